This design comes from an exercise in tuning for small area, a short achievable clock period and few clock cycles on the open sky130 flow, not from production work. The RTL was checked by simulation tests, not by an equivalence proof against the original design. The runs stand in the order in which they began. Some may have run side by side, so a run need not build on the results above it, and the first need not be the original design. Some runs may be left out. An edit can pass the tests and still lose a function that they never use. No activity file was given, so power comes from the tool's default toggle rates.

### design/flow/design.v
module uriscv_alu (
    input       [3:0]   op_i,
    input       [31:0]  a_i,
    input       [31:0]  b_i,
    output      [31:0]  p_o
);
logic   [31:0]      result_r;
logic   [31:16]     shift_right_fill_r;
logic   [31:0]      shift_right_1_r;
logic   [31:0]      shift_right_2_r;
logic   [31:0]      shift_right_4_r;
logic   [31:0]      shift_right_8_r;
logic   [31:0]      shift_left_1_r;
logic   [31:0]      shift_left_2_r;
logic   [31:0]      shift_left_4_r;
logic   [31:0]      shift_left_8_r;
logic   [31:0]      sub_res_w;
assign sub_res_w = a_i - b_i;
always_comb
begin
    shift_right_fill_r = 'h0;
    shift_right_1_r    = 'h0;
    shift_right_2_r    = 'h0;
    shift_right_4_r    = 'h0;
    shift_right_8_r    = 'h0;
    shift_left_1_r     = 'h0;
    shift_left_2_r     = 'h0;
    shift_left_4_r     = 'h0;
    shift_left_8_r     = 'h0;
    case (op_i)
        4'b0001 :
        begin
             if (b_i[0] == 1'b1)
                 shift_left_1_r = {a_i[30:0],1'b0};
             else
                 shift_left_1_r = a_i;
             if (b_i[1] == 1'b1)
                 shift_left_2_r = {shift_left_1_r[29:0],2'b00};
             else
                 shift_left_2_r = shift_left_1_r;
             if (b_i[2] == 1'b1)
                 shift_left_4_r = {shift_left_2_r[27:0],4'b0000};
             else
                 shift_left_4_r = shift_left_2_r;
             if (b_i[3] == 1'b1)
                 shift_left_8_r = {shift_left_4_r[23:0],8'b00000000};
             else
                 shift_left_8_r = shift_left_4_r;
             if (b_i[4] == 1'b1)
                 result_r = {shift_left_8_r[15:0],16'b0000000000000000};
             else
                 result_r = shift_left_8_r;
        end
        4'b0010, 4'b0011:
        begin
             if (a_i[31] == 1'b1 && op_i == 4'b0011)
                 shift_right_fill_r = 16'b1111111111111111;
             else
                 shift_right_fill_r = 16'b0000000000000000;
             if (b_i[0] == 1'b1)
                 shift_right_1_r = {shift_right_fill_r[31], a_i[31:1]};
             else
                 shift_right_1_r = a_i;
             if (b_i[1] == 1'b1)
                 shift_right_2_r = {shift_right_fill_r[31:30], shift_right_1_r[31:2]};
             else
                 shift_right_2_r = shift_right_1_r;
             if (b_i[2] == 1'b1)
                 shift_right_4_r = {shift_right_fill_r[31:28], shift_right_2_r[31:4]};
             else
                 shift_right_4_r = shift_right_2_r;
             if (b_i[3] == 1'b1)
                 shift_right_8_r = {shift_right_fill_r[31:24], shift_right_4_r[31:8]};
             else
                 shift_right_8_r = shift_right_4_r;
             if (b_i[4] == 1'b1)
                 result_r = {shift_right_fill_r[31:16], shift_right_8_r[31:16]};
             else
                 result_r = shift_right_8_r;
        end
        4'b0100 :
        begin
             result_r      = (a_i + b_i);
        end
        4'b0110 :
        begin
             result_r      = sub_res_w;
        end
        4'b0111 :
        begin
             result_r      = (a_i & b_i);
        end
        4'b1000  :
        begin
             result_r      = (a_i | b_i);
        end
        4'b1001 :
        begin
             result_r      = (a_i ^ b_i);
        end
        4'b1010 :
        begin
             result_r      = (a_i < b_i) ? 32'h1 : 32'h0;
        end
        4'b1011 :
        begin
             if (a_i[31] != b_i[31])
                 result_r  = a_i[31] ? 32'h1 : 32'h0;
             else
                 result_r  = sub_res_w[31] ? 32'h1 : 32'h0;
        end
        default :
        begin
             result_r      = a_i;
        end
    endcase
end
assign p_o = result_r;
endmodule
module uriscv_branch (
    input   [31:0]      pc_i,
    input   [31:0]      opcode_i,
    input   [31:0]      rs1_val_i,
    input   [31:0]      rs2_val_i,
    output              branch_o,
    output  [31:0]      branch_target_o
);
function [0:0] less_than_signed;
    input  [31:0] x;
    input  [31:0] y;
    reg [31:0] v;
begin
    v = (x - y);
    if (x[31] != y[31])
        less_than_signed = x[31];
    else
        less_than_signed = v[31];
end
endfunction
function [0:0] greater_than_signed;
    input  [31:0] x;
    input  [31:0] y;
    reg [31:0] v;
begin
    v = (y - x);
    if (x[31] != y[31])
        greater_than_signed = y[31];
    else
        greater_than_signed = v[31];
end
endfunction
wire            type_branch_w  = (opcode_i[6:2] == 5'b11000);
wire            type_jalr_w    = (opcode_i[6:2] == 5'b11001);
wire            type_jal_w     = (opcode_i[6:2] == 5'b11011);
wire    [2:0]   func3_w        = opcode_i[14:12];  
wire            branch_beq_w   = (func3_w == 3'b000);
wire            branch_bne_w   = (func3_w == 3'b001);
wire            branch_blt_w   = (func3_w == 3'b100);
wire            branch_bge_w   = (func3_w == 3'b101);
wire            branch_bltu_w  = (func3_w == 3'b110);
wire            branch_bgeu_w  = (func3_w == 3'b111);
logic           branch_r;
logic   [31:0]  branch_target_r;
logic   [31:0]  imm12_r;
logic   [31:0]  bimm_r;
logic   [31:0]  jimm20_r;
always_comb
begin
    branch_r        = 1'b0;
    branch_target_r = 32'b0;
    imm12_r         = {{20{opcode_i[31]}}, opcode_i[31:20]};
    bimm_r          = {{19{opcode_i[31]}}, opcode_i[31],    opcode_i[7],  opcode_i[30:25], opcode_i[11:8],  1'b0};
    jimm20_r        = {{12{opcode_i[31]}}, opcode_i[19:12], opcode_i[20], opcode_i[30:25], opcode_i[24:21], 1'b0};
    branch_target_r = (pc_i + bimm_r);
    if (type_jal_w)
    begin
        branch_r        = 1'b1;
        branch_target_r = pc_i + jimm20_r;
    end
    else if (type_jalr_w)
    begin
        branch_r            = 1'b1;
        branch_target_r     = rs1_val_i + imm12_r;
        branch_target_r[0]  = 1'b0;
    end
    else if (type_branch_w)
    begin
        case (1'b1)
            branch_beq_w:  
                branch_r      = (rs1_val_i == rs2_val_i);
            branch_bne_w:  
                branch_r      = (rs1_val_i != rs2_val_i);
            branch_blt_w:  
                branch_r      = less_than_signed(rs1_val_i, rs2_val_i);
            branch_bge_w:  
                branch_r      = greater_than_signed(rs1_val_i, rs2_val_i) | (rs1_val_i == rs2_val_i);
            branch_bltu_w:  
                branch_r      = (rs1_val_i < rs2_val_i);
            branch_bgeu_w:  
                branch_r      = (rs1_val_i >= rs2_val_i);
            default : ;
        endcase
    end
end
assign branch_o        = branch_r;
assign branch_target_o = branch_target_r;
endmodule
module uriscv_lsu (
    input   [31:0]  opcode_i,
    input   [31:0]  rs1_val_i,
    input   [31:0]  rs2_val_i,
    output          mem_rd_o,
    output  [3:0]   mem_wr_o,
    output  [31:0]  mem_addr_o,
    output  [31:0]  mem_data_o,
    output          mem_misaligned_o
);
wire    [2:0]   func3_w      = opcode_i[14:12];  
wire            type_load_w  = (opcode_i[6:2] == 5'b00000);
wire            type_store_w = (opcode_i[6:2] == 5'b01000);
wire            inst_lh_w    = type_load_w  & (func3_w == 3'b001);
wire            inst_lw_w    = type_load_w  & (func3_w == 3'b010);
wire            inst_lhu_w   = type_load_w  & (func3_w == 3'b101);
wire            inst_sb_w    = type_store_w & (func3_w == 3'b000);
wire            inst_sh_w    = type_store_w & (func3_w == 3'b001);
wire            inst_sw_w    = type_store_w & (func3_w == 3'b010);
logic   [31:0]  imm12_r;
logic   [31:0]  storeimm_r;
logic   [31:0]  mem_addr_r;
logic   [31:0]  mem_data_r;
logic   [3:0]   mem_wr_r;
logic           mem_rd_r;
logic           mem_misaligned_r;
always_comb
begin
    imm12_r     = {{20{opcode_i[31]}}, opcode_i[31:20]};
    storeimm_r  = {{20{opcode_i[31]}}, opcode_i[31:25], opcode_i[11:7]};
    mem_addr_r  = rs1_val_i + (type_store_w ? storeimm_r : imm12_r);
    mem_misaligned_r = (inst_lh_w | inst_lhu_w | inst_sh_w) ? mem_addr_r[0]:
                       (inst_lw_w | inst_sw_w)              ? (|mem_addr_r[1:0]):
                       1'b0;
    mem_data_r = 32'h00000000;
    mem_wr_r   = 4'b0000;
    mem_rd_r   = 1'b0;
    case (1'b1)
        type_load_w:
            mem_rd_r   = 1'b1;
        inst_sb_w:
        begin
            case (mem_addr_r[1:0])
            2'h3 :
            begin
                mem_data_r      = {rs2_val_i[7:0], 24'h000000};
                mem_wr_r        = 4'b1000;
                mem_rd_r        = 1'b0;
            end
            2'h2 :
            begin
                mem_data_r      = {8'h00,rs2_val_i[7:0],16'h0000};
                mem_wr_r        = 4'b0100;
                mem_rd_r        = 1'b0;
            end
            2'h1 :
            begin
                mem_data_r      = {16'h0000,rs2_val_i[7:0],8'h00};
                mem_wr_r        = 4'b0010;
                mem_rd_r        = 1'b0;
            end
            2'h0 :
            begin
                mem_data_r      = {24'h000000,rs2_val_i[7:0]};
                mem_wr_r        = 4'b0001;
                mem_rd_r        = 1'b0;
            end
            default : ;
            endcase
        end
        inst_sh_w:
        begin
            case (mem_addr_r[1:0])
            2'h2 :
            begin
                mem_data_r      = {rs2_val_i[15:0],16'h0000};
                mem_wr_r        = 4'b1100;
                mem_rd_r        = 1'b0;
            end
            default :
            begin
                mem_data_r      = {16'h0000,rs2_val_i[15:0]};
                mem_wr_r        = 4'b0011;
                mem_rd_r        = 1'b0;
            end
            endcase
        end
        inst_sw_w:
        begin
            mem_data_r          = rs2_val_i;
            mem_wr_r            = 4'b1111;
            mem_rd_r            = 1'b0;
        end
        default : ;
    endcase
end
assign mem_rd_o         = mem_rd_r;
assign mem_wr_o         = mem_wr_r;
assign mem_addr_o       = mem_addr_r;
assign mem_data_o       = mem_data_r;
assign mem_misaligned_o = mem_misaligned_r;
endmodule
module uriscv_csr (
    input               clk,
    input               rst_n,
    input               intr_i,
    input   [31:0]      cpu_id_i,
    input               valid_i,
    input   [31:0]      pc_i,
    input   [31:0]      opcode_i,
    input   [31:0]      rs1_val_i,
    input   [31:0]      rs2_val_i,
    output  [31:0]      csr_rdata_o,
    input               excpn_invalid_inst_i,
    input               excpn_lsu_align_i,
    input   [31:0]      mem_addr_i,
    output  [31:0]      csr_mepc_o,
    output              exception_o,
    output  [5:0]       exception_type_o,
    output  [31:0]      exception_pc_o
);
logic   take_interrupt_w;
logic   exception_w;
wire [2:0] func3_w     = opcode_i[14:12];  
wire [4:0] rs1_w       = opcode_i[19:15];
wire type_system_w     = (opcode_i[6:2] == 5'b11100);
wire type_store_w      = (opcode_i[6:2] == 5'b01000);
wire inst_csr_w        = type_system_w && (func3_w != 3'b000 && func3_w != 3'b100);
wire inst_csrrw_w      = inst_csr_w  && (func3_w == 3'b001);
wire inst_csrrs_w      = inst_csr_w  && (func3_w == 3'b010);
wire inst_csrrc_w      = inst_csr_w  && (func3_w == 3'b011);
wire inst_csrrwi_w     = inst_csr_w  && (func3_w == 3'b101);
wire inst_csrrsi_w     = inst_csr_w  && (func3_w == 3'b110);
wire inst_csrrci_w     = inst_csr_w  && (func3_w == 3'b111);
wire inst_ecall_w      = type_system_w && (opcode_i[31:7] == 25'h000000);
wire inst_ebreak_w     = type_system_w && (opcode_i[31:7] == 25'h002000);
wire inst_mret_w       = type_system_w && (opcode_i[31:7] == 25'h604000);
wire [11:0] csr_addr_w = valid_i ? opcode_i[31:20] : 12'b0;
wire [31:0] csr_data_w = (inst_csrrwi_w || inst_csrrsi_w || inst_csrrci_w) ? {27'b0, rs1_w} : rs1_val_i;
wire        csr_set_w  = (valid_i && !exception_w) ? (inst_csrrw_w || inst_csrrs_w || inst_csrrwi_w || inst_csrrsi_w): 1'b0;
wire        csr_clr_w  = (valid_i && !exception_w) ? (inst_csrrw_w || inst_csrrc_w || inst_csrrwi_w || inst_csrrci_w): 1'b0;
reg [31:0] csr_mepc_q;
reg [31:0] csr_mepc_r;
reg [31:0] csr_mcause_q;
reg [31:0] csr_mcause_r;
reg [31:0] csr_sr_q;
reg [31:0] csr_sr_r;
reg [31:0] csr_mscratch_q;
reg [31:0] csr_mscratch_r;
reg [31:0] csr_mip_q;
reg [31:0] csr_mip_r;
reg [31:0] csr_mie_q;
reg [31:0] csr_mie_r;
reg [31:0] csr_mtvec_q;
reg [31:0] csr_mtvec_r;
reg [31:0] csr_mtval_q;
reg [31:0] csr_mtval_r;
always_comb
begin
    csr_mepc_r      = csr_mepc_q;
    csr_mcause_r    = csr_mcause_q;
    csr_sr_r        = csr_sr_q;
    csr_mscratch_r  = csr_mscratch_q;
    csr_mip_r       = csr_mip_q;
    csr_mie_r       = csr_mie_q;
    csr_mtvec_r     = csr_mtvec_q;
    csr_mtval_r     = csr_mtval_q;
    if (intr_i)
        csr_mip_r[11] = 1'b1;
    if (valid_i)
    begin
        if (exception_w || inst_ebreak_w || inst_ecall_w)
        begin
            csr_sr_r[7] = csr_sr_q[3];
            csr_sr_r[12:11]  = 3;
            csr_sr_r[3]  = 1'b0;
            csr_mepc_r           = pc_i;
            csr_mtval_r          = 32'b0;
            if (excpn_invalid_inst_i)
            begin
                csr_mcause_r   = ((0 << 31) | 2);
                csr_mtval_r    = opcode_i;
            end
            else if (inst_ebreak_w)
                csr_mcause_r   = ((0 << 31) | 3);
            else if (inst_ecall_w)
                csr_mcause_r   = ((0 << 31) | 11);
            else if (excpn_lsu_align_i)
            begin
                csr_mcause_r   = type_store_w ? ((0 << 31) | 6) : ((0 << 31) | 4);
                csr_mtval_r    = mem_addr_i;
            end
            else if (take_interrupt_w)
                csr_mcause_r   = (1'b1 << 31);
        end
        else if (inst_mret_w)
        begin
            csr_sr_r[3]  = csr_sr_r[7];
            csr_sr_r[7] = 1'b1;
            csr_sr_r[12:11] = 3;
        end
        else
        begin
            case (csr_addr_w)
                12'h341:
                begin
                    if (csr_set_w && csr_clr_w)
                        csr_mepc_r = csr_data_w;
                    else if (csr_set_w)
                        csr_mepc_r = csr_mepc_r | csr_data_w;
                    else if (csr_clr_w)
                        csr_mepc_r = csr_mepc_r & ~csr_data_w;
                end
                12'h342:
                begin
                    if (csr_set_w && csr_clr_w)
                        csr_mcause_r = csr_data_w;
                    else if (csr_set_w)
                        csr_mcause_r = csr_mcause_r | csr_data_w;
                    else if (csr_clr_w)
                        csr_mcause_r = csr_mcause_r & ~csr_data_w;
                end
                12'h300:
                begin
                    if (csr_set_w && csr_clr_w)
                        csr_sr_r = csr_data_w;
                    else if (csr_set_w)
                        csr_sr_r = csr_sr_r | csr_data_w;
                    else if (csr_clr_w)
                        csr_sr_r = csr_sr_r & ~csr_data_w;
                end
                12'h340:
                begin
                    if (csr_set_w && csr_clr_w)
                        csr_mscratch_r = csr_data_w;
                    else if (csr_set_w)
                        csr_mscratch_r = csr_mscratch_r | csr_data_w;
                    else if (csr_clr_w)
                        csr_mscratch_r = csr_mscratch_r & ~csr_data_w;
                end
                12'h344:
                begin
                    if (csr_set_w && csr_clr_w)
                        csr_mip_r = csr_data_w;
                    else if (csr_set_w)
                        csr_mip_r = csr_mip_r | csr_data_w;
                    else if (csr_clr_w)
                        csr_mip_r = csr_mip_r & ~csr_data_w;
                end
                12'h304:
                begin
                    if (csr_set_w && csr_clr_w)
                        csr_mie_r = csr_data_w;
                    else if (csr_set_w)
                        csr_mie_r = csr_mie_r | csr_data_w;
                    else if (csr_clr_w)
                        csr_mie_r = csr_mie_r & ~csr_data_w;
                end
                12'h305:
                begin
                    if (csr_set_w && csr_clr_w)
                        csr_mtvec_r = csr_data_w;
                    else if (csr_set_w)
                        csr_mtvec_r = csr_mtvec_r | csr_data_w;
                    else if (csr_clr_w)
                        csr_mtvec_r = csr_mtvec_r & ~csr_data_w;
                end
                12'h343:
                begin
                    if (csr_set_w && csr_clr_w)
                        csr_mtval_r = csr_data_w;
                    else if (csr_set_w)
                        csr_mtval_r = csr_mtval_r | csr_data_w;
                    else if (csr_clr_w)
                        csr_mtval_r = csr_mtval_r & ~csr_data_w;
                end
                default : ;
            endcase
        end
    end
end
always_ff @(posedge clk, negedge rst_n)
begin
    if (~rst_n)
    begin
        csr_mepc_q       <= 32'b0;
        csr_mcause_q     <= 32'b0;
        csr_sr_q         <= 32'b0;
        csr_mscratch_q   <= 32'b0;
        csr_mie_q        <= 32'b0;
        csr_mip_q        <= 32'b0;
        csr_mtvec_q      <= 32'b0;
        csr_mtval_q      <= 32'b0;
    end
    else
    begin
        csr_mepc_q       <= csr_mepc_r;
        csr_mcause_q     <= csr_mcause_r;
        csr_sr_q         <= csr_sr_r;
        csr_mscratch_q   <= csr_mscratch_r;
        csr_mie_q        <= csr_mie_r;
        csr_mip_q        <= csr_mip_r;
        csr_mtvec_q      <= csr_mtvec_r;
        csr_mtval_q      <= csr_mtval_r;
    end
end
reg [31:0] csr_data_r;
always_comb
begin
    csr_data_r = 32'b0;
    case (csr_addr_w)
        12'h341:      csr_data_r = csr_mepc_q & 32'hFFFFFFFF;
        12'h342:    csr_data_r = csr_mcause_q & 32'h8000000F;
        12'h300:   csr_data_r = csr_sr_q & 32'hFFFFFFFF;
        12'h305:     csr_data_r = csr_mtvec_q & 32'hFFFFFFFF;
        12'h343:     csr_data_r = csr_mtval_q & 32'hFFFFFFFF;
        12'h340:  csr_data_r = csr_mscratch_q & 32'hFFFFFFFF;
        12'h344:       csr_data_r = csr_mip_q & ((1 << 11)   |                       (1 << 7) |                       (1 << 3));
        12'h304:       csr_data_r = csr_mie_q & ((1 << 11)   |                       (1 << 7) |                       (1 << 3));
        12'h301:      csr_data_r = 32'h00001000 | 32'h40000000 | 32'h00000100;
        12'hF14:   csr_data_r = cpu_id_i;
        default:        csr_data_r = 32'b0;
    endcase
end
assign csr_rdata_o       = csr_data_r;
assign take_interrupt_w  = (|(csr_mip_q & csr_mie_q)) & csr_sr_q[3];
assign exception_w       = valid_i && (take_interrupt_w || excpn_invalid_inst_i || excpn_lsu_align_i);
assign exception_o       = exception_w;
assign exception_pc_o    = csr_mtvec_q;
assign csr_mepc_o        = csr_mepc_q;
reg [5:0] v_etype_r;
always_comb
begin
    v_etype_r = 6'b0;
    if (csr_mcause_r[31])
        v_etype_r = 6'h20;
    else
        case (csr_mcause_r)
            ((0 << 31) | 0)   : v_etype_r = 6'h10;
            ((0 << 31) | 1)        : v_etype_r = 6'h11;
            ((0 << 31) | 2): v_etype_r = 6'h12;
            ((0 << 31) | 3)         : v_etype_r = 6'h13;
            ((0 << 31) | 4)    : v_etype_r = 6'h14;
            ((0 << 31) | 5)         : v_etype_r = 6'h15;
            ((0 << 31) | 6)   : v_etype_r = 6'h16;
            ((0 << 31) | 7)        : v_etype_r = 6'h17;
            ((0 << 31) | 8)            : v_etype_r = 6'h18;
            ((0 << 31) | 9)            : v_etype_r = 6'h19;
            ((0 << 31) | 10)            : v_etype_r = 6'h1a;
            ((0 << 31) | 11)            : v_etype_r = 6'h1b;
            ((0 << 31) | 12)    : v_etype_r = 6'h1c;
            ((0 << 31) | 13)    : v_etype_r = 6'h1d;
            ((0 << 31) | 15)   : v_etype_r = 6'h1f;
            default                    : v_etype_r = 6'b0;
        endcase
end
assign exception_type_o = v_etype_r;
endmodule
module uriscv_muldiv (
    input           clk,
    input           rst_n,
    input           valid_i,
    input           inst_mul_i,
    input           inst_mulh_i,
    input           inst_mulhsu_i,
    input           inst_mulhu_i,
    input           inst_div_i,
    input           inst_divu_i,
    input           inst_rem_i,
    input           inst_remu_i,
    input   [31:0]  operand_ra_i,
    input   [31:0]  operand_rb_i,
    output          ready_o,
    output  [31:0]  result_o
);
logic   [32:0]      mul_operand_a_q;
logic   [32:0]      mul_operand_b_q;
logic               mulhi_sel_q;
logic   [64:0]      mult_result_w;
logic   [32:0]      operand_b_r;
logic   [32:0]      operand_a_r;
logic   [31:0]      mul_result_r;
logic               mul_busy_q;
logic   [31:0]      dividend_q;
logic   [62:0]      divisor_q;
logic   [31:0]      quotient_q;
logic   [31:0]      q_mask_q;
logic               div_inst_q;
logic               div_busy_q;
logic               invert_res_q;
logic   [31:0]      div_result_r;
logic   [31:0]      result_q;
logic               ready_q;
logic               stall_w;
wire mult_inst_w    = inst_mul_i     |
                      inst_mulh_i    |
                      inst_mulhsu_i  |
                      inst_mulhu_i;
always_comb
begin
    if (inst_mulhsu_i)
        operand_a_r = {operand_ra_i[31], operand_ra_i[31:0]};
    else if (inst_mulh_i)
        operand_a_r = {operand_ra_i[31], operand_ra_i[31:0]};
    else  
        operand_a_r = {1'b0, operand_ra_i[31:0]};
end
always_comb
begin
    if (inst_mulhsu_i)
        operand_b_r = {1'b0, operand_rb_i[31:0]};
    else if (inst_mulh_i)
        operand_b_r = {operand_rb_i[31], operand_rb_i[31:0]};
    else  
        operand_b_r = {1'b0, operand_rb_i[31:0]};
end
always_ff @(posedge clk, negedge rst_n)
begin
    if (~rst_n)
    begin
        mul_operand_a_q <= 33'b0;
        mul_operand_b_q <= 33'b0;
        mulhi_sel_q     <= 1'b0;
    end
    else if (valid_i && mult_inst_w)
    begin
        mul_operand_a_q <= operand_a_r;
        mul_operand_b_q <= operand_b_r;
        mulhi_sel_q     <= ~inst_mul_i;
    end
    else
    begin
        mul_operand_a_q <= 33'b0;
        mul_operand_b_q <= 33'b0;
        mulhi_sel_q     <= 1'b0;
    end
end
assign mult_result_w = {{ 32 {mul_operand_a_q[32]}}, mul_operand_a_q}*{{ 32 {mul_operand_b_q[32]}}, mul_operand_b_q};
always_comb
begin
    mul_result_r = mulhi_sel_q ? mult_result_w[63:32] : mult_result_w[31:0];
end
always_ff @(posedge clk, negedge rst_n)
begin
    if (~rst_n)
        mul_busy_q <= 1'b0;
    else
        mul_busy_q <= valid_i & mult_inst_w;
end
wire div_rem_inst_w     = inst_div_i  |
                          inst_divu_i |
                          inst_rem_i  |
                          inst_remu_i;
wire signed_operation_w = inst_div_i | inst_rem_i;
wire div_operation_w    = inst_div_i | inst_divu_i;
wire div_start_w    = valid_i & div_rem_inst_w & !stall_w;
wire div_complete_w = !(|q_mask_q) & div_busy_q;
always_ff @(posedge clk, negedge rst_n)
begin
    if (~rst_n)
    begin
        div_busy_q     <= 1'b0;
        dividend_q     <= 32'b0;
        divisor_q      <= 63'b0;
        invert_res_q   <= 1'b0;
        quotient_q     <= 32'b0;
        q_mask_q       <= 32'b0;
        div_inst_q     <= 1'b0;
    end
    else if (div_start_w)
    begin
        div_busy_q     <= 1'b1;
        div_inst_q     <= div_operation_w;
        if (signed_operation_w && operand_ra_i[31])
            dividend_q <= -operand_ra_i;
        else
            dividend_q <= operand_ra_i;
        if (signed_operation_w && operand_rb_i[31])
            divisor_q <= {-operand_rb_i, 31'b0};
        else
            divisor_q <= {operand_rb_i, 31'b0};
        invert_res_q  <= (inst_div_i && (operand_ra_i[31] != operand_rb_i[31]) && |operand_rb_i) ||
                         (inst_rem_i && operand_ra_i[31]);
        quotient_q     <= 32'b0;
        q_mask_q       <= 32'h80000000;
    end
    else if (div_complete_w)
    begin
        div_busy_q <= 1'b0;
    end
    else if (div_busy_q)
    begin
        if (divisor_q <= {31'b0, dividend_q})
        begin
            dividend_q <= dividend_q - divisor_q[31:0];
            quotient_q <= quotient_q | q_mask_q;
        end
        divisor_q <= {1'b0, divisor_q[62:1]};
        q_mask_q  <= {1'b0, q_mask_q[31:1]};
    end
end
always_comb
begin
    div_result_r = 32'b0;
    if (div_inst_q)
        div_result_r = invert_res_q ? -quotient_q : quotient_q;
    else
        div_result_r = invert_res_q ? -dividend_q : dividend_q;
end
assign stall_w = (div_busy_q & (mult_inst_w | div_rem_inst_w)) |
                 (mul_busy_q & div_rem_inst_w);
always_ff @(posedge clk, negedge rst_n)
begin
    if (~rst_n)
        ready_q <= 1'b0;
    else if (mul_busy_q)
        ready_q <= 1'b1;
    else if (div_complete_w)
        ready_q <= 1'b1;
    else
        ready_q <= 1'b0;
end
always_ff @(posedge clk, negedge rst_n)
begin
    if (~rst_n)
        result_q <= 32'b0;
    else if (div_complete_w)
        result_q <= div_result_r;
    else if (mul_busy_q)
        result_q <= mul_result_r;
end
assign result_o  = result_q;
assign ready_o   = ready_q;
endmodule
module uriscv_core #(
    parameter   SUPPORT_BRAM_REGFILE = 1,
    parameter   RST_VECTOR           = 32'h00000000
) (
    input           clk,
    input           rst_n,
    input           intr_i,
    output          mem_i_rd_o,
    output  [31:0]  mem_i_pc_o,
    input   [31:0]  mem_i_inst_i,
    input           mem_i_accept_i,
    input           mem_i_valid_i,
    output          mem_d_rd_o,
    output  [3:0]   mem_d_wr_o,
    output  [31:0]  mem_d_addr_o,
    input   [31:0]  mem_d_data_rd_i,
    output  [31:0]  mem_d_data_wr_o,
    input           mem_d_accept_i,
    input           mem_d_ack_i
);
localparam  STATE_RESET    = 3'h0;
localparam  STATE_FETCH_WB = 3'h1;
localparam  STATE_EXEC     = 3'h2;
localparam  STATE_MEM      = 3'h3;
localparam  STATE_DECODE   = 3'h4;  
logic   [2:0]   state_q;
logic   [31:0]  pc_q;
logic   [4:0]   rd_q;
logic           rd_wr_en_q;
logic   [31:0]  alu_a_q;
logic   [31:0]  alu_b_q;
logic   [3:0]   alu_func_q;
logic   [31:0]  csr_data_w;
logic           invalid_inst_r;
logic   [4:0]   rd_w;
logic   [31:0]  rs1_val_w;
logic   [31:0]  rs2_val_w;
logic   [31:0]  opcode_w;
logic           opcode_valid_w;
logic           opcode_fetch_w;
logic           exception_w;
logic   [5:0]   exception_type_w;
logic   [31:0]  exception_target_w;
logic   [31:0]  csr_mepc_w;
logic   [31:0]  load_result_r;
logic           rd_writeen_w;
logic   [31:0]  rd_val_w;
logic           mem_misaligned_w;
logic   [31:0]  mem_addr_q;
logic   [31:0]  mem_data_q;
logic   [3:0]   mem_wr_q;
logic           mem_rd_q;
logic   [1:0]   load_offset_q;
logic           load_signed_q;
logic           load_byte_q;
logic           load_half_q;
logic   [31:0]  muldiv_result_w;
logic           muldiv_ready_w;
logic           muldiv_inst_w;
uriscv_alu u_alu (
    .op_i   (alu_func_q ),
    .a_i    (alu_a_q    ),
    .b_i    (alu_b_q    ),
    .p_o    (rd_val_w   )
);
logic   [31:0]  reg_file[0:31];
logic   [31:0]  rs1_val_gpr_w;
logic   [31:0]  rs2_val_gpr_w;
logic   [31:0]  rs1_val_gpr_q;
logic   [31:0]  rs2_val_gpr_q;
always_ff @(posedge clk)
begin
    reg_file[rd_q] <= rd_writeen_w ? rd_val_w : reg_file[rd_q];
end
assign rs1_val_gpr_w = reg_file[mem_i_inst_i[19:15]];
assign rs2_val_gpr_w = reg_file[mem_i_inst_i[24:20]];
always_ff @(posedge clk)
begin
    rs1_val_gpr_q <= rs1_val_gpr_w;
    rs2_val_gpr_q <= rs2_val_gpr_w;
end
assign rs1_val_w = SUPPORT_BRAM_REGFILE ? rs1_val_gpr_q : rs1_val_gpr_w;
assign rs2_val_w = SUPPORT_BRAM_REGFILE ? rs2_val_gpr_q : rs2_val_gpr_w;
assign rd_writeen_w  = rd_wr_en_q & (state_q == STATE_FETCH_WB);
wire [31:0] x0_zero_w = reg_file[0];
wire [31:0] x1_ra_w   = reg_file[1];
wire [31:0] x2_sp_w   = reg_file[2];
wire [31:0] x3_gp_w   = reg_file[3];
wire [31:0] x4_tp_w   = reg_file[4];
wire [31:0] x5_t0_w   = reg_file[5];
wire [31:0] x6_t1_w   = reg_file[6];
wire [31:0] x7_t2_w   = reg_file[7];
wire [31:0] x8_s0_w   = reg_file[8];
wire [31:0] x9_s1_w   = reg_file[9];
wire [31:0] x10_a0_w  = reg_file[10];
wire [31:0] x11_a1_w  = reg_file[11];
wire [31:0] x12_a2_w  = reg_file[12];
wire [31:0] x13_a3_w  = reg_file[13];
wire [31:0] x14_a4_w  = reg_file[14];
wire [31:0] x15_a5_w  = reg_file[15];
wire [31:0] x16_a6_w  = reg_file[16];
wire [31:0] x17_a7_w  = reg_file[17];
wire [31:0] x18_s2_w  = reg_file[18];
wire [31:0] x19_s3_w  = reg_file[19];
wire [31:0] x20_s4_w  = reg_file[20];
wire [31:0] x21_s5_w  = reg_file[21];
wire [31:0] x22_s6_w  = reg_file[22];
wire [31:0] x23_s7_w  = reg_file[23];
wire [31:0] x24_s8_w  = reg_file[24];
wire [31:0] x25_s9_w  = reg_file[25];
wire [31:0] x26_s10_w = reg_file[26];
wire [31:0] x27_s11_w = reg_file[27];
wire [31:0] x28_t3_w  = reg_file[28];
wire [31:0] x29_t4_w  = reg_file[29];
wire [31:0] x30_t5_w  = reg_file[30];
wire [31:0] x31_t6_w  = reg_file[31];
wire type_rvc_w     = (opcode_w[1:0] != 2'b11);
wire type_load_w    = (opcode_w[6:2] == 5'b00000);
wire type_opimm_w   = (opcode_w[6:2] == 5'b00100);
wire type_auipc_w   = (opcode_w[6:2] == 5'b00101);
wire type_store_w   = (opcode_w[6:2] == 5'b01000);
wire type_op_w      = (opcode_w[6:2] == 5'b01100);
wire type_lui_w     = (opcode_w[6:2] == 5'b01101);
wire type_branch_w  = (opcode_w[6:2] == 5'b11000);
wire type_jalr_w    = (opcode_w[6:2] == 5'b11001);
wire type_jal_w     = (opcode_w[6:2] == 5'b11011);
wire type_system_w  = (opcode_w[6:2] == 5'b11100);
wire type_miscm_w   = (opcode_w[6:2] == 5'b00011);
wire [2:0] func3_w  = opcode_w[14:12];  
wire [6:0] func7_w  = opcode_w[31:25];  
wire type_alu_op_w  = (type_op_w && (func7_w == 7'b0000000)) ||
                      (type_op_w && (func7_w == 7'b0100000));
wire inst_lb_w       = (func3_w == 3'b000);
wire inst_lh_w       = (func3_w == 3'b001);
wire inst_lbu_w      = (func3_w == 3'b100);
wire inst_lhu_w      = (func3_w == 3'b101);
wire inst_ecall_w    = type_system_w && (opcode_w[31:7] == 25'h000000);
wire inst_ebreak_w   = type_system_w && (opcode_w[31:7] == 25'h002000);
wire inst_mret_w     = type_system_w && (opcode_w[31:7] == 25'h604000);
wire inst_csr_w      = type_system_w && (func3_w != 3'b000 && func3_w != 3'b100);
wire mul_inst_w      = type_op_w && (func7_w == 7'b0000001) && ~func3_w[2];
wire div_inst_w      = type_op_w && (func7_w == 7'b0000001) &&  func3_w[2];
wire inst_mul_w      = mul_inst_w && (func3_w == 3'b000);
wire inst_mulh_w     = mul_inst_w && (func3_w == 3'b001);
wire inst_mulhsu_w   = mul_inst_w && (func3_w == 3'b010);
wire inst_mulhu_w    = mul_inst_w && (func3_w == 3'b011);
wire inst_div_w      = div_inst_w && (func3_w == 3'b100);
wire inst_divu_w     = div_inst_w && (func3_w == 3'b101);
wire inst_rem_w      = div_inst_w && (func3_w == 3'b110);
wire inst_remu_w     = div_inst_w && (func3_w == 3'b111);
wire inst_nop_w      = (type_miscm_w && (func3_w == 3'b000)) |  
                       (type_miscm_w && (func3_w == 3'b001));   
logic   [2:0]   next_state_r;
always_comb
begin
    next_state_r = state_q;
    case (state_q)
        STATE_RESET:
        begin
            next_state_r = STATE_FETCH_WB;
        end
        STATE_FETCH_WB :
        begin
            if (opcode_fetch_w)
                next_state_r    = SUPPORT_BRAM_REGFILE ? STATE_DECODE : STATE_EXEC;
        end
        STATE_DECODE:
        begin
            if (mem_i_valid_i)
                next_state_r = STATE_EXEC;
        end
        STATE_EXEC :
        begin
            if (opcode_valid_w)
            begin
                if (exception_w)
                    next_state_r    = STATE_FETCH_WB;
                else if (type_load_w || type_store_w)
                    next_state_r    = STATE_MEM;
                else if (muldiv_inst_w)
                    ;
                else
                    next_state_r    = STATE_FETCH_WB;
            end
            else if (muldiv_ready_w)
                next_state_r    = STATE_FETCH_WB;
        end
        STATE_MEM :
        begin
            if (mem_d_ack_i)
                next_state_r = STATE_FETCH_WB;
        end
        default : ;
    endcase
end
always_ff @(posedge clk, negedge rst_n)
begin
    if (~rst_n)
        state_q   <= STATE_RESET;
    else
        state_q   <= next_state_r;
end
logic   [31:0]  opcode_q;
logic           opcode_valid_q;
always_ff @(posedge clk, negedge rst_n)
begin
    if (~rst_n)
        opcode_q <= 32'h0;
    else if (state_q == STATE_DECODE)
        opcode_q <= mem_i_inst_i;
end
always_ff @(posedge clk, negedge rst_n)
begin
    if (~rst_n)
        opcode_valid_q <= 1'b0;
    else if (state_q == STATE_DECODE)
        opcode_valid_q <= mem_i_valid_i;
    else
        opcode_valid_q <= 1'b0;
end
assign opcode_fetch_w = mem_i_rd_o & mem_i_accept_i;
assign opcode_w       = SUPPORT_BRAM_REGFILE ? opcode_q : mem_i_inst_i;
assign opcode_valid_w = SUPPORT_BRAM_REGFILE ? opcode_valid_q : mem_i_valid_i;
assign rd_w  = opcode_w[11:7];
assign muldiv_inst_w = mul_inst_w | div_inst_w;
logic   [31:0]      imm20_r;
logic   [31:0]      imm12_r;
always_comb
begin
    imm20_r = {opcode_w[31:12], 12'b0};
    imm12_r = {{20{opcode_w[31]}}, opcode_w[31:20]};
end
logic   [3:0]   alu_func_r;
logic   [31:0]  alu_input_a_r;
logic   [31:0]  alu_input_b_r;
logic           write_rd_r;
always_comb
begin
    alu_func_r     = 4'b0000;
    alu_input_a_r  = rs1_val_w;
    alu_input_b_r  = rs2_val_w;
    write_rd_r     = 1'b0;
    case (1'b1)
        type_alu_op_w:
        begin
            alu_input_a_r  = rs1_val_w;
            alu_input_b_r  = rs2_val_w;
        end
        type_opimm_w:
        begin
            alu_input_a_r  = rs1_val_w;
            alu_input_b_r  = imm12_r;
        end
        type_lui_w:
        begin
            alu_input_a_r  = 32'b0;
            alu_input_b_r  = imm20_r;
        end
        type_auipc_w:
        begin
            alu_input_a_r  = pc_q;
            alu_input_b_r  = imm20_r;
        end
        type_jal_w,
        type_jalr_w:
        begin
            alu_input_a_r  = pc_q;
            alu_input_b_r  = 32'd4;
        end
        default : ;
    endcase
    if (muldiv_inst_w)
        write_rd_r     = 1'b1;
    else if (type_opimm_w || type_alu_op_w)
    begin
        case (func3_w)
            3'b000:  alu_func_r =  (type_op_w & opcode_w[30]) ?
                                  4'b0110:               
                                  4'b0100;               
            3'b001:  alu_func_r = 4'b0001;            
            3'b010:  alu_func_r = 4'b1011;  
            3'b011:  alu_func_r = 4'b1010;         
            3'b100:  alu_func_r = 4'b1001;               
            3'b101:  alu_func_r = opcode_w[30] ?
                                  4'b0011:      
                                  4'b0010;            
            3'b110:  alu_func_r = 4'b1000;                
            3'b111:  alu_func_r = 4'b0111;               
        endcase
        write_rd_r = 1'b1;
    end
    else if (inst_csr_w)
    begin
        alu_func_r     = 4'b0100;
        alu_input_a_r  = 32'b0;
        alu_input_b_r  = csr_data_w;
        write_rd_r     = 1'b1;
    end
    else if (type_auipc_w || type_lui_w || type_jalr_w || type_jal_w)
    begin
        write_rd_r     = 1'b1;
        alu_func_r     = 4'b0100;
    end
    else if (type_load_w)
        write_rd_r     = 1'b1;
end
always_comb
begin
    load_result_r = 32'b0;
    if (load_byte_q)
    begin
        case (load_offset_q[1:0])
            2'h3:
                load_result_r = {24'b0, mem_d_data_rd_i[31:24]};
            2'h2:
                load_result_r = {24'b0, mem_d_data_rd_i[23:16]};
            2'h1:
                load_result_r = {24'b0, mem_d_data_rd_i[15:8]};
            2'h0:
                load_result_r = {24'b0, mem_d_data_rd_i[7:0]};
        endcase
        if (load_signed_q && load_result_r[7])
            load_result_r = {24'hFFFFFF, load_result_r[7:0]};
    end
    else if (load_half_q)
    begin
        if (load_offset_q[1])
            load_result_r = {16'b0, mem_d_data_rd_i[31:16]};
        else
            load_result_r = {16'b0, mem_d_data_rd_i[15:0]};
        if (load_signed_q && load_result_r[15])
            load_result_r = {16'hFFFF, load_result_r[15:0]};
    end
    else
        load_result_r = mem_d_data_rd_i;
end
logic           branch_w;
logic   [31:0]  branch_target_w;
uriscv_branch u_branch (
    .pc_i               (pc_q               ),
    .opcode_i           (opcode_w           ),
    .rs1_val_i          (rs1_val_w          ),
    .rs2_val_i          (rs2_val_w          ),
    .branch_o           (branch_w           ),
    .branch_target_o    (branch_target_w    )
);
always_comb
begin
    invalid_inst_r = 1'b1;
    if (   type_load_w
         | type_opimm_w
         | type_auipc_w
         | type_store_w
         | type_alu_op_w
         | type_lui_w
         | type_branch_w
         | type_jalr_w
         | type_jal_w
         | inst_ecall_w
         | inst_ebreak_w
         | inst_mret_w
         | inst_csr_w
         | inst_nop_w
         | muldiv_inst_w)
        invalid_inst_r = type_rvc_w;
end
always_ff @(posedge clk, negedge rst_n)
begin
    if (~rst_n)
    begin
        alu_func_q   <= 4'b0000;
        alu_a_q      <= 32'h00000000;
        alu_b_q      <= 32'h00000000;
        rd_q         <= 5'b00000;
        rd_wr_en_q   <= 1'b1;
    end
    else if ((state_q == STATE_MEM) && mem_d_ack_i)
    begin
        alu_func_q   <= 4'b0000;
        alu_a_q      <= load_result_r;
        alu_b_q      <= 32'b0;
    end
    else if (muldiv_ready_w)
    begin
        alu_func_q   <= 4'b0000;
        alu_a_q      <= muldiv_result_w;
        alu_b_q      <= 32'b0;
    end
    else if (opcode_valid_w)
    begin
        alu_func_q   <= alu_func_r;
        alu_a_q      <= alu_input_a_r;
        alu_b_q      <= alu_input_b_r;
        if (exception_w)
        begin
            rd_q         <= 5'b0;
            rd_wr_en_q   <= 1'b0;
        end
        else
        begin
            rd_q         <= rd_w;
            rd_wr_en_q   <= write_rd_r & (rd_w != 5'b0);
        end
    end
    else if (state_q == STATE_FETCH_WB)
       rd_wr_en_q   <= 1'b0;
end
always_ff @(posedge clk, negedge rst_n)
begin
    if (~rst_n)
        pc_q <= RST_VECTOR;
    else if (state_q == STATE_RESET)
        pc_q <= RST_VECTOR;
    else if (opcode_valid_w)
    begin
        if (exception_w || inst_ebreak_w || inst_ecall_w)
            pc_q <= exception_target_w;
        else if (inst_mret_w)
            pc_q <= csr_mepc_w;
        else if (branch_w)
            pc_q <= branch_target_w;
        else
            pc_q <= pc_q + 32'h4;
    end
end
assign mem_i_rd_o = (state_q == STATE_FETCH_WB);
assign mem_i_pc_o = pc_q;
logic           mem_rd_w;
logic   [3:0]   mem_wr_w;
logic   [31:0]  mem_addr_w;
logic   [31:0]  mem_data_w;
uriscv_lsu u_lsu (
    .opcode_i           (opcode_w           ),
    .rs1_val_i          (rs1_val_w          ),
    .rs2_val_i          (rs2_val_w          ),
    .mem_rd_o           (mem_rd_w           ),
    .mem_wr_o           (mem_wr_w           ),
    .mem_addr_o         (mem_addr_w         ),
    .mem_data_o         (mem_data_w         ),
    .mem_misaligned_o   (mem_misaligned_w   )
);
always_ff @(posedge clk, negedge rst_n)
begin
    if (~rst_n)
    begin
        mem_addr_q <= 32'h00000000;
        mem_data_q <= 32'h00000000;
        mem_wr_q   <= 4'b0000;
        mem_rd_q   <= 1'b0;
    end
    else if (opcode_valid_w && !exception_w)
    begin
        mem_addr_q <= {mem_addr_w[31:2], 2'b0};
        mem_data_q <= mem_data_w;
        mem_wr_q   <= mem_wr_w;
        mem_rd_q   <= mem_rd_w;
    end
    else if (mem_d_accept_i)
    begin
        mem_wr_q   <= 4'b0000;
        mem_rd_q   <= 1'b0;
    end
end
always_ff @(posedge clk, negedge rst_n)
begin
    if (~rst_n)
    begin
        load_signed_q  <= 1'b0;
        load_byte_q    <= 1'b0;
        load_half_q    <= 1'b0;
        load_offset_q  <= 2'b0;
    end
    else if (opcode_valid_w)
    begin
        load_signed_q  <= inst_lh_w | inst_lb_w;
        load_byte_q    <= inst_lb_w | inst_lbu_w;
        load_half_q    <= inst_lh_w | inst_lhu_w;
        load_offset_q  <= mem_addr_w[1:0];
    end
end
assign mem_d_addr_o    = mem_addr_q;
assign mem_d_data_wr_o = mem_data_q;
assign mem_d_wr_o      = mem_wr_q;
assign mem_d_rd_o      = mem_rd_q;
uriscv_csr u_csr (
    .clk                    (clk                    ),
    .rst_n                  (rst_n                  ),
    .cpu_id_i               (32'h0                  ),
    .intr_i                 (intr_i                 ),
    .valid_i                (opcode_valid_w         ),
    .opcode_i               (opcode_w               ),
    .pc_i                   (pc_q                   ),
    .rs1_val_i              (rs1_val_w              ),
    .rs2_val_i              (rs2_val_w              ),
    .csr_rdata_o            (csr_data_w             ),
    .excpn_invalid_inst_i   (invalid_inst_r         ),
    .excpn_lsu_align_i      (mem_misaligned_w       ),
    .mem_addr_i             (mem_addr_w             ),
    .csr_mepc_o             (csr_mepc_w             ),
    .exception_o            (exception_w            ),
    .exception_type_o       (exception_type_w       ),
    .exception_pc_o         (exception_target_w     )
);
uriscv_muldiv u_muldiv (
    .clk                    (clk                            ),
    .rst_n                  (rst_n                          ),
    .valid_i                (opcode_valid_w & ~exception_w  ),
    .inst_mul_i             (inst_mul_w                     ),
    .inst_mulh_i            (inst_mulh_w                    ),
    .inst_mulhsu_i          (inst_mulhsu_w                  ),
    .inst_mulhu_i           (inst_mulhu_w                   ),
    .inst_div_i             (inst_div_w                     ),
    .inst_divu_i            (inst_divu_w                    ),
    .inst_rem_i             (inst_rem_w                     ),
    .inst_remu_i            (inst_remu_w                    ),
    .operand_ra_i           (rs1_val_w                      ),
    .operand_rb_i           (rs2_val_w                      ),
    .ready_o                (muldiv_ready_w                 ),
    .result_o               (muldiv_result_w                )
);
endmodule
### design/flow/run.sh
#!/bin/bash
# synth_recipe.tcl (not shown) runs the flow's synth.tcl, then flattens the netlist and writes it again
# the make line also repeats each setting of config.mk as NAME=value (left out here)
make -C /OpenROAD-flow-scripts/flow DESIGN_CONFIG=/design/flow/config.mk WORK_HOME=/design/flow/orfs CLKGATE_MAP_FILE= SYNTH_SCRIPT=/design/flow/synth_recipe.tcl finish
### design/flow/config.mk
export PLATFORM = sky130hd
export DESIGN_NAME = uriscv_core
export DESIGN_NICKNAME = uriscv_core
export VERILOG_FILES = /design/flow/design.v
export SDC_FILE = /design/flow/constraint.sdc
export NUM_CORES = 4
export LEC_CHECK = 0
export CAP_MARGIN = 20
export CORE_MARGIN = 2
export CORE_UTILIZATION = 35
export SLEW_MARGIN = 20
### design/flow/constraint.sdc
create_clock -name core_clock -period 10.0 [get_ports {clk}]
set_input_delay 2.0000 -clock core_clock [delete_from_list [all_inputs] [get_ports {clk}]]
set_output_delay 2.0000 -clock core_clock [all_outputs]
set_load 0.01 [all_outputs]
==> results of run 1 <==
==> worst paths after layout <==
| path | slack (ps) | from | end | cells past startpoint |
|---|---|---|---|---|
| worst min-delay path | 470 | mem_data_q[31] | mem_data_q[31] | 2 |
| worst max register to register | 940 | u_muldiv.mul_operand_b_q[9] | u_muldiv.result_q[31] | 28 |
| worst max-delay path | 940 | u_muldiv.mul_operand_b_q[9] | u_muldiv.result_q[31] | 28 |
| min in group asynchronous | 1100 | rst_n | opcode_q[31] | 1 |
| worst min register to register | 470 | mem_data_q[31] | mem_data_q[31] | 2 |
| max in group asynchronous | 7280 | rst_n | alu_b_q[21] | 2 |
==> cell families after synthesis <==
| logic type | Yosys count |
|---|---|
| adder cells (fa/ha/maj) | 1653 |
| AND/OR/NAND/NOR | 3423 |
| buffers and inverters | 2273 |
| flip-flops | 1794 |
| XOR/XNOR | 360 |
| AO/OA/AOI/OAI | 2776 |
| other | 1 |
| multiplexers | 909 |
==> power breakdown <==
group	internal (mW)	total, mW	switching (mW)
registers	9.77	10.7	0.949
logic	4.08	14.1	10.0
clock network	4.63	8.06	3.42
==> cells in the final DEF, fill, tap and decap left out, types with 274 or more instances in the layout <==
cell type  Yosys  routed
buf_4          2     382
a21oi_1      792     775
fa_1        1135    1135
dfrtp_1      705     693
ha_1         518     518
xnor2_1      276     274
and2_1       557     556
mux4_2       669     669
nor2_1       596     558
edfxtp_1    1024    1024
o21ai_0      902     875
nand2_1     1478    1472
inv_1       1369    1369
==> metal layers <==
layer	up-vias	global-route usage [%]
met4	40	17.3
met2	6137	40.1
met1	56500	35.6
li1	46100	-
met5	-	0
met3	1347	7.16
==> cell type report <==
type | instances | area share, %
diodes | 24 | 0.0382
clock buffers | 269 | 3.60
clock inverters | 115 | 0.913
inverters | 1377 | 3.29
multi-input cells | 9123 | 53.2
flip-flops and latches | 1794 | 31.7
well taps | 5287 | 4.21
repair buffers | 565 | 3.08
==> worst reg2reg max path, delay by kind of cell (launching register included) <==
| kind | cells | cell delay, ps |
|---|---|---|
| AOI/OAI and AO/OA | 8 | 1420 |
| adders and majority gates | 9 | 5100 |
| buffers and inverters | 8 | 1200 |
| DFF | 1 | 650 |
| muxes | 1 | 140 |
| and+or+nand+nor | 2 | 430 |
==> per-stage QoR <==
stage | util [%] | total power, mW | instance area [sq um] | setup WS [ps]
floorplan | - | 17.8 | 141000 | 2100
global placement | 37.2 | 24.4 | 150000 | 1120
detailed placement | 37.3 | 24.4 | 150000 | 1030
CTS | 39.0 | 32.4 | 157000 | 985
global route | 39.1 | 33.8 | 157000 | 497
finish | 39.1 | 32.9 | 157000 | 937
==> impl_metrics.tcl, run 1 <==
set metrics [dict create \
    outcome "timing/DRC/antenna clean" \
    grt_start_max_net_pins 167 \
    synth_compound_gate_area_share_pct 12.0 \
    finish.net_count 14800 \
    synth_flop_cell "edfxtp_1" \
    finish.cell_count_without_fillers 18600 \
    drc_errors 0 \
    synth_adder_area_share_pct 20.7 \
    multiplexer_area_fraction_after_synthesis_pct 12.5 \
    final_period_minus_worst_setup_slack_ps 9060 \
    grt-ovfl-total 0 \
    synthesis.instances 13200 \
    grt_antenna_before_repair 42 \
    ys_warn_count 6 \
    maxSlewHeadroom_pct 14.8 \
    fraction_of_synthesized_cell_area_taken_by_the_top_area_cell_type_pct 21.8 \
    die_area_sq_mm 0.408 \
    worst_hold_path_type "reg -> reg" \
    worst-path-max-fanout 19 \
    synthArstFlopShare_pct 39.4 \
    cts-htree-levels 4 \
    crit_type "reg -> reg" \
    place.port_buffers 170 \
    dr_wl_met2_um 242000 \
    final.period_utilization_pct 90.6 \
    synth_common_cells "nand2_1 (1478), inv_1 (1369), fa_1 (1135), edfxtp_1 (1024), o21ai_0 (902)" \
    synth.avg_cell_area_sq_um 10.7 \
    post_synthesis_to_final_layout_area_growth_pct 11.3 \
    rsz0062_at_grt "no" \
    vias 110000 \
    yosys.area_share.simple_pct 11.3 \
    path_common_cell "fa_1" \
    synth_most_common_cell "nand2_1" \
    seq_area_sq_mm 0.0497 \
    detailed_router_s_first_iteration_violation_count 13900 \
    pwr_density_cell_mw_per_mm2 209 \
    final_hold_viol_count 0 \
    cp_data_required_time_ps 10800 \
    routed_met3_length_um 61600 \
    max_cap_viol_count 0 \
    antenna_violating_nets_post_route 0 \
    power_leakage_nw 64.5 \
    cp_num_buf_inv 8 \
    synth_enable_flop_cells 1024 \
    post_route_cells_drive_above_1_share_pct 12.7 \
    multi_input_area_sq_mm 0.0835 \
    cp_startpoint_kind "flop" \
    worst_path_largest_cell_delay_ps 830 \
    number_of_buffers_inserted_by_post_cts_setup_repair 0 \
    vdd.ir_drop.worst_mv 0.191 \
    grt_pass1_wl_um 806000 \
    clock_latency_ps 980 \
    syn-cell-area_sq_mm 0.141 \
    track_usage_pct 27.2 \
    share_of_synthesized_area_occupied_by_flip_flops_and_latches_pct 35.2 \
    clock-skew-final_ps 130 \
    final-setup-viol-count 0 \
    synth_seq_cells 1794 \
    cts_tree "built" \
    element_type_at_the_critical_path_end "flop" \
    top_family_by_delay_on_critical_path "adder cells" \
    cts_root_buf "clkbuf_16" \
    gp_congestion 1.02 \
    number_of_instances_resized_during_post_cts_repair 0 \
    final_max_slew_viol_count 0 \
    maxClockFrequency_mhz 110 \
    fin_hold_ws_ps 472 \
    routedLengthMet1_um 217000 \
    crit_arrival_ps 9860 \
    drt-vias-per-instance 5.93 \
    numPlacedInstances 18100 \
    wire_per_inst_um 30.3 \
    setup_total_negative_slack_ps 0 \
    firstDrtPassIters 7 \
    hpwlAfterDp_um 409000 \
    synth-xor-area-share_pct 2.23 \
    cts_made_buffers 207 \
    cts_hold_buffers 0 \
    initial_core_util_pct 35.1 \
    synth_top_cells_by_area "edfxtp_1 (22%), fa_1 (16%), dfrtp_1 (12%), mux4_2 (11%), ha_1 (4.6%)" \
    grt_pass1_vias 108000 \
    timing.critical_path.slowest_stage_cell "fa_1" \
    synth_top_area_cell "edfxtp_1" \
    clk_pin_slew_ps 60 \
    die_x_um 639 \
    final_routed_wirelength_across_all_metal_layers_um 563000 \
    main_combinational_cell_family_by_area_after_synthesis "adder cells" \
    placementRows 233 \
    clock_tree.buffer_depth 4 \
    core_sq_mm 0.402 \
    topRoutingLayerUsed "met5" \
    num_io_pins 173 \
    n_fill_cell 38900 \
    die_y_extent_um 639 \
    yosysUniqueCellTypes 97 \
    clock_sinks 1794 \
    tightest_slew_ps 1280 \
]
Testbench counts, summed over its fixed seeds: cycles 259,986.
==> run 2: changes to the inputs <==
==> design/flow/design.v (replaced) <==
module uriscv_muldiv (
    input           clk,
    input           rst_n,
    input           start_i,
    input   [2:0]   func3_i,
    input   [31:0]  operand_ra_i,
    input   [31:0]  operand_rb_i,
    output          done_o,
    output  [31:0]  result_o
);
localparam  S_IDLE = 3'd0;
localparam  S_MUL  = 3'd1;
localparam  S_NORM = 3'd2;
localparam  S_ITER = 3'd3;
localparam  S_FIN  = 3'd4;
logic   [2:0]   state_q;
logic   [4:0]   cnt_q;
logic   [33:0]  r_q;         
logic   [31:0]  d_q;         
logic   [31:0]  q_q;         
logic           neg_q;
wire        is_div   = func3_i[2];
wire        div_sgn  = ~func3_i[0];            
wire        div_quot = ~func3_i[1];            
wire        a_sgn    = (func3_i[1:0] == 2'b01) | (func3_i[1:0] == 2'b10);
wire        b_sgn    = (func3_i[1:0] == 2'b01);
wire [31:0] a = operand_ra_i;
wire [31:0] b = operand_rb_i;
logic   [8:0]   chunk_r;
always_comb
begin
    case (cnt_q[1:0])
    2'd0:    chunk_r = {1'b0, b[7:0]};
    2'd1:    chunk_r = {1'b0, b[15:8]};
    2'd2:    chunk_r = {1'b0, b[23:16]};
    default: chunk_r = {b_sgn & b[31], b[31:24]};
    endcase
end
wire signed [32:0]  mul_a_w   = {a_sgn & a[31], a};
wire signed [8:0]   mul_c_w   = chunk_r;
wire signed [41:0]  mul_pp_w  = mul_a_w * mul_c_w;
wire signed [41:0]  mul_acc_w = (state_q == S_MUL) ? {{8{r_q[33]}}, r_q} : 42'd0;
wire        [41:0]  mul_sum_w = mul_acc_w + mul_pp_w;
wire        b_zero_w = (b == 32'b0);
wire [31:0] a_abs_w  = (div_sgn & a[31]) ? -a : a;
wire [31:0] b_abs_w  = (div_sgn & b[31]) ? -b : b;
function automatic [5:0] clz32(input [31:0] x);
    integer i;
    begin
        clz32 = 6'd32;
        for (i = 0; i < 32; i = i + 1)
            if (x[i])
                clz32 = 6'd31 - i[5:0];
    end
endfunction
wire [5:0]  clz_r_w  = clz32(r_q[31:0]);
wire [5:0]  clz_d_w  = clz32(d_q);
wire [5:0]  norm_w   = clz_d_w - clz_r_w;
wire        quick_w  = (clz_d_w < clz_r_w);
wire [32:0] diff_w   = {1'b0, r_q[31:0]} - {1'b0, d_q};
wire        ge_w     = ~diff_w[32];
always_ff @(posedge clk, negedge rst_n)
begin
    if (~rst_n)
    begin
        state_q <= S_IDLE;
        cnt_q   <= 5'd0;
    end
    else
    begin
        case (state_q)
        S_IDLE:
            if (start_i)
            begin
                if (!is_div)
                begin
                    cnt_q   <= 5'd1;
                    state_q <= S_MUL;
                end
                else if (!b_zero_w)
                    state_q <= S_NORM;
            end
        S_MUL:
        begin
            cnt_q <= cnt_q + 5'd1;
            if (cnt_q[1:0] == 2'd3)
                state_q <= S_FIN;
        end
        S_NORM:
        begin
            cnt_q <= quick_w ? 5'd0 : norm_w[4:0];
            state_q <= quick_w ? S_IDLE : S_ITER;
        end
        S_ITER:
        begin
            cnt_q <= cnt_q - 5'd1;
            if (cnt_q == 5'd0)
                state_q <= S_FIN;
        end
        default:
        begin
            cnt_q   <= 5'd0;
            state_q <= S_IDLE;
        end
        endcase
    end
end
always_ff @(posedge clk)
begin
    case (state_q)
    S_IDLE:
    begin
        if (!is_div)
        begin
            r_q   <= mul_sum_w[41:8];
            q_q   <= {mul_sum_w[7:0], 24'b0};
            neg_q <= 1'b0;
        end
        else
        begin
            r_q   <= {2'b0, a_abs_w};
            d_q   <= b_abs_w;
            q_q   <= 32'b0;
            neg_q <= div_quot ? (div_sgn & (a[31] ^ b[31])) : (div_sgn & a[31]);
        end
    end
    S_MUL:
    begin
        r_q   <= mul_sum_w[41:8];
        q_q   <= {mul_sum_w[7:0], q_q[31:8]};
    end
    S_NORM:
        d_q   <= d_q << norm_w[4:0];
    S_ITER:
    begin
        if (ge_w)
            r_q[31:0] <= diff_w[31:0];
        q_q   <= {q_q[30:0], ge_w};
        d_q   <= {1'b0, d_q[31:1]};
    end
    default: ;
    endcase
end
wire        sel_q_w  = is_div ? div_quot : (func3_i[1:0] == 2'b00);
wire [31:0] res_w    = sel_q_w ? q_q : r_q[31:0];
wire [31:0] fin_w    = neg_q ? -res_w : res_w;
wire        dz_done_w = (state_q == S_IDLE) & start_i & is_div & b_zero_w;
assign done_o   = (state_q == S_FIN) | ((state_q == S_NORM) & quick_w) | dz_done_w;
assign result_o = dz_done_w ? (div_quot ? 32'hFFFFFFFF : a) : fin_w;
endmodule
module uriscv_core #(
    parameter   SUPPORT_BRAM_REGFILE = 1,
    parameter   RST_VECTOR           = 32'h00000000
) (
    input           clk,
    input           rst_n,
    input           intr_i,
    output          mem_i_rd_o,
    output  [31:0]  mem_i_pc_o,
    input   [31:0]  mem_i_inst_i,
    input           mem_i_accept_i,
    input           mem_i_valid_i,
    output          mem_d_rd_o,
    output  [3:0]   mem_d_wr_o,
    output  [31:0]  mem_d_addr_o,
    input   [31:0]  mem_d_data_rd_i,
    output  [31:0]  mem_d_data_wr_o,
    input           mem_d_accept_i,
    input           mem_d_ack_i
);
logic   [31:0]  nfa_q;           
logic           nfa_inc_q;       
logic   [1:0]   live_q;          
logic   [1:0]   disc_q;          
logic   [1:0]   sk_cnt_q;
logic   [31:0]  sk0_q;
logic   [31:0]  sk1_q;
logic           e_valid_q;
logic           e_first_q;
logic   [31:0]  pc_q;
logic   [31:0]  ir_q;
logic   [31:0]  rs1_q;
logic   [31:0]  rs2_q;
logic   [31:0]  imm_q;
logic           c_alu_q;         
logic           c_bimm_q;        
logic           c_lui_q;
logic           c_auipc_q;
logic           c_jal_q;
logic           c_jalr_q;
logic           c_branch_q;
logic           c_load_q;
logic           c_store_q;
logic           c_csr_q;
logic           c_ecall_q;
logic           c_ebreak_q;
logic           c_mret_q;
logic           c_md_q;
logic           c_illegal_q;
logic           c_wr_q;          
logic   [3:0]   c_aluop_q;
logic           ld_wait_q;
logic   [5:0]   dq_q;            
logic           e_done_w;
logic           redirect_w;
logic   [31:0]  target_w;
logic           wb_en_w;
logic   [31:0]  wb_val_w;
wire    [4:0]   e_rd_w = ir_q[11:7];
wire        sk_has_w  = (sk_cnt_q != 2'd0);
wire        arr_w     = mem_i_valid_i;
wire        arr_live_w= arr_w & (disc_q == 2'd0);
wire        arr_disc_w= arr_w & (disc_q != 2'd0);
wire [31:0] d_inst_w  = sk_has_w ? sk0_q : mem_i_inst_i;
wire        d_avail_w = sk_has_w | arr_live_w;
wire        e_free_w  = ~e_valid_q | e_done_w;
wire        e_load_w  = e_free_w & d_avail_w & ~redirect_w;
wire [4:0]  d_opc     = d_inst_w[6:2];
wire [2:0]  d_f3      = d_inst_w[14:12];
wire [6:0]  d_f7      = d_inst_w[31:25];
wire [4:0]  d_rd      = d_inst_w[11:7];
wire [4:0]  d_rs1     = d_inst_w[19:15];
wire [4:0]  d_rs2     = d_inst_w[24:20];
wire d_rvc     = (d_inst_w[1:0] != 2'b11);
wire d_load    = (d_opc == 5'b00000);
wire d_opimm   = (d_opc == 5'b00100);
wire d_auipc   = (d_opc == 5'b00101);
wire d_store   = (d_opc == 5'b01000);
wire d_op      = (d_opc == 5'b01100);
wire d_lui     = (d_opc == 5'b01101);
wire d_branch  = (d_opc == 5'b11000);
wire d_jalr    = (d_opc == 5'b11001);
wire d_jal     = (d_opc == 5'b11011);
wire d_system  = (d_opc == 5'b11100);
wire d_miscm   = (d_opc == 5'b00011);
wire d_alu_op  = d_op & ((d_f7 == 7'b0000000) | (d_f7 == 7'b0100000));
wire d_md      = d_op & (d_f7 == 7'b0000001);
wire d_ecall   = d_system & (d_inst_w[31:7] == 25'h000000);
wire d_ebreak  = d_system & (d_inst_w[31:7] == 25'h002000);
wire d_mret    = d_system & (d_inst_w[31:7] == 25'h604000);
wire d_csr     = d_system & (d_f3 != 3'b000) & (d_f3 != 3'b100);
wire d_nop     = d_miscm & (d_f3[2:1] == 2'b00);
wire d_known   = d_load | d_opimm | d_auipc | d_store | d_alu_op | d_lui |
                 d_branch | d_jalr | d_jal | d_ecall | d_ebreak | d_mret |
                 d_csr | d_nop | d_md;
wire d_illegal = ~d_known | d_rvc;
wire d_wr      = (d_md | d_opimm | d_alu_op | d_csr | d_auipc | d_lui |
                  d_jalr | d_jal | d_load) & (d_rd != 5'b0);
logic [3:0] d_aluop;
always_comb
begin
    case (d_f3)
    3'b000:  d_aluop = (d_op & d_inst_w[30]) ? 4'b0110 : 4'b0100;
    3'b001:  d_aluop = 4'b0001;
    3'b010:  d_aluop = 4'b1011;
    3'b011:  d_aluop = 4'b1010;
    3'b100:  d_aluop = 4'b1001;
    3'b101:  d_aluop = d_inst_w[30] ? 4'b0011 : 4'b0010;
    3'b110:  d_aluop = 4'b1000;
    default: d_aluop = 4'b0111;
    endcase
end
logic [31:0] d_imm;
always_comb
begin
    if (d_store)
        d_imm = {{20{d_inst_w[31]}}, d_inst_w[31:25], d_inst_w[11:7]};
    else if (d_lui | d_auipc)
        d_imm = {d_inst_w[31:12], 12'b0};
    else if (d_branch)
        d_imm = {{19{d_inst_w[31]}}, d_inst_w[31], d_inst_w[7], d_inst_w[30:25], d_inst_w[11:8], 1'b0};
    else if (d_jal)
        d_imm = {{11{d_inst_w[31]}}, d_inst_w[31], d_inst_w[19:12], d_inst_w[20], d_inst_w[30:21], 1'b0};
    else
        d_imm = {{20{d_inst_w[31]}}, d_inst_w[31:20]};
end
logic   [31:0]  rf_q [1:31];
always_ff @(posedge clk)
begin
    if (wb_en_w)
        rf_q[e_rd_w] <= wb_val_w;
end
wire [31:0] rf_rs1_w = (d_rs1 == 5'd0) ? 32'b0 : rf_q[d_rs1];
wire [31:0] rf_rs2_w = (d_rs2 == 5'd0) ? 32'b0 : rf_q[d_rs2];
wire [31:0] d_rs1_val = (wb_en_w && (e_rd_w == d_rs1)) ? wb_val_w : rf_rs1_w;
wire [31:0] d_rs2_val = (wb_en_w && (e_rd_w == d_rs2)) ? wb_val_w : rf_rs2_w;
wire [31:0] seq_fa_w = nfa_inc_q ? (nfa_q + 32'd4) : nfa_q;
assign mem_i_pc_o = redirect_w ? target_w : seq_fa_w;
logic run_q;
always_ff @(posedge clk, negedge rst_n)
    if (~rst_n)
        run_q <= 1'b0;
    else
        run_q <= 1'b1;
wire [2:0] f_occ_w = {1'b0, live_q} + {1'b0, sk_cnt_q};
assign mem_i_rd_o = redirect_w | (run_q & (f_occ_w <= 3'd1));
wire        f_acc_w = mem_i_rd_o & mem_i_accept_i;
always_ff @(posedge clk, negedge rst_n)
begin
    if (~rst_n)
    begin
        nfa_q     <= RST_VECTOR;
        nfa_inc_q <= 1'b0;
        live_q    <= 2'd0;
        disc_q    <= 2'd0;
    end
    else
    begin
        if (f_acc_w)
        begin
            nfa_q     <= mem_i_pc_o;
            nfa_inc_q <= 1'b1;
        end
        else if (redirect_w)
        begin
            nfa_q     <= target_w;
            nfa_inc_q <= 1'b0;
        end
        if (redirect_w)
        begin
            disc_q <= disc_q - {1'b0, arr_disc_w} + live_q - {1'b0, arr_live_w};
            live_q <= {1'b0, f_acc_w};
        end
        else
        begin
            disc_q <= disc_q - {1'b0, arr_disc_w};
            live_q <= live_q - {1'b0, arr_live_w} + {1'b0, f_acc_w};
        end
    end
end
wire sk_pop_w  = e_load_w & sk_has_w;
wire sk_push_w = arr_live_w & ~redirect_w & ~(e_load_w & ~sk_has_w);
always_ff @(posedge clk, negedge rst_n)
begin
    if (~rst_n)
        sk_cnt_q <= 2'd0;
    else if (redirect_w)
        sk_cnt_q <= 2'd0;
    else
        sk_cnt_q <= sk_cnt_q - {1'b0, sk_pop_w} + {1'b0, sk_push_w};
end
always_ff @(posedge clk)
begin
    if (sk_pop_w)
    begin
        sk0_q <= (sk_cnt_q == 2'd2) ? sk1_q : mem_i_inst_i;
        sk1_q <= mem_i_inst_i;
    end
    else if (sk_push_w)
    begin
        if (sk_cnt_q == 2'd0)
            sk0_q <= mem_i_inst_i;
        else
            sk1_q <= mem_i_inst_i;
    end
end
always_ff @(posedge clk, negedge rst_n)
begin
    if (~rst_n)
    begin
        e_valid_q <= 1'b0;
        e_first_q <= 1'b0;
    end
    else
    begin
        if (e_load_w)
            e_valid_q <= 1'b1;
        else if (e_done_w)
            e_valid_q <= 1'b0;
        e_first_q <= e_load_w;
    end
end
always_ff @(posedge clk)
begin
    if (e_free_w)
    begin
        ir_q        <= d_inst_w;
        rs1_q       <= d_rs1_val;
        rs2_q       <= d_rs2_val;
        imm_q       <= d_imm;
        c_alu_q     <= d_opimm | d_alu_op;
        c_bimm_q    <= ~d_op & ~d_branch;
        c_lui_q     <= d_lui;
        c_auipc_q   <= d_auipc;
        c_jal_q     <= d_jal;
        c_jalr_q    <= d_jalr;
        c_branch_q  <= d_branch;
        c_load_q    <= d_load;
        c_store_q   <= d_store;
        c_csr_q     <= d_csr;
        c_ecall_q   <= d_ecall;
        c_ebreak_q  <= d_ebreak;
        c_mret_q    <= d_mret;
        c_md_q      <= d_md;
        c_illegal_q <= d_illegal;
        c_wr_q      <= d_wr;
        c_aluop_q   <= (d_opimm | d_alu_op) ? d_aluop : 4'b0100;
    end
end
wire [2:0]  e_f3      = ir_q[14:12];
wire [31:0] alu_b_w   = c_bimm_q ? imm_q : rs2_q;
wire        alu_sub_w = c_branch_q | (c_aluop_q == 4'b0110) |
                        (c_aluop_q == 4'b1010) | (c_aluop_q == 4'b1011);
wire [32:0] alu_sum_w = {1'b0, rs1_q} + {1'b0, alu_sub_w ? ~alu_b_w : alu_b_w} + {32'b0, alu_sub_w};
wire        ltu_w     = ~alu_sum_w[32];
wire        lts_w     = (rs1_q[31] ^ alu_b_w[31]) ? rs1_q[31] : alu_sum_w[31];
wire        eq_w      = (rs1_q == rs2_q);
wire        shl_w     = (c_aluop_q == 4'b0001);
wire [31:0] sh_in_w;
wire [31:0] sh_out_w;
genvar gi;
generate
for (gi = 0; gi < 32; gi = gi + 1)
begin : g_rev
    assign sh_in_w[gi] = shl_w ? rs1_q[31-gi] : rs1_q[gi];
end
endgenerate
wire        sh_fill_w = (c_aluop_q == 4'b0011) & rs1_q[31];
wire [63:0] sh_ext_w  = {{32{sh_fill_w}}, sh_in_w} >> alu_b_w[4:0];
wire [31:0] shr_w     = sh_ext_w[31:0];
generate
for (gi = 0; gi < 32; gi = gi + 1)
begin : g_rev2
    assign sh_out_w[gi] = shl_w ? shr_w[31-gi] : shr_w[gi];
end
endgenerate
logic [31:0] alu_res_r;
always_comb
begin
    case (c_aluop_q)
    4'b0001,
    4'b0010,
    4'b0011:       alu_res_r = sh_out_w;
    4'b1010:          alu_res_r = {31'b0, ltu_w};
    4'b1011:   alu_res_r = {31'b0, lts_w};
    4'b1001:                alu_res_r = rs1_q ^ alu_b_w;
    4'b1000:                 alu_res_r = rs1_q | alu_b_w;
    4'b0111:                alu_res_r = rs1_q & alu_b_w;
    default:                    alu_res_r = alu_sum_w[31:0];
    endcase
end
wire [31:0] pc_imm_w  = pc_q + imm_q;
wire [31:0] pc4_w     = pc_q + 32'd4;
logic br_take_r;
always_comb
begin
    case (e_f3)
    3'b000:  br_take_r = eq_w;
    3'b001:  br_take_r = ~eq_w;
    3'b100:  br_take_r = lts_w;
    3'b101:  br_take_r = ~lts_w;
    3'b110:  br_take_r = ltu_w;
    3'b111:  br_take_r = ~ltu_w;
    default: br_take_r = 1'b0;
    endcase
end
wire [31:0] addr_w    = alu_sum_w[31:0];
wire        ls_half_w = (e_f3 == 3'b001) | (c_load_q & (e_f3 == 3'b101));
wire        ls_word_w = (e_f3 == 3'b010);
wire        misalign_w= (c_load_q | c_store_q) &
                        ((ls_half_w & addr_w[0]) | (ls_word_w & (addr_w[1:0] != 2'b00)));
logic   [31:0]  csr_mepc_q;
logic   [4:0]   csr_mcause_q;    
logic   [31:0]  csr_sr_q;
logic   [31:0]  csr_mscratch_q;
logic   [31:0]  csr_mip_q;
logic   [31:0]  csr_mie_q;
logic   [31:0]  csr_mtvec_q;
logic   [31:0]  csr_mtval_q;
wire [11:0] csr_addr_w = ir_q[31:20];
wire        take_int_w = (|(csr_mip_q & csr_mie_q)) & csr_sr_q[3];
wire        exc_w      = e_valid_q & e_first_q & (take_int_w | c_illegal_q | misalign_w);
wire        trap_w     = exc_w | (e_valid_q & (c_ecall_q | c_ebreak_q));
logic [31:0] csr_rdata_r;
always_comb
begin
    case (csr_addr_w)
    12'h341:      csr_rdata_r = csr_mepc_q;
    12'h342:    csr_rdata_r = {csr_mcause_q[4], 27'b0, csr_mcause_q[3:0]};
    12'h300:   csr_rdata_r = csr_sr_q;
    12'h305:     csr_rdata_r = csr_mtvec_q;
    12'h343:     csr_rdata_r = csr_mtval_q;
    12'h340:  csr_rdata_r = csr_mscratch_q;
    12'h344:       csr_rdata_r = csr_mip_q & ((1 << 11)   |                       (1 << 7) |                       (1 << 3));
    12'h304:       csr_rdata_r = csr_mie_q & ((1 << 11)   |                       (1 << 7) |                       (1 << 3));
    12'h301:      csr_rdata_r = 32'h00001000 | 32'h40000000 | 32'h00000100;
    default:        csr_rdata_r = 32'b0;
    endcase
end
wire [31:0] csr_data_w = e_f3[2] ? {27'b0, ir_q[19:15]} : rs1_q;
wire        csr_set_w  = (e_f3[1:0] == 2'b01) | (e_f3[1:0] == 2'b10);
wire        csr_clr_w  = (e_f3[1:0] == 2'b01) | (e_f3[1:0] == 2'b11);
wire        csr_we_w   = e_valid_q & c_csr_q & ~trap_w;
function automatic [31:0] csr_upd(input [31:0] old, input [31:0] data, input set, input clr);
    begin
        if (set && clr)
            csr_upd = data;
        else if (set)
            csr_upd = old | data;
        else if (clr)
            csr_upd = old & ~data;
        else
            csr_upd = old;
    end
endfunction
wire [31:0] mip_in_w = intr_i ? (csr_mip_q | (32'b1 << 11)) : csr_mip_q;
always_ff @(posedge clk, negedge rst_n)
begin
    if (~rst_n)
    begin
        csr_mepc_q     <= 32'b0;
        csr_mcause_q   <= 5'b0;
        csr_sr_q       <= 32'b0;
        csr_mscratch_q <= 32'b0;
        csr_mip_q      <= 32'b0;
        csr_mie_q      <= 32'b0;
        csr_mtvec_q    <= 32'b0;
        csr_mtval_q    <= 32'b0;
    end
    else
    begin
        csr_mip_q <= mip_in_w;
        if (trap_w)
        begin
            csr_sr_q[7] <= csr_sr_q[3];
            csr_sr_q[12:11]  <= 3;
            csr_sr_q[3]  <= 1'b0;
            csr_mepc_q           <= pc_q;
            if (c_illegal_q)
            begin
                csr_mcause_q <= 5'd2;
                csr_mtval_q  <= ir_q;
            end
            else if (c_ebreak_q)
            begin
                csr_mcause_q <= 5'd3;
                csr_mtval_q  <= 32'b0;
            end
            else if (c_ecall_q)
            begin
                csr_mcause_q <= 5'd11;
                csr_mtval_q  <= 32'b0;
            end
            else if (misalign_w)
            begin
                csr_mcause_q <= c_store_q ? 5'd6 : 5'd4;
                csr_mtval_q  <= addr_w;
            end
            else
            begin
                csr_mcause_q <= 5'b10000;
                csr_mtval_q  <= 32'b0;
            end
        end
        else if (e_valid_q & c_mret_q)
        begin
            csr_sr_q[3]  <= csr_sr_q[7];
            csr_sr_q[7] <= 1'b1;
            csr_sr_q[12:11]  <= 3;
        end
        else if (csr_we_w)
        begin
            case (csr_addr_w)
            12'h341:     csr_mepc_q     <= csr_upd(csr_mepc_q, csr_data_w, csr_set_w, csr_clr_w);
            12'h342:
            begin
                csr_mcause_q[4]   <= csr_upd({31'b0, csr_mcause_q[4]}, {31'b0, csr_data_w[31]}, csr_set_w, csr_clr_w);
                csr_mcause_q[3:0] <= csr_upd({28'b0, csr_mcause_q[3:0]}, {28'b0, csr_data_w[3:0]}, csr_set_w, csr_clr_w);
            end
            12'h300:  csr_sr_q       <= csr_upd(csr_sr_q, csr_data_w, csr_set_w, csr_clr_w);
            12'h340: csr_mscratch_q <= csr_upd(csr_mscratch_q, csr_data_w, csr_set_w, csr_clr_w);
            12'h344:      csr_mip_q      <= csr_upd(mip_in_w, csr_data_w, csr_set_w, csr_clr_w);
            12'h304:      csr_mie_q      <= csr_upd(csr_mie_q, csr_data_w, csr_set_w, csr_clr_w);
            12'h305:    csr_mtvec_q    <= csr_upd(csr_mtvec_q, csr_data_w, csr_set_w, csr_clr_w);
            12'h343:    csr_mtval_q    <= csr_upd(csr_mtval_q, csr_data_w, csr_set_w, csr_clr_w);
            default: ;
            endcase
        end
    end
end
wire        md_start_w = e_valid_q & e_first_q & c_md_q & ~trap_w;
wire        md_done_w;
wire [31:0] md_res_w;
uriscv_muldiv u_muldiv (
    .clk            (clk        ),
    .rst_n          (rst_n      ),
    .start_i        (md_start_w ),
    .func3_i        (e_f3       ),
    .operand_ra_i   (rs1_q      ),
    .operand_rb_i   (rs2_q      ),
    .done_o         (md_done_w  ),
    .result_o       (md_res_w   )
);
wire        dq_ok_w   = (dq_q != 6'd63);
wire        ls_go_w   = e_valid_q & ~trap_w & dq_ok_w;
wire        d_rd_w    = ls_go_w & c_load_q & ~ld_wait_q;
wire        d_st_w    = ls_go_w & c_store_q;
logic [3:0] st_strb_r;
always_comb
begin
    case (e_f3[1:0])
    2'b00:   st_strb_r = 4'b0001 << addr_w[1:0];
    2'b01:   st_strb_r = addr_w[1] ? 4'b1100 : 4'b0011;
    2'b10:   st_strb_r = 4'b1111;
    default: st_strb_r = 4'b0000;
    endcase
end
assign mem_d_rd_o      = d_rd_w;
assign mem_d_wr_o      = d_st_w ? st_strb_r : 4'b0000;
assign mem_d_addr_o    = {addr_w[31:2], 2'b00};
assign mem_d_data_wr_o = (e_f3[1:0] == 2'b00) ? {4{rs2_q[7:0]}} :
                         (e_f3[1:0] == 2'b01) ? {2{rs2_q[15:0]}} : rs2_q;
wire        d_req_acc_w = (mem_d_rd_o | (mem_d_wr_o != 4'b0)) & mem_d_accept_i;
wire        ld_done_w   = ld_wait_q & mem_d_ack_i & (dq_q == 6'd1);
logic [1:0] ld_off_q;
always_ff @(posedge clk, negedge rst_n)
begin
    if (~rst_n)
    begin
        ld_wait_q <= 1'b0;
        dq_q      <= 6'd0;
    end
    else
    begin
        dq_q <= dq_q + {5'b0, d_req_acc_w} - {5'b0, mem_d_ack_i};
        if (d_rd_w & mem_d_accept_i)
            ld_wait_q <= 1'b1;
        else if (ld_done_w)
            ld_wait_q <= 1'b0;
    end
end
always_ff @(posedge clk)
    if (d_rd_w)
        ld_off_q <= addr_w[1:0];
logic [31:0] ld_res_r;
logic [7:0]  lb;
logic [15:0] lh;
always_comb
begin
    case (ld_off_q)
    2'd0:    lb = mem_d_data_rd_i[7:0];
    2'd1:    lb = mem_d_data_rd_i[15:8];
    2'd2:    lb = mem_d_data_rd_i[23:16];
    default: lb = mem_d_data_rd_i[31:24];
    endcase
    lh = ld_off_q[1] ? mem_d_data_rd_i[31:16] : mem_d_data_rd_i[15:0];
    if (e_f3[1:0] == 2'b00)
        ld_res_r = {{24{lb[7] & ~e_f3[2]}}, lb};
    else if (e_f3[1:0] == 2'b01)
        ld_res_r = {{16{lh[15] & ~e_f3[2]}}, lh};
    else
        ld_res_r = mem_d_data_rd_i;
end
always_comb
begin
    if (~e_valid_q)
        e_done_w = 1'b0;
    else if (trap_w)
        e_done_w = 1'b1;
    else if (c_load_q)
        e_done_w = ld_done_w;
    else if (c_store_q)
        e_done_w = mem_d_accept_i & dq_ok_w;
    else if (c_md_q)
        e_done_w = md_done_w;
    else
        e_done_w = 1'b1;
end
assign redirect_w = e_valid_q & (trap_w | c_mret_q | c_jal_q | c_jalr_q | (c_branch_q & br_take_r));
always_comb
begin
    if (trap_w)
        target_w = csr_mtvec_q;
    else if (c_mret_q)
        target_w = csr_mepc_q;
    else if (c_jalr_q)
        target_w = {addr_w[31:1], 1'b0};
    else
        target_w = pc_imm_w;
end
assign wb_en_w = e_done_w & c_wr_q & ~trap_w;
always_comb
begin
    if (c_load_q)
        wb_val_w = ld_res_r;
    else if (c_md_q)
        wb_val_w = md_res_w;
    else if (c_csr_q)
        wb_val_w = csr_rdata_r;
    else if (c_jal_q | c_jalr_q)
        wb_val_w = pc4_w;
    else if (c_auipc_q)
        wb_val_w = pc_imm_w;
    else if (c_lui_q)
        wb_val_w = imm_q;
    else
        wb_val_w = alu_res_r;
end
always_ff @(posedge clk, negedge rst_n)
begin
    if (~rst_n)
        pc_q <= RST_VECTOR;
    else if (e_done_w)
        pc_q <= redirect_w ? target_w : pc4_w;
end
endmodule
--- a/design/flow/config.mk
+++ b/design/flow/config.mk
@@ -8,4 +8,5 @@
 export CAP_MARGIN = 20
 export CORE_MARGIN = 2
 export CORE_UTILIZATION = 35
+export SETUP_SLACK_MARGIN = 3
 export SLEW_MARGIN = 20
==> run 2 against run 1 <==
Compared with the run above: hold slack got worse by 2.0 ps; clock skew decreased by 20 ps; maximum frequency increased by 18%; final cell count decreased by 12%; clock-buffer cell count decreased by 35; die area decreased by 22%; critical path depth decreased by 6; global-route usage increased by 4.4 points; core utilization increased by 1.5 points; largest cell class unchanged.
==> impl_metrics.tcl, run 2 <==
set metrics [dict create \
    cts_root_buf "clkbuf_16" \
    placementRows 205 \
    clk_pin_slew_ps 60 \
    synth.avg_cell_area_sq_um 9.15 \
    initial_core_util_pct 35.2 \
    track_usage_pct 31.6 \
    clock-skew-final_ps 110 \
    final_period_minus_worst_setup_slack_ps 7670 \
    grt_pass1_wl_um 725000 \
    multi_input_area_sq_mm 0.0593 \
    yosys.area_share.simple_pct 18.6 \
    synth_top_cells_by_area "edfxtp_1 (36%), nand2_1 (8.4%), dfrtp_1 (7.2%), fa_1 (5.1%), nand3_1 (3.6%)" \
    place.port_buffers 170 \
    synth_most_common_cell "nand2_1" \
    final_max_slew_viol_count 0 \
    synth-xor-area-share_pct 3.07 \
    yosysUniqueCellTypes 108 \
    top_family_by_delay_on_critical_path "compound AO/OA/AOI/OAI gates" \
    synth_flop_cell "edfxtp_1" \
    syn-cell-area_sq_mm 0.110 \
    grt_antenna_before_repair 50 \
    synthesis.instances 12000 \
    timing.critical_path.slowest_stage_cell "or4_4" \
    seq_area_sq_mm 0.0471 \
    hpwlAfterDp_um 347000 \
    synth_compound_gate_area_share_pct 17.3 \
    mostFrequentLayoutCells "nand2_1 (2433), edfxtp_1 (1303), nand3_1 (783)" \
    worst_path_largest_cell_delay_ps 530 \
    synth_common_cells "nand2_1 (2447), edfxtp_1 (1303), nand3_1 (789), a21oi_1 (724), clkbuf_1 (707)" \
    firstDrtPassIters 10 \
    cts-htree-levels 4 \
    grt_start_max_net_pins 160 \
    maxSlewHeadroom_pct 4.08 \
    synth_top_area_cell "edfxtp_1" \
    synthArstFlopShare_pct 19.6 \
    cts_made_buffers 189 \
    rsz0062_at_grt "yes" \
    final_hold_viol_count 0 \
    fraction_of_synthesized_cell_area_taken_by_the_top_area_cell_type_pct 35.6 \
    n_fill_cell 30500 \
    post_synthesis_to_final_layout_area_growth_pct 15.2 \
    wire_per_inst_um 31.9 \
    crit_path_cell_trace "nor2b_1 -> buf_4 -> a211oi_4 -> buf_6 -> buf_12 -> xnor2_4 -> ha_4 -> or4_4 -> o21ai_2 -> a2111o_1 -> o211ai_4 -> a2111o_1 -> a21bo_2 -> a41oi_4 -> a31oi_4 -> a21oi_4 -> buf_12 -> buf_8 -> buf_6 -> nand2_1 -> a21boi_2 -> buf_2" \
    synth_seq_cells 1621 \
    clock_sinks 1621 \
    drt-vias-per-instance 6.27 \
    worst-path-max-fanout 7 \
    core_sq_mm 0.312 \
    grt_pass1_vias 94500 \
    detailed_router_s_first_iteration_violation_count 16400 \
    cts_tree "built" \
    die_x_um 564 \
    final.period_utilization_pct 76.7 \
    main_combinational_cell_family_by_area_after_synthesis "simple AND/OR/NAND/NOR gates" \
    setup_total_negative_slack_ps 0 \
    antenna_violating_nets_post_route 0 \
    crit_arrival_ps 5670 \
    die_y_extent_um 564 \
    cp_startpoint_kind "flop" \
    final-setup-viol-count 0 \
    grt-ovfl-total 0 \
    synth_adder_area_share_pct 8.43 \
    vias 102000 \
    element_type_at_the_critical_path_end "output port" \
    worst_hold_path_type "reg -> reg" \
    maxClockFrequency_mhz 130 \
    synth_enable_flop_cells 1303 \
    die_area_sq_mm 0.319 \
    final_routed_wirelength_across_all_metal_layers_um 521000 \
    multiplexer_area_fraction_after_synthesis_pct 4.43 \
    layout_commonest_cell "nand2_1" \
    tightest_slew_ps 1420 \
    clock_latency_ps 920 \
    finish.net_count 12700 \
    cp_num_buf_inv 7 \
    gp_congestion 1.07 \
    post_route_cells_drive_above_1_share_pct 11.7 \
    ys_warn_count 2 \
    crit_type "reg -> out" \
    share_of_synthesized_area_occupied_by_flip_flops_and_latches_pct 42.8 \
    num_io_pins 173 \
    drc_errors 0 \
    max_cap_viol_count 0 \
    outcome "timing/DRC/antenna clean" \
    clock_tree.buffer_depth 4 \
    cp_data_required_time_ps 8000 \
    reg2reg_setup_slack_ps 2890 \
]
[run 2: changes by cell type after synthesis, moves of 279 or more]
cell      previous run  this run
and2_1             557       140
a311oi_1             7       338
dfrtp_1            705       318
nand3_1            143       789
edfxtp_1          1024      1303
nand2_1           1478      2447
fa_1              1135       282
mux4_2             669        44
inv_1             1369       547
[run 2: through the flow]
stage | setup slack [ps] | util, % | area [sq um] | instances | hold slack (ps)
after CTS | 2370 | 40.2 | 126000 | 16300 | 474
after detailed placement | 1480 | 37.3 | 117000 | 15700 | 459
after global routing | 2210 | 40.5 | 127000 | 16300 | 511
after global placement | 1490 | 37.3 | 117000 | 15700 | 471
final | 2330 | 40.6 | 127000 | 16300 | 470
after floorplan | 3010 | - | 110000 | 12000 | 439
[run 2: worst paths after layout]
path	from	to	cells after the start
max	c_aluop_q[3]	mem_i_pc_o[11]	22
min	nfa_q[1]	nfa_q[1]	2
max reg2reg	rs2_q[3]	u_muldiv.r_q[25]	27
min reg2reg	nfa_q[1]	nfa_q[1]	2
max in group asynchronous	rst_n	e_first_q	2
min in group asynchronous	rst_n	async pin	1
[run 2: logic make-up (layout without fill, tap and decap cells)]
kind of cell    after synthesis  in the layout
simple gates               4631           4632
fa+ha+maj                   571            571
mux                         418            422
compound gates             2893           2896
buf+inv                    1495           1643
xor+xnor                    385            385
other cells                   2             24
flops                      1621           1621
[run 2: worst register-to-register path, cell delays in order, from the launching register on]
cell and delay, ps:
edfxtp_1 420, buf_4 160, buf_6 110, buf_12 120, mux4_2 490, buf_12 180, and2_4 160, fa_1 530
inv_1 50, fa_1 460, fa_1 520, fa_1 500, inv_1 50, fa_1 510, ha_4 320, and3_4 190
o211ai_1 100, o21ai_2 220, buf_4 170, a31oi_4 80, buf_6 140, buf_4 130, o21a_4 230, o211ai_1 220
a31oi_2 160, buf_4 160, xnor2_1 120, a221o_1 290
[run 2: cell type report]
class                   count  share of cell area [%]
inverters                 562                    1.71
clock inverters            98                   0.788
clock buffers             234                    3.96
multi-input cells        8909                    46.9
well taps                4140                    4.09
repair inverters            1                 0.00395
flip-flops and latches   1621                    37.2
diodes                     21                  0.0415
repair buffers            748                    5.36
[run 2: layer usage]
metal / global-route usage [%] / share of wire, % / vias to the layer above
li1: - / - / 43400
met1: 41.1 / 38 / 50100
met2: 46.3 / 42 / 7278
met3: 9.00 / 13 / 1598
met4: 19.8 / 7.4 / 24
met5: 0 / 0.044 / -
[run 2: repair_timing]
item	CTS	global route
hold buffers	0	0
setup buffers	201	45
endpoints found under the setup margin	903	1346
gates cloned	14	2
resized for setup	456	152
pin swaps	102	81
Testbench counts for the RTL of run 2, summed over its fixed seeds: cycles 84,660.
Power of run 2 is left out: the tool's default activity adds up to more than one toggle a clock period on the data nets, which glitch-free logic cannot reach.
==> run 3: changes to the inputs <==
--- a/design/flow/design.v
+++ b/design/flow/design.v
@@ -168,8 +168,6 @@
     input           mem_d_accept_i,
     input           mem_d_ack_i
 );
-logic   [31:0]  nfa_q;           
-logic           nfa_inc_q;       
 logic   [1:0]   live_q;          
 logic   [1:0]   disc_q;          
 logic   [1:0]   sk_cnt_q;
@@ -284,48 +282,46 @@
 wire [31:0] rf_rs2_w = (d_rs2 == 5'd0) ? 32'b0 : rf_q[d_rs2];
 wire [31:0] d_rs1_val = (wb_en_w && (e_rd_w == d_rs1)) ? wb_val_w : rf_rs1_w;
 wire [31:0] d_rs2_val = (wb_en_w && (e_rd_w == d_rs2)) ? wb_val_w : rf_rs2_w;
-wire [31:0] seq_fa_w = nfa_inc_q ? (nfa_q + 32'd4) : nfa_q;
-assign mem_i_pc_o = redirect_w ? target_w : seq_fa_w;
-logic run_q;
-always_ff @(posedge clk, negedge rst_n)
-    if (~rst_n)
-        run_q <= 1'b0;
+logic           f_rd_q;
+logic   [31:0]  f_pc_q;
+logic   [1:0]   live_n;
+logic   [1:0]   disc_n;
+logic   [1:0]   sk_cnt_n;
+assign mem_i_rd_o = f_rd_q;
+assign mem_i_pc_o = f_pc_q;
+wire        f_acc_w = f_rd_q & mem_i_accept_i;
+always_comb
+begin
+    if (redirect_w)
+    begin
+        disc_n = disc_q - {1'b0, arr_disc_w} + live_q - {1'b0, arr_live_w} + {1'b0, f_acc_w};
+        live_n = 2'd0;
+    end
     else
-        run_q <= 1'b1;
-wire [2:0] f_occ_w = {1'b0, live_q} + {1'b0, sk_cnt_q};
-assign mem_i_rd_o = redirect_w | (run_q & (f_occ_w <= 3'd1));
-wire        f_acc_w = mem_i_rd_o & mem_i_accept_i;
+    begin
+        disc_n = disc_q - {1'b0, arr_disc_w};
+        live_n = live_q - {1'b0, arr_live_w} + {1'b0, f_acc_w};
+    end
+end
+wire [2:0] f_occ_n = {1'b0, live_n} + {1'b0, sk_cnt_n};
 always_ff @(posedge clk, negedge rst_n)
 begin
     if (~rst_n)
     begin
-        nfa_q     <= RST_VECTOR;
-        nfa_inc_q <= 1'b0;
-        live_q    <= 2'd0;
-        disc_q    <= 2'd0;
+        f_rd_q  <= 1'b0;
+        f_pc_q  <= RST_VECTOR;
+        live_q  <= 2'd0;
+        disc_q  <= 2'd0;
     end
     else
     begin
-        if (f_acc_w)
-        begin
-            nfa_q     <= mem_i_pc_o;
-            nfa_inc_q <= 1'b1;
-        end
-        else if (redirect_w)
-        begin
-            nfa_q     <= target_w;
-            nfa_inc_q <= 1'b0;
-        end
+        f_rd_q <= redirect_w | (f_occ_n <= 3'd1);
         if (redirect_w)
-        begin
-            disc_q <= disc_q - {1'b0, arr_disc_w} + live_q - {1'b0, arr_live_w};
-            live_q <= {1'b0, f_acc_w};
-        end
-        else
-        begin
-            disc_q <= disc_q - {1'b0, arr_disc_w};
-            live_q <= live_q - {1'b0, arr_live_w} + {1'b0, f_acc_w};
-        end
+            f_pc_q <= target_w;
+        else if (f_acc_w)
+            f_pc_q <= f_pc_q + 32'd4;
+        live_q <= live_n;
+        disc_q <= disc_n;
     end
 end
 wire sk_pop_w  = e_load_w & sk_has_w;
@@ -334,11 +330,10 @@
 begin
     if (~rst_n)
         sk_cnt_q <= 2'd0;
-    else if (redirect_w)
-        sk_cnt_q <= 2'd0;
     else
-        sk_cnt_q <= sk_cnt_q - {1'b0, sk_pop_w} + {1'b0, sk_push_w};
+        sk_cnt_q <= sk_cnt_n;
 end
+assign sk_cnt_n = redirect_w ? 2'd0 : (sk_cnt_q - {1'b0, sk_pop_w} + {1'b0, sk_push_w});
 always_ff @(posedge clk)
 begin
     if (sk_pop_w)
@@ -591,10 +586,16 @@
     .done_o         (md_done_w  ),
     .result_o       (md_res_w   )
 );
-wire        dq_ok_w   = (dq_q != 6'd63);
-wire        ls_go_w   = e_valid_q & ~trap_w & dq_ok_w;
-wire        d_rd_w    = ls_go_w & c_load_q & ~ld_wait_q;
-wire        d_st_w    = ls_go_w & c_store_q;
+logic           m_rd_q;
+logic   [3:0]   m_wr_q;
+logic   [31:0]  m_addr_q;
+logic   [31:0]  m_data_q;
+wire        m_act_w   = m_rd_q | (m_wr_q != 4'b0);
+wire        m_free_w  = ~m_act_w | mem_d_accept_i;
+wire        dq_ok_w   = (dq_q[5:1] != 5'b11111);
+wire        ls_go_w   = e_valid_q & ~trap_w & dq_ok_w & m_free_w;
+wire        ld_iss_w  = ls_go_w & c_load_q & ~ld_wait_q;
+wire        st_iss_w  = ls_go_w & c_store_q;
 logic [3:0] st_strb_r;
 always_comb
 begin
@@ -605,13 +606,39 @@
     default: st_strb_r = 4'b0000;
     endcase
 end
-assign mem_d_rd_o      = d_rd_w;
-assign mem_d_wr_o      = d_st_w ? st_strb_r : 4'b0000;
-assign mem_d_addr_o    = {addr_w[31:2], 2'b00};
-assign mem_d_data_wr_o = (e_f3[1:0] == 2'b00) ? {4{rs2_q[7:0]}} :
-                         (e_f3[1:0] == 2'b01) ? {2{rs2_q[15:0]}} : rs2_q;
-wire        d_req_acc_w = (mem_d_rd_o | (mem_d_wr_o != 4'b0)) & mem_d_accept_i;
-wire        ld_done_w   = ld_wait_q & mem_d_ack_i & (dq_q == 6'd1);
+always_ff @(posedge clk, negedge rst_n)
+begin
+    if (~rst_n)
+    begin
+        m_rd_q <= 1'b0;
+        m_wr_q <= 4'b0;
+    end
+    else if (ld_iss_w | st_iss_w)
+    begin
+        m_rd_q <= ld_iss_w;
+        m_wr_q <= st_iss_w ? st_strb_r : 4'b0000;
+    end
+    else if (mem_d_accept_i)
+    begin
+        m_rd_q <= 1'b0;
+        m_wr_q <= 4'b0;
+    end
+end
+always_ff @(posedge clk)
+begin
+    if (ld_iss_w | st_iss_w)
+    begin
+        m_addr_q <= {addr_w[31:2], 2'b00};
+        m_data_q <= (e_f3[1:0] == 2'b00) ? {4{rs2_q[7:0]}} :
+                    (e_f3[1:0] == 2'b01) ? {2{rs2_q[15:0]}} : rs2_q;
+    end
+end
+assign mem_d_rd_o      = m_rd_q;
+assign mem_d_wr_o      = m_wr_q;
+assign mem_d_addr_o    = m_addr_q;
+assign mem_d_data_wr_o = m_data_q;
+wire        d_req_acc_w = m_act_w & mem_d_accept_i;
+wire        ld_done_w   = ld_wait_q & ~m_act_w & mem_d_ack_i & (dq_q == 6'd1);
 logic [1:0] ld_off_q;
 always_ff @(posedge clk, negedge rst_n)
 begin
@@ -623,14 +650,14 @@
     else
     begin
         dq_q <= dq_q + {5'b0, d_req_acc_w} - {5'b0, mem_d_ack_i};
-        if (d_rd_w & mem_d_accept_i)
+        if (ld_iss_w)
             ld_wait_q <= 1'b1;
         else if (ld_done_w)
             ld_wait_q <= 1'b0;
     end
 end
 always_ff @(posedge clk)
-    if (d_rd_w)
+    if (ld_iss_w)
         ld_off_q <= addr_w[1:0];
 logic [31:0] ld_res_r;
 logic [7:0]  lb;
@@ -660,7 +687,7 @@
     else if (c_load_q)
         e_done_w = ld_done_w;
     else if (c_store_q)
-        e_done_w = mem_d_accept_i & dq_ok_w;
+        e_done_w = m_free_w & dq_ok_w;
     else if (c_md_q)
         e_done_w = md_done_w;
     else
==> design/flow/config.mk (replaced) <==
export PLATFORM = sky130hd
export DESIGN_NAME = uriscv_core
export DESIGN_NICKNAME = uriscv_core
export VERILOG_FILES = /design/flow/design.v
export SDC_FILE = /design/flow/constraint.sdc
export NUM_CORES = 4
export LEC_CHECK = 0
export CAP_MARGIN = 40
export CORE_MARGIN = 2
export CORE_UTILIZATION = 30
export SETUP_SLACK_MARGIN = 4
export SLEW_MARGIN = 20
==> run 3 against run 2 <==
Compared with the run above: still clean; critical path depth unchanged; clock skew fell by 6.2 ps; synthesized cell count up 2.0%; critical path type is now reg -> reg.
==> impl_metrics.tcl, run 3 <==
set metrics [dict create \
    outcome "timing/DRC/antenna clean" \
    max_cap_viol_count 0 \
    finish.net_count 13000 \
    timing.rr.start "u_muldiv.cnt_q[0]" \
    synth_seq_cells 1687 \
    n_fill_cell 37600 \
    layout_commonest_cell "nand2_1" \
    synthesis.instances 12300 \
    reg2reg_setup_slack_ps 3090 \
    fraction_of_synthesized_cell_area_taken_by_the_top_area_cell_type_pct 36.6 \
    drc_errors 0 \
    worst-path-max-fanout 7 \
    num_io_pins 173 \
    cts_made_buffers 191 \
    clock_tree.buffer_depth 4 \
    tightest_slew_ps 1030 \
    topRoutingLayerUsed "met5" \
    finish.cell_count_without_fillers 17500 \
    antenna_violating_nets_post_route 0 \
    placementRows 224 \
    hpwlAfterDp_um 367000 \
    synth_top_area_cell "edfxtp_1" \
    synth_top_cells_by_area "edfxtp_1 (37%), nand2_1 (8.3%), dfrtp_1 (7.2%), fa_1 (5.1%), nand3_1 (4.5%)" \
    grt_pass1_vias 96700 \
    grt_start_max_net_pins 151 \
    wire_per_inst_um 30.6 \
    vias 106000 \
    final.period_utilization_pct 69.1 \
    synth_enable_flop_cells 1365 \
    element_type_at_the_critical_path_end "flop" \
    holdCritStartpoint "f_pc_q[1]" \
    die_x_um 615 \
    die_y_extent_um 615 \
    clock-skew-final_ps 103 \
    share_of_synthesized_area_occupied_by_flip_flops_and_latches_pct 43.8 \
    crit_arrival_ps 7510 \
    setup_total_negative_slack_ps 0 \
    final-setup-viol-count 0 \
    cts_tree "built" \
    cts_hold_buffers 0 \
    clock_sinks 1687 \
    synthArstFlopShare_pct 19.1 \
    cp_data_required_time_ps 10600 \
    post_synthesis_to_final_layout_area_growth_pct 16.8 \
    worst_hold_path_type "reg -> reg" \
    timing.rr.end "u_muldiv.r_q[30]" \
    synth_common_cells "nand2_1 (2470), edfxtp_1 (1365), nand3_1 (996), o21ai_0 (742), clkbuf_1 (718)" \
    final_period_minus_worst_setup_slack_ps 6910 \
    track_usage_pct 27.0 \
    maxSlewHeadroom_pct 31.1 \
    crit_type "reg -> reg" \
    clock_latency_ps 970 \
    core_sq_mm 0.372 \
    seq_area_sq_mm 0.0491 \
    gp_congestion 1.10 \
    post_route_cells_drive_above_1_share_pct 11.3 \
    place.port_buffers 170 \
    synth_flop_cell "edfxtp_1" \
    dr_wl_met2_um 224000 \
    clk_pin_slew_ps 60 \
    drt-vias-per-instance 6.05 \
    maxClockFrequency_mhz 145 \
    initial_core_util_pct 30.1 \
    firstDrtPassIters 8 \
    grt-ovfl-total 0 \
    cts_root_buf "clkbuf_16" \
    cp_startpoint_kind "flop" \
    final_max_slew_viol_count 0 \
    final_hold_viol_count 0 \
    whs_path_depth 2 \
    yosysUniqueCellTypes 104 \
    min_delay_worst_endpoint "f_pc_q[1]" \
    routed_met3_length_um 72100 \
    synth.avg_cell_area_sq_um 9.14 \
    synth_most_common_cell "nand2_1" \
    grt_pass1_wl_um 745000 \
    final_routed_wirelength_across_all_metal_layers_um 535000 \
    multi_input_area_sq_mm 0.0595 \
    ys_warn_count 2 \
    syn-cell-area_sq_mm 0.112 \
    detailed_router_s_first_iteration_violation_count 16800 \
    die_area_sq_mm 0.378 \
    cts-htree-levels 4 \
    worst-r2r-cell-count 22 \
    numPlacedInstances 16900 \
    mostFrequentLayoutCells "nand2_1 (2458), edfxtp_1 (1365), nand3_1 (990)" \
    rsz0062_at_grt "yes" \
    routedLengthMet1_um 201000 \
    grt_antenna_before_repair 49 \
]
-- run 3: cells by family after synthesis --
group,Yosys count,share of synthesized area (%)
compound gates,2861,16.5
xor+xnor,340,2.66
fa+ha+maj,571,8.28
buf+inv,1429,4.92
flops,1687,43.8
mux,373,4.12
other cells,1,0.00335
simple gates,4989,19.7
-- run 3: through the flow --
stage / util (%) / hold slack (ps) / setup WS, ps / area [sq um]
floorplan: - / 421 / 2870 / 112000
global placement: 32.3 / 466 / 2430 / 120000
detailed placement: 32.6 / 485 / 2410 / 121000
CTS: 34.8 / 499 / 3220 / 129000
global route: 35.2 / 513 / 2950 / 131000
finish: 35.2 / 492 / 3090 / 131000
-- run 3: cell type report --
class	count	share of cell area [%]
clock inverter	109	0.840
timing repair buffer	813	5.99
multi-input combinational	9142	45.5
sequential	1687	37.5
antenna	24	0.0459
tap	4972	4.76
inverter	499	1.48
clock buffer	235	3.88
-- run 3: timing repair --
action,CTS,global route
gates resized for setup,155,118
setup endpoints to repair,2178,715
pin swaps,64,75
gates cloned,7,5
buffers inserted,143,61
-- run 3: layer usage --
layer  GRT usage, %  up-vias
met5          0.227        -
met1           35.2    51600
li1               -    44600
met4           15.9       36
met3           8.49     1623
met2           39.2     7914
-- run 3: worst max path at each step --
stage | slack (ps) | end | from | depth (start not counted)
final | 3090 | u_muldiv.r_q[30] | u_muldiv.cnt_q[0] | 22
after global routing | 2950 | u_muldiv.r_q[30] | u_muldiv.cnt_q[0] | 22
after CTS | 3220 | u_muldiv.r_q[30] | u_muldiv.cnt_q[0] | 23
after detailed placement | 2410 | u_muldiv.r_q[26] | u_muldiv.cnt_q[0] | 20
after global placement | 2430 | u_muldiv.r_q[32] | u_muldiv.cnt_q[0] | 20
after floorplan | 2870 | f_rd_q | u_muldiv.d_q[2] | 26
-- run 3: worst max-delay path: stages, from the launching register on --
cell	delay (ps)
dfrtp_4	500
buf_12	160
mux4_2	620
buf_6	200
and2_1	160
fa_2	520
inv_1	50
fa_2	540
fa_2	460
fa_1	490
inv_1	60
fa_2	530
ha_2	300
and3_1	220
nand2_1	70
a21boi_0	70
a311o_1	410
a211o_4	410
a31oi_4	240
a21oi_4	100
a31oi_1	180
xor2_1	190
o211ai_1	100
Testbench counts for the RTL of run 3, summed over its fixed seeds: cycles 97,181.
Power of run 3 is left out for the same reason.
==> run 4: changes to the inputs <==
--- a/design/flow/design.v
+++ b/design/flow/design.v
@@ -5,6 +5,7 @@
     input   [2:0]   func3_i,
     input   [31:0]  operand_ra_i,
     input   [31:0]  operand_rb_i,
+    input   [31:0]  operand_ra_raw_i,
     output          done_o,
     output  [31:0]  result_o
 );
@@ -19,6 +20,7 @@
 logic   [31:0]  d_q;         
 logic   [31:0]  q_q;         
 logic           neg_q;
+logic   [9:0]   pph_q;       
 wire        is_div   = func3_i[2];
 wire        div_sgn  = ~func3_i[0];            
 wire        div_quot = ~func3_i[1];            
@@ -26,21 +28,12 @@
 wire        b_sgn    = (func3_i[1:0] == 2'b01);
 wire [31:0] a = operand_ra_i;
 wire [31:0] b = operand_rb_i;
-logic   [8:0]   chunk_r;
-always_comb
-begin
-    case (cnt_q[1:0])
-    2'd0:    chunk_r = {1'b0, b[7:0]};
-    2'd1:    chunk_r = {1'b0, b[15:8]};
-    2'd2:    chunk_r = {1'b0, b[23:16]};
-    default: chunk_r = {b_sgn & b[31], b[31:24]};
-    endcase
-end
-wire signed [32:0]  mul_a_w   = {a_sgn & a[31], a};
-wire signed [8:0]   mul_c_w   = chunk_r;
+wire [31:0] ar = operand_ra_raw_i;
+wire                mul_top_w = (cnt_q[2:0] == 3'd4);
+wire signed [32:0]  mul_a_w   = {a_sgn & ar[31], ar};
+wire signed [8:0]   mul_c_w   = {mul_top_w & b_sgn & q_q[7], q_q[7:0]};
 wire signed [41:0]  mul_pp_w  = mul_a_w * mul_c_w;
-wire signed [41:0]  mul_acc_w = (state_q == S_MUL) ? {{8{r_q[33]}}, r_q} : 42'd0;
-wire        [41:0]  mul_sum_w = mul_acc_w + mul_pp_w;
+wire        [41:0]  mul_sum_w = {{8{r_q[33]}}, r_q} + {pph_q, d_q};
 wire        b_zero_w = (b == 32'b0);
 wire [31:0] a_abs_w  = (div_sgn & a[31]) ? -a : a;
 wire [31:0] b_abs_w  = (div_sgn & b[31]) ? -b : b;
@@ -83,13 +76,16 @@
         S_MUL:
         begin
             cnt_q <= cnt_q + 5'd1;
-            if (cnt_q[1:0] == 2'd3)
-                state_q <= S_FIN;
+            if (cnt_q[2:0] == 3'd5)
+            begin
+                cnt_q   <= 5'd0;
+                state_q <= S_IDLE;
+            end
         end
         S_NORM:
         begin
-            cnt_q <= quick_w ? 5'd0 : norm_w[4:0];
-            state_q <= quick_w ? S_IDLE : S_ITER;
+            cnt_q   <= quick_w ? 5'd0 : norm_w[4:0];
+            state_q <= quick_w ? S_FIN : S_ITER;
         end
         S_ITER:
         begin
@@ -112,9 +108,10 @@
     begin
         if (!is_div)
         begin
-            r_q   <= mul_sum_w[41:8];
-            q_q   <= {mul_sum_w[7:0], 24'b0};
-            neg_q <= 1'b0;
+            r_q          <= 34'b0;
+            {pph_q, d_q} <= 42'b0;
+            q_q          <= b;
+            neg_q        <= 1'b0;
         end
         else
         begin
@@ -126,8 +123,9 @@
     end
     S_MUL:
     begin
-        r_q   <= mul_sum_w[41:8];
-        q_q   <= {mul_sum_w[7:0], q_q[31:8]};
+        r_q          <= mul_sum_w[41:8];
+        q_q          <= {mul_sum_w[7:0], q_q[31:8]};
+        {pph_q, d_q} <= mul_pp_w;
     end
     S_NORM:
         d_q   <= d_q << norm_w[4:0];
@@ -144,9 +142,12 @@
 wire        sel_q_w  = is_div ? div_quot : (func3_i[1:0] == 2'b00);
 wire [31:0] res_w    = sel_q_w ? q_q : r_q[31:0];
 wire [31:0] fin_w    = neg_q ? -res_w : res_w;
-wire        dz_done_w = (state_q == S_IDLE) & start_i & is_div & b_zero_w;
-assign done_o   = (state_q == S_FIN) | ((state_q == S_NORM) & quick_w) | dz_done_w;
-assign result_o = dz_done_w ? (div_quot ? 32'hFFFFFFFF : a) : fin_w;
+wire        dz_done_w  = (state_q == S_IDLE) & start_i & is_div & b_zero_w;
+wire        mul_last_w = (state_q == S_MUL) & (cnt_q[2:0] == 3'd5);
+wire [31:0] mul_res_w  = (func3_i[1:0] == 2'b00) ? {mul_sum_w[7:0], q_q[31:8]} : mul_sum_w[39:8];
+assign done_o   = (state_q == S_FIN) | dz_done_w | mul_last_w;
+assign result_o = mul_last_w ? mul_res_w :
+                  dz_done_w  ? (div_quot ? 32'hFFFFFFFF : a) : fin_w;
 endmodule
 module uriscv_core #(
     parameter   SUPPORT_BRAM_REGFILE = 1,
@@ -178,13 +179,16 @@
 logic   [31:0]  pc_q;
 logic   [31:0]  ir_q;
 logic   [31:0]  rs1_q;
-logic   [31:0]  rs2_q;
-logic   [31:0]  imm_q;
+logic   [31:0]  opb_q;           
+logic   [31:0]  tgt_q;           
+logic           fwd1_q;          
+logic           fwd2_q;          
+logic           fwdb_q;          
 logic           c_alu_q;         
-logic           c_bimm_q;        
 logic           c_lui_q;
 logic           c_auipc_q;
 logic           c_jal_q;
+logic           c_pred_q;        
 logic           c_jalr_q;
 logic           c_branch_q;
 logic           c_load_q;
@@ -197,7 +201,14 @@
 logic           c_illegal_q;
 logic           c_wr_q;          
 logic   [3:0]   c_aluop_q;
-logic           ld_wait_q;
+logic           ld_wait_q;       
+logic   [4:0]   lp_rd_q;
+logic           lp_wr_q;
+logic   [2:0]   lp_f3_q;
+logic           ld_done_w;
+logic           ld_iss_w;
+logic           lw_en_w;
+logic   [31:0]  ld_res_r;
 logic   [5:0]   dq_q;            
 logic           e_done_w;
 logic           redirect_w;
@@ -205,6 +216,7 @@
 logic           wb_en_w;
 logic   [31:0]  wb_val_w;
 wire    [4:0]   e_rd_w = ir_q[11:7];
+wire    [31:0]  pc4_w  = pc_q + 32'd4;
 wire        sk_has_w  = (sk_cnt_q != 2'd0);
 wire        arr_w     = mem_i_valid_i;
 wire        arr_live_w= arr_w & (disc_q == 2'd0);
@@ -212,7 +224,8 @@
 wire [31:0] d_inst_w  = sk_has_w ? sk0_q : mem_i_inst_i;
 wire        d_avail_w = sk_has_w | arr_live_w;
 wire        e_free_w  = ~e_valid_q | e_done_w;
-wire        e_load_w  = e_free_w & d_avail_w & ~redirect_w;
+logic       d_blk_w;
+wire        e_load_w  = e_free_w & d_avail_w & ~redirect_w & ~d_blk_w;
 wire [4:0]  d_opc     = d_inst_w[6:2];
 wire [2:0]  d_f3      = d_inst_w[14:12];
 wire [6:0]  d_f7      = d_inst_w[31:25];
@@ -273,15 +286,44 @@
         d_imm = {{20{d_inst_w[31]}}, d_inst_w[31:20]};
 end
 logic   [31:0]  rf_q [1:31];
+logic           w_en_q;
+logic   [4:0]   w_rd_q;
+logic   [31:0]  w_val_q;
+always_ff @(posedge clk, negedge rst_n)
+    if (~rst_n)
+        w_en_q <= 1'b0;
+    else
+        w_en_q <= wb_en_w | lw_en_w;
+always_ff @(posedge clk)
+    if (lw_en_w)
+    begin
+        w_rd_q  <= lp_rd_q;
+        w_val_q <= ld_res_r;
+    end
+    else if (wb_en_w)
+    begin
+        w_rd_q  <= e_rd_w;
+        w_val_q <= wb_val_w;
+    end
 always_ff @(posedge clk)
 begin
-    if (wb_en_w)
-        rf_q[e_rd_w] <= wb_val_w;
+    if (w_en_q)
+        rf_q[w_rd_q] <= w_val_q;
 end
 wire [31:0] rf_rs1_w = (d_rs1 == 5'd0) ? 32'b0 : rf_q[d_rs1];
 wire [31:0] rf_rs2_w = (d_rs2 == 5'd0) ? 32'b0 : rf_q[d_rs2];
-wire [31:0] d_rs1_val = (wb_en_w && (e_rd_w == d_rs1)) ? wb_val_w : rf_rs1_w;
-wire [31:0] d_rs2_val = (wb_en_w && (e_rd_w == d_rs2)) ? wb_val_w : rf_rs2_w;
+wire [31:0] d_rs1_val = (w_en_q && (w_rd_q == d_rs1)) ? w_val_q : rf_rs1_w;
+wire [31:0] d_rs2_val = (w_en_q && (w_rd_q == d_rs2)) ? w_val_q : rf_rs2_w;
+wire        src_en_w  = wb_en_w | lw_en_w;
+wire [4:0]  src_rd_w  = lw_en_w ? lp_rd_q : e_rd_w;
+wire        d_fwd1    = src_en_w && (src_rd_w == d_rs1);
+wire        d_fwd2    = src_en_w && (src_rd_w == d_rs2);
+wire        d_lsmd_w = d_load | d_store | d_md;
+assign d_blk_w = (ld_wait_q & ~ld_done_w &
+                  (d_lsmd_w | (lp_wr_q & ((lp_rd_q == d_rs1) | (lp_rd_q == d_rs2) | (lp_rd_q == d_rd))))) |
+                 (ld_iss_w &
+                  (d_lsmd_w | (c_wr_q & ((e_rd_w == d_rs1) | (e_rd_w == d_rs2) | (e_rd_w == d_rd)))));
+wire        d_bimm    = ~d_op & ~d_branch;
 logic           f_rd_q;
 logic   [31:0]  f_pc_q;
 logic   [1:0]   live_n;
@@ -290,9 +332,15 @@
 assign mem_i_rd_o = f_rd_q;
 assign mem_i_pc_o = f_pc_q;
 wire        f_acc_w = f_rd_q & mem_i_accept_i;
+wire        d_pred_w   = d_jal | (d_branch & d_inst_w[31]);
+wire        d_redir_w  = e_load_w & d_pred_w;
+wire [31:0] d_pc_w     = e_valid_q ? (c_pred_q ? tgt_q : pc4_w) : pc_q;
+wire [31:0] d_tgt_w    = d_pc_w + d_imm;
+wire        f_redir_w  = redirect_w | d_redir_w;
+wire [31:0] f_target_w = redirect_w ? target_w : d_tgt_w;
 always_comb
 begin
-    if (redirect_w)
+    if (f_redir_w)
     begin
         disc_n = disc_q - {1'b0, arr_disc_w} + live_q - {1'b0, arr_live_w} + {1'b0, f_acc_w};
         live_n = 2'd0;
@@ -315,9 +363,9 @@
     end
     else
     begin
-        f_rd_q <= redirect_w | (f_occ_n <= 3'd1);
-        if (redirect_w)
-            f_pc_q <= target_w;
+        f_rd_q <= f_redir_w | (f_occ_n <= 3'd1);
+        if (f_redir_w)
+            f_pc_q <= f_target_w;
         else if (f_acc_w)
             f_pc_q <= f_pc_q + 32'd4;
         live_q <= live_n;
@@ -325,7 +373,7 @@
     end
 end
 wire sk_pop_w  = e_load_w & sk_has_w;
-wire sk_push_w = arr_live_w & ~redirect_w & ~(e_load_w & ~sk_has_w);
+wire sk_push_w = arr_live_w & ~f_redir_w & ~(e_load_w & ~sk_has_w);
 always_ff @(posedge clk, negedge rst_n)
 begin
     if (~rst_n)
@@ -333,7 +381,7 @@
     else
         sk_cnt_q <= sk_cnt_n;
 end
-assign sk_cnt_n = redirect_w ? 2'd0 : (sk_cnt_q - {1'b0, sk_pop_w} + {1'b0, sk_push_w});
+assign sk_cnt_n = f_redir_w ? 2'd0 : (sk_cnt_q - {1'b0, sk_pop_w} + {1'b0, sk_push_w});
 always_ff @(posedge clk)
 begin
     if (sk_pop_w)
@@ -370,11 +418,8 @@
     if (e_free_w)
     begin
         ir_q        <= d_inst_w;
-        rs1_q       <= d_rs1_val;
-        rs2_q       <= d_rs2_val;
-        imm_q       <= d_imm;
+        c_pred_q    <= d_pred_w;
         c_alu_q     <= d_opimm | d_alu_op;
-        c_bimm_q    <= ~d_op & ~d_branch;
         c_lui_q     <= d_lui;
         c_auipc_q   <= d_auipc;
         c_jal_q     <= d_jal;
@@ -392,14 +437,42 @@
         c_aluop_q   <= (d_opimm | d_alu_op) ? d_aluop : 4'b0100;
     end
 end
+wire unfwd_w = ~e_free_w;
+always_ff @(posedge clk)
+begin
+    if (e_free_w)
+    begin
+        rs1_q  <= d_rs1_val;
+        fwd1_q <= d_fwd1;
+        opb_q  <= d_bimm ? d_imm : d_rs2_val;
+        fwdb_q <= d_fwd2 & ~d_bimm;
+        tgt_q  <= d_store ? d_rs2_val : d_tgt_w;
+        fwd2_q <= d_fwd2;
+    end
+    else if (unfwd_w)
+    begin
+        if (fwd1_q)
+            rs1_q <= w_val_q;
+        if (fwdb_q)
+            opb_q <= w_val_q;
+        if (fwd2_q & c_store_q)
+            tgt_q <= w_val_q;
+        fwd1_q <= 1'b0;
+        fwdb_q <= 1'b0;
+        fwd2_q <= 1'b0;
+    end
+end
 wire [2:0]  e_f3      = ir_q[14:12];
-wire [31:0] alu_b_w   = c_bimm_q ? imm_q : rs2_q;
+wire [31:0] op1_w     = fwd1_q ? w_val_q : rs1_q;
+wire [31:0] alu_b_w   = fwdb_q ? w_val_q : opb_q;
+wire [31:0] op2_w     = alu_b_w;                         
+wire [31:0] st_data_w = fwd2_q ? w_val_q : tgt_q;        
 wire        alu_sub_w = c_branch_q | (c_aluop_q == 4'b0110) |
                         (c_aluop_q == 4'b1010) | (c_aluop_q == 4'b1011);
-wire [32:0] alu_sum_w = {1'b0, rs1_q} + {1'b0, alu_sub_w ? ~alu_b_w : alu_b_w} + {32'b0, alu_sub_w};
+wire [32:0] alu_sum_w = {1'b0, op1_w} + {1'b0, alu_sub_w ? ~alu_b_w : alu_b_w} + {32'b0, alu_sub_w};
 wire        ltu_w     = ~alu_sum_w[32];
-wire        lts_w     = (rs1_q[31] ^ alu_b_w[31]) ? rs1_q[31] : alu_sum_w[31];
-wire        eq_w      = (rs1_q == rs2_q);
+wire        lts_w     = (op1_w[31] ^ alu_b_w[31]) ? op1_w[31] : alu_sum_w[31];
+wire        eq_w      = (op1_w == op2_w);
 wire        shl_w     = (c_aluop_q == 4'b0001);
 wire [31:0] sh_in_w;
 wire [31:0] sh_out_w;
@@ -407,10 +480,10 @@
 generate
 for (gi = 0; gi < 32; gi = gi + 1)
 begin : g_rev
-    assign sh_in_w[gi] = shl_w ? rs1_q[31-gi] : rs1_q[gi];
+    assign sh_in_w[gi] = shl_w ? op1_w[31-gi] : op1_w[gi];
 end
 endgenerate
-wire        sh_fill_w = (c_aluop_q == 4'b0011) & rs1_q[31];
+wire        sh_fill_w = (c_aluop_q == 4'b0011) & op1_w[31];
 wire [63:0] sh_ext_w  = {{32{sh_fill_w}}, sh_in_w} >> alu_b_w[4:0];
 wire [31:0] shr_w     = sh_ext_w[31:0];
 generate
@@ -428,14 +501,13 @@
     4'b0011:       alu_res_r = sh_out_w;
     4'b1010:          alu_res_r = {31'b0, ltu_w};
     4'b1011:   alu_res_r = {31'b0, lts_w};
-    4'b1001:                alu_res_r = rs1_q ^ alu_b_w;
-    4'b1000:                 alu_res_r = rs1_q | alu_b_w;
-    4'b0111:                alu_res_r = rs1_q & alu_b_w;
+    4'b1001:                alu_res_r = op1_w ^ alu_b_w;
+    4'b1000:                 alu_res_r = op1_w | alu_b_w;
+    4'b0111:                alu_res_r = op1_w & alu_b_w;
     default:                    alu_res_r = alu_sum_w[31:0];
     endcase
 end
-wire [31:0] pc_imm_w  = pc_q + imm_q;
-wire [31:0] pc4_w     = pc_q + 32'd4;
+wire [31:0] pc_imm_w  = tgt_q;
 logic br_take_r;
 always_comb
 begin
@@ -482,10 +554,10 @@
     default:        csr_rdata_r = 32'b0;
     endcase
 end
-wire [31:0] csr_data_w = e_f3[2] ? {27'b0, ir_q[19:15]} : rs1_q;
+wire [31:0] csr_data_w = e_f3[2] ? {27'b0, ir_q[19:15]} : op1_w;
 wire        csr_set_w  = (e_f3[1:0] == 2'b01) | (e_f3[1:0] == 2'b10);
 wire        csr_clr_w  = (e_f3[1:0] == 2'b01) | (e_f3[1:0] == 2'b11);
-wire        csr_we_w   = e_valid_q & c_csr_q & ~trap_w;
+wire        csr_we_w   = e_done_w & c_csr_q & ~trap_w;
 function automatic [31:0] csr_upd(input [31:0] old, input [31:0] data, input set, input clr);
     begin
         if (set && clr)
@@ -547,7 +619,7 @@
                 csr_mtval_q  <= 32'b0;
             end
         end
-        else if (e_valid_q & c_mret_q)
+        else if (e_done_w & c_mret_q)
         begin
             csr_sr_q[3]  <= csr_sr_q[7];
             csr_sr_q[7] <= 1'b1;
@@ -581,8 +653,9 @@
     .rst_n          (rst_n      ),
     .start_i        (md_start_w ),
     .func3_i        (e_f3       ),
-    .operand_ra_i   (rs1_q      ),
-    .operand_rb_i   (rs2_q      ),
+    .operand_ra_i   (op1_w      ),
+    .operand_rb_i   (op2_w      ),
+    .operand_ra_raw_i (rs1_q    ),
     .done_o         (md_done_w  ),
     .result_o       (md_res_w   )
 );
@@ -594,7 +667,7 @@
 wire        m_free_w  = ~m_act_w | mem_d_accept_i;
 wire        dq_ok_w   = (dq_q[5:1] != 5'b11111);
 wire        ls_go_w   = e_valid_q & ~trap_w & dq_ok_w & m_free_w;
-wire        ld_iss_w  = ls_go_w & c_load_q & ~ld_wait_q;
+assign      ld_iss_w  = ls_go_w & c_load_q & ~ld_wait_q;
 wire        st_iss_w  = ls_go_w & c_store_q;
 logic [3:0] st_strb_r;
 always_comb
@@ -629,8 +702,8 @@
     if (ld_iss_w | st_iss_w)
     begin
         m_addr_q <= {addr_w[31:2], 2'b00};
-        m_data_q <= (e_f3[1:0] == 2'b00) ? {4{rs2_q[7:0]}} :
-                    (e_f3[1:0] == 2'b01) ? {2{rs2_q[15:0]}} : rs2_q;
+        m_data_q <= (e_f3[1:0] == 2'b00) ? {4{st_data_w[7:0]}} :
+                    (e_f3[1:0] == 2'b01) ? {2{st_data_w[15:0]}} : st_data_w;
     end
 end
 assign mem_d_rd_o      = m_rd_q;
@@ -638,7 +711,8 @@
 assign mem_d_addr_o    = m_addr_q;
 assign mem_d_data_wr_o = m_data_q;
 wire        d_req_acc_w = m_act_w & mem_d_accept_i;
-wire        ld_done_w   = ld_wait_q & ~m_act_w & mem_d_ack_i & (dq_q == 6'd1);
+assign      ld_done_w   = ld_wait_q & ~m_act_w & mem_d_ack_i & (dq_q == 6'd1);
+assign      lw_en_w     = ld_done_w & lp_wr_q;
 logic [1:0] ld_off_q;
 always_ff @(posedge clk, negedge rst_n)
 begin
@@ -658,8 +732,12 @@
 end
 always_ff @(posedge clk)
     if (ld_iss_w)
+    begin
         ld_off_q <= addr_w[1:0];
-logic [31:0] ld_res_r;
+        lp_rd_q  <= e_rd_w;
+        lp_wr_q  <= c_wr_q;
+        lp_f3_q  <= e_f3;
+    end
 logic [7:0]  lb;
 logic [15:0] lh;
 always_comb
@@ -671,10 +749,10 @@
     default: lb = mem_d_data_rd_i[31:24];
     endcase
     lh = ld_off_q[1] ? mem_d_data_rd_i[31:16] : mem_d_data_rd_i[15:0];
-    if (e_f3[1:0] == 2'b00)
-        ld_res_r = {{24{lb[7] & ~e_f3[2]}}, lb};
-    else if (e_f3[1:0] == 2'b01)
-        ld_res_r = {{16{lh[15] & ~e_f3[2]}}, lh};
+    if (lp_f3_q[1:0] == 2'b00)
+        ld_res_r = {{24{lb[7] & ~lp_f3_q[2]}}, lb};
+    else if (lp_f3_q[1:0] == 2'b01)
+        ld_res_r = {{16{lh[15] & ~lp_f3_q[2]}}, lh};
     else
         ld_res_r = mem_d_data_rd_i;
 end
@@ -685,15 +763,16 @@
     else if (trap_w)
         e_done_w = 1'b1;
     else if (c_load_q)
-        e_done_w = ld_done_w;
+        e_done_w = ld_iss_w;
     else if (c_store_q)
         e_done_w = m_free_w & dq_ok_w;
     else if (c_md_q)
         e_done_w = md_done_w;
     else
-        e_done_w = 1'b1;
+        e_done_w = ~(c_wr_q & ld_done_w);   
 end
-assign redirect_w = e_valid_q & (trap_w | c_mret_q | c_jal_q | c_jalr_q | (c_branch_q & br_take_r));
+wire   br_miss_w  = c_branch_q & (br_take_r ^ c_pred_q);
+assign redirect_w = e_done_w & (trap_w | c_mret_q | c_jalr_q | br_miss_w);
 always_comb
 begin
     if (trap_w)
@@ -702,15 +781,15 @@
         target_w = csr_mepc_q;
     else if (c_jalr_q)
         target_w = {addr_w[31:1], 1'b0};
+    else if (c_pred_q)
+        target_w = pc4_w;            
     else
         target_w = pc_imm_w;
 end
-assign wb_en_w = e_done_w & c_wr_q & ~trap_w;
+assign wb_en_w = e_done_w & c_wr_q & ~trap_w & ~c_load_q;
 always_comb
 begin
-    if (c_load_q)
-        wb_val_w = ld_res_r;
-    else if (c_md_q)
+    if (c_md_q)
         wb_val_w = md_res_w;
     else if (c_csr_q)
         wb_val_w = csr_rdata_r;
@@ -719,7 +798,7 @@
     else if (c_auipc_q)
         wb_val_w = pc_imm_w;
     else if (c_lui_q)
-        wb_val_w = imm_q;
+        wb_val_w = opb_q;
     else
         wb_val_w = alu_res_r;
 end
@@ -728,6 +807,6 @@
     if (~rst_n)
         pc_q <= RST_VECTOR;
     else if (e_done_w)
-        pc_q <= redirect_w ? target_w : pc4_w;
+        pc_q <= redirect_w ? target_w : (c_pred_q ? tgt_q : pc4_w);
 end
 endmodule
==> run 4 against run 3 <==
Compared with the run above: clock-buffer cell count up 9; critical path depth down 1; global-route usage increased by 1.0 points; first-iteration DRC count up 5.4%; area after synthesis rose by 4.0%; worst setup slack better by 370 ps; via count is 2.5% higher; final cell count rose by 0.38%; die area increased by 4.0%; still clean.
==> impl_metrics.tcl, run 4 <==
set metrics [dict create \
    grt_pass1_wl_um 788000 \
    die_y_extent_um 627 \
    final-setup-viol-count 0 \
    finish.net_count 12800 \
    initial_core_util_pct 30.2 \
    drc_errors 0 \
    max_cap_viol_count 0 \
    clock_sinks 1748 \
    yosysUniqueCellTypes 101 \
    die_x_um 627 \
    synthesis.instances 12200 \
    post_route_cells_drive_above_1_share_pct 12.6 \
    cts-htree-levels 4 \
    cp_data_required_time_ps 10800 \
    setup_total_negative_slack_ps 0 \
    use_met1_pct 36.9 \
    grt-ovfl-total 0 \
    clock_latency_ps 940 \
    worst_hold_path_type "reg -> reg" \
    final_period_minus_worst_setup_slack_ps 6540 \
    maxSlewHeadroom_pct 29.5 \
    drt-vias-per-instance 6.18 \
    synth_common_cells "nand2_1 (2155), edfxtp_1 (1358), o21ai_0 (814), clkbuf_1 (750), nor2_1 (732)" \
    clk_pin_slew_ps 80 \
    final_hold_viol_count 0 \
    cp_startpoint_kind "flop" \
    synth_seq_cells 1748 \
    hpwlAfterDp_um 399000 \
    critical_path.startpoint "w_val_q[26]" \
    synth.avg_cell_area_sq_um 9.58 \
    cts_tree "built" \
    global_route.usage.met2_pct 39.4 \
    post_synthesis_to_final_layout_area_growth_pct 15.6 \
    synth_top_area_cell "edfxtp_1" \
    element_type_at_the_critical_path_end "flop" \
    place.port_buffers 170 \
    die_area_sq_mm 0.393 \
    synth_flop_cell "edfxtp_1" \
    ys_warn_count 2 \
    clock_tree.buffer_depth 4 \
    grt_pass1_vias 98900 \
    timing.rr.start "w_val_q[26]" \
    crit_arrival_ps 7340 \
    synth_top_cells_by_area "edfxtp_1 (35%), nand2_1 (6.9%), dfrtp_1 (6.9%), fa_1 (4.2%), mux4_2 (3.8%)" \
    layout_commonest_cell "nand2_1" \
    fraction_of_synthesized_cell_area_taken_by_the_top_area_cell_type_pct 35.0 \
    syn-cell-area_sq_mm 0.116 \
    final_routed_wirelength_across_all_metal_layers_um 572000 \
    maxClockFrequency_mhz 153 \
    cts_root_buf "clkbuf_16" \
    placementRows 228 \
    core_sq_mm 0.386 \
    use_met3_pct 9.22 \
    outcome "timing/DRC/antenna clean" \
    clock-skew-final_ps 114 \
    synthArstFlopShare_pct 18.5 \
    synth_enable_flop_cells 1358 \
    mostFrequentLayoutCells "nand2_1 (2147), edfxtp_1 (1358), o21ai_0 (799)" \
    wire_per_inst_um 32.6 \
    firstDrtPassIters 7 \
    grt_start_max_net_pins 159 \
    top_usage_layer "met2" \
    final_max_slew_viol_count 0 \
    synth_most_common_cell "nand2_1" \
    detailed_router_s_first_iteration_violation_count 17700 \
    share_of_synthesized_area_occupied_by_flip_flops_and_latches_pct 43.1 \
    cts_made_buffers 199 \
    worst-path-max-fanout 36 \
    gp_congestion 1.15 \
    rsz0062_at_grt "yes" \
    vias 108000 \
    cts_hold_buffers 0 \
    grt_antenna_before_repair 63 \
    track_usage_pct 28.1 \
    num_io_pins 173 \
    tightest_slew_ps 1050 \
    final.period_utilization_pct 65.4 \
    crit_type "reg -> reg" \
    antenna_violating_nets_post_route 0 \
]
## run 4: changes by cell type after synthesis, sizes merged, moves of 82 or more
cell / change
o21ai: +91
and3: +82
nand3: -542
nand2: -315
mux4: +139
a21oi: -85
## run 4: stage by stage
stage          setup slack, ps  util [%]  cells  hold slack [ps]  instance area, sq um
2_1_floorplan             3470         -  12200              424                117000
3_3_place_gp              2110      32.4  17000              472                125000
3_5_place_dp              2330      32.6  17000              477                126000
4_1_cts                   3540      34.6  17400              491                133000
5_1_grt                   3420      34.9  17500              504                135000
6_report                  3460      34.9  17500              489                135000
## run 4: repair_timing
| action | CTS | global route |
|---|---|---|
| setup buffers | 52 | 33 |
| setup endpoints to repair | 570 | 292 |
| endpoints found under the hold margin | 0 | 0 |
| cloned | 4 | 1 |
| gates resized for setup | 121 | 92 |
| pin swaps | 44 | 36 |
## run 4: worst paths after layout
path                                     end  slack (ps)  cells past startpoint
max                                   f_rd_q        3460                     21
min                                     flop         490                      1
max reg2reg                           f_rd_q        3460                     21
min reg2reg                             flop         490                      1
max in group asynchronous  u_muldiv.cnt_q[0]        7410                      2
min in group asynchronous          async pin        1210                      1
## run 4: metal layers
metal  share of wire, %  wire length (um)
met1                 38            219000
met5              0.051               290
met3                 14             77300
met2                 41            232000
met4                7.6             43400
## run 4: final cells by class
cell class | instances | area (sq um)
multi-input combinational | 9005 | 62700
tap | 5175 | 6470
inverter | 489 | 1900
clock buffer | 244 | 5260
fill | 38800 | 251000
clock inverter | 108 | 1190
timing repair buffer | 741 | 6820
sequential | 1748 | 50200
antenna | 37 | 92.6
## run 4: critical path: stages, from the launching register on
cell and delay (ps):
edfxtp_1 510, buf_4 330, mux2i_1 260, buf_4 360
inv_1 300, ha_2 500, nand2_1 120, or4_1 540
or4_1 470, a211o_4 400, or4_4 470, a31oi_4 200
buf_12 170, nand2b_4 180, a211o_1 150, ha_1 240
inv_1 60, ha_1 220, and3_1 160, ha_1 190
fa_1 490, o21bai_1 70
## run 4: kinds of logic (layout without fill, tap and decap cells)
family          after synthesis  after routing  synth area share, %
simple gates               4396           4397                 16.9
compound gates             3053           3053                 17.3
flops                      1748           1748                 43.1
buf+inv                    1408           1582                 4.62
mux                         597            598                 7.44
fa+ha+maj                   568            568                 7.69
xor+xnor                    387            387                 2.91
other cells                   1             39              0.00322
Testbench counts for the RTL of run 4, summed over its fixed seeds: cycles 92,488.
Power of run 4 is left out for the same reason.
==> run 5: changes to the inputs <==
--- a/design/flow/design.v
+++ b/design/flow/design.v
@@ -200,6 +200,7 @@
 logic           c_md_q;
 logic           c_illegal_q;
 logic           c_wr_q;          
+logic           c_alusel_q;      
 logic   [3:0]   c_aluop_q;
 logic           ld_wait_q;       
 logic   [4:0]   lp_rd_q;
@@ -225,7 +226,8 @@
 wire        d_avail_w = sk_has_w | arr_live_w;
 wire        e_free_w  = ~e_valid_q | e_done_w;
 logic       d_blk_w;
-wire        e_load_w  = e_free_w & d_avail_w & ~redirect_w & ~d_blk_w;
+wire        e_take_w  = e_free_w & d_avail_w & ~d_blk_w;      
+wire        e_load_w  = e_take_w & ~redirect_w;
 wire [4:0]  d_opc     = d_inst_w[6:2];
 wire [2:0]  d_f3      = d_inst_w[14:12];
 wire [6:0]  d_f7      = d_inst_w[31:25];
@@ -351,7 +353,12 @@
         live_n = live_q - {1'b0, arr_live_w} + {1'b0, f_acc_w};
     end
 end
-wire [2:0] f_occ_n = {1'b0, live_n} + {1'b0, sk_cnt_n};
+wire [2:0] f_base_w = {1'b0, live_q} + {1'b0, sk_cnt_q};
+wire       f_le0_w  = (f_base_w == 3'd0);
+wire       f_le1_w  = (f_base_w <= 3'd1);
+wire       f_le2_w  = (f_base_w <= 3'd2);
+wire       f_room_w = e_load_w ? (f_acc_w ? f_le1_w : f_le2_w)
+                               : (f_acc_w ? f_le0_w : f_le1_w);
 always_ff @(posedge clk, negedge rst_n)
 begin
     if (~rst_n)
@@ -363,7 +370,7 @@
     end
     else
     begin
-        f_rd_q <= f_redir_w | (f_occ_n <= 3'd1);
+        f_rd_q <= f_redir_w | f_room_w;
         if (f_redir_w)
             f_pc_q <= f_target_w;
         else if (f_acc_w)
@@ -382,14 +389,16 @@
         sk_cnt_q <= sk_cnt_n;
 end
 assign sk_cnt_n = f_redir_w ? 2'd0 : (sk_cnt_q - {1'b0, sk_pop_w} + {1'b0, sk_push_w});
+wire sk_popd_w  = e_take_w & sk_has_w;
+wire sk_pushd_w = arr_live_w & ~(e_take_w & ~sk_has_w);
 always_ff @(posedge clk)
 begin
-    if (sk_pop_w)
+    if (sk_popd_w)
     begin
         sk0_q <= (sk_cnt_q == 2'd2) ? sk1_q : mem_i_inst_i;
         sk1_q <= mem_i_inst_i;
     end
-    else if (sk_push_w)
+    else if (sk_pushd_w)
     begin
         if (sk_cnt_q == 2'd0)
             sk0_q <= mem_i_inst_i;
@@ -419,6 +428,7 @@
     begin
         ir_q        <= d_inst_w;
         c_pred_q    <= d_pred_w;
+        c_alusel_q  <= ~(d_md | d_csr | d_jal | d_jalr | d_auipc | d_lui);
         c_alu_q     <= d_opimm | d_alu_op;
         c_lui_q     <= d_lui;
         c_auipc_q   <= d_auipc;
@@ -787,21 +797,12 @@
         target_w = pc_imm_w;
 end
 assign wb_en_w = e_done_w & c_wr_q & ~trap_w & ~c_load_q;
-always_comb
-begin
-    if (c_md_q)
-        wb_val_w = md_res_w;
-    else if (c_csr_q)
-        wb_val_w = csr_rdata_r;
-    else if (c_jal_q | c_jalr_q)
-        wb_val_w = pc4_w;
-    else if (c_auipc_q)
-        wb_val_w = pc_imm_w;
-    else if (c_lui_q)
-        wb_val_w = opb_q;
-    else
-        wb_val_w = alu_res_r;
-end
+assign wb_val_w = ({32{c_md_q}}              & md_res_w)    |
+                  ({32{c_csr_q}}             & csr_rdata_r) |
+                  ({32{c_jal_q | c_jalr_q}}  & pc4_w)       |
+                  ({32{c_auipc_q}}           & pc_imm_w)    |
+                  ({32{c_lui_q}}             & opb_q)       |
+                  ({32{c_alusel_q}}          & alu_res_r);
 always_ff @(posedge clk, negedge rst_n)
 begin
     if (~rst_n)
==> run 5 against run 4 <==
Compared with the run above: still clean on timing, DRC and antenna; register-to-register slack better by 160 ps; sequential share of layout area grew 0.45 points; routed wire length is 5.1% lower; synthesized cell count down 8.4%; core utilization about the same; critical path depth up 2; clock-buffer cell count decreased by 17; final cell count is 6.0% lower; first-iteration DRC count down 6.5%; clock skew rose by 22 ps; largest cell class unchanged; highest routed layer unchanged.
==> impl_metrics.tcl, run 5 <==
set metrics [dict create \
    preCtsSetupSlack_ps 2110 \
    clock_sinks 1749 \
    drt-vias-per-instance 6.11 \
    final_hold_viol_count 0 \
    synth_most_common_cell "nand2_1" \
    hpwlAfterDp_um 385000 \
    worst-path-max-fanout 17 \
    cts-htree-levels 4 \
    element_type_at_the_critical_path_end "flop" \
    grt_pass1_wl_um 741000 \
    max_cap_viol_count 0 \
    grt_antenna_before_repair 40 \
    final.period_utilization_pct 63.8 \
    maxSlewHeadroom_pct 28.2 \
    post_route_cells_drive_above_1_share_pct 15.6 \
    core_sq_mm 0.381 \
    rsz0062_at_grt "yes" \
    synth.avg_cell_area_sq_um 10.3 \
    crit_type "reg -> reg" \
    die_y_extent_um 622 \
    fin_hold_ws_ps 510 \
    num_io_pins 173 \
    drc_errors 0 \
    clk_pin_slew_ps 70 \
    synth_top_area_cell "edfxtp_1" \
    post_synthesis_to_final_layout_area_growth_pct 16.1 \
    grt_start_max_net_pins 179 \
    crit_arrival_ps 6930 \
    yosysUniqueCellTypes 103 \
    synthArstFlopShare_pct 18.5 \
    synth_top_cells_by_area "edfxtp_1 (36%), dfrtp_1 (7.0%), mux4_2 (6.6%), nand2_1 (4.9%), fa_1 (4.3%)" \
    antenna_violating_nets_post_route 0 \
    clock-skew-final_ps 137 \
    n_fill_cell 38000 \
    synth_common_cells "nand2_1 (1501), edfxtp_1 (1359), o21ai_0 (772), nor2_1 (716), a21oi_1 (684)" \
    tightest_slew_ps 1070 \
    share_of_synthesized_area_occupied_by_flip_flops_and_latches_pct 43.8 \
    crit_path_setup_slack_layout_ps 3620 \
    mostFrequentLayoutCells "nand2_1 (1494), edfxtp_1 (1359), o21ai_0 (748)" \
    finalInstanceArea_sq_mm 0.133 \
    maxClockFrequency_mhz 157 \
    ys_warn_count 2 \
    cts_root_buf "clkbuf_16" \
    die_area_sq_mm 0.387 \
    track_usage_pct 26.8 \
    initial_core_util_pct 30.1 \
    dpl_cell_area_sq_mm 0.124 \
    final_routed_wirelength_across_all_metal_layers_um 543000 \
    wire_per_inst_um 32.9 \
    cp_data_required_time_ps 10550 \
    syn-cell-area_sq_mm 0.115 \
    outcome "timing/DRC/antenna clean" \
    final_max_slew_viol_count 0 \
    synth_enable_flop_cells 1359 \
    grt_pass1_vias 92400 \
    cts_tree "built" \
    cts_made_buffers 194 \
    cts_hold_buffers 0 \
    firstDrtPassIters 10 \
    layout_commonest_cell "nand2_1" \
    cp_startpoint_kind "flop" \
    die_x_um 622 \
    setup_total_negative_slack_ps 0 \
    grt-ovfl-total 0 \
    fraction_of_synthesized_cell_area_taken_by_the_top_area_cell_type_pct 35.6 \
    final-setup-viol-count 0 \
    synth_flop_cell "edfxtp_1" \
    final_period_minus_worst_setup_slack_ps 6380 \
    clock_latency_ps 960 \
    place.port_buffers 170 \
    placementRows 227 \
    clock_tree.buffer_depth 4 \
    vias 101000 \
    synth_seq_cells 1749 \
    synthesis.instances 11100 \
    gp_congestion 1.07 \
    detailed_router_s_first_iteration_violation_count 16600 \
    worst_hold_path_type "reg -> reg" \
    finish.net_count 11900 \
]
==> run 5: cell types whose count changed after synthesis, sizes merged, moves of 103 or more <==
| cell | previous run | this run |
|---|---|---|
| mux4 | 199 | 336 |
| nand2 | 2155 | 1501 |
| mux2i | 267 | 426 |
| a311oi | 242 | 139 |
| and3 | 217 | 73 |
| clkbuf | 751 | 645 |
==> run 5: logic make-up (layout without fill, tap and decap cells) <==
logic type,count (synthesis),after routing,share of synthesized area [%]
flops,1749,1749,43.8
other cells,1,40,0.00327
mux,932,932,12.0
buf+inv,1357,1643,4.52
compound gates,2826,2826,16.0
xor+xnor,373,373,2.85
fa+ha+maj,567,567,7.80
simple gates,3332,3333,12.9
==> run 5: final timing paths <==
check	from	to	slack (ps)	cells after the start
worst max-delay path	ir_q[13]	u_muldiv.d_q[31]	3620	23
min in group asynchronous	rst_n	async pin	1160	1
max in group asynchronous	rst_n	pc_q[6]	7090	5
worst max register to register	ir_q[13]	u_muldiv.d_q[31]	3620	23
worst min register to register	flop	flop	510	1
worst min-delay path	flop	flop	510	1
==> run 5: repair_timing <==
| action | in CTS | in global routing |
|---|---|---|
| cloned | 1 | 6 |
| pin swaps | 45 | 49 |
| setup buffers | 39 | 43 |
| endpoints found under the setup margin | 684 | 207 |
| gates resized for setup | 142 | 105 |
==> run 5: final cells by class <==
| class | instances | area, sq um | area share, % |
|---|---|---|---|
| multi-input combinational | 8033 | 61300 | 46.1 |
| clock buffer | 227 | 5030 | 3.78 |
| tap | 5038 | 6300 | 4.74 |
| sequential | 1749 | 50200 | 37.7 |
| clock inverter | 116 | 1330 | 1.00 |
| inverter | 550 | 2140 | 1.61 |
| antenna | 38 | 95.1 | 0.0714 |
| timing repair buffer | 750 | 6640 | 4.98 |
==> run 5: layer usage <==
metal / vias up / track usage [%] / wire length, um
met5: - / 0 / 130
met4: 18 / 16.0 / 40300
met3: 1433 / 8.13 / 71700
met2: 7216 / 38.7 / 225000
met1: 50500 / 35.3 / 206000
li1: 41800 / - / -
==> run 5: worst max-delay path, stage by stage (launching register included) <==
cell and delay [ps]:
edfxtp_1 510, inv_4 110, ha_4 240, nand4_1 200, buf_4 210, bufbuf_16 290
or2_2 290, fa_1 460, fa_1 400, fa_1 510, inv_1 50, fa_1 440
ha_1 290, ha_2 460, o21ai_2 110, a31oi_4 230, o211ai_1 140, buf_4 180
a31oi_4 210, a31oi_4 110, o21bai_1 140, a21oi_1 90, xor2_1 260, o21ai_1 90
==> run 5: metrics by stage <==
step	utilization, %	cells
after global placement	32.4	15900
after detailed placement	32.6	16000
after CTS	34.6	16400
after floorplan	-	11100
after global routing	34.9	16500
final	34.9	16500
Testbench counts for the RTL of run 5, summed over its fixed seeds: cycles 92,488.
Power of run 5 is left out for the same reason.
==> run 6: changes to the inputs <==
--- a/design/flow/design.v
+++ b/design/flow/design.v
@@ -21,6 +21,8 @@
 logic   [31:0]  q_q;         
 logic           neg_q;
 logic   [9:0]   pph_q;       
+logic           sa_q;        
+logic           sb_q;        
 wire        is_div   = func3_i[2];
 wire        div_sgn  = ~func3_i[0];            
 wire        div_quot = ~func3_i[1];            
@@ -30,20 +32,30 @@
 wire [31:0] b = operand_rb_i;
 wire [31:0] ar = operand_ra_raw_i;
 wire                mul_top_w = (cnt_q[2:0] == 3'd4);
-wire signed [32:0]  mul_a_w   = {a_sgn & ar[31], ar};
-wire signed [8:0]   mul_c_w   = {mul_top_w & b_sgn & q_q[7], q_q[7:0]};
+wire signed [32:0]  mul_a_w   = {sa_q, ar};
+wire signed [8:0]   mul_c_w   = {mul_top_w & sb_q, q_q[7:0]};
 wire signed [41:0]  mul_pp_w  = mul_a_w * mul_c_w;
 wire        [41:0]  mul_sum_w = {{8{r_q[33]}}, r_q} + {pph_q, d_q};
 wire        b_zero_w = (b == 32'b0);
 wire [31:0] a_abs_w  = (div_sgn & a[31]) ? -a : a;
 wire [31:0] b_abs_w  = (div_sgn & b[31]) ? -b : b;
 function automatic [5:0] clz32(input [31:0] x);
-    integer i;
-    begin
-        clz32 = 6'd32;
-        for (i = 0; i < 32; i = i + 1)
-            if (x[i])
-                clz32 = 6'd31 - i[5:0];
+    reg        z16, z8, z4, z2, z1;
+    reg [15:0] y16;
+    reg [7:0]  y8;
+    reg [3:0]  y4;
+    reg [1:0]  y2;
+    begin
+        z16 = ~|x[31:16];
+        y16 = z16 ? x[15:0] : x[31:16];
+        z8  = ~|y16[15:8];
+        y8  = z8 ? y16[7:0] : y16[15:8];
+        z4  = ~|y8[7:4];
+        y4  = z4 ? y8[3:0] : y8[7:4];
+        z2  = ~|y4[3:2];
+        y2  = z2 ? y4[1:0] : y4[3:2];
+        z1  = ~y2[1];
+        clz32 = (x == 32'b0) ? 6'd32 : {1'b0, z16, z8, z4, z2, z1};
     end
 endfunction
 wire [5:0]  clz_r_w  = clz32(r_q[31:0]);
@@ -112,6 +124,8 @@
             {pph_q, d_q} <= 42'b0;
             q_q          <= b;
             neg_q        <= 1'b0;
+            sa_q         <= a_sgn & a[31];
+            sb_q         <= b_sgn & b[31];
         end
         else
         begin
@@ -201,6 +215,8 @@
 logic           c_illegal_q;
 logic           c_wr_q;          
 logic           c_alusel_q;      
+logic           c_mhalf_q;       
+logic           c_mword_q;       
 logic   [3:0]   c_aluop_q;
 logic           ld_wait_q;       
 logic   [4:0]   lp_rd_q;
@@ -320,7 +336,7 @@
 wire [4:0]  src_rd_w  = lw_en_w ? lp_rd_q : e_rd_w;
 wire        d_fwd1    = src_en_w && (src_rd_w == d_rs1);
 wire        d_fwd2    = src_en_w && (src_rd_w == d_rs2);
-wire        d_lsmd_w = d_load | d_store | d_md;
+wire        d_lsmd_w = d_load | d_md;            
 assign d_blk_w = (ld_wait_q & ~ld_done_w &
                   (d_lsmd_w | (lp_wr_q & ((lp_rd_q == d_rs1) | (lp_rd_q == d_rs2) | (lp_rd_q == d_rd))))) |
                  (ld_iss_w &
@@ -429,6 +445,8 @@
         ir_q        <= d_inst_w;
         c_pred_q    <= d_pred_w;
         c_alusel_q  <= ~(d_md | d_csr | d_jal | d_jalr | d_auipc | d_lui);
+        c_mhalf_q   <= (d_load | d_store) & ((d_f3 == 3'b001) | (d_load & (d_f3 == 3'b101)));
+        c_mword_q   <= (d_load | d_store) & (d_f3 == 3'b010);
         c_alu_q     <= d_opimm | d_alu_op;
         c_lui_q     <= d_lui;
         c_auipc_q   <= d_auipc;
@@ -532,10 +550,8 @@
     endcase
 end
 wire [31:0] addr_w    = alu_sum_w[31:0];
-wire        ls_half_w = (e_f3 == 3'b001) | (c_load_q & (e_f3 == 3'b101));
-wire        ls_word_w = (e_f3 == 3'b010);
-wire        misalign_w= (c_load_q | c_store_q) &
-                        ((ls_half_w & addr_w[0]) | (ls_word_w & (addr_w[1:0] != 2'b00)));
+wire [1:0]  ls_lo_w   = op1_w[1:0] + alu_b_w[1:0];
+wire        misalign_w= (c_mhalf_q & ls_lo_w[0]) | (c_mword_q & (ls_lo_w != 2'b00));
 logic   [31:0]  csr_mepc_q;
 logic   [4:0]   csr_mcause_q;    
 logic   [31:0]  csr_sr_q;
@@ -721,7 +737,13 @@
 assign mem_d_addr_o    = m_addr_q;
 assign mem_d_data_wr_o = m_data_q;
 wire        d_req_acc_w = m_act_w & mem_d_accept_i;
-assign      ld_done_w   = ld_wait_q & ~m_act_w & mem_d_ack_i & (dq_q == 6'd1);
+logic [5:0] ld_pos_q;
+assign      ld_done_w   = ld_wait_q & ~m_rd_q & mem_d_ack_i & (ld_pos_q == 6'd0);
+always_ff @(posedge clk)
+    if (ld_iss_w)
+        ld_pos_q <= dq_q + {5'b0, m_act_w & mem_d_accept_i} - {5'b0, mem_d_ack_i};
+    else if (mem_d_ack_i && (ld_pos_q != 6'd0))
+        ld_pos_q <= ld_pos_q - 6'd1;
 assign      lw_en_w     = ld_done_w & lp_wr_q;
 logic [1:0] ld_off_q;
 always_ff @(posedge clk, negedge rst_n)
--- a/design/flow/config.mk
+++ b/design/flow/config.mk
@@ -8,5 +8,5 @@
 export CAP_MARGIN = 40
 export CORE_MARGIN = 2
 export CORE_UTILIZATION = 30
-export SETUP_SLACK_MARGIN = 4
+export SETUP_SLACK_MARGIN = 4.5
 export SLEW_MARGIN = 20
==> run 6 against run 5 <==
Compared with the run above: critical path type unchanged; via count grew 3.0%; non-clock buffer count grew 111; clock skew shrank 34 ps; sequential share of layout area shrank 0.36 points; core utilization grew 0.51 points; routed wire length grew 0.37%; still clean on timing, DRC and antenna; cell area grew 1.6%; largest cell class unchanged; clock-buffer cell count grew 26; critical endpoint is now u_muldiv.pph_q[5]; hold slack lost 25 ps.
==> impl_metrics.tcl, run 6 <==
set metrics [dict create \
    timing.rr.end "u_muldiv.pph_q[5]" \
    top_family_by_delay_on_critical_path "adder cells" \
    timing.rr.start "u_muldiv.cnt_q[0]" \
    final_routed_wirelength_across_all_metal_layers_um 545000 \
    wire_per_inst_um 31.7 \
    seq_area_sq_mm 0.0506 \
    whs_path_depth 2 \
    vias 104000 \
    critical_path.startpoint "u_muldiv.cnt_q[0]" \
    multi_input_area_sq_mm 0.0619 \
    placementRows 227 \
    cts-htree-levels 4 \
    final.period_utilization_pct 62.4 \
    initial_core_util_pct 30.1 \
    n_fill_cell 38000 \
    worst_hold_path_type "reg -> reg" \
    outcome "timing/DRC/antenna clean" \
    post_route_cells_drive_above_1_share_pct 15.6 \
    clock_sinks 1759 \
    element_type_at_the_critical_path_end "flop" \
    final-setup-viol-count 0 \
    tightest_slew_ps 1300 \
    synth_top_cells_by_area "edfxtp_1 (36%), dfrtp_1 (7.0%), nand2_1 (6.4%), mux4_2 (5.0%), fa_1 (4.3%)" \
    cts_made_buffers 199 \
    fraction_of_synthesized_cell_area_taken_by_the_top_area_cell_type_pct 35.7 \
    layout_commonest_cell "nand2_1" \
    timing.critical_path.slowest_stage_cell "fa_2" \
    track_usage_pct 26.8 \
    core_sq_mm 0.382 \
    clock_latency_ps 940 \
    gp_congestion 1.09 \
    clk_pin_slew_ps 60 \
    num_io_pins 173 \
    clock_tree.buffer_depth 4 \
    crit_arrival_ps 6830 \
    cp_data_required_time_ps 10600 \
    global_route.usage.met2_pct 38.9 \
    grt_antenna_before_repair 50 \
    path_common_cell "fa_2" \
    synthesis.instances 11700 \
    place.port_buffers 170 \
    synth_common_cells "nand2_1 (1967), edfxtp_1 (1369), o21ai_0 (877), a21oi_1 (770), nor2_1 (720)" \
    reg2reg_setup_slack_ps 3760 \
    cts_root_buf "clkbuf_16" \
    detailed_router_s_first_iteration_violation_count 17500 \
    grt-ovfl-total 0 \
    die_y_extent_um 623 \
    drt-vias-per-instance 6.05 \
    final_max_slew_viol_count 0 \
    cp_num_buf_inv 5 \
    top_usage_layer "met2" \
    worst-r2r-cell-count 26 \
    die_area_sq_mm 0.388 \
    die_x_um 623 \
    firstDrtPassIters 8 \
    synth_enable_flop_cells 1369 \
    final_hold_viol_count 0 \
    maxSlewHeadroom_pct 13.1 \
    antenna_violating_nets_post_route 0 \
    worst-path-max-fanout 7 \
    synth_most_common_cell "nand2_1" \
    maxClockFrequency_mhz 160 \
    clock-skew-final_ps 102 \
    synth.avg_cell_area_sq_um 9.80 \
    synth_top_area_cell "edfxtp_1" \
    cp_startpoint_kind "flop" \
    yosysUniqueCellTypes 101 \
    synth_seq_cells 1759 \
    grt_pass1_vias 96300 \
    mostFrequentLayoutCells "nand2_1 (1953), edfxtp_1 (1369), o21ai_0 (832)" \
    crit_type "reg -> reg" \
    cts_tree "built" \
    worst_path_largest_cell_delay_ps 540 \
    share_of_synthesized_area_occupied_by_flip_flops_and_latches_pct 43.9 \
    drc_errors 0 \
    synthArstFlopShare_pct 18.4 \
    use_met1_pct 34.1 \
    use_met3_pct 9.02 \
    ys_warn_count 2 \
    synth_flop_cell "edfxtp_1" \
    final_period_minus_worst_setup_slack_ps 6240 \
    rsz0062_at_grt "yes" \
    grt_pass1_wl_um 751000 \
    syn-cell-area_sq_mm 0.115 \
    post_synthesis_to_final_layout_area_growth_pct 17.6 \
    setup_total_negative_slack_ps 0 \
    grt_start_max_net_pins 169 \
    max_cap_viol_count 0 \
    finish.net_count 12600 \
    hpwlAfterDp_um 375000 \
]
## run 6: cell types whose count changed after synthesis, moves of 58 or more
cell | before | now
a21oi_1 | 684 | 770
a311oi_1 | 139 | 65
a32o_1 | 1 | 62
a32oi_1 | 98 | 34
mux2i_1 | 420 | 362
mux4_2 | 336 | 255
nand2_1 | 1501 | 1967
nand3_1 | 425 | 646
o21ai_0 | 772 | 877
## run 6: cells by family after synthesis
group           after synthesis  synth area share (%)
fa+ha+maj                   566                  7.76
simple gates               3997                  15.2
flops                      1759                  43.9
mux                         766                  9.62
other cells                   1               0.00326
buf+inv                    1357                  4.55
compound gates             2899                  16.0
xor+xnor                    394                  3.00
## run 6: cell type report
type                    count  area share, %
multi-input cells        8634           45.8
diodes                     17         0.0315
inverters                 502           1.46
flip-flops and latches   1759           37.4
clock buffers             253           3.94
well taps                5038           4.66
repair buffers            861           5.80
clock inverters           114          0.928
## run 6: metrics by stage
stage          area (sq um)  instances  util (%)  setup slack (ps)  hold slack, ps
2_1_floorplan        116000      11700         -              4010             424
3_3_place_gp         124000      16400      32.4              2630             462
3_5_place_dp         125000      16500      32.6              2900             470
4_1_cts              133000      17000      34.8              3740             483
5_1_grt              135000      17200      35.4              3600             506
6_report             135000      17200      35.4              3760             485
## run 6: worst max-delay path by stage
stage | depth (start not counted) | slack (ps) | to
finish | 26 | 3760 | u_muldiv.pph_q[5]
global route | 25 | 3600 | u_muldiv.pph_q[5]
CTS | 25 | 3740 | u_muldiv.pph_q[9]
detailed placement | 17 | 2900 | f_pc_q[4]
global placement | 13 | 2630 | w_val_q[18]
floorplan | 25 | 4010 | u_muldiv.pph_q[9]
## run 6: what timing repair did
action / 4_1_cts / 5_1_grt
endpoints found under the setup margin: 631 / 398
hold buffers: 0 / 0
setup buffers: 93 / 121
gates resized for setup: 186 / 237
gates cloned: 7 / 12
pin swaps: 89 / 133
## run 6: per-layer routing
layer	vias up	wire, um
met5	-	141
met4	22	44200
met3	1686	73900
met2	7625	226000
met1	51100	201000
li1	43400	-
## run 6: worst min-delay path, delay by kind of cell (launching register included)
kind / cells / cell delay [ps]
and+or+nand+nor: 1 / 40
DFF: 1 / 350
AOI/OAI and AO/OA: 1 / 60
Testbench counts for the RTL of run 6, summed over its fixed seeds: cycles 91,527.
Power of run 6 is left out for the same reason.
==> run 7: changes to the inputs <==
--- a/design/flow/design.v
+++ b/design/flow/design.v
@@ -6,6 +6,8 @@
     input   [31:0]  operand_ra_i,
     input   [31:0]  operand_rb_i,
     input   [31:0]  operand_ra_raw_i,
+    input   [7:0]   operand_rb_raw_i,    
+    input           raw_ok_i,            
     output          done_o,
     output  [31:0]  result_o
 );
@@ -20,7 +22,8 @@
 logic   [31:0]  d_q;         
 logic   [31:0]  q_q;         
 logic           neg_q;
-logic   [9:0]   pph_q;       
+logic   [5:0]   pph_q;       
+logic   [37:0]  pphi_q;      
 logic           sa_q;        
 logic           sb_q;        
 wire        is_div   = func3_i[2];
@@ -32,10 +35,16 @@
 wire [31:0] b = operand_rb_i;
 wire [31:0] ar = operand_ra_raw_i;
 wire                mul_top_w = (cnt_q[2:0] == 3'd4);
-wire signed [32:0]  mul_a_w   = {sa_q, ar};
-wire signed [8:0]   mul_c_w   = {mul_top_w & sb_q, q_q[7:0]};
-wire signed [41:0]  mul_pp_w  = mul_a_w * mul_c_w;
-wire        [41:0]  mul_sum_w = {{8{r_q[33]}}, r_q} + {pph_q, d_q};
+wire                mul_idle_w = (state_q == S_IDLE);
+wire signed [32:0]  mul_a_w   = {mul_idle_w ? (a_sgn & ar[31]) : sa_q, ar};
+wire        [7:0]   mul_cb_w  = mul_idle_w ? operand_rb_raw_i : q_q[7:0];
+wire signed [8:0]   mul_c_w   = {mul_top_w & sb_q, mul_cb_w};
+wire signed [4:0]   mul_cl_w  = {1'b0, mul_c_w[3:0]};
+wire signed [4:0]   mul_ch_w  = mul_c_w[8:4];
+wire signed [37:0]  mul_pl_w  = mul_a_w * mul_cl_w;
+wire signed [37:0]  mul_ph_w  = mul_a_w * mul_ch_w;
+wire        [41:0]  mul_sum_w = {{8{r_q[33]}}, r_q} + {{4{pph_q[5]}}, pph_q, d_q} +
+                                {pphi_q, 4'b0};
 wire        b_zero_w = (b == 32'b0);
 wire [31:0] a_abs_w  = (div_sgn & a[31]) ? -a : a;
 wire [31:0] b_abs_w  = (div_sgn & b[31]) ? -b : b;
@@ -79,7 +88,7 @@
             begin
                 if (!is_div)
                 begin
-                    cnt_q   <= 5'd1;
+                    cnt_q   <= raw_ok_i ? 5'd2 : 5'd1;
                     state_q <= S_MUL;
                 end
                 else if (!b_zero_w)
@@ -121,8 +130,18 @@
         if (!is_div)
         begin
             r_q          <= 34'b0;
-            {pph_q, d_q} <= 42'b0;
-            q_q          <= b;
+            if (raw_ok_i)
+            begin
+                {pph_q, d_q} <= mul_pl_w;
+                pphi_q       <= mul_ph_w;
+                q_q          <= {8'b0, b[31:8]};
+            end
+            else
+            begin
+                {pph_q, d_q} <= 38'b0;
+                pphi_q       <= 38'b0;
+                q_q          <= b;
+            end
             neg_q        <= 1'b0;
             sa_q         <= a_sgn & a[31];
             sb_q         <= b_sgn & b[31];
@@ -139,7 +158,8 @@
     begin
         r_q          <= mul_sum_w[41:8];
         q_q          <= {mul_sum_w[7:0], q_q[31:8]};
-        {pph_q, d_q} <= mul_pp_w;
+        {pph_q, d_q} <= mul_pl_w;
+        pphi_q       <= mul_ph_w;
     end
     S_NORM:
         d_q   <= d_q << norm_w[4:0];
@@ -217,7 +237,10 @@
 logic           c_alusel_q;      
 logic           c_mhalf_q;       
 logic           c_mword_q;       
-logic   [3:0]   c_aluop_q;
+logic           c_sub_q;         
+logic           c_shl_q;         
+logic           c_sra_q;         
+logic           r_add_q, r_sh_q, r_slt_q, r_sltu_q, r_xor_q, r_or_q, r_and_q;
 logic           ld_wait_q;       
 logic   [4:0]   lp_rd_q;
 logic           lp_wr_q;
@@ -462,7 +485,19 @@
         c_md_q      <= d_md;
         c_illegal_q <= d_illegal;
         c_wr_q      <= d_wr;
-        c_aluop_q   <= (d_opimm | d_alu_op) ? d_aluop : 4'b0100;
+        c_sub_q     <= d_branch | ((d_opimm | d_alu_op) &
+                       ((d_aluop == 4'b0110) | (d_aluop == 4'b1010) |
+                        (d_aluop == 4'b1011)));
+        c_shl_q     <= (d_opimm | d_alu_op) & (d_aluop == 4'b0001);
+        c_sra_q     <= (d_opimm | d_alu_op) & (d_aluop == 4'b0011);
+        r_add_q     <= ~(d_opimm | d_alu_op) | (d_aluop == 4'b0100) | (d_aluop == 4'b0110);
+        r_sh_q      <= (d_opimm | d_alu_op) & ((d_aluop == 4'b0001) | (d_aluop == 4'b0010) |
+                                              (d_aluop == 4'b0011));
+        r_slt_q     <= (d_opimm | d_alu_op) & (d_aluop == 4'b1011);
+        r_sltu_q    <= (d_opimm | d_alu_op) & (d_aluop == 4'b1010);
+        r_xor_q     <= (d_opimm | d_alu_op) & (d_aluop == 4'b1001);
+        r_or_q      <= (d_opimm | d_alu_op) & (d_aluop == 4'b1000);
+        r_and_q     <= (d_opimm | d_alu_op) & (d_aluop == 4'b0111);
     end
 end
 wire unfwd_w = ~e_free_w;
@@ -495,13 +530,12 @@
 wire [31:0] alu_b_w   = fwdb_q ? w_val_q : opb_q;
 wire [31:0] op2_w     = alu_b_w;                         
 wire [31:0] st_data_w = fwd2_q ? w_val_q : tgt_q;        
-wire        alu_sub_w = c_branch_q | (c_aluop_q == 4'b0110) |
-                        (c_aluop_q == 4'b1010) | (c_aluop_q == 4'b1011);
+wire        alu_sub_w = c_sub_q;
 wire [32:0] alu_sum_w = {1'b0, op1_w} + {1'b0, alu_sub_w ? ~alu_b_w : alu_b_w} + {32'b0, alu_sub_w};
 wire        ltu_w     = ~alu_sum_w[32];
 wire        lts_w     = (op1_w[31] ^ alu_b_w[31]) ? op1_w[31] : alu_sum_w[31];
 wire        eq_w      = (op1_w == op2_w);
-wire        shl_w     = (c_aluop_q == 4'b0001);
+wire        shl_w     = c_shl_q;
 wire [31:0] sh_in_w;
 wire [31:0] sh_out_w;
 genvar gi;
@@ -511,7 +545,7 @@
     assign sh_in_w[gi] = shl_w ? op1_w[31-gi] : op1_w[gi];
 end
 endgenerate
-wire        sh_fill_w = (c_aluop_q == 4'b0011) & op1_w[31];
+wire        sh_fill_w = c_sra_q & op1_w[31];
 wire [63:0] sh_ext_w  = {{32{sh_fill_w}}, sh_in_w} >> alu_b_w[4:0];
 wire [31:0] shr_w     = sh_ext_w[31:0];
 generate
@@ -520,21 +554,13 @@
     assign sh_out_w[gi] = shl_w ? shr_w[31-gi] : shr_w[gi];
 end
 endgenerate
-logic [31:0] alu_res_r;
-always_comb
-begin
-    case (c_aluop_q)
-    4'b0001,
-    4'b0010,
-    4'b0011:       alu_res_r = sh_out_w;
-    4'b1010:          alu_res_r = {31'b0, ltu_w};
-    4'b1011:   alu_res_r = {31'b0, lts_w};
-    4'b1001:                alu_res_r = op1_w ^ alu_b_w;
-    4'b1000:                 alu_res_r = op1_w | alu_b_w;
-    4'b0111:                alu_res_r = op1_w & alu_b_w;
-    default:                    alu_res_r = alu_sum_w[31:0];
-    endcase
-end
+wire [31:0] alu_res_r = ({32{r_add_q}}  & alu_sum_w[31:0])  |
+                       ({32{r_sh_q}}   & sh_out_w)          |
+                       ({32{r_sltu_q}} & {31'b0, ltu_w})    |
+                       ({32{r_slt_q}}  & {31'b0, lts_w})    |
+                       ({32{r_xor_q}}  & (op1_w ^ alu_b_w)) |
+                       ({32{r_or_q}}   & (op1_w | alu_b_w)) |
+                       ({32{r_and_q}}  & (op1_w & alu_b_w));
 wire [31:0] pc_imm_w  = tgt_q;
 logic br_take_r;
 always_comb
@@ -682,6 +708,8 @@
     .operand_ra_i   (op1_w      ),
     .operand_rb_i   (op2_w      ),
     .operand_ra_raw_i (rs1_q    ),
+    .operand_rb_raw_i (opb_q[7:0]),
+    .raw_ok_i       (~fwd1_q & ~fwdb_q),
     .done_o         (md_done_w  ),
     .result_o       (md_res_w   )
 );
--- a/design/flow/config.mk
+++ b/design/flow/config.mk
@@ -5,7 +5,7 @@
 export SDC_FILE = /design/flow/constraint.sdc
 export NUM_CORES = 4
 export LEC_CHECK = 0
-export CAP_MARGIN = 40
+export CAP_MARGIN = 30
 export CORE_MARGIN = 2
 export CORE_UTILIZATION = 30
 export SETUP_SLACK_MARGIN = 4.5
==> run 7 against run 6 <==
Compared with the run above: global-route usage hardly changed; worst setup slack better by 140 ps; synthesized cell count is 2.9% lower.
==> impl_metrics.tcl, run 7 <==
set metrics [dict create \
    final.period_utilization_pct 61.0 \
    crit_type "reg -> reg" \
    grt-ovfl-total 0 \
    mostFrequentLayoutCells "edfxtp_1 (1409), nand2_1 (1228), a21oi_1 (795)" \
    timing.critical_path.slowest_stage_cell "edfxtp_1" \
    die_x_um 634 \
    antenna_violating_nets_post_route 0 \
    grt_start_max_net_pins 157 \
    gp_congestion 1.10 \
    holdCritStartpoint "dq_q[0]" \
    final-setup-viol-count 0 \
    clock-skew-final_ps 101 \
    setup_total_negative_slack_ps 0 \
    track_usage_pct 26.9 \
    final_hold_viol_count 0 \
    detailed_router_s_first_iteration_violation_count 17100 \
    yosysUniqueCellTypes 99 \
    cts_root_buf "clkbuf_16" \
    maxClockFrequency_mhz 164 \
    crit_arrival_ps 6770 \
    finish.net_count 12400 \
    cp_data_required_time_ps 10670 \
    synthesis.instances 11400 \
    yosys.area_share.simple_pct 12.0 \
    syn-cell-area_sq_mm 0.119 \
    synth_top_cells_by_area "edfxtp_1 (36%), mux4_2 (8.3%), dfrtp_1 (6.8%), ha_1 (4.4%), nand2_1 (4.0%)" \
    worst_hold_path_type "reg -> reg" \
    reg2reg_setup_slack_ps 3900 \
    synth.avg_cell_area_sq_um 10.4 \
    num_io_pins 173 \
    timing.rr.end "w_val_q[24]" \
    whs_path_depth 1 \
    die_y_extent_um 634 \
    synth_top_area_cell "edfxtp_1" \
    cts_made_buffers 205 \
    cts-htree-levels 4 \
    max_cap_viol_count 0 \
    fin_hold_ws_ps 507 \
    grt_pass1_vias 96900 \
    main_combinational_cell_family_by_area_after_synthesis "compound AO/OA/AOI/OAI gates" \
    post_route_cells_drive_above_1_share_pct 20.2 \
    hpwlAfterDp_um 381000 \
    clock_latency_ps 960 \
    firstDrtPassIters 10 \
    synth_compound_gate_area_share_pct 15.9 \
    final_routed_wirelength_across_all_metal_layers_um 563000 \
    synth_most_common_cell "edfxtp_1" \
    final_period_minus_worst_setup_slack_ps 6100 \
    rsz0062_at_grt "yes" \
    ys_warn_count 2 \
    core_sq_mm 0.395 \
    place.port_buffers 170 \
    worst_path_largest_cell_delay_ps 510 \
    drt-vias-per-instance 6.13 \
    clock_sinks 1799 \
    wire_per_inst_um 32.8 \
    element_type_at_the_critical_path_end "flop" \
    worst-r2r-cell-count 30 \
    clk_pin_slew_ps 60 \
    post_synthesis_to_final_layout_area_growth_pct 19.9 \
    vias 105000 \
    synth_adder_area_share_pct 7.34 \
    drc_errors 0 \
    grt_pass1_wl_um 768000 \
    final_max_slew_viol_count 0 \
    n_fill_cell 38900 \
    clock_tree.buffer_depth 4 \
    min_delay_worst_endpoint "dq_q[0]" \
    cts_hold_buffers 0 \
    synth-xor-area-share_pct 3.44 \
    multiplexer_area_fraction_after_synthesis_pct 13.4 \
    maxSlewHeadroom_pct 16.5 \
    layout_commonest_cell "edfxtp_1" \
    timing.rr.start "u_muldiv.d_q[0]" \
    initial_core_util_pct 30.1 \
    outcome "timing/DRC/antenna clean" \
    tightest_slew_ps 1250 \
    fraction_of_synthesized_cell_area_taken_by_the_top_area_cell_type_pct 35.6 \
    synth_flop_cell "edfxtp_1" \
    worst-path-max-fanout 6 \
    synth_enable_flop_cells 1409 \
    die_area_sq_mm 0.401 \
    cts_tree "built" \
    synth_common_cells "edfxtp_1 (1409), nand2_1 (1254), a21oi_1 (893), nor2_1 (837), o21ai_0 (748)" \
    synthArstFlopShare_pct 18.0 \
    share_of_synthesized_area_occupied_by_flip_flops_and_latches_pct 43.5 \
    cp_startpoint_kind "flop" \
    placementRows 231 \
    synth_seq_cells 1799 \
    grt_antenna_before_repair 37 \
]
==> run 7: changes by cell type after synthesis, moves of 123 or more <==
cell and change:
mux4_2 +181, a21oi_1 +123, nand2_1 -713, nor2b_1 +169, o21ai_0 -129, nand3_1 -408
==> run 7: kinds of logic (layout without fill, tap and decap cells) <==
kind of cell               Yosys count  in the layout
xor gates and xnor gates           465            465
other                                1             23
buffers and inverters             1360           1835
DFF                               1799           1799
muxes                             1020           1020
AOI/OAI and AO/OA                 2996           2996
and+or+nand+nor                   3169           3171
adders and majority gates          591            591
==> run 7: worst max path at each step <==
stage,start,end,slack (ps),cells past startpoint
2_1_floorplan,mem_i_inst_i[2],sk0_q[0],4460,10
3_3_place_gp,mem_i_inst_i[4],f_pc_q[30],2470,20
3_5_place_dp,mem_i_inst_i[6],f_pc_q[30],2530,20
4_1_cts,u_muldiv.state_q[1],u_muldiv.pphi_q[37],4050,24
5_1_grt,u_muldiv.d_q[0],w_val_q[27],3670,26
6_report,u_muldiv.d_q[0],w_val_q[24],3900,30
==> run 7: layout make-up <==
type                       count  area (sq um)  area share (%)
antenna                       21          52.6          0.0368
inverter                     568          2300            1.61
clock buffer                 255          5420            3.80
multi-input combinational   8245         66800            46.9
tap                         5242          6560            4.60
timing repair buffer         893          8450            5.92
sequential                  1799         51800            36.3
clock inverter               113          1170           0.822
timing repair inverter         6          73.8          0.0518
==> run 7: repair_timing <==
item / CTS / global route
setup buffers: 196 / 116
resized for setup: 531 / 422
endpoints found under the setup margin: 741 / 487
cloned: 21 / 7
pin swaps: 194 / 238
==> run 7: metal layers <==
metal / track usage, % / vias to the layer above / part of all wire (%)
met5: 0.447 / - / 0.071
met4: 18.5 / 28 / 8.6
met3: 7.66 / 1764 / 13
met2: 38.9 / 7586 / 42
met1: 34.5 / 52500 / 37
li1: - / 43200 / -
==> run 7: per-stage QoR <==
stage	utilization [%]	worst slack [ps]	instances	area, sq um
5_1_grt	36.1	3670	17100	143000
3_5_place_dp	32.4	2530	16400	128000
4_1_cts	35.3	4050	17000	139000
6_report	36.1	3900	17100	143000
2_1_floorplan	-	4460	11400	119000
3_3_place_gp	32.4	2470	16400	128000
==> run 7: critical path, delay by kind of cell, from the launching register on <==
kind / cells / cell delay (ps)
AOI/OAI and AO/OA: 14 / 2450
and+or+nand+nor: 7 / 1310
buffers and inverters: 5 / 640
DFF: 1 / 510
adders and majority gates: 2 / 510
xor gates and xnor gates: 2 / 460
Testbench counts for the RTL of run 7, summed over its fixed seeds: cycles 89,848.
Power of run 7 is left out for the same reason.
==> run 8: changes to the inputs <==
--- a/design/flow/config.mk
+++ b/design/flow/config.mk
@@ -8,5 +8,5 @@
 export CAP_MARGIN = 30
 export CORE_MARGIN = 2
 export CORE_UTILIZATION = 30
-export SETUP_SLACK_MARGIN = 4.5
+export SETUP_SLACK_MARGIN = 5
 export SLEW_MARGIN = 20
==> run 8 against run 7 <==
Compared with the run above: still clean on timing, DRC and antenna; hold slack improved by 1.2 ps; final cell count rose by 2.0%; global-route usage increased by 0.47 points; routed wire length is 2.8% higher; die area unchanged; area after synthesis stayed put; critical path depth is 8 lower; register-to-register slack lost 95 ps; critical path type unchanged; critical endpoint is now w_val_q[31].
==> impl_metrics.tcl, run 8 <==
set metrics [dict create \
    synth-xor-area-share_pct 3.44 \
    crit_arrival_ps 6830 \
    ys_warn_count 2 \
    drt-vias-per-instance 6.14 \
    top_family_by_delay_on_critical_path "compound AO/OA/AOI/OAI gates" \
    post_synthesis_to_final_layout_area_growth_pct 25.4 \
    crit_type "reg -> reg" \
    crit_path_cell_trace "inv_1 -> ha_4 -> nor2_1 -> o211ai_1 -> a31oi_2 -> o22ai_4 -> nor4_4 -> o21ai_2 -> o211ai_1 -> nand2_1 -> xnor2_1 -> ha_1 -> and4_1 -> and4_1 -> nor3b_2 -> a211o_1 -> a31o_4 -> a2111oi_4 -> nor3_4 -> xor2_4 -> o311ai_4 -> a31oi_1" \
    core_sq_mm 0.395 \
    final_routed_wirelength_across_all_metal_layers_um 578000 \
    synth_top_cells_by_area "edfxtp_1 (36%), mux4_2 (8.3%), dfrtp_1 (6.8%), ha_1 (4.4%), nand2_1 (4.0%)" \
    synth.avg_cell_area_sq_um 10.4 \
    cp_startpoint_kind "flop" \
    clock_tree.buffer_depth 4 \
    tightest_slew_ps 1260 \
    dpl_cell_area_sq_mm 0.129 \
    final_period_minus_worst_setup_slack_ps 6190 \
    placementRows 231 \
    clock_sinks 1799 \
    element_type_at_the_critical_path_end "flop" \
    top_usage_layer "met2" \
    final_max_slew_viol_count 0 \
    cp_num_buf_inv 1 \
    finalInstanceArea_sq_mm 0.149 \
    seq_area_sq_mm 0.0518 \
    grt_pass1_wl_um 780000 \
    main_combinational_cell_family_by_area_after_synthesis "compound AO/OA/AOI/OAI gates" \
    synthArstFlopShare_pct 18.0 \
    maxClockFrequency_mhz 162 \
    cts_root_buf "clkbuf_16" \
    final-setup-viol-count 0 \
    synth_seq_cells 1799 \
    use_met1_pct 34.8 \
    post_route_cells_drive_above_1_share_pct 24.9 \
    synth_flop_cell "edfxtp_1" \
    timing.critical_path.slowest_stage_cell "o311ai_4" \
    global_route.usage.met2_pct 39.5 \
    clock-skew-final_ps 129 \
    final_hold_viol_count 0 \
    mostFrequentLayoutCells "edfxtp_1 (1409), nand2_1 (1212), a21oi_1 (759)" \
    outcome "timing/DRC/antenna clean" \
    fraction_of_synthesized_cell_area_taken_by_the_top_area_cell_type_pct 35.6 \
    cts_made_buffers 206 \
    synthesis.instances 11400 \
    track_usage_pct 27.3 \
    die_y_extent_um 634 \
    wire_per_inst_um 33.0 \
    antenna_violating_nets_post_route 0 \
    rsz0062_at_grt "yes" \
    setup_total_negative_slack_ps 0 \
    maxSlewHeadroom_pct 15.2 \
    cp_data_required_time_ps 10640 \
    yosysUniqueCellTypes 99 \
    cts_tree "built" \
    synth_common_cells "edfxtp_1 (1409), nand2_1 (1254), a21oi_1 (893), nor2_1 (837), o21ai_0 (748)" \
    worst_hold_path_type "reg -> reg" \
    synth_compound_gate_area_share_pct 15.9 \
    die_x_um 634 \
    synth_enable_flop_cells 1409 \
    grt_pass1_vias 99000 \
    firstDrtPassIters 8 \
    final.period_utilization_pct 61.9 \
    share_of_synthesized_area_occupied_by_flip_flops_and_latches_pct 43.5 \
    layout_commonest_cell "edfxtp_1" \
    finish.net_count 12700 \
    clk_pin_slew_ps 70 \
    syn-cell-area_sq_mm 0.119 \
    yosys.area_share.simple_pct 12.0 \
    detailed_router_s_first_iteration_violation_count 17400 \
    utilization_pct 37.7 \
    vias 107000 \
    grt-ovfl-total 0 \
    worst-path-max-fanout 7 \
    clock_latency_ps 960 \
    grt_antenna_before_repair 40 \
    n_fill_cell 38100 \
    gp_congestion 1.10 \
    place.port_buffers 170 \
    use_met3_pct 8.38 \
    synth_adder_area_share_pct 7.34 \
    synth_top_area_cell "edfxtp_1" \
    worst_path_largest_cell_delay_ps 590 \
    cts-htree-levels 4 \
    num_io_pins 173 \
    synth_most_common_cell "edfxtp_1" \
    cts_hold_buffers 0 \
    die_area_sq_mm 0.401 \
    grt_start_max_net_pins 163 \
    max_cap_viol_count 0 \
    initial_core_util_pct 30.1 \
    drc_errors 0 \
    hpwlAfterDp_um 384000 \
    multi_input_area_sq_mm 0.0691 \
    multiplexer_area_fraction_after_synthesis_pct 13.4 \
]
## run 8: final timing paths
| kind | slack (ps) | start | to | cells after the start |
|---|---|---|---|---|
| max | 3810 | u_muldiv.d_q[5] | w_val_q[31] | 22 |
| min | 510 | csr_mip_q[1] | csr_mip_q[1] | 2 |
| max reg2reg | 3810 | u_muldiv.d_q[5] | w_val_q[31] | 22 |
| min reg2reg | 510 | csr_mip_q[1] | csr_mip_q[1] | 2 |
| max in group asynchronous | 7230 | rst_n | u_muldiv.state_q[2] | 2 |
| min in group asynchronous | 1130 | rst_n | async pin | 1 |
## run 8: worst register-to-register path: stages, from the launching register on
cell and delay [ps]:
edfxtp_1 540, inv_1 150, ha_4 280, nor2_1 90, o211ai_1 160, a31oi_2 310
o22ai_4 150, nor4_4 300, o21ai_2 140, o211ai_1 300, nand2_1 120, xnor2_1 270
ha_1 420, and4_1 260, and4_1 220, nor3b_2 150, a211o_1 350, a31o_4 270
a2111oi_4 410, nor3_4 110, xor2_4 220, o311ai_4 600, a31oi_1 160
## run 8: layout make-up
type	instances	area share, %
Inverter	568	1.59
Antenna cell	27	0.0453
Tap cell	5242	4.40
Clock buffer	255	3.74
Multi-Input combinational cell	8249	46.4
Sequential cell	1799	34.7
Clock inverter	123	0.897
Timing Repair Buffer	1223	8.21
Timing Repair inverter	5	0.0386
## run 8: cells by family after synthesis
kind of cell	Yosys count
fa+ha+maj	591
flops	1799
xor+xnor	465
mux	1020
simple gates	3169
buf+inv	1360
other cells	1
compound gates	2996
## run 8: metal layers
metal | wire (um) | vias up
li1 | - | 43900
met1 | 209000 | 53500
met2 | 238000 | 8146
met3 | 78800 | 1939
met4 | 52000 | 30
met5 | 345 | -
## run 8: timing repair
| item | 4_1_cts | 5_1_grt |
|---|---|---|
| buffers inserted | 300 | 331 |
| setup endpoints to repair | 844 | 443 |
| pin swaps | 278 | 348 |
| gates resized for setup | 910 | 647 |
| gates cloned | 31 | 18 |
## run 8: per-stage QoR
stage	hold slack, ps	instances	setup slack (ps)
global route	526	17500	3700
floorplan	424	11400	4470
global placement	484	16400	1140
detailed placement	486	16400	2460
finish	508	17500	3810
CTS	507	17100	4100
Power of run 8 is left out for the same reason.
==> run 9: changes to the inputs <==
--- a/design/flow/config.mk
+++ b/design/flow/config.mk
@@ -8,5 +8,6 @@
 export CAP_MARGIN = 30
 export CORE_MARGIN = 2
 export CORE_UTILIZATION = 30
-export SETUP_SLACK_MARGIN = 5
+export CTS_BUF_LIST = sky130_fd_sc_hd__clkbuf_4 sky130_fd_sc_hd__clkbuf_8
+export SETUP_SLACK_MARGIN = 4.5
 export SLEW_MARGIN = 20
==> run 9 against run 8 <==
Compared with the run above: cell area fell by 4.6%; clock skew rose by 1.5 ps; still clean; critical path depth rose by 2; clock-buffer cell count rose by 193; flip-flop and latch count did not move; non-clock buffer count fell by 313; largest cell class unchanged; synthesized cell count did not move; routed wire length fell by 3.0%; global-route usage fell by 0.56 points; worst setup slack improved by 230 ps; maximum frequency rose by 3.9%; hold slack got worse by 3.9 ps.
==> impl_metrics.tcl, run 9 <==
set metrics [dict create \
    utilization_pct 36.0 \
    cts_tree "built" \
    final_period_minus_worst_setup_slack_ps 5960 \
    worst-path-max-fanout 6 \
    synthArstFlopShare_pct 18.0 \
    max_cap_viol_count 0 \
    num_io_pins 173 \
    holdCritStartpoint "dq_q[0]" \
    vias 105000 \
    syn-cell-area_sq_mm 0.119 \
    placementRows 231 \
    final-setup-viol-count 0 \
    crit_path_cell_trace "buf_4 -> ha_2 -> o21ai_0 -> a31oi_2 -> o22ai_4 -> nor4_4 -> o21ai_2 -> o211ai_1 -> a41oi_2 -> xnor2_1 -> ha_2 -> o21ai_1 -> nand2b_1 -> a21oi_1 -> a21oi_1 -> a211o_1 -> buf_6 -> a211o_4 -> a21o_1 -> a21oi_2 -> xor2_2 -> buf_6 -> nor3_4 -> o31a_1" \
    detailed_router_s_first_iteration_violation_count 16400 \
    place.port_buffers 170 \
    topRoutingLayerUsed "met5" \
    track_usage_pct 26.8 \
    setup_total_negative_slack_ps 0 \
    initial_core_util_pct 30.1 \
    antenna_violating_nets_post_route 0 \
    critical_path.endpoint "w_val_q[27]" \
    worst_hold_path_type "reg -> reg" \
    synth_top_area_cell "edfxtp_1" \
    clock_latency_ps 1100 \
    reg2reg_setup_slack_ps 4040 \
    synth_enable_flop_cells 1409 \
    gp_congestion 1.10 \
    final_routed_wirelength_across_all_metal_layers_um 561000 \
    routed_met3_length_um 71700 \
    finish.cell_count_without_fillers 17400 \
    cts_made_buffers 321 \
    yosys.area_share.simple_pct 12.0 \
    crit_path_setup_slack_layout_ps 4040 \
    final_hold_viol_count 0 \
    final.period_utilization_pct 59.6 \
    synth_common_cells "edfxtp_1 (1409), nand2_1 (1254), a21oi_1 (893), nor2_1 (837), o21ai_0 (748)" \
    main_combinational_cell_family_by_area_after_synthesis "compound AO/OA/AOI/OAI gates" \
    worst_path_largest_cell_delay_ps 530 \
    synth_most_common_cell "edfxtp_1" \
    maxSlewHeadroom_pct 22.3 \
    grt-ovfl-total 0 \
    die_y_extent_um 634 \
    timing.rr.start "u_muldiv.d_q[4]" \
    synth-xor-area-share_pct 3.44 \
    synth_top_cells_by_area "edfxtp_1 (36%), mux4_2 (8.3%), dfrtp_1 (6.8%), ha_1 (4.4%), nand2_1 (4.0%)" \
    core_sq_mm 0.395 \
    synth_compound_gate_area_share_pct 15.9 \
    post_synthesis_to_final_layout_area_growth_pct 19.6 \
    critical_path.startpoint "u_muldiv.d_q[4]" \
    cp_data_required_time_ps 10830 \
    maxClockFrequency_mhz 168 \
    outcome "timing/DRC/antenna clean" \
    numPlacedInstances 16400 \
    cts_root_buf "clkbuf_8" \
    clock-skew-final_ps 130 \
    finish.net_count 12500 \
    firstDrtPassIters 10 \
    grt_start_max_net_pins 184 \
    die_area_sq_mm 0.401 \
    preCtsSetupSlack_ps 2530 \
    hpwlAfterDp_um 381000 \
    synthesis.instances 11400 \
    worst-r2r-cell-count 24 \
    timing.critical_path.slowest_stage_cell "edfxtp_1" \
    dr_wl_met2_um 232000 \
    synth_adder_area_share_pct 7.34 \
    tightest_slew_ps 1160 \
    multiplexer_area_fraction_after_synthesis_pct 13.4 \
    final_max_slew_viol_count 0 \
    clock_sinks 1799 \
    ys_warn_count 2 \
    yosysUniqueCellTypes 99 \
    synth_seq_cells 1799 \
    clk_pin_slew_ps 70 \
    mostFrequentLayoutCells "edfxtp_1 (1409), nand2_1 (1225), a21oi_1 (802)" \
    synth.avg_cell_area_sq_um 10.4 \
    crit_type "reg -> reg" \
    cts-htree-levels 5 \
    crit_arrival_ps 6790 \
    wire_per_inst_um 32.3 \
    fraction_of_synthesized_cell_area_taken_by_the_top_area_cell_type_pct 35.6 \
    die_x_um 634 \
    routedLengthMet1_um 208000 \
    share_of_synthesized_area_occupied_by_flip_flops_and_latches_pct 43.5 \
    timing.rr.end "w_val_q[27]" \
    post_route_cells_drive_above_1_share_pct 21.6 \
    element_type_at_the_critical_path_end "flop" \
    cp_startpoint_kind "flop" \
    n_fill_cell 39100 \
    rsz0062_at_grt "yes" \
    clock_tree.buffer_depth 4 \
    grt_antenna_before_repair 47 \
    layout_commonest_cell "edfxtp_1" \
    synth_flop_cell "edfxtp_1" \
    drc_errors 0 \
    grt_pass1_wl_um 766000 \
    grt_pass1_vias 97700 \
    drt-vias-per-instance 6.06 \
]
[run 9: how the worst min path moves through the flow]
| stage | endpoint | slack (ps) | cells after the start |
|---|---|---|---|
| finish | dq_q[0] | 500 | 1 |
| global route | flop | 520 | 1 |
| CTS | csr_mip_q[1] | 510 | 2 |
| detailed placement | csr_mip_q[1] | 490 | 2 |
| floorplan | lp_rd_q[0] | 420 | 0 |
| global placement | flop | 490 | 2 |
[run 9: critical path: cells and delay by family, from the launching register on]
kind | cells | cell delay (ps)
flip-flops | 1 | 530
AND/OR/NAND/NOR | 3 | 500
AO/OA/AOI/OAI | 14 | 3070
buffers and inverters | 3 | 600
adder cells (fa/ha/maj) | 2 | 620
XOR/XNOR | 2 | 420
[run 9: what timing repair did]
item	CTS	global route
setup endpoints to repair	741	488
cloned	17	7
pin swaps	173	228
buffers inserted	198	131
resized for setup	472	439
hold buffers	0	0
[run 9: kinds of logic after synthesis]
| family | count (synthesis) |
|---|---|
| AO/OA/AOI/OAI | 2996 |
| XOR/XNOR | 465 |
| adder cells (fa/ha/maj) | 591 |
| buffers and inverters | 1360 |
| flip-flops | 1799 |
| multiplexers | 1020 |
| other | 1 |
| AND/OR/NAND/NOR | 3169 |
[run 9: final cells by class]
type	instances	area [sq um]	area share, %
sequential	1799	51800	36.4
inverter	568	2290	1.61
clock inverter	117	858	0.603
tap	5242	6560	4.61
timing repair inverter	4	47.5	0.0334
multi-input combinational	8245	66600	46.8
clock buffer	448	5510	3.87
timing repair buffer	910	8560	6.02
antenna	22	55.1	0.0387
[run 9: stage by stage]
stage	area, sq um	hold WS, ps
3_5_place_dp	128000	493
6_report	142000	504
3_3_place_gp	128000	489
4_1_cts	139000	507
2_1_floorplan	119000	424
5_1_grt	142000	521
[run 9: per-layer routing]
layer	GRT usage, %	vias to the layer above
met5	0.0966	-
met4	19.3	26
met3	7.95	1715
met2	38.5	7540
met1	34.1	52400
li1	-	43500
Power of run 9 is left out for the same reason.
==> run 10: changes to the inputs <==
==> design/flow/design.v: back to that of run 6 <==
--- a/design/flow/config.mk
+++ b/design/flow/config.mk
@@ -5,7 +5,7 @@
 export SDC_FILE = /design/flow/constraint.sdc
 export NUM_CORES = 4
 export LEC_CHECK = 0
-export CAP_MARGIN = 30
+export CAP_MARGIN = 40
 export CORE_MARGIN = 2
 export CORE_UTILIZATION = 30
 export CTS_BUF_LIST = sky130_fd_sc_hd__clkbuf_4 sky130_fd_sc_hd__clkbuf_8
==> run 10 against run 9 <==
Compared with the run above: still clean; final cell count hardly changed; die area is 3.2% lower; via count hardly changed; register-to-register slack worse by 280 ps; clock skew is 31 ps lower; critical path type unchanged.
==> impl_metrics.tcl, run 10 <==
set metrics [dict create \
    grt_pass1_wl_um 758000 \
    vias 105000 \
    preCtsSetupSlack_ps 2900 \
    synth_flop_cell "edfxtp_1" \
    top_usage_layer "met2" \
    clk_pin_slew_ps 60 \
    grt_antenna_before_repair 56 \
    drc_errors 0 \
    rsz0062_at_grt "yes" \
    synth_most_common_cell "nand2_1" \
    cts_hold_buffers 0 \
    cts_made_buffers 317 \
    post_route_cells_drive_above_1_share_pct 16.6 \
    synth_enable_flop_cells 1369 \
    use_met3_pct 9.28 \
    cp_data_required_time_ps 10790 \
    mostFrequentLayoutCells "nand2_1 (1954), edfxtp_1 (1369), o21ai_0 (832)" \
    final_routed_wirelength_across_all_metal_layers_um 547000 \
    cp_num_buf_inv 6 \
    grt_start_max_net_pins 169 \
    fraction_of_synthesized_cell_area_taken_by_the_top_area_cell_type_pct 35.7 \
    final-setup-viol-count 0 \
    post_synthesis_to_final_layout_area_growth_pct 17.0 \
    clock_sinks 1759 \
    grt-ovfl-total 0 \
    setup_total_negative_slack_ps 0 \
    crit_path_setup_slack_layout_ps 3760 \
    final_period_minus_worst_setup_slack_ps 6240 \
    utilization_pct 35.2 \
    core_sq_mm 0.382 \
    gp_congestion 1.09 \
    hpwlAfterDp_um 375000 \
    die_x_um 623 \
    outcome "timing/DRC/antenna clean" \
    worst_path_largest_cell_delay_ps 550 \
    timing.critical_path.slowest_stage_cell "fa_2" \
    share_of_synthesized_area_occupied_by_flip_flops_and_latches_pct 43.9 \
    synth_top_area_cell "edfxtp_1" \
    final_hold_viol_count 0 \
    maxSlewHeadroom_pct 5.21 \
    crit_type "reg -> reg" \
    place.port_buffers 170 \
    die_area_sq_mm 0.388 \
    element_type_at_the_critical_path_end "flop" \
    synth.avg_cell_area_sq_um 9.80 \
    yosysUniqueCellTypes 101 \
    synth_seq_cells 1759 \
    detailed_router_s_first_iteration_violation_count 17100 \
    maxClockFrequency_mhz 160 \
    synth_top_cells_by_area "edfxtp_1 (36%), dfrtp_1 (7.0%), nand2_1 (6.4%), mux4_2 (5.0%), fa_1 (4.3%)" \
    worst_hold_path_type "reg -> reg" \
    num_io_pins 173 \
    syn-cell-area_sq_mm 0.115 \
    layout_commonest_cell "nand2_1" \
    use_met1_pct 34.3 \
    grt_pass1_vias 97800 \
    path_common_cell "fa_2" \
    cp_startpoint_kind "flop" \
    crit_arrival_ps 7030 \
    cts_tree "built" \
    placementRows 227 \
    synth_common_cells "nand2_1 (1967), edfxtp_1 (1369), o21ai_0 (877), a21oi_1 (770), nor2_1 (720)" \
    tightest_slew_ps 1420 \
    clock_tree.buffer_depth 4 \
    max_cap_viol_count 0 \
    worst-path-max-fanout 5 \
    wire_per_inst_um 31.5 \
    die_y_extent_um 623 \
    global_route.usage.met2_pct 39.1 \
    synthArstFlopShare_pct 18.4 \
    fin_hold_ws_ps 484 \
    finish.net_count 12700 \
    cts_root_buf "clkbuf_8" \
    cts-htree-levels 5 \
    synthesis.instances 11700 \
    track_usage_pct 27.1 \
    top_family_by_delay_on_critical_path "adder cells" \
    final.period_utilization_pct 62.4 \
    ys_warn_count 2 \
    final_max_slew_viol_count 0 \
    drt-vias-per-instance 6.05 \
    antenna_violating_nets_post_route 0 \
    firstDrtPassIters 19 \
    initial_core_util_pct 30.1 \
    clock-skew-final_ps 99.0 \
    clock_latency_ps 1130 \
]
==> run 10: worst min-delay path, stage by stage, from the launching register on <==
cell	delay, ps
dfrtp_1	340
nand2_1	50
o21ai_0	60
==> run 10: repair_timing <==
item / CTS / global route
setup buffers: 119 / 74
endpoints found under the hold margin: 0 / 0
resized for setup: 233 / 142
pin swaps: 109 / 86
endpoints found under the setup margin: 628 / 376
gates cloned: 14 / 2
==> run 10: stage by stage <==
step,cell area (sq um),instances
global route,135000,17300
detailed placement,125000,16500
global placement,124000,16400
floorplan,116000,11700
CTS,133000,17200
finish,135000,17400
==> run 10: final cells by class <==
cell class                 count  area (sq um)
inverter                     502          1980
sequential                  1759         50600
fill                       38100        247000
tap                         5038          6300
multi-input combinational   8633         61800
clock inverter               135           948
antenna                       30          75.1
clock buffer                 423          5260
timing repair inverter         1          8.76
timing repair buffer         837          7690
==> run 10: cell families after synthesis <==
kind of cell               count (synthesis)  synth area share, %
DFF                                     1759                 43.9
adders and majority gates                566                 7.76
muxes                                    766                 9.62
xor gates and xnor gates                 394                 3.00
buffers and inverters                   1357                 4.55
AOI/OAI and AO/OA                       2899                 16.0
other                                      1              0.00326
and+or+nand+nor                         3997                 15.2
==> run 10: routing by layer <==
metal / up-vias / routed length (um)
met3: 1821 / 75000
met2: 7940 / 225000
li1: 43700 / -
met4: 26 / 44700
met5: - / 223
met1: 51500 / 201000
==> run 10: path summary, 6_finish.rpt <==
path	startpoint	end	slack, ps	cells after the start
setup / recovery	u_muldiv.cnt_q[0]	u_muldiv.pph_q[5]	3760	27
hold / removal	flop	flop	480	2
setup reg to reg	u_muldiv.cnt_q[0]	u_muldiv.pph_q[5]	3760	27
hold reg to reg	flop	flop	480	2
max in group asynchronous	rst_n	u_muldiv.cnt_q[2]	7510	2
min in group asynchronous	rst_n	async pin	1000	1
Testbench counts for the RTL of run 10, summed over its fixed seeds: cycles 91,527.
Power of run 10 is left out for the same reason.
==> run 11: changes to the inputs <==
--- a/design/flow/config.mk
+++ b/design/flow/config.mk
@@ -7,7 +7,6 @@
 export LEC_CHECK = 0
 export CAP_MARGIN = 40
 export CORE_MARGIN = 2
-export CORE_UTILIZATION = 30
-export CTS_BUF_LIST = sky130_fd_sc_hd__clkbuf_4 sky130_fd_sc_hd__clkbuf_8
+export CORE_UTILIZATION = 40
 export SETUP_SLACK_MARGIN = 4.5
 export SLEW_MARGIN = 20
==> run 11 against run 10 <==
Compared with the run above: critical endpoint is now u_muldiv.pph_q[0]; worst setup slack got worse by 130 ps; highest routed layer unchanged; largest cell class unchanged; global-route usage rose by 10 points; sequential share of layout area about the same; core utilization rose by 12 points.
==> impl_metrics.tcl, run 11 <==
set metrics [dict create \
    outcome "timing/DRC/antenna clean" \
    place.port_buffers 170 \
    crit_path_cell_trace "inv_4 -> ha_4 -> nand3_4 -> or2_4 -> fa_1 -> fa_1 -> inv_1 -> fa_1 -> fa_1 -> inv_1 -> fa_1 -> inv_2 -> ha_4 -> inv_2 -> o21ai_4 -> a2111oi_4 -> or4b_4 -> a31oi_4 -> nand4_1 -> and2_1 -> nand2b_1 -> a21oi_1 -> xor2_1 -> nor2_1" \
    clock_tree.buffer_depth 4 \
    final_hold_viol_count 0 \
    critical_path.startpoint "u_muldiv.cnt_q[1]" \
    crit_type "reg -> reg" \
    final_routed_wirelength_across_all_metal_layers_um 564000 \
    syn-cell-area_sq_mm 0.115 \
    post_route_cells_drive_above_1_share_pct 16.1 \
    n_fill_cell 26400 \
    die_y_extent_um 540 \
    cts-htree-levels 4 \
    synth_flop_cell "edfxtp_1" \
    cts_root_buf "clkbuf_16" \
    synth_seq_cells 1759 \
    clock_latency_ps 940 \
    wire_per_inst_um 35.4 \
    cp_data_required_time_ps 10630 \
    mostFrequentLayoutCells "nand2_1 (1953), edfxtp_1 (1369), o21ai_0 (825)" \
    track_usage_pct 37.1 \
    grt_pass1_wl_um 771000 \
    detailed_router_s_first_iteration_violation_count 16800 \
    crit_path_setup_slack_layout_ps 3640 \
    cts_made_buffers 206 \
    maxClockFrequency_mhz 157 \
    synth_most_common_cell "nand2_1" \
    layout_commonest_cell "nand2_1" \
    firstDrtPassIters 10 \
    num_io_pins 173 \
    antenna_violating_nets_post_route 0 \
    cp_startpoint_kind "flop" \
    critical_path.endpoint "u_muldiv.pph_q[0]" \
    die_x_um 540 \
    cts_tree "built" \
    post_synthesis_to_final_layout_area_growth_pct 17.0 \
    maxSlewHeadroom_pct 23.7 \
    final_period_minus_worst_setup_slack_ps 6360 \
    initial_core_util_pct 40.3 \
    share_of_synthesized_area_occupied_by_flip_flops_and_latches_pct 43.9 \
    utilization_pct 47.1 \
    finish.net_count 12600 \
    final_max_slew_viol_count 0 \
    synth_common_cells "nand2_1 (1967), edfxtp_1 (1369), o21ai_0 (877), a21oi_1 (770), nor2_1 (720)" \
    die_area_sq_mm 0.292 \
    grt-ovfl-total 0 \
    synth_top_cells_by_area "edfxtp_1 (36%), dfrtp_1 (7.0%), nand2_1 (6.4%), mux4_2 (5.0%), fa_1 (4.3%)" \
    preCtsSetupSlack_ps 2630 \
    crit_arrival_ps 7000 \
    core_sq_mm 0.286 \
    drc_errors 0 \
    clk_pin_slew_ps 60 \
    synth_top_area_cell "edfxtp_1" \
    grt_start_max_net_pins 147 \
    synth_enable_flop_cells 1369 \
    clock-skew-final_ps 105 \
    grt_antenna_before_repair 51 \
    fraction_of_synthesized_cell_area_taken_by_the_top_area_cell_type_pct 35.7 \
    tightest_slew_ps 1140 \
    ys_warn_count 2 \
    grt_pass1_vias 98400 \
    synthArstFlopShare_pct 18.4 \
    reg2reg_setup_slack_ps 3640 \
    yosysUniqueCellTypes 101 \
    fin_hold_ws_ps 487 \
    element_type_at_the_critical_path_end "flop" \
    worst-r2r-cell-count 24 \
    setup_total_negative_slack_ps 0 \
    timing.rr.end "u_muldiv.pph_q[0]" \
    worst-path-max-fanout 5 \
    synth.avg_cell_area_sq_um 9.80 \
    gp_congestion 1.08 \
    final-setup-viol-count 0 \
    worst_path_largest_cell_delay_ps 530 \
    timing.rr.start "u_muldiv.cnt_q[1]" \
    final.period_utilization_pct 63.6 \
    timing.critical_path.slowest_stage_cell "or4b_4" \
    synthesis.instances 11700 \
    placementRows 196 \
    path_common_cell "fa_1" \
    drt-vias-per-instance 6.61 \
    max_cap_viol_count 0 \
    worst_hold_path_type "reg -> reg" \
    vias 105000 \
    clock_sinks 1759 \
    rsz0062_at_grt "yes" \
    hpwlAfterDp_um 386000 \
]
run 11: kinds of logic after synthesis:
family / synth area share, %
xor+xnor: 3.00
fa+ha+maj: 7.76
simple gates: 15.2
other cells: 0.00326
compound gates: 16.0
buf+inv: 4.55
flops: 43.9
mux: 9.62
run 11: final cells by class:
cell class	instances	area, sq um	area share, %
clock inverters	114	1200	0.892
multi-input cells	8628	62200	46.3
flip-flops and latches	1759	50600	37.6
clock buffers	261	5550	4.12
diodes	20	50.0	0.0372
repair inverters	1	8.76	0.00651
repair buffers	881	8200	6.10
inverters	502	2000	1.49
well taps	3762	4710	3.50
run 11: how the worst min path moves through the flow:
stage	start	to	slack, ps	cells past startpoint
after floorplan	ir_q[8]	lp_rd_q[1]	420	0
after global placement	flop	flop	460	2
after detailed placement	flop	flop	470	2
after CTS	flop	flop	490	2
after global routing	flop	flop	510	2
final	flop	flop	490	2
run 11: critical path: cells and delay by family, from the launching register on:
kind	cells	cell delay (ps)
flip-flops	1	440
AO/OA/AOI/OAI	4	550
AND/OR/NAND/NOR	7	1890
buffers and inverters	5	250
adder cells (fa/ha/maj)	7	2830
XOR/XNOR	1	150
run 11: metrics by stage:
stage / cells / cell area (sq um)
after floorplan: 11700 / 116000
after global placement: 15200 / 122000
after detailed placement: 15200 / 123000
after CTS: 15800 / 132000
after global routing: 15900 / 134000
final: 15900 / 135000
run 11: routing by layer:
layer	wire [um]	track usage, %
met1	212000	48.2
met2	239000	54.7
met3	67800	9.73
met4	44900	23.9
met5	383	0.164
run 11: what timing repair did:
item	CTS	global route
pin swaps	95	139
cloned	12	5
hold buffers	0	0
setup buffers	137	125
gates resized for setup	250	282
setup endpoints to repair	571	374
Power of run 11 is left out for the same reason.
==> run 12: changes to the inputs <==
--- a/design/flow/config.mk
+++ b/design/flow/config.mk
@@ -7,6 +7,7 @@
 export LEC_CHECK = 0
 export CAP_MARGIN = 40
 export CORE_MARGIN = 2
-export CORE_UTILIZATION = 40
-export SETUP_SLACK_MARGIN = 4.5
+export CORE_UTILIZATION = 30
+export CTS_BUF_LIST = sky130_fd_sc_hd__clkbuf_4 sky130_fd_sc_hd__clkbuf_8
+export SETUP_SLACK_MARGIN = 4.25
 export SLEW_MARGIN = 20
==> run 12 against run 11 <==
Compared with the run above: sequential share of layout area about the same; global-route usage shrank 10 points; critical path depth grew 8; synthesized cell count stayed put; clock skew down 23 ps; critical endpoint is now u_muldiv.d_q[9].
==> impl_metrics.tcl, run 12 <==
set metrics [dict create \
    outcome "timing/DRC/antenna clean" \
    wire_per_inst_um 31.5 \
    num_io_pins 173 \
    synth_flop_cell "edfxtp_1" \
    maxSlewHeadroom_pct 25.6 \
    cts_root_buf "clkbuf_8" \
    timing.rr.start "u_muldiv.cnt_q[1]" \
    mostFrequentLayoutCells "nand2_1 (1953), edfxtp_1 (1369), o21ai_0 (844)" \
    final_max_slew_viol_count 0 \
    syn-cell-area_sq_mm 0.115 \
    finalInstanceArea_sq_mm 0.134 \
    layout_commonest_cell "nand2_1" \
    synth.avg_cell_area_sq_um 9.80 \
    final-setup-viol-count 0 \
    synth_compound_gate_area_share_pct 16.0 \
    core_sq_mm 0.382 \
    post_synthesis_to_final_layout_area_growth_pct 16.8 \
    synthesis.instances 11700 \
    antenna_violating_nets_post_route 0 \
    cts-htree-levels 5 \
    yosysUniqueCellTypes 101 \
    synth_top_area_cell "edfxtp_1" \
    maxClockFrequency_mhz 156 \
    grt-ovfl-total 0 \
    synthArstFlopShare_pct 18.4 \
    final_routed_wirelength_across_all_metal_layers_um 548000 \
    cp_data_required_time_ps 10930 \
    setup_total_negative_slack_ps 0 \
    cts_hold_buffers 0 \
    worst_hold_path_type "reg -> reg" \
    grt_pass1_vias 97500 \
    ys_warn_count 2 \
    place.port_buffers 170 \
    final_period_minus_worst_setup_slack_ps 6390 \
    path_common_cell "buf_4" \
    track_usage_pct 27.0 \
    main_combinational_cell_family_by_area_after_synthesis "compound AO/OA/AOI/OAI gates" \
    synth_seq_cells 1759 \
    synth-xor-area-share_pct 3.00 \
    clock_tree.buffer_depth 4 \
    max_cap_viol_count 0 \
    grt_start_max_net_pins 182 \
    drt-vias-per-instance 6.02 \
    reg2reg_setup_slack_ps 3610 \
    element_type_at_the_critical_path_end "flop" \
    synth_common_cells "nand2_1 (1967), edfxtp_1 (1369), o21ai_0 (877), a21oi_1 (770), nor2_1 (720)" \
    clock_sinks 1759 \
    clock-skew-final_ps 81.8 \
    gp_congestion 1.08 \
    detailed_router_s_first_iteration_violation_count 16700 \
    finish.net_count 12700 \
    fraction_of_synthesized_cell_area_taken_by_the_top_area_cell_type_pct 35.7 \
    hpwlAfterDp_um 382000 \
    tightest_slew_ps 1120 \
    post_route_cells_drive_above_1_share_pct 16.5 \
    placementRows 227 \
    worst-path-max-fanout 4 \
    crit_arrival_ps 7320 \
    worst_path_largest_cell_delay_ps 510 \
    seq_area_sq_mm 0.0506 \
    rsz0062_at_grt "yes" \
    synth_most_common_cell "nand2_1" \
    cp_startpoint_kind "flop" \
    multi_input_area_sq_mm 0.0614 \
    clk_pin_slew_ps 60 \
    firstDrtPassIters 9 \
    cts_made_buffers 324 \
    synth_adder_area_share_pct 7.76 \
    die_area_sq_mm 0.388 \
    n_fill_cell 38200 \
    initial_core_util_pct 30.1 \
    timing.rr.end "u_muldiv.d_q[9]" \
    drc_errors 0 \
    grt_antenna_before_repair 52 \
    multiplexer_area_fraction_after_synthesis_pct 9.62 \
    crit_type "reg -> reg" \
    die_x_um 623 \
    synth_top_cells_by_area "edfxtp_1 (36%), dfrtp_1 (7.0%), nand2_1 (6.4%), mux4_2 (5.0%), fa_1 (4.3%)" \
    vias 105000 \
    worst-r2r-cell-count 32 \
    dpl_cell_area_sq_mm 0.124 \
    synth_enable_flop_cells 1369 \
    clock_latency_ps 1110 \
    die_y_extent_um 623 \
    final.period_utilization_pct 63.9 \
    share_of_synthesized_area_occupied_by_flip_flops_and_latches_pct 43.9 \
    yosys.area_share.simple_pct 15.2 \
    cts_tree "built" \
    whs_path_depth 2 \
    timing.critical_path.slowest_stage_cell "fa_1" \
    final_hold_viol_count 0 \
    grt_pass1_wl_um 757000 \
]
==> run 12: cell counts after synthesis <==
Identical to the previous run, type by type.
==> run 12: area by class of cell <==
type	instances	share of cell area (%)
clock inverter	124	0.754
clock buffer	450	4.16
tap	5038	4.69
inverter	502	1.46
sequential	1759	37.6
timing repair buffer	848	5.59
antenna	25	0.0465
multi-input combinational	8627	45.7
==> run 12: cells by family (layout without fill, tap and decap cells) <==
logic type | after synthesis | count (layout)
AO/OA/AOI/OAI | 2899 | 2899
adder cells (fa/ha/maj) | 566 | 566
multiplexers | 766 | 768
XOR/XNOR | 394 | 394
other | 1 | 27
flip-flops | 1759 | 1759
AND/OR/NAND/NOR | 3997 | 3998
buffers and inverters | 1357 | 1924
==> run 12: worst max-delay path, delay by kind of cell (launching register included) <==
family          cells  cell delay (ps)
compound gates      3              320
flops               1              390
fa+ha+maj           7             2780
simple gates        3              590
buf+inv            19             2150
==> run 12: how the worst max path moves through the flow <==
stage,startpoint,endpoint
final,u_muldiv.cnt_q[1],u_muldiv.d_q[9]
after global routing,u_muldiv.cnt_q[1],u_muldiv.pph_q[5]
after CTS,u_muldiv.cnt_q[1],u_muldiv.pph_q[9]
after detailed placement,fwd1_q,sk_cnt_q[1]
after global placement,fwd1_q,sk_cnt_q[1]
after floorplan,u_muldiv.cnt_q[0],u_muldiv.pph_q[9]
==> run 12: routing by layer <==
layer  GRT usage, %  vias up  wire length, um  part of all wire [%]
met5              0        -              296                 0.054
met4           17.4       36            43100                   7.9
met3           8.45     1758            72300                    13
met2           39.4     7670           229000                    42
met1           34.6    51500           204000                    37
li1               -    43600                -                     -
==> run 12: what timing repair did <==
action,4_1_cts,5_1_grt
endpoints found under the setup margin,407,270
cloned,4,6
setup buffers,112,72
pin swaps,55,78
gates resized for setup,157,175
==> run 12: stage by stage <==
| step | worst slack, ps | hold slack, ps | cells | util [%] |
|---|---|---|---|---|
| global route | 3470 | 510 | 17400 | 35.2 |
| floorplan | 4010 | 424 | 11700 | - |
| CTS | 3700 | 483 | 17200 | 34.7 |
| global placement | 2450 | 461 | 16500 | 32.4 |
| detailed placement | 2510 | 470 | 16600 | 32.6 |
| finish | 3610 | 483 | 17400 | 35.2 |
Power of run 12 is left out for the same reason.
==> run 13: changes to the inputs <==
==> design/flow/design.v: back to that of run 7 <==
--- a/design/flow/config.mk
+++ b/design/flow/config.mk
@@ -9,5 +9,5 @@
 export CORE_MARGIN = 2
 export CORE_UTILIZATION = 30
 export CTS_BUF_LIST = sky130_fd_sc_hd__clkbuf_4 sky130_fd_sc_hd__clkbuf_8
-export SETUP_SLACK_MARGIN = 4.25
+export SETUP_SLACK_MARGIN = 4.5
 export SLEW_MARGIN = 20
==> run 13 against run 12 <==
Compared with the run above: maximum frequency rose by 5.8%; worst setup slack improved by 350 ps; clock skew rose by 37 ps; core utilization rose by 0.91 points; die area rose by 3.4%; first-iteration DRC count barely moved; critical endpoint is now w_val_q[23].
==> impl_metrics.tcl, run 13 <==
set metrics [dict create \
    n_fill_cell 38900 \
    grt_pass1_vias 98500 \
    setup_total_negative_slack_ps 0 \
    drt-vias-per-instance 6.09 \
    rsz0062_at_grt "yes" \
    worst_hold_path_type "reg -> reg" \
    fin_hold_ws_ps 504 \
    hpwlAfterDp_um 382000 \
    place.port_buffers 170 \
    post_synthesis_to_final_layout_area_growth_pct 20.0 \
    num_io_pins 173 \
    grt_antenna_before_repair 35 \
    synthArstFlopShare_pct 18.0 \
    maxClockFrequency_mhz 166 \
    final.period_utilization_pct 60.4 \
    cts-htree-levels 5 \
    worst_path_largest_cell_delay_ps 560 \
    clock_sinks 1799 \
    die_area_sq_mm 0.401 \
    synth_flop_cell "edfxtp_1" \
    antenna_violating_nets_post_route 0 \
    timing.critical_path.slowest_stage_cell "edfxtp_1" \
    cp_startpoint_kind "flop" \
    clock-skew-final_ps 119 \
    synth_common_cells "edfxtp_1 (1409), nand2_1 (1254), a21oi_1 (893), nor2_1 (837), o21ai_0 (748)" \
    multi_input_area_sq_mm 0.0666 \
    final_period_minus_worst_setup_slack_ps 6040 \
    synth_top_area_cell "edfxtp_1" \
    layout_commonest_cell "edfxtp_1" \
    outcome "timing/DRC/antenna clean" \
    die_x_um 634 \
    share_of_synthesized_area_occupied_by_flip_flops_and_latches_pct 43.5 \
    synthesis.instances 11400 \
    gp_congestion 1.10 \
    tightest_slew_ps 1080 \
    core_sq_mm 0.395 \
    detailed_router_s_first_iteration_violation_count 16700 \
    clock_latency_ps 1120 \
    path_common_cell "nor2_1" \
    drc_errors 0 \
    synth_most_common_cell "edfxtp_1" \
    vias 106000 \
    synth.avg_cell_area_sq_um 10.4 \
    max_cap_viol_count 0 \
    crit_type "reg -> reg" \
    fraction_of_synthesized_cell_area_taken_by_the_top_area_cell_type_pct 35.6 \
    cts_root_buf "clkbuf_8" \
    mostFrequentLayoutCells "edfxtp_1 (1409), nand2_1 (1226), a21oi_1 (806)" \
    die_y_extent_um 634 \
    ys_warn_count 2 \
    clk_pin_slew_ps 60 \
    final_max_slew_viol_count 0 \
    syn-cell-area_sq_mm 0.119 \
    synth_enable_flop_cells 1409 \
    grt-ovfl-total 0 \
    crit_arrival_ps 6820 \
    placementRows 231 \
    grt_pass1_wl_um 770000 \
    synth_seq_cells 1799 \
    wire_per_inst_um 32.4 \
    synth_top_cells_by_area "edfxtp_1 (36%), mux4_2 (8.3%), dfrtp_1 (6.8%), ha_1 (4.4%), nand2_1 (4.0%)" \
    element_type_at_the_critical_path_end "flop" \
    yosysUniqueCellTypes 99 \
    final_hold_viol_count 0 \
    final_routed_wirelength_across_all_metal_layers_um 563000 \
    seq_area_sq_mm 0.0518 \
    cp_data_required_time_ps 10770 \
    final-setup-viol-count 0 \
    worst-path-max-fanout 5 \
    grt_start_max_net_pins 157 \
    cts_made_buffers 321 \
    post_route_cells_drive_above_1_share_pct 21.5 \
    clock_tree.buffer_depth 4 \
    initial_core_util_pct 30.1 \
    firstDrtPassIters 13 \
    cts_tree "built" \
    finish.net_count 12500 \
    track_usage_pct 26.9 \
    maxSlewHeadroom_pct 27.1 \
]
==> run 13: cell types whose count changed in the layout (fill, tap and decap cells not counted), moves of 64 or more <==
| cell | delta |
|---|---|
| nand2_1 | -727 |
| nand3_1 | -408 |
| mux4_2 | +181 |
| nor2b_1 | +166 |
| o21ai_0 | -155 |
| nor2_1 | +108 |
| and2_1 | -93 |
| a211oi_1 | +82 |
| o22ai_1 | +73 |
| fa_1 | -69 |
| ha_1 | +64 |
==> run 13: cell type report <==
type	instances	area share [%]
Antenna cell	27	0.0473
Timing Repair Buffer	930	6.24
Inverter	568	1.60
Clock buffer	434	3.81
Tap cell	5242	4.60
Clock inverter	127	0.732
Sequential cell	1799	36.3
Timing Repair inverter	4	0.0394
Multi-Input combinational cell	8246	46.7
==> run 13: cells by family (layout without fill, tap and decap cells) <==
| kind of cell | after synthesis | count (layout) | share of synthesized area, % |
|---|---|---|---|
| compound gates | 2996 | 2996 | 15.9 |
| xor+xnor | 465 | 465 | 3.44 |
| fa+ha+maj | 591 | 591 | 7.34 |
| flops | 1799 | 1799 | 43.5 |
| simple gates | 3169 | 3172 | 12.0 |
| buf+inv | 1360 | 2063 | 4.36 |
| other cells | 1 | 29 | 0.00315 |
| mux | 1020 | 1020 | 13.4 |
==> run 13: stage by stage <==
stage	worst slack [ps]	cell area, sq um	std cells	utilization (%)
final	3960	143000	17400	36.1
after global routing	3910	143000	17400	36.1
after CTS	4150	139000	17200	35.3
after detailed placement	2550	129000	16400	32.6
after global placement	2470	128000	16400	32.4
after floorplan	4460	119000	11400	-
==> run 13: layer usage <==
layer | vias up | part of all wire, % | track usage (%)
li1 | 43500 | - | -
met1 | 52800 | 37 | 34.2
met2 | 7665 | 41 | 38.6
met3 | 1845 | 13 | 8.09
met4 | 28 | 8.7 | 19.2
met5 | - | 0.085 | 0.0121
==> run 13: worst paths after layout <==
path	cells past startpoint	slack, ps	end	from
worst min-delay path	2	500	flop	flop
worst max register to register	28	3960	w_val_q[23]	u_muldiv.d_q[5]
max in group asynchronous	2	7480	f_pc_q[4]	rst_n
worst min register to register	2	500	flop	flop
min in group asynchronous	1	1000	csr_mip_q[2]	rst_n
worst max-delay path	28	3960	w_val_q[23]	u_muldiv.d_q[5]
==> run 13: timing repair <==
item / CTS / global route
endpoints found under the setup margin: 738 / 434
pin swaps: 186 / 218
gates cloned: 19 / 6
hold endpoints to repair: 0 / 0
setup buffers: 186 / 116
hold buffers: 0 / 0
gates resized for setup: 477 / 399
==> run 13: critical path: cells and delay by family, from the launching register on <==
family	cells	cell delay, ps
AO/OA/AOI/OAI	12	2490
XOR/XNOR	2	330
AND/OR/NAND/NOR	7	1110
flip-flops	1	560
adder cells (fa/ha/maj)	2	540
buffers and inverters	5	730
Testbench counts for the RTL of run 13, summed over its fixed seeds: cycles 89,848.
Power of run 13 is left out for the same reason.

## afterwards: timing with drivers on the ports
No port has a modelled driver above. Below, the same layouts with a new extraction and two added sets of constraints.
Step 1 (the two cells are an assumption about what drives the block):
set clk [get_ports {clk}]
set_driving_cell -lib_cell sky130_fd_sc_hd__clkbuf_16 $clk
set_driving_cell -lib_cell sky130_fd_sc_hd__buf_2 [delete_from_list [all_inputs] $clk]
Step 2, shift: input delay + t, output delay - t, t = (earliest + latest rising clock arrival at the registers) / 2. This alone moves slack from input paths to output paths.
Three values: ideal ports, drivers, drivers and shift; two values: the first two.
| run | shift t [ns] | setup WS [ns] | clock arrival spread, ns | slew at the worst register clock pin (ns) |
|---|---|---|---|---|
| run 1 | 1.029 | 0.937 / 0.937 / 0.937 | 0.134 / 0.134 | 0.07 / 0.07 |
| run 2 | 0.947 | 2.328 / 2.244 / 2.894 | 0.110 / 0.110 | 0.08 / 0.08 |
| run 3 | 1.013 | 3.091 / 3.091 / 3.091 | 0.104 / 0.104 | 0.09 / 0.09 |
| run 4 | 0.998 | 3.461 / 3.461 / 2.909 | 0.117 / 0.117 | 0.08 / 0.08 |
| run 5 | 1.000 | 3.617 / 3.617 / 3.077 | 0.137 / 0.136 | 0.07 / 0.07 |
| run 6 | 0.997 | 3.765 / 3.765 / 3.653 | 0.102 / 0.103 | 0.08 / 0.08 |
| run 7 | 1.008 | 3.905 / 3.905 / 3.579 | 0.112 / 0.112 | 0.08 / 0.08 |
| run 8 | 1.022 | 3.809 / 3.809 / 3.809 | 0.137 / 0.136 | 0.07 / 0.07 |
| run 9 | 1.147 | 4.040 / 4.040 / 3.400 | 0.136 / 0.136 | 0.08 / 0.08 |
| run 10 | 1.188 | 3.765 / 3.765 / 3.397 | 0.107 / 0.107 | 0.07 / 0.07 |
| run 11 | 0.980 | 3.638 / 3.638 / 3.538 | 0.105 / 0.105 | 0.07 / 0.07 |
| run 12 | 1.179 | 3.608 / 3.608 / 3.165 | 0.081 / 0.081 | 0.08 / 0.08 |
| run 13 | 1.160 | 3.958 / 3.958 / 3.380 | 0.120 / 0.119 | 0.08 / 0.08 |
After both steps setup and hold are still met in every run listed. The setup slack of run 9, which loses most, moves by 0.000 ns with the drivers and by -0.640 ns with both steps.
